From an optimization exercise on the open Yosys and OpenROAD flow, aimed at small area; shortcuts taken in it are not production practice. At most, simulation tests tie the RTL to the original design; equivalence was not proved. Order is by start time. A run may have started before the one above it ended, and the first run may already hold edits. Not every run is shown, and edits may drop behaviour that the tests do not exercise. The RTL of runs 10 to 13 was laid out without a check of its function. No driver is modelled on the clock port, so clocking that relies on it looks cheaper here than on a real chip. No activity file was given, so power comes from the tool's default toggle rates.

[constraint.sdc]
create_clock -name core_clock -period 10.0 [get_ports {clk}]
set_input_delay 2.0000 -clock core_clock [delete_from_list [all_inputs] [get_ports {clk}]]
set_output_delay 2.0000 -clock core_clock [all_outputs]
set_load 0.01 [all_outputs]
[run.sh]
#!/bin/bash
# synth_recipe.tcl (not shown) runs the flow's synth.tcl, then flattens the netlist and writes it again
# the make line also repeats each setting of config.mk as NAME=value (left out here)
make -C /OpenROAD-flow-scripts/flow DESIGN_CONFIG=/design/flow/config.mk WORK_HOME=/design/flow/orfs CLKGATE_MAP_FILE= SYNTH_SCRIPT=/design/flow/synth_recipe.tcl finish
[design.v]
`timescale 1ns / 1ps
module keypad_scan(
    input clk,
    input rst,
    input [3:0] col,           
    output reg [3:0] row,      
    output reg [3:0] key_code,
    output reg key_valid
);
    reg [9:0] cnt;
    reg [12:0] debounce_cnt;
    reg [3:0] last_col;
    reg [3:0] last_row;
    reg key_pressed;
    localparam SCAN_PERIOD   = 10'd125;         
    localparam DEBOUNCE_TIME = 13'd2500;        
    always @(posedge clk or posedge rst) begin
        if (rst) begin
            row <= 4'b1110;
            cnt <= 0;
            debounce_cnt <= 0;
            last_col <= 4'b1111;
            last_row <= 4'b1110;
            key_pressed <= 0;
            key_code <= 4'h0;
            key_valid <= 1'b0;
        end else begin
            if (!key_pressed)
                key_valid <= 1'b0;
            if (debounce_cnt == 0 && !key_pressed) begin
                if (cnt >= SCAN_PERIOD) begin
                    cnt <= 0;
                    row <= {row[2:0], row[3]};
                end else
                    cnt <= cnt + 1;
            end
            if (col != 4'b1111 && !key_pressed) begin
                if (debounce_cnt == 0) begin
                    last_col <= col;
                    last_row <= row;
                    debounce_cnt <= 1;
                end else if (debounce_cnt < DEBOUNCE_TIME) begin
                    debounce_cnt <= debounce_cnt + 1;
                end else begin
                    key_pressed <= 1'b1;
                    key_valid   <= 1'b1;
                    debounce_cnt <= 0;
                    case ({last_row, last_col})
                        8'b1110_1110: key_code <= 4'h1;
                        8'b1110_1101: key_code <= 4'h2;
                        8'b1110_1011: key_code <= 4'h3;
                        8'b1110_0111: key_code <= 4'hA;
                        8'b1101_1110: key_code <= 4'h4;
                        8'b1101_1101: key_code <= 4'h5;
                        8'b1101_1011: key_code <= 4'h6;
                        8'b1101_0111: key_code <= 4'hB;
                        8'b1011_1110: key_code <= 4'h7;
                        8'b1011_1101: key_code <= 4'h8;
                        8'b1011_1011: key_code <= 4'h9;
                        8'b1011_0111: key_code <= 4'hC;
                        8'b0111_1110: key_code <= 4'hE;  
                        8'b0111_1101: key_code <= 4'h0;
                        8'b0111_1011: key_code <= 4'hF;  
                        8'b0111_0111: key_code <= 4'hD;
                        default: key_code <= 4'h0;
                    endcase
                end
            end
            else if (col == 4'b1111) begin
                debounce_cnt <= 0;
                key_pressed <= 0;
                key_valid <= 0;
            end
        end
    end
endmodule
`timescale 1ns / 1ps
module digilock(
    input clk,
    input rst,
    input key_valid,
    input [3:0] key_code,
    output reg led0,
    output reg [2:0] wrong_leds
);
    localparam LOCKED           = 3'd0,
               UNLOCKED         = 3'd1,
               LOCKED_OUT       = 3'd2,
               CHANGE_PASS_OLD  = 3'd3,
               CHANGE_PASS_NEW  = 3'd4,
               CHANGE_PASS_CONF = 3'd5;
    reg [2:0] state, prev_state;
    reg [15:0] stored_pass, entered_pass, new_pass;
    reg [2:0] digit_cnt, wrong_cnt;
    reg [21:0] lockout_timer;
    reg [16:0] blink_cnt;      
    localparam LOCKOUT_TIME = 22'd375_000;    
    localparam BLINK_HALF   = 17'd62_500;     
    reg key_valid_d;
    wire key_pulse = key_valid & ~key_valid_d;
    always @(posedge clk or posedge rst)
        if (rst) key_valid_d <= 1'b0;
        else     key_valid_d <= key_valid;
    wire is_digit   = (key_code <= 4'd9);
    wire is_clear   = (key_code == 4'hA);  
    wire is_confirm = (key_code == 4'hB);  
    always @(posedge clk or posedge rst) begin
        if (rst)
            blink_cnt <= 0;
        else if (state == LOCKED_OUT ||
                 state == CHANGE_PASS_OLD ||
                 state == CHANGE_PASS_NEW ||
                 state == CHANGE_PASS_CONF)
            blink_cnt <= blink_cnt + 1;
        else
            blink_cnt <= 0;
    end
    wire blink = (blink_cnt < BLINK_HALF);
    always @(posedge clk or posedge rst) begin
        if (rst) begin
            state <= LOCKED;
            prev_state <= LOCKED;
            stored_pass <= 16'h1234;
            entered_pass <= 0;
            new_pass <= 0;
            digit_cnt <= 0;
            wrong_cnt <= 0;
            lockout_timer <= 0;
        end else begin
            if (state != prev_state) begin
                entered_pass <= 0;
                digit_cnt <= 0;
            end
            prev_state <= state;
            case (state)
                LOCKED: if (key_pulse) begin
                    if (is_digit && digit_cnt < 4) begin
                        entered_pass <= {entered_pass[11:0], key_code};
                        digit_cnt <= digit_cnt + 1;
                    end
                    else if (is_clear) begin
                        entered_pass <= 0;
                        digit_cnt <= 0;
                    end
                    else if (is_confirm && digit_cnt == 4) begin
                        if (entered_pass == stored_pass) begin
                            state <= UNLOCKED;
                            wrong_cnt <= 0;
                        end else begin
                            if (wrong_cnt == 2) begin
                                state <= LOCKED_OUT;
                                lockout_timer <= 0;
                                wrong_cnt <= 3;
                            end else
                                wrong_cnt <= wrong_cnt + 1;
                        end
                    end
                end
                UNLOCKED: if (key_pulse) begin
                    if (is_confirm)
                        state <= LOCKED;           
                    else if (is_clear)
                        state <= CHANGE_PASS_OLD;  
                end
                LOCKED_OUT: begin
                    if (lockout_timer >= LOCKOUT_TIME) begin
                        state <= LOCKED;
                        wrong_cnt <= 0;
                        lockout_timer <= 0;
                    end else
                        lockout_timer <= lockout_timer + 1;
                end
                CHANGE_PASS_OLD: if (key_pulse) begin
                    if (is_digit && digit_cnt < 4) begin
                        entered_pass <= {entered_pass[11:0], key_code};
                        digit_cnt <= digit_cnt + 1;
                    end
                    else if (is_confirm)
                        state <= (digit_cnt == 4 && entered_pass == stored_pass)
                                  ? CHANGE_PASS_NEW : LOCKED;
                    else if (is_clear)
                        state <= LOCKED;
                end
                CHANGE_PASS_NEW: if (key_pulse) begin
                    if (is_digit && digit_cnt < 4) begin
                        entered_pass <= {entered_pass[11:0], key_code};
                        digit_cnt <= digit_cnt + 1;
                    end
                    else if (is_confirm && digit_cnt == 4) begin
                        new_pass <= entered_pass;
                        state <= CHANGE_PASS_CONF;
                    end
                    else if (is_clear)
                        state <= LOCKED;
                end
                CHANGE_PASS_CONF: if (key_pulse) begin
                    if (is_digit && digit_cnt < 4) begin
                        entered_pass <= {entered_pass[11:0], key_code};
                        digit_cnt <= digit_cnt + 1;
                    end
                    else if (is_confirm) begin
                        if (digit_cnt == 4 && entered_pass == new_pass) begin
                            stored_pass <= new_pass;    
                            state <= UNLOCKED;
                            wrong_cnt <= 0;
                        end else
                            state <= LOCKED;
                    end
                    else if (is_clear)
                        state <= LOCKED;
                end
            endcase
        end
    end
    always @(*) begin
        case (state)
            UNLOCKED: begin
                led0 = 1'b1;
                wrong_leds = 3'b000;
            end
            LOCKED_OUT: begin
                led0 = 1'b0;
                wrong_leds = blink ? 3'b111 : 3'b000;  
            end
            CHANGE_PASS_OLD,
            CHANGE_PASS_NEW,
            CHANGE_PASS_CONF: begin
                led0 = blink;           
                wrong_leds = 3'b000;
            end
            default: begin
                led0 = 1'b0;
                wrong_leds[0] = (wrong_cnt >= 1);
                wrong_leds[1] = (wrong_cnt >= 2);
                wrong_leds[2] = (wrong_cnt >= 3);
            end
        endcase
    end
endmodule
`timescale 1ns / 1ps
module top(
    input clk,
    input rst,
    input [3:0] col,
    output [3:0] row,
    output led0,
    output [2:0] wrong_leds
);
    wire [3:0] key_code;
    wire key_valid;
    keypad_scan U1 (
        .clk(clk),
        .rst(rst),
        .col(col),
        .row(row),
        .key_code(key_code),
        .key_valid(key_valid)
    );
    digilock U2 (
        .clk(clk),
        .rst(rst),
        .key_valid(key_valid),
        .key_code(key_code),
        .led0(led0),
        .wrong_leds(wrong_leds)
    );
endmodule
[config.mk]
export PLATFORM = sky130hd
export DESIGN_NAME = top
export DESIGN_NICKNAME = top
export VERILOG_FILES = /design/flow/design.v
export SDC_FILE = /design/flow/constraint.sdc
export NUM_CORES = 4
export LEC_CHECK = 0
export CAP_MARGIN = 20
export CORE_MARGIN = 2
export CORE_UTILIZATION = 40
export SLEW_MARGIN = 20
==> impl_metrics.csv, run 1 <==
group,metric,value,unit
status,status,"finished clean",
timing,fmax,222.5,MHz
timing,finalHoldWorstSlack,0.5021,ns
layout,diodes,0,
route,drt-met1-wl,7245,um
cts,postCtsHoldBufs,0,
cts,clockBufferDepth,2,
logic_synthesis,synth-seq-cells,141,
timing,worstMarginPinSlew,0.9410,ns
logic_synthesis,synth_top_area_cell,"dfrtp_1",
worst_setup_path,crit_path_start_kind,"register",
power,p_leak,3.644,nW
route,remaining_drc_errors,0,
worst_setup_path,critPathCaptureType,"primary output",
die,die_y,140.7,um
timing,rsz0062_at_grt,"no",
logic_synthesis,synth_area_per_cell,10.10,um2
route,wirelength,15220,um
power,swShare,27.08,%
worst_setup_path,path_max_fanout,5,
timing,max_slew_margin,37.15,%
logic_synthesis,synthDistinctLibCells,71,
logic_synthesis,synth_seq_area_share,47.44,%
logic_synthesis,synth.most_common_cell,"dfrtp_1",
die,design.core.area,18520,um2
cts,cts.sinks,141,
logic_synthesis,yosys-top-cells-area,"dfrtp_1, dfstp_2, mux2_2, o21ai_0, xnor2_1",
timing,setup_tns,0,ns
logic_synthesis,syn_area,7477,um2
route,drt_first_pass_iters,5,
grt,grt_pass1_wl,26220,um
die,die_w,140.7,um
cts,cts_root_buf,"clkbuf_16",
route,initialDrtViolationCount,436,
grt,grt_pass1_vias,5407,
worst_setup_path,cp_data_required_time,8.00,ns
logic_synthesis,synthFlopType,"dfrtp_1",
route,final_antenna_net_count,0,
cts,clk_latency,0.43,ns
logic_synthesis,synth_top_area_share,42.17,%
power,power,1.576,mW
cts,htreeDepth,4,
grt,antenna_found_initial,0,
layout,drive_above_1_share,15.09,%
cts,clk_pin_slew,0.06,ns
route,met2WireLength,7259,um
grt,grt_max_degree,88,
logic_synthesis,synthArstFlopShare,100.0,%
layout,final_core_util,45.80,%
logic_synthesis,ys_warn_count,2,
die,start_util,40.38,%
placement,dpl_cell_area,7814,um2
route,routed.top_layer,"met4",
power,sequentialPowerShare,42.2,%
timing,setup_viol,0,
placement,portBuffers,13,
cts,cts_setup_buffers,0,
logic_synthesis,syn-num-nets,760,
grt,grt_usage,16.27,%
logic_synthesis,netlist_top_cells_count,"dfrtp_1, o21ai_0, nand2_1",
min_path,hp-class,"register to register",
layout,syn2layout_area_growth,13.44,%
power,combPwrFrac,12.8,%
timing,layout_setup_ws,5.506,ns
worst_setup_path,criticalPathCategory,"register to primary output",
power,p_int,1.149,mW
power,switchingPower,426.7,uW
placement,hpwl,10210,um
worst_setup_path,worstPathArrival,2.49,ns
die,die_area,19800,um2
layout,final_cells,996,
timing,fin_worst_skew,0.009386,ns
layout,nets,769,
power,peakVddDrop,0.1656,mV
cts,cts_resized,0,
route,dr_total_vias,5542,
timing,period_minus_slack,4.494,ns
cts,cts_tree,"built",
job,drv_cap,0,
timing,hold_viol,0,
route,vias_per_cell,5.564,
timing,final_max_slew_viol_count,0,
route,wl_met3,503,um
die,row_count,50,
placement,dp_cells,964,
power,powerDensity,185.8,nW/um2
power,p_clk_share,45.0,%
logic_synthesis,netlist_instances,740,
route,routedWlPerCell,15.28,um
grt,overflow,0,
placement,place.gp.congestion,0.8767,
placement,preCtsSetupSlack,5.893,ns
layout,final_area,8482,um2
timing,fin_crit_sh,44.94,%
cts,numCtsBuffers,17,
logic_synthesis,synth-edff-count,0,
die,ioPinCount,14,
layout,fill_cells,1707,
## sequential cells by signal, indices dropped and copies added (netlist names), 4 cells and up
signal / flops
U2.lockout_timer: 22
U2.blink_cnt: 17
U2.entered_pass: 16
U2.new_pass: 16
U2.stored_pass: 16
U1.debounce_cnt: 13
U1.cnt: 10
U1.key_code: 4
U1.last_col: 4
U1.last_row: 4
U1.row: 4
## power by group through the flow
stage	logic [mW]	clock network, mW	registers, mW
after CTS	0.203	0.726	0.664
after global placement	0.193	0	0.669
after global routing	0.232	0.753	0.672
after floorplan	0.185	0	0.638
final	0.202	0.709	0.665
after detailed placement	0.202	0	0.673
## layer usage
layer	vias up	track usage, %
li1	2712	-
met1	2708	21.80
met2	104	26.01
met3	18	3.906
met4	0	5.579
met5	-	0
## placed cells by master, fill, tap and decap left out, drive strengths merged, types with 3 or more instances in the layout
master	Yosys	layout
o21ai	64	64
bufinv	0	5
a22o	19	19
a2111oi	4	4
dfstp	15	15
and3	16	16
a31oi	12	12
a211oi	3	3
xor2	29	29
o2111ai	3	3
nand2	56	56
inv	26	26
clkdlybuf4s50	0	13
o41ai	5	5
clkbuf	19	22
nor4	10	10
ha	14	14
nand3	34	34
nor3	19	19
nand2b	3	3
dfrtp	126	126
or3	7	7
mux2	44	44
xnor2	29	29
nand4	21	21
o21a	6	6
o31ai	4	4
clkinv	0	3
nand3b	4	4
buf	11	7
nor2b	9	9
and2	5	5
nor2	53	53
a21oi	30	30
a21o	7	7
or2	4	4
## path summary, 6_finish.rpt
check	from	end	slack, ns	depth (start not counted)
worst min-delay path	U1.row[1]$_DFFE_PP1P_	U1.last_row[1]$_DFFE_PP1P_	0.50	2
max in group asynchronous	rst	U2.blink_cnt[13]$_DFF_PP0_	6.71	3
worst min register to register	U1.row[1]$_DFFE_PP1P_	U1.last_row[1]$_DFFE_PP1P_	0.50	2
worst max register to register	U2.digit_cnt[0]$_DFF_PP0_	U2.stored_pass[13]$_DFFE_PP0P_	7.30	8
min in group asynchronous	rst	U1.debounce_cnt[10]$_DFFE_PP0P_	2.09	2
worst max-delay path	U2.blink_cnt[9]$_DFF_PP0_	wrong_leds[2]	5.51	7
## worst max-delay path, stage by stage (launching register included)
cell             delay (ns)
dfrtp_1                0.42
nor4_1                 0.29
nand2_1                0.08
a21o_1                 0.19
a31oi_1                0.25
nand3_1                0.15
o21ai_0                0.13
clkdlybuf4s50_1        0.56
## area by class of cell
cell class	instances	area (um2)	share of cell area, %
multi-input combinational	543	3689	43.49
sequential	141	3547	41.82
clock buffer	22	484.2	5.709
tap	234	292.8	3.452
clock inverter	10	183.9	2.168
timing repair buffer	20	182.7	2.154
inverter	26	102.6	1.210
## cell families (layout without fill, tap and decap cells)
| logic type | Yosys count | count (layout) | synth area share, % |
|---|---|---|---|
| XOR/XNOR | 58 | 58 | 6.794 |
| multiplexers | 44 | 44 | 7.128 |
| adder cells (fa/ha/maj) | 14 | 14 | 2.343 |
| flip-flops | 141 | 141 | 47.44 |
| AND/OR/NAND/NOR | 251 | 251 | 17.69 |
| buffers and inverters | 56 | 78 | 3.229 |
| AO/OA/AOI/OAI | 176 | 176 | 15.38 |
==> inputs of run 2 (changes only) <==
==> design.v (replaced) <==
`timescale 1ns / 1ps
module keypad_scan(
    input clk,
    input rst,
    input [3:0] col,           
    output [3:0] row,          
    output reg [3:0] key_code,
    output key_pulse
);
    reg [1:0] rowi;
    reg [6:0] cnt;
    reg [11:0] deb;
    localparam SCAN_LAST = 7'd125;
    localparam DEB_LAST  = 12'd2500;
    localparam DEB_PULSE = 12'd2501;
    localparam DEB_HELD  = 12'd2502;
    assign row = ~(4'b0001 << rowi);
    wire idle = (deb == 12'd0);
    wire none = (col == 4'b1111);
    assign key_pulse = (deb == DEB_PULSE);
    reg [1:0] c;
    reg one;
    always @(*) begin
        one = 1'b1;
        case (col)
            4'b1110: c = 2'd0;
            4'b1101: c = 2'd1;
            4'b1011: c = 2'd2;
            4'b0111: c = 2'd3;
            default: begin c = 2'd1; one = 1'b0; end
        endcase
    end
    always @(posedge clk or posedge rst) begin
        if (rst) begin
            rowi <= 2'd0;
            cnt <= 7'd0;
            deb <= 12'd0;
        end else begin
            if (idle) begin
                if (cnt == SCAN_LAST) begin
                    cnt <= 7'd0;
                    rowi <= rowi + 2'd1;
                end else
                    cnt <= cnt + 7'd1;
            end
            if (none)
                deb <= 12'd0;
            else if (deb != DEB_HELD)
                deb <= deb + 12'd1;
        end
    end
    always @(posedge clk)
        if (idle && !none)
            key_code <= {one ? rowi : 2'd3, c};
endmodule
`timescale 1ns / 1ps
module digilock(
    input clk,
    input rst,
    input key_pulse,
    input [3:0] key_code,
    output reg led0,
    output reg [2:0] wrong_leds
);
    localparam L0   = 3'd0,
               L1   = 3'd1,
               L2   = 3'd2,
               OUT  = 3'd3,
               UNL  = 3'd4,
               OLD  = 3'd5,
               NEW  = 3'd6,
               CONF = 3'd7;
    localparam LOCKOUT_TIME = 19'd375_000;
    localparam BLINK_HALF   = 17'd62_500;
    reg [2:0] state;
    reg [2:0] dcnt;           
    reg match;                
    reg [15:0] stored;        
    reg [15:0] newp;          
    reg [18:0] tmr;           
    wire is_clear   = (key_code == 4'd3);
    wire is_confirm = (key_code == 4'd7);
    wire is_digit   = !(key_code == 4'd3 || key_code == 4'd7 || key_code == 4'd11 ||
                        key_code == 4'd12 || key_code == 4'd14 || key_code == 4'd15);
    wire locked = (state == L0 || state == L1 || state == L2);
    wire timing = (state == OUT || state == OLD || state == NEW || state == CONF);
    reg [3:0] sdig;
    always @(*)
        case (dcnt[1:0])
            2'd0: sdig = stored[15:12];
            2'd1: sdig = stored[11:8];
            2'd2: sdig = stored[7:4];
            default: sdig = stored[3:0];
        endcase
    wire [3:0] want = (state == CONF) ? newp[15:12] : sdig;
    wire same = (key_code == want);
    wire take = key_pulse && is_digit && !dcnt[2] && state != UNL && state != OUT;
    wire full = dcnt[2];
    always @(posedge clk)
        if (timing)
            tmr <= tmr + 19'd1;
        else
            tmr <= 19'd0;
    wire blink = (tmr[16:0] < BLINK_HALF);
    wire lockout_end = ((tmr & LOCKOUT_TIME) == LOCKOUT_TIME);
    always @(posedge clk)
        if (take) begin
            match <= (dcnt == 3'd0 || match) && same;
            if (state == NEW || state == CONF)
                newp <= {newp[11:0], (state == NEW) ? key_code : newp[15:12]};
        end
    always @(posedge clk or posedge rst) begin
        if (rst) begin
            state <= L0;
            dcnt <= 3'd0;
            stored <= 16'h0124;
        end else if (take) begin
            dcnt <= dcnt + 3'd1;
        end else if (state == OUT) begin
            if (lockout_end)
                state <= L0;
        end else if (key_pulse) begin
            if (locked) begin
                if (is_clear)
                    dcnt <= 3'd0;
                else if (is_confirm && full) begin
                    if (match) begin
                        state <= UNL;
                        dcnt <= 3'd0;
                    end else if (state == L2) begin
                        state <= OUT;
                        dcnt <= 3'd0;
                    end else
                        state <= state + 3'd1;
                end
            end else if (state == UNL) begin
                if (is_confirm)
                    state <= L0;
                else if (is_clear)
                    state <= OLD;
            end else if (is_clear) begin
                state <= L0;
                dcnt <= 3'd0;
            end else if (is_confirm) begin
                if (state == NEW) begin
                    if (full) begin
                        state <= CONF;
                        dcnt <= 3'd0;
                    end
                end else if (full && match) begin
                    state <= (state == OLD) ? NEW : UNL;
                    dcnt <= 3'd0;
                    if (state == CONF)
                        stored <= newp;
                end else begin
                    state <= L0;
                    dcnt <= 3'd0;
                end
            end
        end
    end
    always @(*) begin
        led0 = 1'b0;
        wrong_leds = 3'b000;
        case (state)
            L1:   wrong_leds = 3'b001;
            L2:   wrong_leds = 3'b011;
            OUT:  wrong_leds = {3{blink}};
            UNL:  led0 = 1'b1;
            OLD, NEW, CONF: led0 = blink;
            default: ;
        endcase
    end
endmodule
`timescale 1ns / 1ps
module top(
    input clk,
    input rst,
    input [3:0] col,
    output [3:0] row,
    output led0,
    output [2:0] wrong_leds
);
    wire [3:0] key_code;
    wire key_pulse;
    keypad_scan U1 (
        .clk(clk),
        .rst(rst),
        .col(col),
        .row(row),
        .key_code(key_code),
        .key_pulse(key_pulse)
    );
    digilock U2 (
        .clk(clk),
        .rst(rst),
        .key_pulse(key_pulse),
        .key_code(key_code),
        .led0(led0),
        .wrong_leds(wrong_leds)
    );
endmodule
--- a/config.mk
+++ b/config.mk
@@ -5,6 +5,7 @@
 export SDC_FILE = /design/flow/constraint.sdc
 export NUM_CORES = 4
 export LEC_CHECK = 0
+export ABC_AREA = 1
 export CAP_MARGIN = 20
 export CORE_MARGIN = 2
 export CORE_UTILIZATION = 40
==> impl_metrics.csv, run 2 <==
group,metric,value,unit
status,status,"finished clean",
route,met2WireLength,5206,um
logic_synthesis,synth-seq-cells,83,
cts,cts_root_buf,"clkbuf_16",
route,initialDrtViolationCount,240,
layout,drive_above_1_share,10.00,%
cts,htreeDepth,3,
logic_synthesis,synth-edff-count,21,
logic_synthesis,syn_area,4762,um2
grt,grt_pass1_vias,3784,
layout,nets,652,
logic_synthesis,syn-num-nets,635,
cts,cts_setup_buffers,0,
placement,hpwl,7699,um
logic_synthesis,synthMuxAreaShare,0,%
worst_setup_path,worstPathArrival,2.04,ns
route,drt_first_pass_iters,5,
route,final_antenna_net_count,0,
die,die_area,12790,um2
layout,top_register,"U2.tmr",
layout,mostFrequentLayoutCells,"nand2_1, inv_1, nor2_1, nand3_1, dfrtp_1",
logic_synthesis,synth_top_area_share,21.02,%
timing,max_slew_margin,38.03,%
grt,antenna_found_initial,0,
logic_synthesis,synth-xor-area-share,2.207,%
power,peakVddDrop,0.1264,mV
logic_synthesis,synth_seq_area_share,43.90,%
layout,largest_reg_flops,19,
logic_synthesis,synth_area_per_cell,7.832,um2
layout,fill_cells,1117,
grt,grt_max_degree,44,
power,power,786.1,uW
timing,final_max_slew_viol_count,0,
cts,clk_latency,0.34,ns
die,row_count,39,
route,routed.top_layer,"met4",
timing,worstMarginPinSlew,0.9285,ns
timing,period_minus_slack,4.042,ns
timing,setup_viol,0,
grt,grt_usage,17.98,%
cts,clockBufferDepth,2,
cts,clk_pin_slew,0.06,ns
cts,cts.sinks,83,
timing,fmax,247.4,MHz
route,wirelength,10670,um
worst_setup_path,r2r_cells,9,
grt,grt_pass1_wl,18200,um
logic_synthesis,synthArstFlopShare,51.81,%
worst_setup_path,ff2ff_setup_slack,7.12,ns
die,design.core.area,11520,um2
min_path,holdPathStages,0,
route,vias_per_cell,5.119,
route,routedWlPerCell,13.80,um
logic_synthesis,ys_warn_count,2,
logic_synthesis,synth_adder_area_share,5.518,%
die,ioPinCount,14,
layout,reg_top3,"U2.tmr (19), U2.newp (16), U2.stored (16)",
placement,portBuffers,13,
cts,postCtsHoldBufs,0,
min_path,min_from,"U2.newp[5]$_DFFE_PP_",
cts,cts_tree,"built",
layout,final_common_cell,"nand2_1",
route,remaining_drc_errors,0,
timing,setup_tns,0,ns
logic_synthesis,synthDistinctLibCells,39,
power,p_leak,2.353,nW
die,start_util,41.35,%
logic_synthesis,synth_top_area_cell,"dfrtp_1",
grt,overflow,0,
timing,fin_crit_sh,40.42,%
worst_setup_path,criticalPathCategory,"register to primary output",
logic_synthesis,synth.most_common_cell,"nand2_1",
worst_setup_path,crit_path_start_kind,"register",
logic_synthesis,netlist_instances,608,
die,die_w,113.1,um
logic_synthesis,synth-compound-area-share,11.40,%
die,die_y,113.1,um
logic_synthesis,netlist_top_cells_count,"nand2_1, inv_1, nor2_1",
min_path,hp-class,"register to register",
layout,diodes,0,
logic_synthesis,yosys-top-cells-area,"dfrtp_1, edfxtp_1, nand2_1, dfxtp_1, inv_1",
worst_setup_path,critPathCaptureType,"primary output",
placement,place.gp.congestion,0.9098,
worst_setup_path,r2r-start,"U2.state[0]$_DFFE_PP0P_",
logic_synthesis,synthFlopType,"dfrtp_1",
worst_setup_path,rr_endpoint,"U2.stored[6]$_DFFE_PP0P_",
timing,rsz0062_at_grt,"no",
cts,numCtsBuffers,9,
power,powerDensity,148.7,nW/um2
worst_setup_path,path_max_fanout,6,
route,drt-met1-wl,4741,um
timing,hold_viol,0,
route,wl_met3,438,um
route,dr_total_vias,3957,
cts,cts_resized,0,
layout,syn2layout_area_growth,11.01,%
min_path,min_to,"U2.newp[9]$_DFFE_PP_",
worst_setup_path,cp_data_required_time,8.00,ns
logic_synthesis,synth_top_family_by_area,"simple AND/OR/NAND/NOR gates",
job,drv_cap,0,
timing,fin_worst_skew,0.007347,ns
logic_synthesis,synthSimpleGateAreaFrac,29.06,%
==> run 2: changes by cell type after synthesis, sizes merged, moves of 19 or more <==
cell,before,now
xor2,29,9
nand2,56,161
a22o,19,0
dfxtp,0,19
xnor2,29,3
inv,26,85
mux2,44,0
o21ai,64,44
nand3,34,53
edfxtp,0,21
dfrtp,126,40
==> run 2: power by group <==
group	total, mW	internal, mW	switching (mW)
registers	0.393	0.366	0.0273
clock network	0.305	0.174	0.132
logic	0.0877	0.0315	0.0562
total	0.786	0.571	0.215
==> run 2: worst max-delay path by stage <==
stage | start | end | slack [ns]
6_report | U2.state[0]$_DFFE_PP0P_ | wrong_leds[0] | 5.96
5_1_grt | U2.state[0]$_DFFE_PP0P_ | wrong_leds[0] | 5.81
4_1_cts | U2.state[0]$_DFFE_PP0P_ | wrong_leds[0] | 5.94
3_5_place_dp | col[0] | U1.deb[1]$_DFFE_PP0P_ | 6.28
3_3_place_gp | col[0] | U1.deb[1]$_DFFE_PP0P_ | 6.33
2_1_floorplan | U2.state[0]$_DFFE_PP0P_ | wrong_leds[0] | 6.90
==> run 2: layout make-up <==
class	instances	area (um2)	share of cell area [%]
sequential	83	2091	39.55
clock inverter	3	13.76	0.2604
tap	143	178.9	3.385
inverter	85	320.3	6.059
clock buffer	13	250.2	4.734
timing repair buffer	14	137.6	2.604
multi-input combinational	432	2295	43.41
==> run 2: critical path, stage by stage, from the launching register on <==
cell	delay [ns]
dfrtp_1	0.44
ha_1	0.24
ha_1	0.26
nand3_1	0.14
nand3_1	0.09
clkdlybuf4s50_1	0.53
==> run 2: per-layer routing <==
| layer | track usage, % | vias up |
|---|---|---|
| met4 | 7.398 | 0 |
| met1 | 22.10 | 1827 |
| met3 | 5.088 | 21 |
| li1 | - | 2010 |
| met2 | 29.78 | 99 |
| met5 | 0 | - |
==> run 2: per-stage QoR <==
stage	hold slack, ns	util (%)	setup slack [ns]	area (um2)	instances
global placement	0.4303	43.60	6.330	5021	757
finish	0.4503	45.90	5.958	5286	773
detailed placement	0.4386	43.60	6.283	5021	757
floorplan	0.4264	-	6.899	4762	608
CTS	0.4530	45.89	5.940	5285	773
global route	0.4548	45.90	5.813	5286	773
==> run 2: cell families (layout without fill, tap and decap cells) <==
logic type,count (synthesis),after routing
and+or+nand+nor,311,311
buffers and inverters,93,115
AOI/OAI and AO/OA,88,88
DFF,83,83
adders and majority gates,21,21
xor gates and xnor gates,12,12
==> inputs of run 3 (changes only) <==
--- a/design.v
+++ b/design.v
@@ -10,14 +10,13 @@
     reg [1:0] rowi;
     reg [6:0] cnt;
     reg [11:0] deb;
-    localparam SCAN_LAST = 7'd125;
-    localparam DEB_LAST  = 12'd2500;
-    localparam DEB_PULSE = 12'd2501;
-    localparam DEB_HELD  = 12'd2502;
+    reg held;
+    localparam SCAN_LAST = 7'd32;       
+    localparam DEB_PULSE = 12'd1257;    
     assign row = ~(4'b0001 << rowi);
-    wire idle = (deb == 12'd0);
     wire none = (col == 4'b1111);
-    assign key_pulse = (deb == DEB_PULSE);
+    wire idle = (deb == 12'd0) && !held;
+    assign key_pulse = (deb == DEB_PULSE) && !held;
     reg [1:0] c;
     reg one;
     always @(*) begin
@@ -35,18 +34,23 @@
             rowi <= 2'd0;
             cnt <= 7'd0;
             deb <= 12'd0;
+            held <= 1'b0;
         end else begin
             if (idle) begin
                 if (cnt == SCAN_LAST) begin
                     cnt <= 7'd0;
                     rowi <= rowi + 2'd1;
                 end else
-                    cnt <= cnt + 7'd1;
+                    cnt <= {cnt[5:0], ~(cnt[6] ^ cnt[5])};
             end
-            if (none)
+            if (none) begin
                 deb <= 12'd0;
-            else if (deb != DEB_HELD)
-                deb <= deb + 12'd1;
+                held <= 1'b0;
+            end else begin
+                deb <= {deb[10:0], ~(deb[11] ^ deb[10] ^ deb[9] ^ deb[3])};
+                if (key_pulse)
+                    held <= 1'b1;
+            end
         end
     end
     always @(posedge clk)
@@ -76,6 +80,7 @@
     reg [2:0] dcnt;           
     reg match;                
     reg [15:0] stored;        
+    reg dflt;                 
     reg [15:0] newp;          
     reg [18:0] tmr;           
     wire is_clear   = (key_code == 4'd3);
@@ -84,13 +89,14 @@
                         key_code == 4'd12 || key_code == 4'd14 || key_code == 4'd15);
     wire locked = (state == L0 || state == L1 || state == L2);
     wire timing = (state == OUT || state == OLD || state == NEW || state == CONF);
+    wire [15:0] code = dflt ? 16'h0124 : stored;
     reg [3:0] sdig;
     always @(*)
         case (dcnt[1:0])
-            2'd0: sdig = stored[15:12];
-            2'd1: sdig = stored[11:8];
-            2'd2: sdig = stored[7:4];
-            default: sdig = stored[3:0];
+            2'd0: sdig = code[15:12];
+            2'd1: sdig = code[11:8];
+            2'd2: sdig = code[7:4];
+            default: sdig = code[3:0];
         endcase
     wire [3:0] want = (state == CONF) ? newp[15:12] : sdig;
     wire same = (key_code == want);
@@ -103,6 +109,9 @@
             tmr <= 19'd0;
     wire blink = (tmr[16:0] < BLINK_HALF);
     wire lockout_end = ((tmr & LOCKOUT_TIME) == LOCKOUT_TIME);
+    always @(posedge clk)
+        if (key_pulse && is_confirm && state == CONF && full && match)
+            stored <= newp;
     always @(posedge clk)
         if (take) begin
             match <= (dcnt == 3'd0 || match) && same;
@@ -113,7 +122,7 @@
         if (rst) begin
             state <= L0;
             dcnt <= 3'd0;
-            stored <= 16'h0124;
+            dflt <= 1'b1;
         end else if (take) begin
             dcnt <= dcnt + 3'd1;
         end else if (state == OUT) begin
@@ -151,7 +160,7 @@
                     state <= (state == OLD) ? NEW : UNL;
                     dcnt <= 3'd0;
                     if (state == CONF)
-                        stored <= newp;
+                        dflt <= 1'b0;
                 end else begin
                     state <= L0;
                     dcnt <= 3'd0;
==> impl_metrics.csv, run 3 <==
group,metric,value,unit
status,status,"finished clean",
cts,clk_latency,0.36,ns
logic_synthesis,synth.most_common_cell,"nand2_1",
worst_setup_path,r2r_cells,5,
logic_synthesis,yosys-top-cells-area,"edfxtp_1, dfrtp_1, dfxtp_1, nand2_1, nor2_1",
route,initialDrtViolationCount,195,
route,final_antenna_net_count,0,
cts,clockBufferDepth,2,
grt,overflow,0,
die,start_util,41.35,%
timing,hold_viol,0,
logic_synthesis,syn-num-nets,514,
grt,grt_pass1_vias,2980,
cts,htreeDepth,3,
cts,clk_pin_slew,0.08,ns
logic_synthesis,synth-seq-cells,85,
worst_setup_path,cp_data_required_time,8.00,ns
logic_synthesis,synth_area_per_cell,8.695,um2
timing,rsz0062_at_grt,"no",
timing,fmax,235.5,MHz
worst_setup_path,ff2ff_setup_slack,7.58,ns
logic_synthesis,synth_top_area_cell,"edfxtp_1",
placement,hpwl,6079,um
job,drv_cap,0,
timing,final_max_slew_viol_count,0,
route,remaining_drc_errors,0,
cts,cts.sinks,85,
logic_synthesis,synthFlopType,"edfxtp_1",
timing,period_minus_slack,4.246,ns
cts,cts_resized,0,
logic_synthesis,synth_top_area_share,26.03,%
worst_setup_path,crit_end,"led0",
die,ioPinCount,14,
logic_synthesis,syn_area,4269,um2
die,die_y,107.3,um
timing,setup_viol,0,
layout,nets,538,
layout,diodes,0,
layout,final_cells,656,
cts,cts_root_buf,"clkbuf_8",
power,peakVddDrop,0.08246,mV
cts,cts_tree,"built",
cts,numCtsBuffers,9,
route,routedWlPerCell,12.48,um
route,drt_first_pass_iters,5,
logic_synthesis,synth_seq_area_share,51.96,%
logic_synthesis,netlist_instances,491,
logic_synthesis,synthArstFlopShare,34.12,%
timing,finalHoldWorstSlack,0.4509,ns
timing,worstMarginPinSlew,0.7832,ns
layout,largest_reg_flops,19,
timing,setup_tns,0,ns
grt,grt_usage,15.76,%
die,die_area,11520,um2
logic_synthesis,synthDistinctLibCells,39,
route,vias_per_cell,4.791,
min_path,holdPathStages,0,
worst_setup_path,r2r-start,"U2.state[1]$_DFFE_PP0P_",
timing,fin_crit_sh,42.46,%
layout,reg_top3,"U2.tmr (19), U2.newp (16), U2.stored (16)",
worst_setup_path,rr_endpoint,"U2.stored[8]$_DFFE_PP_",
layout,syn2layout_area_growth,12.28,%
die,design.core.area,10320,um2
logic_synthesis,synth-edff-count,37,
layout,mostFrequentLayoutCells,"nand2_1, nor2_1, inv_1, edfxtp_1, nand3_1",
layout,top_register,"U2.tmr",
placement,portBuffers,13,
timing,fin_worst_skew,0.01307,ns
power,p_leak,1.971,nW
worst_setup_path,crit_path_start_kind,"register",
route,wirelength,8189,um
worst_setup_path,criticalPathCategory,"register to primary output",
grt,grt_max_degree,30,
grt,antenna_found_initial,0,
route,dr_total_vias,3143,
placement,place.gp.congestion,0.8378,
layout,drive_above_1_share,10.38,%
layout,final_common_cell,"nand2_1",
timing,max_slew_margin,47.60,%
cts,cts_setup_buffers,0,
logic_synthesis,ys_warn_count,2,
worst_setup_path,startpoint,"U2.state[1]$_DFFE_PP0P_",
worst_setup_path,critPathCaptureType,"primary output",
grt,grt_pass1_wl,14120,um
die,die_w,107.3,um
die,row_count,37,
placement,dp_cells,640,
min_path,hp-class,"register to register",
logic_synthesis,netlist_top_cells_count,"nand2_1, nor2_1, inv_1",
power,powerDensity,156.1,nW/um2
worst_setup_path,path_max_fanout,10,
cts,postCtsHoldBufs,0,
worst_setup_path,worstPathArrival,2.25,ns
[run 3: cell count changes after synthesis, moves of 6 or more]
cell	before	now
nand2_1	143	94
nand3_1	52	32
edfxtp_1	21	37
o21ai_2	16	1
inv_1	82	68
nor2_1	59	72
dfrtp_1	40	28
nand2_2	17	8
nor3_1	13	6
a21oi_1	31	25
nor2_4	0	6
o21ai_0	27	21
[run 3: power breakdown]
part	switching, mW	total, mW	internal [mW]	leakage [nW]
clock network	0.117	0.255	0.137	0.106
registers	0.0187	0.408	0.389	0.755
logic	0.0538	0.0852	0.0314	1.11
total	0.190	0.748	0.558	1.97
[run 3: routing by layer]
metal	vias to the layer above	GRT usage (%)	routed length [um]
li1	1642	-	-
met1	1433	21.33	4093
met2	56	24.55	3657
met3	12	3.511	296
met4	0	6.308	141
met5	-	0	0
[run 3: worst min path at each step]
| stage | start | end | slack (ns) |
|---|---|---|---|
| 2_1_floorplan | U2.tmr[0]$_SDFF_PN0_ | U2.tmr[0]$_SDFF_PN0_ | 0.42 |
| 3_3_place_gp | U2.newp[10]$_DFFE_PP_ | U2.newp[14]$_DFFE_PP_ | 0.42 |
| 3_5_place_dp | U2.newp[1]$_DFFE_PP_ | U2.newp[5]$_DFFE_PP_ | 0.43 |
| 4_1_cts | U2.newp[1]$_DFFE_PP_ | U2.newp[5]$_DFFE_PP_ | 0.45 |
| 5_1_grt | U2.newp[10]$_DFFE_PP_ | U2.stored[10]$_DFFE_PP_ | 0.47 |
| 6_report | U2.newp[1]$_DFFE_PP_ | U2.newp[5]$_DFFE_PP_ | 0.45 |
[run 3: logic make-up after synthesis]
logic type / synth area share (%)
compound gates: 7.503
buf+inv: 6.975
simple gates: 27.14
xor+xnor: 1.436
flops: 51.96
fa+ha+maj: 4.982
[run 3: per-stage QoR]
stage | utilization (%) | power (mW) | area, um2 | worst slack [ns]
2_1_floorplan | - | 0.4791 | 4269 | 6.722
3_3_place_gp | 44.37 | 0.5009 | 4581 | 6.180
3_5_place_dp | 44.37 | 0.5019 | 4581 | 6.142
4_1_cts | 46.43 | 0.7599 | 4793 | 5.742
5_1_grt | 46.43 | 0.7884 | 4793 | 5.593
6_report | 46.43 | 0.7480 | 4793 | 5.754
[run 3: area by class of cell]
type,instances,area (um2)
Clock buffer,13,170.2
Clock inverter,3,42.54
Fill cell,1016,5530
Inverter,73,274.0
Multi-Input combinational cell,329,1758
Sequential cell,85,2218
Tap cell,136,170.2
Timing Repair Buffer,17,160.2
[run 3: critical path: stages (launching register included)]
cell	delay (ns)
dfrtp_1	0.41
ha_1	0.24
ha_1	0.42
nor2_1	0.09
inv_1	0.08
nand3_1	0.07
nand2_1	0.06
clkdlybuf4s50_1	0.52
==> inputs of run 4 (changes only) <==
--- a/config.mk
+++ b/config.mk
@@ -5,8 +5,8 @@
 export SDC_FILE = /design/flow/constraint.sdc
 export NUM_CORES = 4
 export LEC_CHECK = 0
-export ABC_AREA = 1
 export CAP_MARGIN = 20
 export CORE_MARGIN = 2
-export CORE_UTILIZATION = 40
+export CORE_UTILIZATION = 75
+export PLACE_DENSITY = 0.85
 export SLEW_MARGIN = 20
==> impl_metrics.csv, run 4 <==
group,metric,value,unit
status,status,"finished clean",
route,initialDrtViolationCount,292,
layout,multi_input_area,1678,um2
logic_synthesis,netlist_instances,353,
power,p_int,517.5,uW
min_path,holdPathStages,0,
timing,fmax,225.7,MHz
logic_synthesis,synth_seq_area_share,55.39,%
die,die_area,5941,um2
route,remaining_drc_errors,0,
layout,final_area,4400,um2
cts,htreeDepth,3,
layout,nets,395,
cts,postCtsHoldBufs,0,
grt,grt_usage,28.81,%
logic_synthesis,synthMuxAreaShare,4.374,%
die,row_count,26,
grt,grt_max_degree,30,
placement,place.gp.congestion,0.9458,
cts,clk_pin_slew,0.10,ns
worst_setup_path,max_stage_delay,0.58,ns
layout,largest_reg_flops,19,
worst_setup_path,criticalPathCategory,"register to primary output",
route,wirelength,7830,um
layout,reg_top3,"U2.tmr (19), U2.newp (16), U2.stored (16)",
worst_setup_path,ff2ff_setup_slack,7.38,ns
die,ioPinCount,14,
die,start_util,77.92,%
power,combPwrFrac,9.4,%
layout,drive_above_1_share,12.20,%
power,peakVddDrop,0.1854,mV
cts,clockBufferDepth,2,
grt,grt_pass1_wl,13030,um
cts,cts_resized,0,
worst_setup_path,critPathTopFamily,"buffers and inverters",
timing,setup_tns,0,ns
worst_setup_path,rr_endpoint,"U2.state[0]$_DFFE_PP0P_",
placement,portBuffers,13,
logic_synthesis,synthDistinctLibCells,57,
worst_setup_path,slowest_stage,"dfrtp_1",
logic_synthesis,synthArstFlopShare,34.12,%
worst_setup_path,cp_cell_sequence,"inv_1 -> ha_1 -> and2_1 -> o31a_1 -> clkdlybuf4s50_1",
layout,syn2layout_area_growth,9.872,%
worst_setup_path,crit_path_start_kind,"register",
grt,antenna_found_initial,0,
route,routedWlPerCell,17.52,um
worst_setup_path,r2r_cells,6,
logic_synthesis,synthSimpleGateAreaFrac,16.78,%
route,vias_per_cell,6.110,
logic_synthesis,synth_top_area_share,27.74,%
route,final_antenna_net_count,0,
timing,fin_worst_skew,0.01285,ns
logic_synthesis,syn_area,4005,um2
power,swShare,27.03,%
power,p_clk_share,32.9,%
timing,setup_viol,0,
logic_synthesis,ys_warn_count,2,
min_path,min_from,"U2.newp[5]$_DFFE_PP_",
layout,fill_cells,276,
cts,cts_setup_buffers,0,
logic_synthesis,synth.most_common_cell,"nor2_1",
cts,cts_root_buf,"clkbuf_8",
logic_synthesis,syn-num-nets,376,
timing,hold_viol,0,
logic_synthesis,synth-edff-count,37,
cts,cts.sinks,85,
logic_synthesis,synth_adder_area_share,5.311,%
power,sequentialPowerShare,57.7,%
timing,max_slew_margin,48.65,%
min_path,hp-class,"register to register",
worst_setup_path,path_max_fanout,14,
route,dr_total_vias,2731,
placement,hpwl,5335,um
cts,cts_tree,"built",
min_path,min_to,"U2.stored[5]$_DFFE_PP_",
worst_setup_path,r2r-start,"U2.state[1]$_DFFE_PP0P_",
worst_setup_path,crit_buf_inv,2,
timing,period_minus_slack,4.431,ns
layout,top_register,"U2.tmr",
worst_setup_path,worstPathArrival,2.43,ns
die,die_w,77.08,um
layout,diodes,0,
layout,regArea,2218,um2
cts,numCtsBuffers,9,
logic_synthesis,synth-compound-area-share,8.903,%
route,drt_first_pass_iters,5,
die,design.core.area,5140,um2
worst_setup_path,critPathCaptureType,"primary output",
logic_synthesis,synth-xor-area-share,6.342,%
power,switchingPower,191.7,uW
power,p_leak,1.586,nW
timing,worstMarginPinSlew,0.7632,ns
timing,rsz0062_at_grt,"no",
timing,fin_crit_sh,44.31,%
cts,clk_latency,0.37,ns
power,powerDensity,161.2,nW/um2
grt,overflow,0,
grt,grt_pass1_vias,2778,
job,drv_cap,0,
logic_synthesis,synth_top_family_by_area,"simple AND/OR/NAND/NOR gates",
logic_synthesis,netlist_top_cells_count,"nor2_1, edfxtp_1, dfrtp_1",
logic_synthesis,synthFlopType,"edfxtp_1",
logic_synthesis,synth-seq-cells,85,
layout,final_common_cell,"nor2_1",
die,die_y,77.08,um
worst_setup_path,cp_data_required_time,8.00,ns
timing,final_max_slew_viol_count,0,
logic_synthesis,synth_top_area_cell,"edfxtp_1",
placement,dpl_cell_area,4212,um2
layout,mostFrequentLayoutCells,"nor2_1, edfxtp_1, dfrtp_1, nand2_1, inv_1",
logic_synthesis,yosys-top-cells-area,"edfxtp_1, dfrtp_1, dfxtp_1, ha_1, xor2_1",
logic_synthesis,synth_area_per_cell,11.35,um2
[run 4: cell count changes in the layout (fill, tap and decap cells not counted), moves of 5 or more]
cell     previous run  this run
a22oi_1             0         5
inv_1              68        20
mux2_2              0        12
and2_1              0        13
nor2_2              7         1
xor2_1              5        17
a21oi_1            25         8
o21ai_0            21        12
nor2_4              6         0
nand2_2             8         0
nand3_1            32         8
xnor2_1             2        12
nand2_1            94        21
nor2_1             72        38
[run 4: how the worst max path moves through the flow]
stage	startpoint	end	slack, ns	cells after the start
floorplan	U2.state[2]$_DFFE_PP0P_	wrong_leds[0]	6.60	5
global placement	U2.state[2]$_DFFE_PP0P_	wrong_leds[0]	6.07	5
detailed placement	U2.state[2]$_DFFE_PP0P_	wrong_leds[0]	6.01	5
CTS	U2.state[2]$_DFFE_PP0P_	wrong_leds[0]	5.59	5
global route	U2.state[2]$_DFFE_PP0P_	wrong_leds[0]	5.46	5
finish	U2.state[2]$_DFFE_PP0P_	wrong_leds[0]	5.57	5
[run 4: power by group through the flow]
stage                     registers, mW  clock network (mW)  logic [mW]
final                             0.409               0.233      0.0668
after global routing              0.413               0.247      0.0751
after floorplan                   0.408                   0      0.0503
after CTS                         0.409               0.235      0.0669
after global placement            0.413                   0      0.0591
after detailed placement          0.416                   0      0.0656
[run 4: cells by family after synthesis]
| family | after synthesis |
|---|---|
| flops | 85 |
| xor+xnor | 29 |
| simple gates | 127 |
| compound gates | 51 |
| fa+ha+maj | 17 |
| buf+inv | 28 |
| mux | 16 |
[run 4: per-stage QoR]
step	worst slack, ns	utilization (%)	cells	hold WS (ns)	power [mW]
6_report	5.569	85.61	447	0.4598	0.7092
3_5_place_dp	6.008	81.94	431	0.4322	0.4813
5_1_grt	5.465	85.61	447	0.4689	0.7346
2_1_floorplan	6.595	-	353	0.4175	0.4587
4_1_cts	5.591	85.61	447	0.4584	0.7113
3_3_place_gp	6.074	81.89	431	0.4233	0.4725
[run 4: routing by layer]
layer / vias up / global-route usage [%] / wire, um / part of all wire, %
met2: 96 / 48.51 / 3992 / 51
met5: - / 0 / 0 / 0
met4: 0 / 10.54 / 138 / 1.8
met3: 18 / 8.235 / 415 / 5.3
li1: 1293 / - / - / -
met1: 1324 / 35.74 / 3283 / 42
[run 4: area by class of cell]
cell class	instances	area share [%]
sequential	85	50.41
multi-input combinational	240	38.13
clock inverter	7	1.479
timing repair buffer	16	3.469
tap	70	1.990
clock buffer	9	2.815
inverter	20	1.706
==> inputs of run 5 (changes only) <==
==> flow/run.sh (new file) <==
#!/bin/bash
set -euo pipefail
W=$(cd "$(dirname "$0")/.." && pwd)
F=$W/flow
cd "$W"
R=$W/orfs/results/$FLOW_PLATFORM/top/base
LIB=$FLOW_HOME/platforms/$FLOW_PLATFORM/lib/sky130_fd_sc_hd__tt_025C_1v80.lib
YOSYS=$(command -v yosys || echo "$FLOW_HOME/../tools/install/yosys/bin/yosys")

bash standard.sh synth > "$W/synth_standard.log" 2>&1
cp "$R/1_2_yosys.v" "$W/std_1_2_yosys.v"

# don't-use cells, as the platform lists them
DU=""
for c in $(sed -n '/DONT_USE_CELLS/,/^$/p' "$FLOW_HOME/platforms/$FLOW_PLATFORM/config.mk" | tr -d '\\' | tr ' ' '\n' | grep '^sky130'); do
  DU="$DU -dont_use $c"
done
FLOPS=$(grep -oE "sky130_fd_sc_hd__(df|edf|sdf|dl)[a-z0-9_]+" "$W/std_1_2_yosys.v" | sort -u | tr '\n' ' ')

cat > "$W/resynth.ys" <<EOY
read_liberty -ignore_miss_func $LIB
blackbox $FLOPS
read_verilog $W/std_1_2_yosys.v
hierarchy -top $FLOW_TOP
flatten
opt_clean -purge
opt -purge
abc -liberty $LIB $DU -script $F/area.abc
read_liberty -lib -overwrite $LIB
splitnets
opt_clean -purge
hilomap -singleton -hicell sky130_fd_sc_hd__conb_1 HI -locell sky130_fd_sc_hd__conb_1 LO
opt_clean -purge
check -assert -mapped
stat -liberty $LIB
write_verilog -noattr -nohex -nodec $W/resynth_1_2_yosys.v
EOY
ok=1
"$YOSYS" -s "$W/resynth.ys" > "$W/resynth.log" 2>&1 || ok=0

if [[ $ok == 1 ]]; then
  # equivalence: registers cut into ports, combinational SAT proof
  python3 "$F/cutff.py" "$W/std_1_2_yosys.v" "$W/eq_gold.v" gold > "$W/cutff.log" 2>&1 || ok=0
  python3 "$F/cutff.py" "$W/resynth_1_2_yosys.v" "$W/eq_gate.v" gate >> "$W/cutff.log" 2>&1 || ok=0
fi
if [[ $ok == 1 ]]; then
  "$YOSYS" -p "read_liberty -ignore_miss_func $LIB; read_verilog $W/eq_gold.v $W/eq_gate.v; hierarchy; flatten; opt_clean; miter -equiv -flatten -make_assert -ignore_gold_x gold gate miter; hierarchy -top miter; sat -verify -prove-asserts -set-init-zero" > "$W/equiv.log" 2>&1 || ok=0
fi
if [[ $ok == 1 ]]; then
  cp "$W/resynth_1_2_yosys.v" "$R/1_2_yosys.v"
  rm -f "$R/1_synth.odb" "$R/1_synth.sdc"
  echo "using the re-mapped netlist" > "$W/resynth_used.txt"
else
  echo "re-mapping failed or not proven; keeping the standard netlist" > "$W/resynth_used.txt"
fi

bash standard.sh > "$W/layout_standard.log" 2>&1
==> flow/area.abc (new file) <==
strash
&get -n
&deepsyn -T 20
&put
dch -f
amap
==> flow/cutff.py (new file) <==
import re,sys
# Replace flop instances by module ports: Q -> input ff_<n>_Q, other pins -> outputs ff_<n>_<pin>
src=open(sys.argv[1]).read()
name=sys.argv[3]
inst_re=re.compile(r'\n\s*(sky130_fd_sc_hd__(?:df|edf|sdf|dl)[a-z0-9_]+)\s+(\\\S+|\S+)\s*\((.*?)\);',re.S)
ins=[];outs=[];assigns=[]
def san(s): return re.sub(r'[^A-Za-z0-9_]','_',s)
def rep(m):
    cell,inst,body=m.group(1),m.group(2),m.group(3)
    key=san(inst)
    for pm in re.finditer(r'\.(\w+)\(([^()]*)\)',body):
        pin,net=pm.group(1),pm.group(2).strip()+' '
        if pin=='CLK': continue
        p=f'ff_{key}_{pin}'
        if pin in ('Q','Q_N'):
            ins.append(p); assigns.append(f'  assign {net} = {p};')
        else:
            outs.append(p); assigns.append(f'  assign {p} = {net};')
    return '\n'
src=inst_re.sub(rep,src)
m=re.search(r'module top\((.*?)\);',src,re.S)
ports=m.group(1).strip()
newports=ports+''.join(', '+p for p in ins+outs)
decl=''.join(f'  input {p};\n' for p in ins)+''.join(f'  output {p};\n' for p in outs)
src=src[:m.start()]+f'module {name}({newports});\n'+decl+src[m.end():]
src=src.replace('endmodule','\n'.join(assigns)+'\nendmodule')
open(sys.argv[2],'w').write(src)
print(len(ins),len(outs),file=sys.stderr)
==> standard.sh (new file) <==
#!/bin/bash
# synth_recipe.tcl (not shown) runs the flow's synth.tcl, then flattens the netlist and writes it again
# the make line also repeats each setting of config.mk as NAME=value (left out here)
make -C /OpenROAD-flow-scripts/flow DESIGN_CONFIG=/design/flow/config.mk WORK_HOME=/design/flow/orfs CLKGATE_MAP_FILE= SYNTH_SCRIPT=/design/flow/synth_recipe.tcl "${@:-finish}"
--- a/config.mk
+++ b/config.mk
@@ -7,6 +7,5 @@
 export LEC_CHECK = 0
 export CAP_MARGIN = 20
 export CORE_MARGIN = 2
-export CORE_UTILIZATION = 75
-export PLACE_DENSITY = 0.85
+export CORE_UTILIZATION = 40
 export SLEW_MARGIN = 20
removed: run.sh
==> impl_metrics.csv, run 5 <==
group,metric,value,unit
cts,postCtsHoldBufs,0,
cts,cts.sinks,85,
worst_setup_path,ff2ff_setup_slack,7.38,ns
power,combPwrFrac,8.5,%
placement,place.gp.congestion,0.7982,
worst_setup_path,path_max_fanout,4,
timing,worstMarginPinSlew,0.5811,ns
grt,grt_pass1_wl,11310,um
worst_setup_path,cp_data_required_time,8.00,ns
layout,fill_cells,786,
die,start_util,41.27,%
layout,syn2layout_area_growth,14.61,%
layout,diodes,0,
placement,hpwl,4619,um
power,p_clk_share,34.3,%
power,switchingPower,172.5,uW
status,status,"finished clean",
timing,fmax,230.0,MHz
route,remaining_drc_errors,0,
die,row_count,33,
worst_setup_path,crit_path_start_kind,"register",
cts,numCtsBuffers,9,
route,initialDrtViolationCount,122,
cts,htreeDepth,3,
die,ioPinCount,14,
logic_synthesis,netlist_instances,331,
cts,clk_latency,0.35,ns
timing,period_minus_slack,4.349,ns
die,design.core.area,8258,um2
layout,drive_above_1_share,5.785,%
cts,cts_tree,"built",
logic_synthesis,ys_warn_count,2,
timing,setup_tns,0,ns
route,routedWlPerCell,13.96,um
route,final_antenna_net_count,0,
grt,grt_usage,16.20,%
die,die_area,9275,um2
grt,grt_pass1_vias,2437,
logic_synthesis,syn-num-nets,337,
layout,final_cells,468,
worst_setup_path,criticalPathCategory,"register to primary output",
cts,cts_resized,0,
power,peakVddDrop,0.1345,mV
grt,overflow,0,
die,die_y,96.31,um
grt,grt_max_degree,30,
power,swShare,23.88,%
placement,dpl_cell_area,3699,um2
route,wirelength,6532,um
power,sequentialPowerShare,57.2,%
timing,fin_worst_skew,0.01088,ns
worst_setup_path,worstPathArrival,2.35,ns
route,dr_total_vias,2392,
layout,mostFrequentLayoutCells,"nor2_1, clkinv_1, edfxtp_1, nand2_1, dfrtp_1",
layout,top_register,"U2.tmr",
layout,final_core_util,47.30,%
worst_setup_path,r2r-start,"U2.tmr[2]$_SDFF_PN0_",
worst_setup_path,r2r_cells,14,
timing,max_slew_margin,60.90,%
cts,clk_pin_slew,0.08,ns
cts,cts_setup_buffers,0,
route,vias_per_cell,5.111,
layout,largest_reg_flops,19,
worst_setup_path,critPathCaptureType,"primary output",
layout,reg_top3,"U2.tmr (19), U2.newp (16), U2.stored (16)",
die,die_w,96.31,um
min_path,min_from,"U2.tmr[0]$_SDFF_PN0_",
cts,cts_root_buf,"clkbuf_8",
layout,final_area,3906,um2
timing,final_max_slew_viol_count,0,
logic_synthesis,syn_area,3408,um2
power,powerDensity,184.9,nW/um2
cts,clockBufferDepth,2,
layout,final_common_cell,"nor2_1",
min_path,hp-class,"register to register",
placement,dp_cells,452,
timing,rsz0062_at_grt,"no",
route,drt_first_pass_iters,4,
worst_setup_path,rr_endpoint,"U2.tmr[18]$_SDFF_PN0_",
timing,hold_viol,0,
timing,fin_crit_sh,43.49,%
placement,portBuffers,13,
grt,antenna_found_initial,0,
layout,nets,364,
min_path,min_to,"U2.tmr[0]$_SDFF_PN0_",
timing,setup_viol,0,
power,p_int,549.8,uW
logic_synthesis,synth_area_per_cell,10.30,um2
job,drv_cap,0,
min_path,holdPathStages,1,
power,p_leak,1.360,nW
run 5: worst max-delay path by stage:
stage                                  startpoint            end  slack [ns]  cells after the start
after floorplan              U2.tmr[2]$_SDFF_PN0_  wrong_leds[0]        6.54                      8
after CTS                 U2.state[1]$_DFFE_PP0P_  wrong_leds[0]        5.63                      9
after detailed placement  U2.state[1]$_DFFE_PP0P_  wrong_leds[0]        6.03                      9
after global routing      U2.state[1]$_DFFE_PP0P_  wrong_leds[0]        5.33                      9
after global placement       U2.tmr[4]$_SDFF_PN0_  wrong_leds[1]        6.08                      9
final                     U2.state[1]$_DFFE_PP0P_  wrong_leds[0]        5.65                      9
run 5: power by group through the flow:
stage,registers [mW],logic (mW),clock network (mW)
final,0.413,0.0617,0.248
after detailed placement,0.420,0.0629,0
after global placement,0.420,0.0620,0
after global routing,0.417,0.0708,0.272
after CTS,0.413,0.0630,0.256
after floorplan,0.415,0.0492,0
run 5: cell type report:
class	count	area (um2)	area share, %
clock buffers	14	196.4	5.029
inverters	42	158.9	4.068
repair buffers	16	152.6	3.908
clock inverters	2	11.26	0.2883
flip-flops and latches	85	2218	56.79
multi-input cells	204	1037	26.55
well taps	105	131.4	3.363
run 5: metal layers:
metal  track usage, %  vias up  share of wire [%]
met5                0        -                  0
met4            6.925        0                1.8
met3            4.464       10                2.4
met2            26.16       21                 47
met1            20.45     1129                 49
li1                 -     1232                  -
run 5: worst max-delay path: stages (launching register included):
cell and delay, ns:
dfrtp_1 0.38, clkinv_1 0.15, nor2_1 0.22, clkinv_1 0.12, nor2_1 0.15, clkinv_1 0.12, nor2_1 0.15, nor2_1 0.07
nor2_1 0.09, clkdlybuf4s50_1 0.55
run 5: through the flow:
step	setup WS (ns)	hold slack, ns	total power, mW
global route	5.332	0.4474	0.7596
CTS	5.632	0.4384	0.7322
global placement	6.082	0.4192	0.4817
finish	5.651	0.4343	0.7223
floorplan	6.543	0.4098	0.4640
detailed placement	6.030	0.4263	0.4832
==> inputs of run 6 (changes only) <==
==> run.sh (new file) <==
#!/bin/bash
# synth_recipe.tcl (not shown) runs the flow's synth.tcl, then flattens the netlist and writes it again
# the make line also repeats each setting of config.mk as NAME=value (left out here)
make -C /OpenROAD-flow-scripts/flow DESIGN_CONFIG=/design/flow/config.mk WORK_HOME=/design/flow/orfs CLKGATE_MAP_FILE= SYNTH_SCRIPT=/design/flow/synth_recipe.tcl finish
removed: flow/run.sh
removed: flow/area.abc
removed: flow/cutff.py
removed: standard.sh
==> impl_metrics.csv, run 6 <==
group,metric,value,unit
grt,overflow,0,
layout,final_core_util,45.97,%
grt,grt_max_degree,30,
timing,period_minus_slack,4.388,ns
cts,cts_tree,"built",
power,p_leak,1.578,nW
logic_synthesis,synthArstFlopShare,34.12,%
logic_synthesis,syn-num-nets,376,
cts,clk_pin_slew,0.08,ns
cts,clk_latency,0.36,ns
logic_synthesis,syn_area,4005,um2
layout,drive_above_1_share,11.14,%
worst_setup_path,path_max_fanout,14,
cts,clockBufferDepth,2,
cts,postCtsHoldBufs,0,
route,final_antenna_net_count,0,
logic_synthesis,yosys-top-cells-area,"edfxtp_1, dfrtp_1, dfxtp_1, ha_1, xor2_1",
cts,cts_resized,0,
layout,reg_top3,"U2.tmr (19), U2.newp (16), U2.stored (16)",
min_path,hp-class,"register to register",
route,drt_first_pass_iters,5,
route,wirelength,7101,um
worst_setup_path,criticalPathCategory,"register to primary output",
route,routedWlPerCell,13.92,um
grt,grt_usage,14.30,%
layout,regArea,2218,um2
job,drv_cap,0,
status,status,"finished clean",
timing,fin_crit_sh,43.88,%
cts,cts_setup_buffers,0,
worst_setup_path,cp_data_required_time,8.00,ns
power,peakVddDrop,0.08141,mV
cts,numCtsBuffers,9,
die,die_w,104.1,um
cts,cts_root_buf,"clkbuf_8",
logic_synthesis,netlist_top_cells_count,"nor2_1, edfxtp_1, dfrtp_1",
timing,worstMarginPinSlew,0.7436,ns
die,design.core.area,9729,um2
layout,final_common_cell,"nor2_1",
grt,grt_pass1_wl,12260,um
layout,multi_input_area,1678,um2
logic_synthesis,synth-seq-cells,85,
timing,hold_viol,0,
placement,hpwl,4892,um
logic_synthesis,synthDistinctLibCells,57,
layout,nets,395,
route,dr_total_vias,2569,
route,initialDrtViolationCount,144,
grt,grt_pass1_vias,2554,
timing,fmax,227.9,MHz
placement,dp_cells,494,
layout,mostFrequentLayoutCells,"nor2_1, edfxtp_1, dfrtp_1, nand2_1, inv_1",
logic_synthesis,synth_seq_area_share,55.39,%
layout,top_register,"U2.tmr",
route,vias_per_cell,5.037,
cts,htreeDepth,3,
placement,preCtsSetupSlack,5.993,ns
die,die_area,10830,um2
logic_synthesis,synthFlopType,"edfxtp_1",
layout,final_cells,510,
timing,rsz0062_at_grt,"no",
grt,antenna_found_initial,0,
timing,finalHoldWorstSlack,0.4454,ns
logic_synthesis,synth_top_area_cell,"edfxtp_1",
route,remaining_drc_errors,0,
logic_synthesis,ys_warn_count,2,
placement,place.gp.congestion,0.8349,
worst_setup_path,crit_path_start_kind,"register",
logic_synthesis,netlist_instances,353,
placement,portBuffers,13,
timing,setup_viol,0,
layout,diodes,0,
min_path,holdPathStages,0,
worst_setup_path,worstPathArrival,2.39,ns
power,powerDensity,156.7,nW/um2
timing,max_slew_margin,50.37,%
die,start_util,41.17,%
worst_setup_path,r2r_cells,6,
die,ioPinCount,14,
timing,final_max_slew_viol_count,0,
logic_synthesis,synth.most_common_cell,"nor2_1",
timing,fin_worst_skew,0.01084,ns
cts,cts.sinks,85,
die,row_count,36,
layout,syn2layout_area_growth,11.68,%
logic_synthesis,synth-edff-count,37,
worst_setup_path,critPathCaptureType,"primary output",
timing,setup_tns,0,ns
layout,fill_cells,925,
timing,layout_setup_ws,5.612,ns
logic_synthesis,synth_area_per_cell,11.35,um2
logic_synthesis,synth_top_area_share,27.74,%
die,die_y,104.1,um
layout,largest_reg_flops,19,
## run 6: final cells by class
cell class / count / share of cell area, %
multi-input combinational: 240 / 37.51
tap: 133 / 3.720
sequential: 85 / 49.59
clock buffer: 12 / 3.021
clock inverter: 4 / 1.063
timing repair buffer: 16 / 3.413
inverter: 20 / 1.678
## run 6: kinds of logic (layout without fill, tap and decap cells)
kind of cell	after synthesis	in the layout	synth area share (%)
and+or+nand+nor	127	127	16.78
DFF	85	85	55.39
AOI/OAI and AO/OA	51	51	8.904
xor gates and xnor gates	29	29	6.342
buffers and inverters	28	52	2.905
adders and majority gates	17	17	5.311
muxes	16	16	4.374
## run 6: through the flow
| step | total power, mW | instance area (um2) |
|---|---|---|
| final | 0.7010 | 4473 |
| after global placement | 0.4732 | 4288 |
| after CTS | 0.7091 | 4473 |
| after floorplan | 0.4587 | 4005 |
| after detailed placement | 0.4755 | 4290 |
| after global routing | 0.7339 | 4473 |
## run 6: worst max-delay path, stage by stage (launching register included)
cell and delay [ns]:
dfrtp_1 0.58, inv_1 0.22, ha_1 0.32, and2_1 0.19, o31a_1 0.24, clkdlybuf4s50_1 0.48
## run 6: worst paths after layout
kind | from | to | slack [ns]
min reg2reg | U2.newp[6]$_DFFE_PP_ | U2.stored[6]$_DFFE_PP_ | 0.45
max reg2reg | U2.state[1]$_DFFE_PP0P_ | U2.state[1]$_DFFE_PP0P_ | 7.42
min | U2.newp[6]$_DFFE_PP_ | U2.stored[6]$_DFFE_PP_ | 0.45
min in group asynchronous | rst | U1.deb[3]$_DFF_PP0_ | 2.02
max in group asynchronous | rst | U2.dflt$_DFFE_PP1P_ | 7.66
max | U2.state[2]$_DFFE_PP0P_ | wrong_leds[0] | 5.61
## run 6: per-layer routing
layer	part of all wire [%]	global-route usage (%)	wire [um]	vias to the layer above
met1	50	19.53	3515	1234
met2	45	21.57	3214	33
met4	2.0	5.502	144	0
met5	0	0	0	-
met3	3.2	4.073	227	12
li1	-	-	-	1290
## run 6: power by group
| part | leakage [nW] | total [mW] | switching [mW] | internal (mW) |
|---|---|---|---|---|
| clock network | 0.0924 | 0.234 | 0.119 | 0.116 |
| registers | 0.754 | 0.406 | 0.0190 | 0.387 |
| logic | 0.732 | 0.0608 | 0.0266 | 0.0343 |
==> inputs of run 7 (changes only) <==
==> flow/run.sh (new file) <==
#!/bin/bash
set -euo pipefail
W=$(cd "$(dirname "$0")/.." && pwd)
F=$W/flow
cd "$W"
R=$W/orfs/results/$FLOW_PLATFORM/top/base
LIB=$FLOW_HOME/platforms/$FLOW_PLATFORM/lib/sky130_fd_sc_hd__tt_025C_1v80.lib
YOSYS=$(command -v yosys || echo "$FLOW_HOME/../tools/install/yosys/bin/yosys")

bash standard.sh synth > "$W/synth_standard.log" 2>&1
cp "$R/1_2_yosys.v" "$W/std_1_2_yosys.v"

# don't-use cells, as the platform lists them
DU=""
for c in $(sed -n '/DONT_USE_CELLS/,/^$/p' "$FLOW_HOME/platforms/$FLOW_PLATFORM/config.mk" | tr -d '\\' | tr ' ' '\n' | grep '^sky130'); do
  DU="$DU -dont_use $c"
done
FLOPS=$(grep -oE "sky130_fd_sc_hd__(df|edf|sdf|dl)[a-z0-9_]+" "$W/std_1_2_yosys.v" | sort -u | tr '\n' ' ')

cat > "$W/resynth.ys" <<EOY
read_liberty -ignore_miss_func $LIB
blackbox $FLOPS
read_verilog $W/std_1_2_yosys.v
hierarchy -top $FLOW_TOP
flatten
opt_clean -purge
opt -purge
abc -liberty $LIB $DU -script $F/area.abc
read_liberty -lib -overwrite $LIB
splitnets
opt_clean -purge
hilomap -singleton -hicell sky130_fd_sc_hd__conb_1 HI -locell sky130_fd_sc_hd__conb_1 LO
opt_clean -purge
check -assert -mapped
stat -liberty $LIB
write_verilog -noattr -nohex -nodec $W/resynth_1_2_yosys.v
EOY
ok=1
"$YOSYS" -s "$W/resynth.ys" > "$W/resynth.log" 2>&1 || ok=0

if [[ $ok == 1 ]]; then
  # equivalence: registers cut into ports, combinational SAT proof
  python3 "$F/cutff.py" "$W/std_1_2_yosys.v" "$W/eq_gold.v" gold > "$W/cutff.log" 2>&1 || ok=0
  python3 "$F/cutff.py" "$W/resynth_1_2_yosys.v" "$W/eq_gate.v" gate >> "$W/cutff.log" 2>&1 || ok=0
fi
if [[ $ok == 1 ]]; then
  "$YOSYS" -p "read_liberty -ignore_miss_func $LIB; read_verilog $W/eq_gold.v $W/eq_gate.v; hierarchy; flatten; opt_clean; miter -equiv -flatten -make_assert -ignore_gold_x gold gate miter; hierarchy -top miter; sat -verify -prove-asserts -set-init-zero" > "$W/equiv.log" 2>&1 || ok=0
fi
if [[ $ok == 1 ]]; then
  cp "$W/resynth_1_2_yosys.v" "$R/1_2_yosys.v"
  rm -f "$R/1_synth.odb" "$R/1_synth.sdc"
  echo "using the re-mapped netlist" > "$W/resynth_used.txt"
else
  echo "re-mapping failed or not proven; keeping the standard netlist" > "$W/resynth_used.txt"
fi

export BUFFER_PORTS_ARGS="-buffer_cell sky130_fd_sc_hd__buf_1"
export CTS_ARGS="-sink_clustering_enable -repair_clock_nets -dont_use_dummy_load -buf_list sky130_fd_sc_hd__clkbuf_16 -sink_clustering_size 100 -sink_clustering_max_diameter 500"
bash standard.sh > "$W/layout_standard.log" 2>&1
==> flow/area.abc (new file) <==
strash
&get -n
&deepsyn -T 20
&put
dch -f
amap
==> flow/cutff.py (new file) <==
import re,sys
# Replace flop instances by module ports: Q -> input ff_<n>_Q, other pins -> outputs ff_<n>_<pin>
src=open(sys.argv[1]).read()
name=sys.argv[3]
inst_re=re.compile(r'\n\s*(sky130_fd_sc_hd__(?:df|edf|sdf|dl)[a-z0-9_]+)\s+(\\\S+|\S+)\s*\((.*?)\);',re.S)
ins=[];outs=[];assigns=[]
def san(s): return re.sub(r'[^A-Za-z0-9_]','_',s)
def rep(m):
    cell,inst,body=m.group(1),m.group(2),m.group(3)
    key=san(inst)
    for pm in re.finditer(r'\.(\w+)\(([^()]*)\)',body):
        pin,net=pm.group(1),pm.group(2).strip()+' '
        if pin=='CLK': continue
        p=f'ff_{key}_{pin}'
        if pin in ('Q','Q_N'):
            ins.append(p); assigns.append(f'  assign {net} = {p};')
        else:
            outs.append(p); assigns.append(f'  assign {p} = {net};')
    return '\n'
src=inst_re.sub(rep,src)
m=re.search(r'module top\((.*?)\);',src,re.S)
ports=m.group(1).strip()
newports=ports+''.join(', '+p for p in ins+outs)
decl=''.join(f'  input {p};\n' for p in ins)+''.join(f'  output {p};\n' for p in outs)
src=src[:m.start()]+f'module {name}({newports});\n'+decl+src[m.end():]
src=src.replace('endmodule','\n'.join(assigns)+'\nendmodule')
open(sys.argv[2],'w').write(src)
print(len(ins),len(outs),file=sys.stderr)
==> standard.sh (new file) <==
#!/bin/bash
# synth_recipe.tcl (not shown) runs the flow's synth.tcl, then flattens the netlist and writes it again
# the make line also repeats each setting of config.mk as NAME=value (left out here)
make -C /OpenROAD-flow-scripts/flow DESIGN_CONFIG=/design/flow/config.mk WORK_HOME=/design/flow/orfs CLKGATE_MAP_FILE= SYNTH_SCRIPT=/design/flow/synth_recipe.tcl "${@:-finish}"
removed: run.sh
==> impl_metrics.csv, run 7 <==
group,metric,value,unit
power,combPwrFrac,8.4,%
die,row_count,33,
cts,postCtsHoldBufs,0,
power,p_int,579.4,uW
timing,final_max_slew_viol_count,0,
power,swShare,22.27,%
die,die_w,96.31,um
power,powerDensity,192.7,nW/um2
layout,final_core_util,46.85,%
grt,grt_max_degree,21,
status,status,"finished clean",
grt,grt_pass1_wl,10760,um
power,peakVddDrop,0.1394,mV
cts,cts.sinks,85,
timing,fin_crit_sh,39.39,%
cts,clk_latency,0.34,ns
grt,grt_pass1_vias,2267,
layout,final_cells,462,
timing,fin_worst_skew,0.01771,ns
layout,drive_above_1_share,4.202,%
die,die_area,9275,um2
worst_setup_path,cp_cell_sequence,"clkinv_1 -> nor2_1 -> clkinv_1 -> nor2_1 -> clkinv_1 -> nor2_1 -> nor2_1 -> nor2_1 -> buf_1",
logic_synthesis,netlist_instances,331,
placement,dp_cells,453,
min_path,hp-class,"register to register",
worst_setup_path,critPathCaptureType,"primary output",
worst_setup_path,worstPathArrival,1.94,ns
grt,antenna_found_initial,0,
cts,cts_tree,"built",
logic_synthesis,syn-num-nets,337,
job,drv_cap,0,
layout,reg_top3,"U2.tmr (19), U2.newp (16), U2.stored (16)",
placement,place.gp.congestion,0.8218,
logic_synthesis,ys_warn_count,2,
logic_synthesis,synth_area_per_cell,10.30,um2
timing,worstMarginPinSlew,0.5516,ns
layout,top_register,"U2.tmr",
grt,grt_usage,15.56,%
layout,final_area,3869,um2
route,drt_first_pass_iters,4,
layout,largest_reg_flops,19,
timing,finalHoldWorstSlack,0.4302,ns
timing,rsz0062_at_grt,"no",
worst_setup_path,crit_path_start_kind,"register",
cts,cts_setup_buffers,0,
power,sequentialPowerShare,55.5,%
layout,multi_input_area,1037,um2
timing,hold_viol,0,
timing,max_slew_margin,62.89,%
cts,numCtsBuffers,9,
worst_setup_path,max_stage_delay,0.38,ns
logic_synthesis,syn_area,3408,um2
layout,regArea,2218,um2
worst_setup_path,crit_top_cell,"nor2_1",
layout,diodes,0,
timing,setup_tns,0,ns
route,routedWlPerCell,13.58,um
route,remaining_drc_errors,0,
cts,htreeDepth,3,
layout,mostFrequentLayoutCells,"nor2_1, clkinv_1, edfxtp_1, nand2_1, dfrtp_1",
route,vias_per_cell,5.184,
timing,period_minus_slack,3.939,ns
worst_setup_path,criticalPathCategory,"register to primary output",
layout,syn2layout_area_growth,13.51,%
layout,nets,365,
route,final_antenna_net_count,0,
cts,clockBufferDepth,2,
placement,hpwl,4536,um
power,p_leak,1.336,nW
layout,final_common_cell,"nor2_1",
cts,cts_root_buf,"clkbuf_16",
power,switchingPower,166.0,uW
worst_setup_path,path_max_fanout,4,
route,dr_total_vias,2395,
worst_setup_path,cp_data_required_time,8.00,ns
route,initialDrtViolationCount,106,
die,design.core.area,8258,um2
die,ioPinCount,14,
timing,fmax,253.9,MHz
grt,overflow,0,
die,die_y,96.31,um
placement,portBuffers,13,
route,wirelength,6272,um
placement,dpl_cell_area,3643,um2
worst_setup_path,slowest_stage,"dfrtp_1",
cts,cts_resized,0,
layout,fill_cells,780,
power,p_clk_share,36.1,%
die,start_util,41.27,%
timing,setup_viol,0,
cts,clk_pin_slew,0.06,ns
==> run 7: worst paths after layout <==
check,startpoint,endpoint,slack [ns],cells past startpoint
max in group asynchronous,rst,U1.deb[7]$_DFF_PP0_,7.97,3
min,U2.newp[4]$_DFFE_PP_,U2.newp[8]$_DFFE_PP_,0.43,0
min reg2reg,U2.newp[4]$_DFFE_PP_,U2.newp[8]$_DFFE_PP_,0.43,0
min in group asynchronous,rst,U1.rowi[1]$_DFFE_PP0P_,1.60,2
max,U2.state[1]$_DFFE_PP0P_,wrong_leds[1],6.06,9
max reg2reg,U2.tmr[2]$_SDFF_PN0_,U2.tmr[18]$_SDFF_PN0_,7.44,14
==> run 7: final cells by class <==
class	instances	area share, %
repair buffers	17	2.555
multi-input cells	204	26.81
well taps	105	3.396
clock buffers	9	5.821
inverters	42	4.075
flip-flops and latches	85	57.34
==> run 7: routing by layer <==
| metal | track usage [%] | part of all wire [%] | vias to the layer above |
|---|---|---|---|
| met1 | 20.80 | 50 | 1125 |
| met4 | 5.869 | 1.4 | 0 |
| met3 | 5.247 | 3.1 | 10 |
| met5 | 0 | 0 | - |
| li1 | - | - | 1228 |
| met2 | 23.50 | 46 | 32 |
==> run 7: power groups by stage <==
stage          Clock [mW]  Combinational [mW]  Sequential (mW)
4_1_cts             0.278              0.0633            0.413
3_5_place_dp            0              0.0631            0.419
6_report            0.269              0.0626            0.413
3_3_place_gp            0              0.0601            0.419
5_1_grt             0.292              0.0731            0.417
2_1_floorplan           0              0.0492            0.415
==> run 7: worst max-delay path: cells and delay by family, from the launching register on <==
family                 cells  cell delay, ns
buffers and inverters      4            0.55
and+or+nand+nor            5            0.69
DFF                        1            0.38
==> run 7: through the flow <==
| step | setup WS [ns] | total power, mW |
|---|---|---|
| 2_1_floorplan | 6.543 | 0.4640 |
| 3_3_place_gp | 6.469 | 0.4790 |
| 3_5_place_dp | 6.419 | 0.4823 |
| 4_1_cts | 6.060 | 0.7545 |
| 5_1_grt | 5.814 | 0.7818 |
| 6_report | 6.061 | 0.7454 |
==> inputs of run 8 (changes only) <==
--- a/flow/run.sh
+++ b/flow/run.sh
@@ -55,5 +55,5 @@
 fi
 
 export BUFFER_PORTS_ARGS="-buffer_cell sky130_fd_sc_hd__buf_1"
-export CTS_ARGS="-sink_clustering_enable -repair_clock_nets -dont_use_dummy_load -buf_list sky130_fd_sc_hd__clkbuf_16 -sink_clustering_size 100 -sink_clustering_max_diameter 500"
+export CTS_ARGS="-sink_clustering_enable -repair_clock_nets -dont_use_dummy_load"
 bash standard.sh > "$W/layout_standard.log" 2>&1
==> impl_metrics.csv, run 8 <==
group,metric,value,unit
layout,drive_above_1_share,4.202,%
placement,dp_cells,453,
timing,setup_tns,0,ns
timing,final_max_slew_viol_count,0,
worst_setup_path,critPathCaptureType,"primary output",
layout,regArea,2218,um2
cts,cts.sinks,85,
logic_synthesis,syn_area,3408,um2
placement,hpwl,4536,um
route,remaining_drc_errors,0,
grt,antenna_found_initial,0,
route,drt_first_pass_iters,4,
grt,grt_use_met3,4.542,%
route,final_antenna_net_count,0,
logic_synthesis,synth_area_per_cell,10.30,um2
layout,multi_input_area,1037,um2
grt,grt_pass1_wl,10710,um
grt,busiest_layer,"met2",
cts,cts_tree,"built",
worst_setup_path,r2r_cells,14,
worst_setup_path,crit_top_cell,"nor2_1",
worst_setup_path,ff2ff_setup_slack,7.42,ns
die,die_y,96.31,um
worst_setup_path,path_max_fanout,4,
power,powerDensity,174.4,nW/um2
placement,place.gp.congestion,0.8218,
cts,clk_pin_slew,0.08,ns
layout,syn2layout_area_growth,10.54,%
route,initialDrtViolationCount,101,
timing,layout_setup_ws,6.054,ns
cts,postCtsHoldBufs,0,
placement,preCtsSetupSlack,6.419,ns
min_path,holdPathStages,0,
grt,grt_usage,15.40,%
die,design.core.area,8258,um2
cts,clockBufferDepth,2,
route,vias_per_cell,5.154,
layout,final_cells,462,
timing,period_minus_slack,3.946,ns
logic_synthesis,ys_warn_count,2,
die,die_area,9275,um2
worst_setup_path,criticalPathCategory,"register to primary output",
logic_synthesis,netlist_instances,331,
layout,nets,365,
worst_setup_path,crit_path_start_kind,"register",
layout,diodes,0,
layout,mostFrequentLayoutCells,"nor2_1, clkinv_1, edfxtp_1, nand2_1, dfrtp_1",
worst_setup_path,slowest_stage,"dfrtp_1",
timing,max_slew_margin,62.37,%
power,peakVddDrop,0.1092,mV
layout,fill_cells,785,
status,status,"finished clean",
min_path,hp-class,"register to register",
timing,hold_viol,0,
grt,grt_use_met1,20.70,%
die,ioPinCount,14,
placement,dpl_cell_area,3643,um2
layout,top_register,"U2.tmr",
timing,fin_crit_sh,39.46,%
cts,htreeDepth,3,
cts,cts_setup_buffers,0,
layout,final_common_cell,"nor2_1",
power,p_leak,1.290,nW
route,wirelength,6284,um
timing,worstMarginPinSlew,0.5593,ns
route,dr_total_vias,2381,
layout,largest_reg_flops,19,
job,drv_cap,0,
worst_setup_path,cp_data_required_time,8.00,ns
timing,setup_viol,0,
cts,clk_latency,0.35,ns
route,routedWlPerCell,13.60,um
worst_setup_path,max_stage_delay,0.39,ns
timing,fmax,253.5,MHz
logic_synthesis,syn-num-nets,337,
grt,grt_pass1_vias,2245,
layout,reg_top3,"U2.tmr (19), U2.newp (16), U2.stored (16)",
timing,rsz0062_at_grt,"no",
die,die_w,96.31,um
timing,fin_worst_skew,0.02683,ns
cts,cts_root_buf,"clkbuf_8",
grt,grt_use_met2,23.55,%
placement,portBuffers,13,
worst_setup_path,cp_cell_sequence,"clkinv_1 -> nor2_1 -> clkinv_1 -> nor2_1 -> clkinv_1 -> nor2_1 -> nor2_1 -> nor2_1 -> buf_1",
die,start_util,41.27,%
worst_setup_path,worstPathArrival,1.95,ns
die,row_count,33,
grt,grt_max_degree,21,
layout,final_core_util,45.62,%
layout,final_area,3767,um2
grt,overflow,0,
cts,numCtsBuffers,9,
cts,cts_resized,0,
==> run 8: power by group <==
group / internal, mW / total [mW] / switching (mW)
Sequential: 0.393 / 0.413 / 0.0198
Clock: 0.0805 / 0.181 / 0.101
Combinational: 0.0280 / 0.0628 / 0.0348
Total: 0.501 / 0.657 / 0.156
==> run 8: per-stage QoR <==
| stage | hold slack [ns] | total power [mW] |
|---|---|---|
| 2_1_floorplan | 0.4098 | 0.4640 |
| 3_5_place_dp | 0.4259 | 0.4823 |
| 5_1_grt | 0.4345 | 0.6916 |
| 3_3_place_gp | 0.4218 | 0.4790 |
| 4_1_cts | 0.4248 | 0.6650 |
| 6_report | 0.4251 | 0.6569 |
==> run 8: critical path, delay by kind of cell (launching register included) <==
family        cells  cell delay, ns
simple gates      5            0.68
buf+inv           4            0.54
flops             1            0.39
==> run 8: per-layer routing <==
layer / wire [um] / vias to the layer above
li1: - / 1229
met1: 3104 / 1096
met2: 2852 / 49
met3: 247 / 7
met4: 80 / 0
met5: 0 / -
==> run 8: path summary, 6_finish.rpt <==
path	from	to
setup / recovery	U2.state[1]$_DFFE_PP0P_	wrong_leds[1]
hold / removal	U2.newp[4]$_DFFE_PP_	U2.newp[8]$_DFFE_PP_
setup reg to reg	U2.tmr[2]$_SDFF_PN0_	U2.tmr[18]$_SDFF_PN0_
hold reg to reg	U2.newp[4]$_DFFE_PP_	U2.newp[8]$_DFFE_PP_
max in group asynchronous	rst	U1.deb[7]$_DFF_PP0_
min in group asynchronous	rst	U1.rowi[1]$_DFFE_PP0P_
==> run 8: final cells by class <==
class                           instances  area share (%)
Multi-Input combinational cell        204           27.53
Timing Repair Buffer                   17           2.624
Sequential cell                        85           58.88
Tap cell                              105           3.487
Clock buffer                            9           3.288
Inverter                               42           4.185
==> inputs of run 9 (changes only) <==
--- a/design.v
+++ b/design.v
@@ -11,7 +11,7 @@
     reg [6:0] cnt;
     reg [11:0] deb;
     reg held;
-    localparam SCAN_LAST = 7'd32;       
+    localparam SCAN_LAST = 7'd96;       
     localparam DEB_PULSE = 12'd1257;    
     assign row = ~(4'b0001 << rowi);
     wire none = (col == 4'b1111);
@@ -37,11 +37,9 @@
             held <= 1'b0;
         end else begin
             if (idle) begin
-                if (cnt == SCAN_LAST) begin
-                    cnt <= 7'd0;
+                cnt <= {~cnt[6], cnt[4:0], ~(cnt[5] ^ cnt[4])};
+                if (cnt == SCAN_LAST)
                     rowi <= rowi + 2'd1;
-                end else
-                    cnt <= {cnt[5:0], ~(cnt[6] ^ cnt[5])};
             end
             if (none) begin
                 deb <= 12'd0;
@@ -74,15 +72,17 @@
                OLD  = 3'd5,
                NEW  = 3'd6,
                CONF = 3'd7;
-    localparam LOCKOUT_TIME = 19'd375_000;
-    localparam BLINK_HALF   = 17'd62_500;
+    localparam [16:0] T_BLINK_OFF = 17'd76063;
+    localparam [16:0] T_LOCK_END  = 17'd64822;
     reg [2:0] state;
     reg [2:0] dcnt;           
     reg match;                
     reg [15:0] stored;        
     reg dflt;                 
     reg [15:0] newp;          
-    reg [18:0] tmr;           
+    reg [16:0] tlo;
+    reg [1:0] thi;
+    reg blink;
     wire is_clear   = (key_code == 4'd3);
     wire is_confirm = (key_code == 4'd7);
     wire is_digit   = !(key_code == 4'd3 || key_code == 4'd7 || key_code == 4'd11 ||
@@ -102,13 +102,15 @@
     wire same = (key_code == want);
     wire take = key_pulse && is_digit && !dcnt[2] && state != UNL && state != OUT;
     wire full = dcnt[2];
-    always @(posedge clk)
-        if (timing)
-            tmr <= tmr + 19'd1;
-        else
-            tmr <= 19'd0;
-    wire blink = (tmr[16:0] < BLINK_HALF);
-    wire lockout_end = ((tmr & LOCKOUT_TIME) == LOCKOUT_TIME);
+    wire tlo_low0 = (tlo[15:0] == 16'd0);
+    wire tlo_wrap = tlo[16] && tlo_low0;      
+    wire lockout_end = thi[1] && (tlo == T_LOCK_END);
+    always @(posedge clk) begin
+        tlo <= {tlo[15:0], timing && (tlo[16] ^ tlo[13] ^ tlo_low0)};
+        thi[0] <= timing && (thi[0] || tlo_wrap);
+        thi[1] <= timing && (thi[1] || (thi[0] && tlo_wrap));
+        blink <= !timing || tlo_wrap || (blink && tlo != T_BLINK_OFF);
+    end
     always @(posedge clk)
         if (key_pulse && is_confirm && state == CONF && full && match)
             stored <= newp;
==> impl_metrics.csv, run 9 <==
group,metric,value,unit
power,p_leak,1.275,nW
die,design.core.area,7807,um2
worst_setup_path,cp_data_required_time,8.00,ns
grt,grt_pass1_wl,10180,um
cts,htreeDepth,3,
status,status,"finished clean",
placement,hpwl,4156,um
logic_synthesis,netlist_instances,303,
cts,cts_setup_buffers,0,
timing,rsz0062_at_grt,"no",
layout,regArea,2238,um2
layout,syn2layout_area_growth,10.02,%
route,dr_total_vias,2195,
worst_setup_path,worstPathArrival,1.65,ns
timing,setup_tns,0,ns
layout,reg_top3,"U2.tlo (17), U2.newp (16), U2.stored (16)",
grt,antenna_found_initial,0,
cts,postCtsHoldBufs,0,
cts,numCtsBuffers,9,
grt,grt_pass1_vias,2191,
die,die_area,8919,um2
grt,grt_max_degree,30,
layout,drive_above_1_share,4.573,%
logic_synthesis,syn-num-nets,309,
die,start_util,41.91,%
layout,final_core_util,46.11,%
cts,cts_tree,"built",
timing,period_minus_slack,3.651,ns
worst_setup_path,critPathCaptureType,"primary output",
layout,multi_input_area,873.3,um2
layout,diodes,0,
cts,cts.sinks,86,
route,wirelength,5818,um
layout,final_common_cell,"nor2_1",
die,die_w,94.44,um
cts,clockBufferDepth,2,
power,power,648.8,uW
timing,final_max_slew_viol_count,0,
job,drv_cap,0,
placement,place.gp.congestion,0.8051,
logic_synthesis,syn_area,3272,um2
worst_setup_path,criticalPathCategory,"register to primary output",
min_path,hp-class,"register to register",
worst_setup_path,crit_path_start_kind,"register",
die,row_count,32,
logic_synthesis,ys_warn_count,2,
layout,mostFrequentLayoutCells,"nor2_1, clkinv_1, edfxtp_1, dfrtp_1, nand2_1",
cts,clk_latency,0.35,ns
power,powerDensity,180.2,nW/um2
timing,fin_worst_skew,0.02422,ns
worst_setup_path,path_max_fanout,5,
timing,hold_viol,0,
timing,max_slew_margin,45.84,%
timing,setup_viol,0,
cts,clk_pin_slew,0.08,ns
grt,grt_usage,15.05,%
timing,fin_crit_sh,36.51,%
route,initialDrtViolationCount,92,
timing,fmax,273.9,MHz
layout,nets,336,
route,routedWlPerCell,13.53,um
die,ioPinCount,14,
placement,portBuffers,13,
die,die_y,94.44,um
timing,worstMarginPinSlew,0.8094,ns
layout,largest_reg_flops,17,
layout,top_register,"U2.tlo",
route,drt_first_pass_iters,4,
route,remaining_drc_errors,0,
grt,overflow,0,
cts,cts_root_buf,"clkbuf_8",
route,vias_per_cell,5.105,
route,final_antenna_net_count,0,
logic_synthesis,synth_area_per_cell,10.80,um2
cts,cts_resized,0,
layout,fill_cells,736,
power,peakVddDrop,0.1208,mV
-- run 9: cell type report --
class	count	area share, %
sequential	86	62.18
multi-input combinational	173	24.26
inverter	44	4.588
tap	102	3.545
clock buffer	9	3.441
timing repair buffer	16	1.981
-- run 9: power breakdown --
group | internal (mW) | switching, mW
combinational | 0.0242 | 0.0328
clock | 0.0805 | 0.102
sequential | 0.392 | 0.0166
-- run 9: path summary, 6_finish.rpt --
check | start | end | slack, ns | depth (start not counted)
max | U2.state[1]$_DFFE_PP0P_ | wrong_leds[1] | 6.35 | 7
min | U2.tlo[7]$_DFF_P_ | U2.tlo[8]$_DFF_P_ | 0.33 | 0
max reg2reg | U1.held$_DFFE_PP0P_ | U2.state[1]$_DFFE_PP0P_ | 7.57 | 9
min reg2reg | U2.tlo[7]$_DFF_P_ | U2.tlo[8]$_DFF_P_ | 0.33 | 0
max in group asynchronous | rst | U1.held$_DFFE_PP0P_ | 7.87 | 2
min in group asynchronous | rst | U1.deb[3]$_DFF_PP0_ | 1.70 | 2
-- run 9: critical path, cell delays in order (launching register included) --
cell and delay (ns):
dfrtp_1 0.41, clkinv_1 0.14, nor2_1 0.18, nand2_1 0.13
nor2_1 0.14, nor2_1 0.07, nor2_1 0.09, buf_1 0.15
-- run 9: per-layer routing --
layer | GRT usage, % | part of all wire, % | wire length, um | vias to the layer above
li1 | - | - | - | 1101
met1 | 19.13 | 48 | 2774 | 1055
met2 | 24.29 | 48 | 2784 | 34
met3 | 5.028 | 3.5 | 201 | 5
met4 | 5.072 | 0.98 | 57 | 0
met5 | 0 | 0 | 0 | -
-- run 9: per-stage QoR --
step,cells,cell area (um2),setup slack [ns],hold slack (ns)
floorplan,303,3272,6.804,0.3238
global placement,421,3476,6.656,0.3302
detailed placement,421,3476,6.613,0.3413
CTS,430,3600,6.330,0.3354
global route,430,3600,6.176,0.3398
finish,430,3600,6.349,0.3321
==> inputs of run 10 (changes only) <==
--- a/design.v
+++ b/design.v
@@ -7,6 +7,7 @@
     output reg [3:0] key_code,
     output key_pulse
 );
+    reg idle;
     reg [1:0] rowi;
     reg [6:0] cnt;
     reg [11:0] deb;
@@ -15,8 +16,7 @@
     localparam DEB_PULSE = 12'd1257;    
     assign row = ~(4'b0001 << rowi);
     wire none = (col == 4'b1111);
-    wire idle = (deb == 12'd0) && !held;
-    assign key_pulse = (deb == DEB_PULSE) && !held;
+    assign key_pulse = (deb == DEB_PULSE) && !held && !idle;
     reg [1:0] c;
     reg one;
     always @(*) begin
@@ -31,25 +31,24 @@
     end
     always @(posedge clk or posedge rst) begin
         if (rst) begin
+            idle <= 1'b1;
             rowi <= 2'd0;
             cnt <= 7'd0;
-            deb <= 12'd0;
-            held <= 1'b0;
         end else begin
+            idle <= none;
             if (idle) begin
                 cnt <= {~cnt[6], cnt[4:0], ~(cnt[5] ^ cnt[4])};
                 if (cnt == SCAN_LAST)
                     rowi <= rowi + 2'd1;
             end
-            if (none) begin
-                deb <= 12'd0;
-                held <= 1'b0;
-            end else begin
-                deb <= {deb[10:0], ~(deb[11] ^ deb[10] ^ deb[9] ^ deb[3])};
-                if (key_pulse)
-                    held <= 1'b1;
-            end
         end
+    end
+    always @(posedge clk) begin
+        if (idle)
+            deb <= 12'd1;
+        else
+            deb <= {deb[10:0], ~(deb[11] ^ deb[10] ^ deb[9] ^ deb[3])};
+        held <= !none && !idle && (held || key_pulse);
     end
     always @(posedge clk)
         if (idle && !none)
--- a/config.mk
+++ b/config.mk
@@ -5,7 +5,8 @@
 export SDC_FILE = /design/flow/constraint.sdc
 export NUM_CORES = 4
 export LEC_CHECK = 0
-export CAP_MARGIN = 20
+export CAP_MARGIN = 0
 export CORE_MARGIN = 2
 export CORE_UTILIZATION = 40
-export SLEW_MARGIN = 20
+export GPL_TIMING_DRIVEN = 0
+export SLEW_MARGIN = 0
==> impl_metrics.csv, run 10 <==
group,metric,value,unit
timing,setup_viol,0,
timing,fin_crit_sh,37.44,%
grt,grt_pass1_wl,9956,um
logic_synthesis,ys_warn_count,2,
grt,grt_pass1_vias,2060,
route,vias_per_cell,5.097,
layout,drive_above_1_share,4.230,%
worst_setup_path,criticalPathCategory,"register to primary output",
job,drv_cap,0,
cts,numCtsBuffers,9,
cts,cts.sinks,87,
placement,place.gp.congestion,0.8430,
route,wirelength,5787,um
cts,clk_pin_slew,0.09,ns
min_path,hp-class,"register to register",
route,remaining_drc_errors,0,
die,die_y,94.15,um
timing,period_minus_slack,3.744,ns
grt,grt_usage,14.81,%
layout,final_area,3575,um2
cts,clk_latency,0.35,ns
status,status,"finished clean",
route,initialDrtViolationCount,116,
grt,antenna_found_initial,0,
die,design.core.area,7807,um2
worst_setup_path,critPathCaptureType,"primary output",
placement,hpwl,4070,um
timing,hold_viol,0,
timing,rsz0062_at_grt,"no",
cts,cts_resized,0,
worst_setup_path,max_stage_delay,0.43,ns
worst_setup_path,path_max_fanout,5,
timing,worstMarginPinSlew,0.6823,ns
worst_setup_path,critPathTopFamily,"simple AND/OR/NAND/NOR gates",
power,powerDensity,183.9,nW/um2
cts,cts_root_buf,"clkbuf_8",
layout,top_register,"U2.tlo",
cts,htreeDepth,3,
power,p_leak,1.239,nW
power,power,657.4,uW
layout,largest_reg_flops,17,
logic_synthesis,synth_area_per_cell,10.59,um2
worst_setup_path,crit_top_cell,"nor2_1",
layout,mostFrequentLayoutCells,"nor2_1, clkinv_1, edfxtp_1, dfxtp_1, nand2_1",
timing,final_max_slew_viol_count,0,
timing,max_slew_margin,54.23,%
route,final_antenna_net_count,0,
cts,cts_setup_buffers,0,
power,peakVddDrop,0.08493,mV
worst_setup_path,cp_cell_sequence,"clkinv_1 -> nor2b_1 -> nand2_1 -> nor2_1 -> nor2_1 -> nor2_1 -> buf_1",
worst_setup_path,slowest_stage,"dfrtp_1",
die,die_w,94.15,um
timing,setup_tns,0,ns
layout,diodes,0,
layout,nets,339,
cts,cts_tree,"built",
grt,grt_max_degree,23,
cts,clockBufferDepth,2,
worst_setup_path,crit_buf_inv,2,
die,row_count,32,
layout,syn2layout_area_growth,9.969,%
worst_setup_path,crit_path_start_kind,"register",
die,die_area,8863,um2
die,start_util,41.63,%
timing,fmax,267.1,MHz
logic_synthesis,syn_area,3251,um2
logic_synthesis,netlist_instances,307,
layout,final_common_cell,"nor2_1",
route,dr_total_vias,2207,
timing,fin_worst_skew,0.01672,ns
route,drt_first_pass_iters,5,
layout,reg_top3,"U2.tlo (17), U2.newp (16), U2.stored (16)",
worst_setup_path,worstPathArrival,1.74,ns
cts,postCtsHoldBufs,0,
worst_setup_path,cp_data_required_time,8.00,ns
placement,portBuffers,13,
grt,overflow,0,
die,ioPinCount,14,
placement,dpl_cell_area,3451,um2
logic_synthesis,syn-num-nets,313,
route,routedWlPerCell,13.36,um
[run 10: routing by layer]
layer | wire, um | GRT usage (%) | vias up
li1 | - | - | 1123
met1 | 2867 | 20.82 | 1014
met2 | 2513 | 21.43 | 56
met3 | 281 | 4.334 | 14
met4 | 125 | 6.039 | 0
met5 | 0 | 0 | -
[run 10: layout make-up]
class,count,area [um2]
fill,743,4233
sequential,87,2200
multi-input combinational,179,902.1
inverter,41,153.9
tap,102,127.6
clock buffer,9,123.9
timing repair buffer,15,67.56
[run 10: worst register-to-register path, delay by kind of cell, from the launching register on]
kind                   cells  cell delay (ns)
AND/OR/NAND/NOR            5             1.62
AO/OA/AOI/OAI              3             0.60
flip-flops                 1             0.31
buffers and inverters      1             0.06
[run 10: worst paths after layout]
kind | startpoint | endpoint | slack, ns | depth (start not counted)
worst max-delay path | U2.state[1]$_DFFE_PP0P_ | wrong_leds[0] | 6.26 | 7
worst min-delay path | U2.tlo[10]$_DFF_P_ | U2.tlo[11]$_DFF_P_ | 0.35 | 0
worst max register to register | U1.deb[7]$_SDFF_PP0_ | U2.state[1]$_DFFE_PP0P_ | 7.31 | 9
worst min register to register | U2.tlo[10]$_DFF_P_ | U2.tlo[11]$_DFF_P_ | 0.35 | 0
max in group asynchronous | rst | U2.dflt$_DFFE_PP1P_ | 7.99 | 2
min in group asynchronous | rst | U1.cnt[3]$_DFFE_PP0P_ | 1.65 | 2
[run 10: stage by stage]
step | setup WS [ns] | std cells | util [%] | hold slack [ns]
after floorplan | 6.755 | 307 | - | 0.3238
after global placement | 6.148 | 422 | 43.89 | 0.3291
after detailed placement | 6.647 | 424 | 44.20 | 0.3329
after CTS | 6.269 | 433 | 45.79 | 0.3455
after global routing | 6.033 | 433 | 45.79 | 0.3467
final | 6.256 | 433 | 45.79 | 0.3454
[run 10: power breakdown]
part	internal, mW	leakage (nW)	switching [mW]
Combinational	0.0225	0.421	0.0366
Clock	0.0806	0.0647	0.103
Sequential	0.400	0.754	0.0149
==> inputs of run 11 (changes only) <==
--- a/config.mk
+++ b/config.mk
@@ -8,5 +8,4 @@
 export CAP_MARGIN = 0
 export CORE_MARGIN = 2
 export CORE_UTILIZATION = 40
-export GPL_TIMING_DRIVEN = 0
 export SLEW_MARGIN = 0
==> impl_metrics.csv, run 11 <==
group,metric,value,unit
worst_setup_path,rr_endpoint,"U2.state[1]$_DFFE_PP0P_",
route,dr_total_vias,2139,
worst_setup_path,ff2ff_setup_slack,7.29,ns
timing,layout_setup_ws,6.272,ns
logic_synthesis,synth_area_per_cell,10.59,um2
die,ioPinCount,14,
layout,multi_input_area,902.1,um2
cts,cts_resized,0,
worst_setup_path,slowest_stage,"dfrtp_1",
cts,clk_latency,0.36,ns
worst_setup_path,r2r-start,"U1.deb[7]$_SDFF_PP0_",
layout,final_common_cell,"nor2_1",
route,final_antenna_net_count,0,
cts,cts.sinks,87,
logic_synthesis,syn_area,3251,um2
worst_setup_path,cp_data_required_time,8.00,ns
worst_setup_path,r2r_cells,9,
layout,reg_top3,"U2.tlo (17), U2.newp (16), U2.stored (16)",
grt,grt_usage,14.47,%
status,status,"finished clean",
die,start_util,41.63,%
min_path,min_to,"U2.tlo[12]$_DFF_P_",
min_path,min_from,"U2.tlo[11]$_DFF_P_",
timing,setup_tns,0,ns
layout,nets,339,
die,die_w,94.15,um
layout,diodes,0,
layout,drive_above_1_share,4.230,%
grt,overflow,0,
cts,cts_setup_buffers,0,
timing,rsz0062_at_grt,"no",
logic_synthesis,syn-num-nets,313,
layout,regArea,2200,um2
timing,hold_viol,0,
cts,cts_root_buf,"clkbuf_8",
timing,period_minus_slack,3.728,ns
worst_setup_path,path_max_fanout,5,
placement,portBuffers,13,
min_path,hp-class,"register to register",
worst_setup_path,critPathTopFamily,"simple AND/OR/NAND/NOR gates",
timing,fin_crit_sh,37.28,%
placement,preCtsSetupSlack,6.659,ns
route,vias_per_cell,4.940,
cts,cts_tree,"built",
cts,htreeDepth,3,
grt,grt_max_degree,23,
placement,hpwl,4006,um
cts,clockBufferDepth,2,
layout,fill_cells,752,
worst_setup_path,crit_top_cell,"nor2_1",
worst_setup_path,cp_num_cells,7,
logic_synthesis,ys_warn_count,2,
worst_setup_path,crit_buf_inv,2,
layout,syn2layout_area_growth,9.854,%
cts,numCtsBuffers,9,
power,power,658.5,uW
die,die_y,94.15,um
worst_setup_path,worstPathArrival,1.73,ns
route,drt_first_pass_iters,4,
route,wirelength,5628,um
worst_setup_path,cp_cell_sequence,"clkinv_1 -> nor2b_1 -> nand2_1 -> nor2_1 -> nor2_1 -> nor2_1 -> buf_1",
layout,mostFrequentLayoutCells,"nor2_1, clkinv_1, edfxtp_1, dfxtp_1, nand2_1",
grt,antenna_found_initial,0,
placement,place.gp.congestion,0.8511,
layout,top_register,"U2.tlo",
cts,clk_pin_slew,0.09,ns
cts,postCtsHoldBufs,0,
die,die_area,8863,um2
timing,max_slew_margin,55.92,%
grt,grt_pass1_wl,9501,um
power,peakVddDrop,0.1028,mV
worst_setup_path,criticalPathCategory,"register to primary output",
layout,largest_reg_flops,17,
job,drv_cap,0,
timing,setup_viol,0,
min_path,holdPathStages,0,
timing,fin_worst_skew,0.02108,ns
route,initialDrtViolationCount,157,
timing,worstMarginPinSlew,0.6571,ns
grt,grt_pass1_vias,1999,
power,p_leak,1.238,nW
worst_setup_path,crit_path_start_kind,"register",
worst_setup_path,critPathCaptureType,"primary output",
die,design.core.area,7807,um2
timing,fmax,268.2,MHz
power,powerDensity,184.4,nW/um2
route,remaining_drc_errors,0,
die,row_count,32,
route,routedWlPerCell,13.00,um
logic_synthesis,netlist_instances,307,
worst_setup_path,max_stage_delay,0.42,ns
timing,final_max_slew_viol_count,0,
==> run 11: per-layer routing <==
layer / vias up / GRT usage [%] / share of wire, %
li1: 1119 / - / -
met1: 968 / 19.67 / 51
met2: 42 / 20.71 / 43
met3: 10 / 4.815 / 4.1
met4: 0 / 7.005 / 2.2
met5: - / 0 / 0
==> run 11: final cells by class <==
| cell class | instances | area share [%] |
|---|---|---|
| inverters | 41 | 4.310 |
| flip-flops and latches | 87 | 61.60 |
| multi-input cells | 179 | 25.26 |
| clock buffers | 9 | 3.469 |
| repair buffers | 15 | 1.787 |
| well taps | 102 | 3.574 |
==> run 11: worst reg2reg max path, delay by kind of cell (launching register included) <==
kind,cells,cell delay [ns]
and+or+nand+nor,5,1.64
DFF,1,0.32
AOI/OAI and AO/OA,3,0.60
buffers and inverters,1,0.06
==> run 11: how the worst max path moves through the flow <==
stage / from / end
after floorplan: U2.state[1]$_DFFE_PP0P_ / wrong_leds[0]
after global placement: U2.state[1]$_DFFE_PP0P_ / wrong_leds[1]
after detailed placement: U2.state[1]$_DFFE_PP0P_ / wrong_leds[0]
after CTS: U2.state[1]$_DFFE_PP0P_ / wrong_leds[0]
after global routing: U2.state[1]$_DFFE_PP0P_ / wrong_leds[1]
final: U2.state[1]$_DFFE_PP0P_ / wrong_leds[0]
==> run 11: per-stage QoR <==
step                      cells  hold slack [ns]  cell area [um2]  utilization (%)
final                       433           0.3398             3571            45.74
after global routing        433           0.3433             3571            45.74
after CTS                   433           0.3423             3571            45.74
after detailed placement    424           0.3377             3447            44.15
after global placement      424           0.3318             3447            44.15
after floorplan             307           0.3238             3251                -
==> run 11: report_power, final <==
part	internal [mW]	leakage (nW)	total (mW)	switching, mW
clock	0.0805	0.0647	0.184	0.104
combinational	0.0224	0.420	0.0590	0.0365
sequential	0.400	0.754	0.415	0.0152
total	0.503	1.24	0.658	0.156
==> inputs of run 12 (changes only) <==
--- a/flow/run.sh
+++ b/flow/run.sh
@@ -55,5 +55,7 @@
 fi
 
 export BUFFER_PORTS_ARGS="-buffer_cell sky130_fd_sc_hd__buf_1"
+export TREE_ROOT_CELL=sky130_fd_sc_hd__clkbuf_4 TREE_LEAF_CELL=sky130_fd_sc_hd__clkbuf_8 TREE_GROUPS=6
+export PRE_CTS_TCL="$F/tree.tcl"
 export CTS_ARGS="-sink_clustering_enable -repair_clock_nets -dont_use_dummy_load"
 bash standard.sh > "$W/layout_standard.log" 2>&1
==> flow/tree.tcl (new file) <==
# Clock tree by hand: one root buffer at the registers' centroid driving
# one leaf buffer per group of registers (groups split by position).
set root_cell sky130_fd_sc_hd__clkbuf_8
set leaf_cell sky130_fd_sc_hd__clkbuf_8
if {[info exists ::env(TREE_ROOT_CELL)]} { set root_cell $::env(TREE_ROOT_CELL) }
if {[info exists ::env(TREE_LEAF_CELL)]} { set leaf_cell $::env(TREE_LEAF_CELL) }
set ngroups 4
if {[info exists ::env(TREE_GROUPS)]} { set ngroups $::env(TREE_GROUPS) }
set block [ord::get_db_block]
set dbu [$block getDbUnitsPerMicron]
set regs {}
foreach inst [$block getInsts] {
  if {[[$inst getMaster] isSequential]} {
    set bb [$inst getBBox]
    lappend regs [list $inst [expr {([$bb xMin] + [$bb xMax]) / 2.0 / $dbu}] [expr {([$bb yMin] + [$bb yMax]) / 2.0 / $dbu}]]
  }
}
proc centroid {l} {
  set sx 0; set sy 0
  foreach r $l { set sx [expr {$sx + [lindex $r 1]}]; set sy [expr {$sy + [lindex $r 2]}] }
  return [list [expr {$sx / [llength $l]}] [expr {$sy / [llength $l]}]]
}
# split recursively, alternating x and y, into ngroups groups
proc split_groups {l n axis} {
  if {$n <= 1} { return [list $l] }
  set s [lsort -real -index $axis $l]
  set h [expr {[llength $s] / 2}]
  set a [lrange $s 0 [expr {$h - 1}]]
  set b [lrange $s $h end]
  set na [expr {$n / 2}]
  set nb [expr {$n - $na}]
  set next [expr {$axis == 1 ? 2 : 1}]
  return [concat [split_groups $a $na $next] [split_groups $b $nb $next]]
}
set c [centroid $regs]
puts "tree: [llength $regs] registers, root $root_cell at $c"
insert_buffer -buffer_cell $root_cell -net clk -location $c -buffer_name clktree_root -net_name clktree_root_net
set i 0
foreach g [split_groups $regs $ngroups 1] {
  set pins {}
  foreach r $g {
    set inst [lindex $r 0]
    lappend pins [sta::find_pin "[$inst getName]/CLK"]
  }
  set gc [centroid $g]
  puts "tree: leaf $i, [llength $g] registers at $gc"
  insert_buffer -buffer_cell $leaf_cell -net clktree_root_net -load_pins $pins -location $gc -buffer_name clktree_leaf_$i -net_name clktree_leaf_net_$i
  incr i
}
==> impl_metrics.csv, run 12 <==
group,metric,value,unit
worst_setup_path,worstPathArrival,1.76,ns
placement,dp_cells,424,
status,status,"finished clean",
route,dr_total_vias,2120,
worst_setup_path,critPathCaptureType,"primary output",
worst_setup_path,crit_path_start_kind,"register",
worst_setup_path,path_max_fanout,5,
layout,diodes,0,
cts,postCtsHoldBufs,0,
layout,nets,337,
logic_synthesis,netlist_instances,307,
layout,final_core_util,45.30,%
job,drv_cap,0,
layout,largest_reg_flops,17,
placement,preCtsSetupSlack,6.659,ns
route,initialDrtViolationCount,120,
cts,clk_latency,0.43,ns
layout,fill_cells,757,
grt,grt_usage,12.96,%
layout,final_common_cell,"nor2_1",
logic_synthesis,syn-num-nets,313,
route,drt_first_pass_iters,4,
timing,setup_viol,0,
die,design.core.area,7807,um2
timing,worstMarginPinSlew,0.6531,ns
timing,fmax,265.9,MHz
timing,final_max_slew_viol_count,0,
cts,cts_setup_buffers,0,
layout,final_cells,431,
worst_setup_path,criticalPathCategory,"register to primary output",
timing,finalHoldWorstSlack,0.3271,ns
layout,multi_input_area,902.1,um2
timing,max_slew_margin,56.19,%
grt,grt_pass1_vias,1962,
die,die_area,8863,um2
power,peakVddDrop,0.09172,mV
die,ioPinCount,14,
timing,setup_tns,0,ns
layout,drive_above_1_share,3.647,%
grt,grt_max_degree,23,
cts,cts_resized,0,
power,powerDensity,178.6,nW/um2
grt,grt_pass1_wl,9370,um
power,p_leak,1.222,nW
die,die_y,94.15,um
timing,fin_worst_skew,0.04320,ns
timing,period_minus_slack,3.762,ns
route,final_antenna_net_count,0,
worst_setup_path,cp_cell_sequence,"clkinv_1 -> nor2b_1 -> nand2_1 -> nor2_1 -> nor2_1 -> nor2_1 -> buf_1",
timing,hold_viol,0,
worst_setup_path,cp_data_required_time,8.00,ns
placement,place.gp.congestion,0.8511,
worst_setup_path,max_stage_delay,0.41,ns
route,remaining_drc_errors,0,
layout,mostFrequentLayoutCells,"nor2_1, clkinv_1, edfxtp_1, dfxtp_1, nand2_1",
route,routedWlPerCell,12.89,um
worst_setup_path,crit_top_cell,"nor2_1",
placement,hpwl,4006,um
cts,clk_pin_slew,0.12,ns
die,die_w,94.15,um
layout,top_register,"U2.tlo",
grt,overflow,0,
timing,rsz0062_at_grt,"no",
layout,regArea,2200,um2
route,wirelength,5555,um
die,start_util,41.63,%
logic_synthesis,ys_warn_count,2,
layout,syn2layout_area_growth,8.814,%
worst_setup_path,slowest_stage,"dfrtp_1",
min_path,hp-class,"register to register",
layout,reg_top3,"U2.tlo (17), U2.newp (16), U2.stored (16)",
placement,portBuffers,13,
route,vias_per_cell,4.919,
logic_synthesis,syn_area,3251,um2
logic_synthesis,synth_area_per_cell,10.59,um2
timing,fin_crit_sh,37.62,%
die,row_count,32,
grt,antenna_found_initial,0,
timing,layout_setup_ws,6.238,ns
## run 12: cell count changes in the layout (fill, tap and decap cells not counted)
cell / before / now
clkbuf_4: 0 / 1
clkbuf_8: 9 / 6
## run 12: worst max-delay path, delay by kind of cell, from the launching register on
family                 cells  cell delay, ns
buffers and inverters      2            0.29
and+or+nand+nor            5            0.65
DFF                        1            0.41
## run 12: worst paths after layout
check,start,end,slack (ns),cells after the start
setup / recovery,U2.state[1]$_DFFE_PP0P_,wrong_leds[0],6.24,7
setup reg to reg,U1.deb[7]$_SDFF_PP0_,U2.state[1]$_DFFE_PP0P_,7.20,9
hold reg to reg,U2.tlo[10]$_DFF_P_,U2.tlo[11]$_DFF_P_,0.33,0
max in group asynchronous,rst,U2.dflt$_DFFE_PP1P_,8.08,2
min in group asynchronous,rst,U1.cnt[6]$_DFFE_PP0P_,1.53,2
hold / removal,U2.tlo[10]$_DFF_P_,U2.tlo[11]$_DFF_P_,0.33,0
## run 12: area by class of cell, without the clock buffers
type,count,share of cell area [%]
Inverter,41,4.351
Sequential cell,87,62.19
Timing Repair Buffer,15,1.804
Tap cell,102,3.608
Multi-Input combinational cell,179,25.50
## run 12: per-layer routing
layer	global-route usage [%]	part of all wire (%)	up-vias
li1	-	-	1115
met1	19.72	51	952
met2	20.30	42	47
met3	1.605	5.1	6
met4	1.932	1.7	0
met5	0	0	-
## run 12: power breakdown
| part | switching [mW] | leakage (nW) | internal, mW | total [mW] |
|---|---|---|---|---|
| clock network | 0.0995 | 0.0477 | 0.0584 | 0.158 |
| registers | 0.0152 | 0.754 | 0.400 | 0.415 |
| logic | 0.0365 | 0.420 | 0.0224 | 0.0590 |
## run 12: through the flow
stage	area [um2]	power, mW
after floorplan	3251	0.4652
after global placement	3447	0.4799
after detailed placement	3447	0.4825
after CTS	3537	0.6027
after global routing	3537	0.6655
final	3537	0.6317
==> inputs of run 13 (changes only) <==
--- a/flow/run.sh
+++ b/flow/run.sh
@@ -55,7 +55,7 @@
 fi
 
 export BUFFER_PORTS_ARGS="-buffer_cell sky130_fd_sc_hd__buf_1"
-export TREE_ROOT_CELL=sky130_fd_sc_hd__clkbuf_4 TREE_LEAF_CELL=sky130_fd_sc_hd__clkbuf_8 TREE_GROUPS=6
+export TREE_ROOT_CELL=sky130_fd_sc_hd__clkbuf_4 TREE_LEAF_CELL=sky130_fd_sc_hd__clkbuf_8 TREE_GROUPS=5
 export PRE_CTS_TCL="$F/tree.tcl"
 export CTS_ARGS="-sink_clustering_enable -repair_clock_nets -dont_use_dummy_load"
 bash standard.sh > "$W/layout_standard.log" 2>&1
==> impl_metrics.csv, run 13 <==
group,metric,value,unit
worst_setup_path,max_stage_delay,0.42,ns
die,die_area,8863,um2
route,initialDrtViolationCount,134,
worst_setup_path,rr_endpoint,"U2.state[1]$_DFFE_PP0P_",
placement,portBuffers,13,
worst_setup_path,criticalPathCategory,"register to primary output",
grt,grt_usage,12.94,%
route,wl_met3,272,um
die,start_util,41.63,%
worst_setup_path,worstPathArrival,1.75,ns
route,vias_per_cell,4.928,
layout,mostFrequentLayoutCells,"nor2_1, clkinv_1, edfxtp_1, dfxtp_1, nand2_1",
layout,drive_above_1_share,3.354,%
timing,setup_tns,0,ns
grt,antenna_found_initial,0,
worst_setup_path,critPathTopFamily,"simple AND/OR/NAND/NOR gates",
timing,setup_viol,0,
power,p_leak,1.214,nW
grt,grt_pass1_wl,9349,um
min_path,hp-class,"register to register",
route,drt_first_pass_iters,5,
layout,largest_reg_flops,17,
cts,cts_resized,0,
worst_setup_path,crit_buf_inv,2,
route,remaining_drc_errors,0,
timing,max_slew_margin,56.21,%
route,dr_total_vias,2119,
placement,place.gp.congestion,0.8511,
layout,syn2layout_area_growth,8.391,%
cts,postCtsHoldBufs,0,
placement,dp_cells,424,
timing,rsz0062_at_grt,"no",
timing,fin_crit_sh,37.47,%
logic_synthesis,synth_area_per_cell,10.59,um2
power,powerDensity,176.6,nW/um2
min_path,min_to,"U2.tlo[11]$_DFF_P_",
worst_setup_path,ff2ff_setup_slack,7.20,ns
route,routed.top_layer,"met4",
cts,cts_setup_buffers,0,
placement,hpwl,4006,um
power,power,622.2,uW
layout,fill_cells,757,
worst_setup_path,critPathCaptureType,"primary output",
route,met2WireLength,2350,um
grt,overflow,0,
logic_synthesis,syn_area,3251,um2
status,status,"finished clean",
die,ioPinCount,14,
timing,hold_viol,0,
route,final_antenna_net_count,0,
timing,worstMarginPinSlew,0.6528,ns
route,wirelength,5578,um
logic_synthesis,syn-num-nets,313,
timing,fmax,266.9,MHz
min_path,min_from,"U2.tlo[10]$_DFF_P_",
worst_setup_path,crit_path_start_kind,"register",
worst_setup_path,path_max_fanout,5,
timing,period_minus_slack,3.747,ns
grt,grt_pass1_vias,1949,
logic_synthesis,ys_warn_count,2,
layout,final_core_util,45.13,%
timing,fin_worst_skew,0.03815,ns
job,drv_cap,0,
power,peakVddDrop,0.09175,mV
cts,clk_latency,0.42,ns
die,row_count,32,
worst_setup_path,r2r-start,"U1.deb[7]$_SDFF_PP0_",
min_path,holdPathStages,0,
worst_setup_path,cp_cell_sequence,"clkinv_1 -> nor2b_1 -> nand2_1 -> nor2_1 -> nor2_1 -> nor2_1 -> buf_1",
die,design.core.area,7807,um2
layout,final_common_cell,"nor2_1",
cts,clk_pin_slew,0.12,ns
layout,diodes,0,
layout,final_cells,430,
timing,final_max_slew_viol_count,0,
worst_setup_path,slowest_stage,"dfrtp_1",
die,die_w,94.15,um
grt,grt_max_degree,23,
layout,nets,336,
layout,top_register,"U2.tlo",
layout,reg_top3,"U2.tlo (17), U2.newp (16), U2.stored (16)",
route,routedWlPerCell,12.97,um
worst_setup_path,crit_top_cell,"nor2_1",
worst_setup_path,cp_data_required_time,8.00,ns
logic_synthesis,netlist_instances,307,
route,drt-met1-wl,2856,um
worst_setup_path,r2r_cells,9,
die,die_y,94.15,um
## run 13: cell types whose count changed in the layout (fill, tap and decap cells not counted), sizes merged
| cell | before | now |
|---|---|---|
| clkbuf | 7 | 6 |
## run 13: layer usage
layer / GRT usage (%) / vias to the layer above
li1: - / 1114
met1: 19.93 / 956
met2: 20.06 / 43
met3: 1.445 / 6
met4: 2.053 / 0
met5: 0 / -
## run 13: area by class of cell, without the clock buffers
cell class              instances  area [um2]  share of cell area [%]
repair buffers                 15       63.81                   1.811
multi-input cells             179       902.1                   25.60
well taps                     102       127.6                   3.622
inverters                      41       153.9                   4.368
flip-flops and latches         87        2200                   62.43
## run 13: stage by stage
| stage | setup slack [ns] | area (um2) | hold slack, ns |
|---|---|---|---|
| 5_1_grt | 5.992 | 3523 | 0.3380 |
| 4_1_cts | 6.650 | 3523 | 0.3377 |
| 6_report | 6.253 | 3523 | 0.3256 |
| 3_5_place_dp | 6.659 | 3447 | 0.3377 |
| 3_3_place_gp | 6.745 | 3447 | 0.3318 |
| 2_1_floorplan | 6.755 | 3251 | 0.3238 |
## run 13: worst max path at each step
| stage | to | start | slack, ns | cells after the start |
|---|---|---|---|---|
| floorplan | wrong_leds[0] | U2.state[1]$_DFFE_PP0P_ | 6.76 | 6 |
| global placement | wrong_leds[1] | U2.state[1]$_DFFE_PP0P_ | 6.75 | 7 |
| detailed placement | wrong_leds[0] | U2.state[1]$_DFFE_PP0P_ | 6.66 | 7 |
| CTS | wrong_leds[0] | U2.state[1]$_DFFE_PP0P_ | 6.65 | 7 |
| global route | wrong_leds[1] | U2.state[1]$_DFFE_PP0P_ | 5.99 | 7 |
| finish | wrong_leds[0] | U2.state[1]$_DFFE_PP0P_ | 6.25 | 7 |
## run 13: power breakdown
group          switching (mW)  internal, mW
registers              0.0152         0.400
clock network          0.0986        0.0499
logic                  0.0365        0.0224
total                   0.150         0.472
==> inputs of run 14 (changes only) <==
--- a/design.v
+++ b/design.v
@@ -88,15 +88,16 @@
                         key_code == 4'd12 || key_code == 4'd14 || key_code == 4'd15);
     wire locked = (state == L0 || state == L1 || state == L2);
     wire timing = (state == OUT || state == OLD || state == NEW || state == CONF);
-    wire [15:0] code = dflt ? 16'h0124 : stored;
-    reg [3:0] sdig;
+    reg [3:0] rdig;
     always @(*)
         case (dcnt[1:0])
-            2'd0: sdig = code[15:12];
-            2'd1: sdig = code[11:8];
-            2'd2: sdig = code[7:4];
-            default: sdig = code[3:0];
+            2'd0: rdig = stored[15:12];
+            2'd1: rdig = stored[11:8];
+            2'd2: rdig = stored[7:4];
+            default: rdig = stored[3:0];
         endcase
+    wire [3:0] ddig = {1'b0, dcnt[1:0] == 2'd3, dcnt[1:0] == 2'd2, dcnt[1:0] == 2'd1};
+    wire [3:0] sdig = dflt ? ddig : rdig;
     wire [3:0] want = (state == CONF) ? newp[15:12] : sdig;
     wire same = (key_code == want);
     wire take = key_pulse && is_digit && !dcnt[2] && state != UNL && state != OUT;
==> impl_metrics.csv, run 14 <==
group,metric,value,unit
timing,setup_tns,0,ns
worst_setup_path,critPathCaptureType,"primary output",
timing,rsz0062_at_grt,"no",
layout,syn2layout_area_growth,8.256,%
min_path,hp-class,"register to register",
grt,grt_pass1_wl,9680,um
timing,hold_viol,0,
die,row_count,32,
power,peakVddDrop,0.08995,mV
min_path,min_to,"U2.tlo[8]$_DFF_P_",
grt,grt_max_degree,23,
layout,top_register,"U2.tlo",
route,dr_total_vias,2125,
worst_setup_path,slowest_stage,"dfrtp_1",
power,p_int,468.5,uW
timing,max_slew_margin,54.10,%
cts,postCtsHoldBufs,0,
layout,reg_top3,"U2.tlo (17), U2.newp (16), U2.stored (16)",
grt,antenna_found_initial,0,
layout,diodes,0,
layout,final_core_util,44.97,%
status,status,"finished clean",
timing,setup_viol,0,
layout,drive_above_1_share,3.115,%
power,swShare,23.37,%
logic_synthesis,synth_area_per_cell,10.81,um2
worst_setup_path,path_max_fanout,11,
grt,grt_usage,13.37,%
timing,period_minus_slack,3.903,ns
power,combPwrFrac,8.1,%
placement,portBuffers,13,
die,die_area,8844,um2
grt,grt_pass1_vias,2043,
timing,fin_worst_skew,0.03639,ns
timing,fin_crit_sh,39.03,%
route,final_antenna_net_count,0,
layout,final_common_cell,"clkinv_1",
power,sequentialPowerShare,67.6,%
timing,fmax,256.2,MHz
cts,clk_latency,0.41,ns
worst_setup_path,crit_path_start_kind,"register",
worst_setup_path,criticalPathCategory,"register to primary output",
layout,mostFrequentLayoutCells,"clkinv_1, nor2_1, edfxtp_1, dfxtp_1, nand2_1",
worst_setup_path,cp_num_cells,6,
cts,cts_setup_buffers,0,
grt,overflow,0,
worst_setup_path,rr_endpoint,"U2.stored[10]$_DFFE_PP_",
worst_setup_path,r2r_cells,8,
layout,nets,329,
cts,cts_resized,0,
worst_setup_path,crit_buf_inv,3,
worst_setup_path,ff2ff_setup_slack,7.26,ns
timing,worstMarginPinSlew,0.6843,ns
layout,largest_reg_flops,17,
power,switchingPower,142.8,uW
min_path,min_from,"U2.tlo[7]$_DFF_P_",
worst_setup_path,worstPathArrival,1.90,ns
worst_setup_path,r2r-start,"U1.held$_DFF_P_",
worst_setup_path,critPathTopFamily,"buffers and inverters",
power,powerDensity,174.1,nW/um2
min_path,holdPathStages,0,
power,p_leak,1.238,nW
route,wirelength,5609,um
route,vias_per_cell,5.024,
placement,place.gp.congestion,0.8096,
power,p_clk_share,24.3,%
route,remaining_drc_errors,0,
die,die_y,94.05,um
worst_setup_path,cp_data_required_time,8.00,ns
die,start_util,41.54,%
die,ioPinCount,14,
logic_synthesis,netlist_instances,300,
die,die_w,94.05,um
route,initialDrtViolationCount,120,
job,drv_cap,0,
cts,clk_pin_slew,0.12,ns
die,design.core.area,7807,um2
route,drt_first_pass_iters,5,
logic_synthesis,syn-num-nets,306,
timing,final_max_slew_viol_count,0,
logic_synthesis,ys_warn_count,2,
worst_setup_path,max_stage_delay,0.41,ns
logic_synthesis,syn_area,3243,um2
worst_setup_path,cp_cell_sequence,"clkinv_1 -> nor2_1 -> nor2_1 -> clkinv_1 -> a21oi_1 -> buf_1",
route,routedWlPerCell,13.26,um
placement,hpwl,4095,um
run 14: area by class of cell, without the clock buffers:
cell class	count	area, um2
multi-input cells	167	870.8
well taps	102	127.6
inverters	46	172.7
repair buffers	15	63.81
fillers	740	4297
flip-flops and latches	87	2200
run 14: metal layers:
metal | routed length, um | up-vias | global-route usage, %
met5 | 0 | - | 0
met3 | 196 | 8 | 1.445
li1 | - | 1105 | -
met1 | 2916 | 987 | 20.28
met4 | 92 | 0 | 2.053
met2 | 2404 | 25 | 21.19
run 14: power groups by stage:
stage	registers (mW)	clock network, mW	logic, mW
floorplan	0.417	0	0.0394
global placement	0.421	0	0.0484
detailed placement	0.421	0	0.0500
CTS	0.422	0.110	0.0500
global route	0.417	0.165	0.0589
finish	0.413	0.149	0.0494
run 14: worst max-delay path by stage:
stage | from | to
floorplan | U2.state[2]$_DFFE_PP0P_ | led0
global placement | U2.state[2]$_DFFE_PP0P_ | led0
detailed placement | U2.state[2]$_DFFE_PP0P_ | led0
CTS | U2.state[2]$_DFFE_PP0P_ | led0
global route | U2.state[2]$_DFFE_PP0P_ | wrong_leds[1]
finish | U2.state[2]$_DFFE_PP0P_ | led0
run 14: worst reg2reg max path, delay by kind of cell, from the launching register on:
kind	cells	cell delay, ns
buf+inv	1	0.25
simple gates	6	1.65
compound gates	1	0.17
flops	1	0.33
run 14: through the flow:
step                      power (mW)  setup WS, ns  area, um2  hold WS (ns)  instances
after floorplan               0.4568         6.749       3243        0.3238        300
after global placement        0.4691         6.562       3435        0.3294        417
after detailed placement      0.4712         6.493       3435        0.3332        417
after CTS                     0.5812         6.500       3511        0.3332        423
after global routing          0.6410         5.874       3511        0.3594        423
final                         0.6113         6.097       3511        0.3542        423
==> inputs of run 15 (changes only) <==
==> flow/run.sh (replaced) <==
#!/bin/bash
set -euo pipefail
W=$(cd "$(dirname "$0")/.." && pwd)
F=$W/flow
cd "$W"
R=$W/orfs/results/$FLOW_PLATFORM/top/base
LIB=$FLOW_HOME/platforms/$FLOW_PLATFORM/lib/sky130_fd_sc_hd__tt_025C_1v80.lib
YOSYS=$(command -v yosys || echo "$FLOW_HOME/../tools/install/yosys/bin/yosys")

bash standard.sh synth > "$W/synth_standard.log" 2>&1
cp "$R/1_2_yosys.v" "$W/std_1_2_yosys.v"

# don't-use cells, as the platform lists them
DU=""
for c in $(sed -n '/DONT_USE_CELLS/,/^$/p' "$FLOW_HOME/platforms/$FLOW_PLATFORM/config.mk" | tr -d '\\' | tr ' ' '\n' | grep '^sky130'); do
  DU="$DU -dont_use $c"
done
FLOPS=$(grep -oE "sky130_fd_sc_hd__(df|edf|sdf|dl)[a-z0-9_]+" "$W/std_1_2_yosys.v" | sort -u | tr '\n' ' ')

resynth() {  # $1 = candidate name, $2 = mapping commands
  local n=$1
  printf 'strash\n&get -n\n&deepsyn -T 20 -S %s\n&put\n%s\n' "${n#*_s}" "$2" > "$W/rs_$n.abc"
  cat > "$W/rs_$n.ys" <<EOY
read_liberty -ignore_miss_func $LIB
blackbox $FLOPS
read_verilog $W/std_1_2_yosys.v
hierarchy -top $FLOW_TOP
flatten
opt_clean -purge
opt -purge
abc -liberty $LIB $DU -script $W/rs_$n.abc
read_liberty -lib -overwrite $LIB
splitnets
opt_clean -purge
hilomap -singleton -hicell sky130_fd_sc_hd__conb_1 HI -locell sky130_fd_sc_hd__conb_1 LO
opt_clean -purge
check -assert -mapped
tee -o $W/rs_$n.stat stat -liberty $LIB
write_verilog -noattr -nohex -nodec $W/rs_$n.v
EOY
  "$YOSYS" -s "$W/rs_$n.ys" > "$W/rs_$n.log" 2>&1 || rm -f "$W/rs_$n.v"
}

AMAP=$'dch -f\namap'
NF=$'&get -n\n&dch -f\n&nf -R 1000\n&put'
for s in 1 2 3 4; do resynth "amap_s$s" "$AMAP" & resynth "nf_s$s" "$NF" & done
wait

# candidates by area, smallest first
: > "$W/rs_areas.txt"
for v in "$W"/rs_*.v; do
  [[ -f $v ]] || continue
  n=$(basename "$v" .v); n=${n#rs_}
  a=$(grep -m1 "Chip area" "$W/rs_$n.stat" | awk '{print $NF}')
  echo "$a $n" >> "$W/rs_areas.txt"
done
sort -n -o "$W/rs_areas.txt" "$W/rs_areas.txt"

python3 "$F/cutff.py" "$W/std_1_2_yosys.v" "$W/eq_gold.v" gold > "$W/cutff_gold.log" 2>&1
used=""
while read -r a n; do
  if python3 "$F/cutff.py" "$W/rs_$n.v" "$W/eq_gate_$n.v" gate > "$W/cutff_$n.log" 2>&1 &&
     "$YOSYS" -p "read_liberty -ignore_miss_func $LIB; read_verilog $W/eq_gold.v $W/eq_gate_$n.v; hierarchy; flatten; opt_clean; miter -equiv -flatten -make_assert -ignore_gold_x gold gate miter; hierarchy -top miter; sat -verify -prove-asserts -set-init-zero" > "$W/equiv_$n.log" 2>&1; then
    used=$n
    break
  fi
done < "$W/rs_areas.txt"

if [[ -n $used ]]; then
  cp "$W/rs_$used.v" "$R/1_2_yosys.v"
  rm -f "$R/1_synth.odb" "$R/1_synth.sdc"
  echo "using the re-mapped netlist $used" > "$W/resynth_used.txt"
else
  echo "no re-mapped netlist was proven; keeping the standard netlist" > "$W/resynth_used.txt"
fi

export BUFFER_PORTS_ARGS="-buffer_cell sky130_fd_sc_hd__buf_1"
export TREE_ROOT_CELL=sky130_fd_sc_hd__clkbuf_4 TREE_LEAF_CELL=sky130_fd_sc_hd__clkbuf_8 TREE_GROUPS=5
export PRE_CTS_TCL="$F/tree.tcl"
export CTS_ARGS="-sink_clustering_enable -repair_clock_nets -dont_use_dummy_load"
bash standard.sh > "$W/layout_standard.log" 2>&1
removed: flow/area.abc
==> impl_metrics.csv, run 15 <==
group,metric,value,unit
die,start_util,41.59,%
worst_setup_path,critPathTopFamily,"simple AND/OR/NAND/NOR gates",
worst_setup_path,slowest_stage,"dfrtp_1",
layout,drive_above_1_share,3.943,%
timing,rsz0062_at_grt,"no",
worst_setup_path,critPathCaptureType,"primary output",
layout,reg_top3,"U2.tlo (17), U2.newp (16), U2.stored (16)",
layout,syn2layout_area_growth,8.443,%
grt,grt_pass1_wl,9570,um
layout,fill_cells,733,
route,wirelength,5574,um
die,ioPinCount,14,
status,status,"finished clean",
layout,final_common_cell,"edfxtp_1",
worst_setup_path,path_max_fanout,10,
logic_synthesis,netlist_instances,258,
worst_setup_path,worstPathArrival,1.64,ns
route,routedWlPerCell,14.63,um
grt,grt_pass1_vias,1929,
placement,portBuffers,13,
layout,final_area,3503,um2
layout,mostFrequentLayoutCells,"edfxtp_1, dfxtp_1, nor2_1, nor2b_1, a21oi_1",
placement,dpl_cell_area,3427,um2
route,dr_total_vias,1943,
die,design.core.area,7767,um2
timing,worstMarginPinSlew,0.7212,ns
worst_setup_path,max_stage_delay,0.52,ns
die,die_y,93.87,um
logic_synthesis,ys_warn_count,2,
route,drt_first_pass_iters,4,
cts,cts_setup_buffers,0,
layout,top_register,"U2.tlo",
route,remaining_drc_errors,0,
die,die_w,93.87,um
job,drv_cap,0,
worst_setup_path,criticalPathCategory,"register to primary output",
timing,period_minus_slack,3.644,ns
layout,nets,287,
worst_setup_path,cp_cell_sequence,"nand2_1 -> nor2_1 -> and2_0 -> nor2_1 -> nor2_1 -> buf_1",
logic_synthesis,synth_area_per_cell,12.52,um2
die,row_count,32,
power,powerDensity,174.7,nW/um2
logic_synthesis,syn-num-nets,264,
route,final_antenna_net_count,0,
die,die_area,8812,um2
route,vias_per_cell,5.100,
layout,final_cells,381,
grt,grt_max_degree,24,
cts,clk_pin_slew,0.12,ns
cts,clk_latency,0.41,ns
layout,diodes,0,
timing,fmax,274.4,MHz
worst_setup_path,crit_path_start_kind,"register",
worst_setup_path,crit_buf_inv,1,
cts,postCtsHoldBufs,0,
timing,hold_viol,0,
route,initialDrtViolationCount,69,
worst_setup_path,cp_data_required_time,8.00,ns
layout,largest_reg_flops,17,
logic_synthesis,syn_area,3231,um2
power,p_leak,1.120,nW
timing,fin_crit_sh,36.44,%
timing,setup_tns,0,ns
grt,antenna_found_initial,0,
timing,setup_viol,0,
timing,max_slew_margin,51.62,%
timing,fin_worst_skew,0.03581,ns
placement,hpwl,3827,um
grt,grt_usage,13.20,%
timing,final_max_slew_viol_count,0,
worst_setup_path,ff2ff_setup_slack,7.13,ns
grt,overflow,0,
worst_setup_path,crit_top_cell,"nor2_1",
power,peakVddDrop,0.08852,mV
placement,place.gp.congestion,0.7895,
cts,cts_resized,0,
min_path,hp-class,"register to register",
placement,dp_cells,375,
## run 15: final timing paths
check                                             start                 endpoint  cells after the start
max in group asynchronous                           rst      U2.dflt$_DFFE_PP1P_                      2
min in group asynchronous                           rst   U1.rowi[1]$_DFFE_PP0P_                      2
worst min register to register       U2.tlo[10]$_DFF_P_       U2.tlo[11]$_DFF_P_                      0
worst min-delay path                 U2.tlo[10]$_DFF_P_       U2.tlo[11]$_DFF_P_                      0
worst max register to register        U1.idle$_DFF_PP1_  U2.state[2]$_DFFE_PP0P_                      9
worst max-delay path            U2.state[0]$_DFFE_PP0P_            wrong_leds[1]                      6
## run 15: power breakdown
group	switching, mW	leakage (nW)	internal [mW]
clock	0.0971	0.0406	0.0500
combinational	0.0184	0.368	0.0257
sequential	0.0200	0.711	0.401
## run 15: area by class of cell, without the clock buffers
class                           instances  area, um2  share of cell area, %
Sequential cell                        87       2200                  62.79
Multi-Input combinational cell        165       1013                  28.93
Tap cell                              102      127.6                  3.643
Timing Repair Buffer                   15      63.81                  1.821
Inverter                                6      22.52                 0.6429
## run 15: metrics by stage
stage / total power [mW] / utilization [%] / setup slack [ns] / hold WS, ns
after floorplan: 0.4601 / - / 6.867 / 0.3351
after global placement: 0.4717 / 44.12 / 6.838 / 0.3544
after detailed placement: 0.4734 / 44.12 / 6.780 / 0.3541
after CTS: 0.5839 / 45.10 / 6.778 / 0.3542
after global routing: 0.6427 / 45.10 / 6.164 / 0.3377
final: 0.6119 / 45.10 / 6.356 / 0.3313
## run 15: worst reg2reg max path, delay by kind of cell (launching register included)
family | cells | cell delay (ns)
multiplexers | 1 | 0.32
AO/OA/AOI/OAI | 2 | 0.38
AND/OR/NAND/NOR | 6 | 1.52
flip-flops | 1 | 0.51
## run 15: per-layer routing
metal / vias to the layer above / routed length [um] / track usage, %
li1: 981 / - / -
met1: 925 / 2870 / 19.42
met2: 31 / 2410 / 21.61
met3: 6 / 201 / 1.445
met4: 0 / 92 / 1.932
met5: - / 0 / 0
==> inputs of run 16 (changes only) <==
--- a/design.v
+++ b/design.v
@@ -66,8 +66,8 @@
     localparam L0   = 3'd0,
                L1   = 3'd1,
                L2   = 3'd2,
-               OUT  = 3'd3,
-               UNL  = 3'd4,
+               UNL  = 3'd3,
+               OUT  = 3'd4,
                OLD  = 3'd5,
                NEW  = 3'd6,
                CONF = 3'd7;
@@ -87,7 +87,7 @@
     wire is_digit   = !(key_code == 4'd3 || key_code == 4'd7 || key_code == 4'd11 ||
                         key_code == 4'd12 || key_code == 4'd14 || key_code == 4'd15);
     wire locked = (state == L0 || state == L1 || state == L2);
-    wire timing = (state == OUT || state == OLD || state == NEW || state == CONF);
+    wire timing = state[2];
     reg [3:0] rdig;
     always @(*)
         case (dcnt[1:0])
--- a/flow/run.sh
+++ b/flow/run.sh
@@ -43,7 +43,7 @@
 
 AMAP=$'dch -f\namap'
 NF=$'&get -n\n&dch -f\n&nf -R 1000\n&put'
-for s in 1 2 3 4; do resynth "amap_s$s" "$AMAP" & resynth "nf_s$s" "$NF" & done
+for s in 1 2 3 4 5 6 7 8; do resynth "amap_s$s" "$AMAP" & resynth "nf_s$s" "$NF" & done
 wait
 
 # candidates by area, smallest first
--- a/flow/tree.tcl
+++ b/flow/tree.tcl
@@ -24,11 +24,12 @@
 proc split_groups {l n axis} {
   if {$n <= 1} { return [list $l] }
   set s [lsort -real -index $axis $l]
-  set h [expr {[llength $s] / 2}]
+  set na [expr {$n / 2}]
+  set nb [expr {$n - $na}]
+  # split in proportion to the number of groups on each side
+  set h [expr {([llength $s] * $na + $n / 2) / $n}]
   set a [lrange $s 0 [expr {$h - 1}]]
   set b [lrange $s $h end]
-  set na [expr {$n / 2}]
-  set nb [expr {$n - $na}]
   set next [expr {$axis == 1 ? 2 : 1}]
   return [concat [split_groups $a $na $next] [split_groups $b $nb $next]]
 }
==> impl_metrics.csv, run 16 <==
group,metric,value,unit
placement,place.gp.congestion,0.8976,
logic_synthesis,ys_warn_count,2,
timing,setup_viol,0,
worst_setup_path,cp_cell_sequence,"clkinv_1 -> nor2_1 -> nand2_1 -> o21ai_0 -> nor2b_1 -> buf_1",
layout,syn2layout_area_growth,8.697,%
route,drt_first_pass_iters,5,
grt,grt_usage,13.09,%
timing,fmax,255.4,MHz
timing,setup_tns,0,ns
cts,postCtsHoldBufs,0,
timing,worstMarginPinSlew,0.6176,ns
placement,portBuffers,13,
route,wirelength,5649,um
route,dr_total_vias,2146,
grt,grt_pass1_wl,9508,um
power,powerDensity,175.8,nW/um2
timing,fin_worst_skew,0.01214,ns
worst_setup_path,rr_endpoint,"U2.dcnt[1]$_DFFE_PP0P_",
cts,cts_resized,0,
layout,final_core_util,44.89,%
grt,grt_max_degree,22,
layout,drive_above_1_share,3.896,%
logic_synthesis,netlist_instances,287,
worst_setup_path,max_stage_delay,0.42,ns
logic_synthesis,syn-num-nets,293,
worst_setup_path,startpoint,"U2.state[2]$_DFFE_PP0P_",
power,peakVddDrop,0.1300,mV
route,initialDrtViolationCount,176,
worst_setup_path,path_max_fanout,13,
power,p_int,470.5,uW
die,start_util,41.30,%
power,p_leak,1.273,nW
cts,clk_pin_slew,0.10,ns
layout,final_area,3487,um2
route,remaining_drc_errors,0,
layout,diodes,0,
worst_setup_path,crit_path_start_kind,"register",
timing,max_slew_margin,58.57,%
worst_setup_path,critPathCaptureType,"primary output",
grt,grt_pass1_vias,2043,
placement,preCtsSetupSlack,6.515,ns
route,final_antenna_net_count,0,
min_path,min_to,"U2.tlo[8]$_DFF_P_",
die,row_count,32,
worst_setup_path,worstPathArrival,1.92,ns
route,vias_per_cell,5.234,
cts,cts_setup_buffers,0,
power,swShare,23.24,%
layout,fill_cells,738,
die,design.core.area,7767,um2
layout,mostFrequentLayoutCells,"clkinv_1, edfxtp_1, nor2_1, dfxtp_1, nand2_1",
timing,finalHoldWorstSlack,0.3544,ns
grt,antenna_found_initial,0,
die,die_w,93.56,um
cts,clk_latency,0.40,ns
placement,hpwl,3907,um
layout,top_register,"U2.tlo",
timing,hold_viol,0,
die,die_area,8753,um2
min_path,min_from,"U2.tlo[7]$_DFF_P_",
power,switchingPower,142.5,uW
power,p_clk_share,23.9,%
timing,rsz0062_at_grt,"no",
worst_setup_path,criticalPathCategory,"register to primary output",
worst_setup_path,cp_data_required_time,8.00,ns
min_path,holdPathStages,0,
timing,final_max_slew_viol_count,0,
worst_setup_path,slowest_stage,"dfrtp_1",
die,ioPinCount,14,
die,die_y,93.56,um
layout,nets,316,
logic_synthesis,synth_area_per_cell,11.18,um2
timing,layout_setup_ws,6.085,ns
timing,fin_crit_sh,39.15,%
layout,largest_reg_flops,17,
grt,overflow,0,
worst_setup_path,r2r-start,"U1.key_code[2]$_SDFFCE_PN1P_",
status,status,"finished clean",
worst_setup_path,ff2ff_setup_slack,7.59,ns
power,sequentialPowerShare,67.6,%
layout,final_common_cell,"clkinv_1",
layout,reg_top3,"U2.tlo (17), U2.newp (16), U2.stored (16)",
timing,period_minus_slack,3.915,ns
placement,dpl_cell_area,3411,um2
route,routedWlPerCell,13.78,um
worst_setup_path,r2r_cells,8,
job,drv_cap,0,
logic_synthesis,syn_area,3208,um2
min_path,hp-class,"register to register",
power,combPwrFrac,8.5,%
## run 16: cell type report, without the clock buffers
| cell class | count | area (um2) | share of cell area (%) |
|---|---|---|---|
| well taps | 102 | 127.6 | 3.660 |
| flip-flops and latches | 87 | 2200 | 63.08 |
| inverters | 39 | 146.4 | 4.198 |
| multi-input cells | 161 | 873.3 | 25.04 |
| repair buffers | 15 | 63.81 | 1.830 |
## run 16: worst max-delay path, delay by kind of cell, from the launching register on
| kind | cells | cell delay [ns] |
|---|---|---|
| and+or+nand+nor | 3 | 0.50 |
| AOI/OAI and AO/OA | 1 | 0.12 |
| DFF | 1 | 0.42 |
| buffers and inverters | 2 | 0.49 |
## run 16: worst max-delay path by stage
stage | endpoint | slack [ns] | depth (start not counted)
2_1_floorplan | wrong_leds[1] | 6.69 | 5
3_3_place_gp | wrong_leds[1] | 6.62 | 6
3_5_place_dp | wrong_leds[1] | 6.51 | 6
4_1_cts | wrong_leds[1] | 6.51 | 6
5_1_grt | wrong_leds[1] | 5.82 | 6
6_report | wrong_leds[1] | 6.08 | 6
## run 16: per-layer routing
layer	wire, um	track usage, %
met3	254	1.853
met5	0	0
met1	2810	18.96
met2	2471	20.98
met4	113	3.140
## run 16: power by group through the flow
| stage | clock, mW | sequential (mW) | combinational (mW) |
|---|---|---|---|
| floorplan | 0 | 0.419 | 0.0413 |
| global placement | 0 | 0.422 | 0.0508 |
| detailed placement | 0 | 0.422 | 0.0525 |
| CTS | 0.110 | 0.423 | 0.0526 |
| global route | 0.165 | 0.418 | 0.0613 |
| finish | 0.147 | 0.414 | 0.0519 |
## run 16: metrics by stage
stage,cells,power [mW]
5_1_grt,410,0.6443
4_1_cts,410,0.5851
6_report,410,0.6130
2_1_floorplan,287,0.4599
3_5_place_dp,404,0.4748
3_3_place_gp,404,0.4732
==> inputs of run 17 (changes only) <==
--- a/flow/run.sh
+++ b/flow/run.sh
@@ -75,7 +75,7 @@
 fi
 
 export BUFFER_PORTS_ARGS="-buffer_cell sky130_fd_sc_hd__buf_1"
-export TREE_ROOT_CELL=sky130_fd_sc_hd__clkbuf_4 TREE_LEAF_CELL=sky130_fd_sc_hd__clkbuf_8 TREE_GROUPS=5
+export TREE_ROOT_CELL=sky130_fd_sc_hd__clkbuf_4 TREE_LEAF_CELL=sky130_fd_sc_hd__clkbuf_8 TREE_GROUPS=6
 export PRE_CTS_TCL="$F/tree.tcl"
 export CTS_ARGS="-sink_clustering_enable -repair_clock_nets -dont_use_dummy_load"
 bash standard.sh > "$W/layout_standard.log" 2>&1
==> impl_metrics.csv, run 17 <==
group,metric,value,unit
layout,diodes,0,
worst_setup_path,slowest_stage,"dfrtp_1",
grt,antenna_found_initial,0,
worst_setup_path,rr_endpoint,"U2.dcnt[1]$_DFFE_PP0P_",
worst_setup_path,cp_data_required_time,8.00,ns
worst_setup_path,path_max_fanout,13,
worst_setup_path,crit_end,"wrong_leds[1]",
route,routedWlPerCell,13.64,um
route,vias_per_cell,5.148,
job,drv_cap,0,
layout,top_register,"U2.tlo",
logic_synthesis,netlist_instances,287,
layout,mostFrequentLayoutCells,"clkinv_1, edfxtp_1, nor2_1, dfxtp_1, nand2_1",
grt,grt_pass1_wl,9577,um
die,ioPinCount,14,
route,wirelength,5605,um
cts,clk_latency,0.41,ns
cts,cts_setup_buffers,0,
die,start_util,41.30,%
timing,fmax,255.7,MHz
timing,final_max_slew_viol_count,0,
worst_setup_path,r2r_cells,8,
timing,hold_viol,0,
logic_synthesis,syn-num-nets,293,
worst_setup_path,criticalPathCategory,"register to primary output",
worst_setup_path,critPathTopFamily,"simple AND/OR/NAND/NOR gates",
min_path,hp-class,"register to register",
route,initialDrtViolationCount,151,
placement,place.gp.congestion,0.8976,
logic_synthesis,syn_area,3208,um2
grt,overflow,0,
cts,clk_pin_slew,0.09,ns
worst_setup_path,cp_cell_sequence,"clkinv_1 -> nor2_1 -> nand2_1 -> o21ai_0 -> nor2b_1 -> buf_1",
logic_synthesis,synth_area_per_cell,11.18,um2
worst_setup_path,max_stage_delay,0.42,ns
timing,rsz0062_at_grt,"no",
die,die_y,93.56,um
timing,worstMarginPinSlew,0.6217,ns
cts,cts_resized,0,
die,die_w,93.56,um
layout,final_common_cell,"clkinv_1",
timing,period_minus_slack,3.911,ns
layout,drive_above_1_share,4.207,%
timing,max_slew_margin,58.30,%
power,p_leak,1.280,nW
grt,grt_usage,13.18,%
layout,nets,317,
worst_setup_path,startpoint,"U2.state[2]$_DFFE_PP0P_",
timing,fin_crit_sh,39.11,%
die,die_area,8753,um2
route,dr_total_vias,2116,
power,peakVddDrop,0.1206,mV
worst_setup_path,worstPathArrival,1.91,ns
placement,dpl_cell_area,3411,um2
layout,final_area,3501,um2
grt,grt_pass1_vias,2039,
logic_synthesis,ys_warn_count,2,
min_path,min_from,"U2.tlo[9]$_DFF_P_",
layout,fill_cells,741,
worst_setup_path,ff2ff_setup_slack,7.63,ns
route,remaining_drc_errors,0,
power,powerDensity,178.2,nW/um2
timing,setup_tns,0,ns
status,status,"finished clean",
worst_setup_path,critPathCaptureType,"primary output",
die,design.core.area,7767,um2
placement,portBuffers,13,
layout,syn2layout_area_growth,9.126,%
cts,postCtsHoldBufs,0,
route,final_antenna_net_count,0,
grt,grt_max_degree,22,
die,row_count,32,
worst_setup_path,r2r-start,"U1.key_code[2]$_SDFFCE_PN1P_",
worst_setup_path,cp_num_cells,6,
layout,reg_top3,"U2.tlo (17), U2.newp (16), U2.stored (16)",
timing,setup_viol,0,
timing,fin_worst_skew,0.01358,ns
worst_setup_path,crit_buf_inv,2,
route,drt_first_pass_iters,4,
placement,hpwl,3907,um
worst_setup_path,crit_path_start_kind,"register",
layout,largest_reg_flops,17,
==> run 17: metal layers <==
| metal | vias to the layer above | track usage, % | wire, um |
|---|---|---|---|
| met3 | 10 | 1.853 | 271 |
| li1 | 1070 | - | - |
| met5 | - | 0 | 0 |
| met1 | 982 | 19.01 | 2761 |
| met2 | 54 | 21.16 | 2461 |
| met4 | 0 | 3.261 | 110 |
==> run 17: cell type report, without the clock buffers <==
cell class	count	area [um2]	area share, %
repair buffers	15	63.81	1.823
well taps	102	127.6	3.645
inverters	39	146.4	4.182
flip-flops and latches	87	2200	62.83
multi-input cells	161	873.3	24.95
==> run 17: worst min-delay path by stage <==
stage	end	slack [ns]	depth (start not counted)
detailed placement	U2.tlo[8]$_DFF_P_	0.34	0
global placement	U2.tlo[8]$_DFF_P_	0.33	0
CTS	U2.tlo[8]$_DFF_P_	0.34	0
floorplan	U2.tlo[8]$_DFF_P_	0.32	0
global route	U2.tlo[8]$_DFF_P_	0.36	0
finish	U2.tlo[10]$_DFF_P_	0.35	0
==> run 17: stage by stage <==
step	hold WS (ns)	instances	utilization [%]	power, mW	setup WS [ns]
after global placement	0.3285	404	43.91	0.4732	6.617
after global routing	0.3642	411	45.07	0.6557	5.805
final	0.3520	411	45.07	0.6239	6.089
after CTS	0.3359	411	45.07	0.5951	6.515
after floorplan	0.3230	287	-	0.4599	6.693
after detailed placement	0.3359	404	43.91	0.4748	6.515
==> run 17: power breakdown <==
group	switching [mW]	internal, mW	leakage, nW
registers	0.0150	0.399	0.885
logic	0.0308	0.0212	0.348
clock network	0.0991	0.0584	0.0477

[static timing again, ports no longer ideal]
Ports are ideal in the flow. The routed layouts listed here were re-timed in OpenROAD.
Step 1 (the two cells are an assumption about what drives the block):
set clk [get_ports {clk}]
set_driving_cell -lib_cell sky130_fd_sc_hd__clkbuf_16 $clk
set_driving_cell -lib_cell sky130_fd_sc_hd__buf_2 [delete_from_list [all_inputs] $clk]
Step 2 also shifts input and output timing later by t, the mid clock arrival at the registers, as if the neighbouring blocks saw the same clock.
a / b / c = ideal ports / drivers / drivers and shift; a / b = the first two.
run	t, ns	slack for setup (ns)	worst hold slack (ns)	worst setup path at the end	clock arrival spread, ns
run 1	0.466	5.506 / 5.463 / 5.929	0.502 / 0.502 / 0.502	register to output	0.014 / 0.013
run 2	0.378	5.958 / 5.919 / 6.249	0.450 / 0.450 / 0.450	input to register	0.007 / 0.007
run 3	0.383	5.754 / 5.721 / 6.104	0.451 / 0.451 / 0.451	register to output	0.013 / 0.014
run 4	0.398	5.569 / 5.539 / 5.937	0.460 / 0.460 / 0.460	register to output	0.013 / 0.013
run 5	0.381	5.651 / 5.620 / 6.000	0.434 / 0.434 / 0.434	register to output	0.011 / 0.011
run 6	0.385	5.612 / 5.580 / 5.965	0.445 / 0.445 / 0.445	register to output	0.011 / 0.011
run 7	0.361	6.061 / 6.028 / 6.389	0.430 / 0.430 / 0.430	register to output	0.018 / 0.018
run 8	0.367	6.054 / 6.024 / 6.391	0.425 / 0.425 / 0.425	register to output	0.027 / 0.027
run 9	0.373	6.349 / 6.315 / 6.614	0.332 / 0.332 / 0.332	input to register	0.024 / 0.025
run 10	0.371	6.256 / 6.224 / 6.595	0.345 / 0.345 / 0.345	register to output	0.020 / 0.020
run 11	0.384	6.272 / 6.237 / 6.621	0.340 / 0.340 / 0.340	register to output	0.023 / 0.023
run 12	0.436	6.238 / 6.211 / 6.647	0.327 / 0.327 / 0.327	register to output	0.044 / 0.044
run 13	0.424	6.253 / 6.226 / 6.650	0.326 / 0.326 / 0.326	register to output	0.039 / 0.039
run 14	0.419	6.097 / 6.072 / 6.491	0.354 / 0.354 / 0.354	register to output	0.037 / 0.037
run 15	0.416	6.356 / 6.329 / 6.745	0.331 / 0.331 / 0.331	register to output	0.036 / 0.036
run 16	0.423	6.085 / 6.057 / 6.480	0.354 / 0.354 / 0.354	register to output	0.013 / 0.013
run 17	0.427	6.089 / 6.061 / 6.489	0.352 / 0.352 / 0.352	register to output	0.014 / 0.013
After both steps every run listed still meets setup and hold.
